Background: an optimization exercise with open tools, aiming at small area, a short achievable clock period and few clock cycles per item. Do not read the settings as production practice.
At most, simulation tests tie the RTL to the original design; equivalence was not proved.
Order is by start time. A run may have started before the one above it ended, and the first run may already hold edits.
Some runs may be left out. An edit can pass the tests and still lose a function that they never use.
For runs 4, 5 and 16, only the layout was checked, not whether the RTL still works.
Power and IR drop assume default switching activity.

==> flow/design.v <==
`timescale 1ns / 1ps
module my_ma #(
parameter SIZE=8
    )(
    input [SIZE-1:0] A,
    input [SIZE-1:0] B,
    input [SIZE-1:0] C,
    output [SIZE-1:0] P,
    input resetn,
    input clk,
    input valid,
    output dvalid
    );
    reg[SIZE-1:0] result;
    reg temp;
    assign P=result;
    assign dvalid=temp;
    always @(posedge clk) begin
        if(!resetn) begin
           result<=0;
           temp<=0;
        end
        else begin
           if (valid)begin
              result <= C + A*B;
              temp <= 1;
            end
            else begin
              result <= result ;
              temp <=0;
            end
        end
    end
endmodule
`timescale 1ns / 1ps
module my_pe_v1 #(
    parameter SIZE = 8,
    parameter L_RAM_SIZE=3
    )
(
    input aclk,
    input aresetn,
    input [SIZE-1:0] ain,
    input [SIZE-1:0] din,
    input [L_RAM_SIZE-1:0] addr,
    input we,
    input valid,
    output dvalid,
    output [SIZE-1:0] dout
    );
    reg [SIZE-1:0] bin;
    (*ram_style = "block" *) reg [SIZE-1:0] peram [0:2**L_RAM_SIZE-1];
    always @(posedge aclk)
        if(we)
            peram[addr] <= din;
        else
            bin <= peram[addr];
    reg [SIZE-1:0] dout_fb;
    always @(posedge aclk)
        if(!aresetn)
            dout_fb <= 'd0;
        else
            if(dvalid)
                dout_fb <= dout;
            else
                dout_fb <= dout_fb;
    my_ma #(
        .SIZE(SIZE)
    ) MA (
        .A(ain),
        .B(bin),
        .C(dout_fb),
        .P(dout),
        .resetn(aresetn),
        .clk(aclk),
        .valid(valid),
        .dvalid(dvalid)
    );  
endmodule
`timescale 1ns / 1ps
module pe_con#(
       parameter SIZE=16,
       parameter VECTOR_SIZE = 16,  
	   parameter L_RAM_SIZE = 4
    )
    (
        input start,
        output done,
        input aclk,
        input aresetn,
        output [L_RAM_SIZE:0] rdaddr,
	    input [SIZE-1:0] rddata,
	    output reg [SIZE-1:0] wrdata
);
    wire [SIZE-1:0] ain;
    wire [SIZE-1:0] din;
    wire [L_RAM_SIZE-1:0] addr;
    wire we_local;
    wire we_global;
    wire valid;
    wire dvalid;
    wire [SIZE-1:0] dout;
    wire load_done;
    wire calc_done;
    wire done_done;
    wire load_flag_en;
    wire calc_flag_en;
    wire done_flag_en;
    reg load_flag;
    reg calc_flag;
    reg done_flag;
    reg [SIZE-1:0] gdout;
    (* ram_style = "block" *) reg [SIZE-1:0] globalmem [0:VECTOR_SIZE-1];
    always @(posedge aclk)
        if (we_global)
            globalmem[addr] <= rddata;
        else
            gdout <= globalmem[addr];
    localparam [SIZE-1:0] CNTLOAD1 = (4*VECTOR_SIZE) -1;
    localparam [SIZE-1:0] CNTCALC1 = (VECTOR_SIZE) - 1;
    localparam [SIZE-1:0] CNTDONE = 5;
    reg [SIZE-1:0] counter;
    wire [SIZE-1:0] ld_val = (load_flag_en)? CNTLOAD1 :
                         (calc_flag_en)? CNTCALC1 : 
                         (done_flag_en)? CNTDONE  : {SIZE{1'b0}};
    wire counter_ld = load_flag_en || calc_flag_en || done_flag_en;
    wire counter_en = load_flag || dvalid || done_flag;
    wire counter_reset = !aresetn || load_done || calc_done || done_done;
    always @(posedge aclk)
        if (counter_reset)
            counter <= 'd0;
        else
            if (counter_ld)
                counter <= ld_val;
            else if (counter_en)
                counter <= counter - 1;
    reg [3:0] state, state_d;
    localparam S_IDLE = 4'd0;
    localparam S_LOAD = 4'd1;
    localparam S_CALC = 4'd2;
    localparam S_DONE = 4'd3;
    always @(posedge aclk)
        if (!aresetn)
            state <= S_IDLE;
        else
            case (state)
                S_IDLE:
                    state <= (start)? S_LOAD : S_IDLE;
                S_LOAD:  
                    state <= (load_done)? S_CALC : S_LOAD;
                S_CALC:  
                    state <= (calc_done)? S_DONE : S_CALC;
                S_DONE:
                    state <= (done_done)? S_IDLE : S_DONE;
                default:
                    state <= S_IDLE;
            endcase
    always @(posedge aclk)
        if (!aresetn)
            state_d <= S_IDLE;
        else
            state_d <= state;
    wire load_flag_reset = !aresetn || load_done;
    assign load_flag_en = (state_d == S_IDLE) && (state == S_LOAD);
    always @(posedge aclk)
        if (load_flag_reset)
            load_flag <= 'd0;
        else
            if (load_flag_en)
                load_flag <= 'd1;
            else
                load_flag <= load_flag;
    wire calc_flag_reset = !aresetn || calc_done;
    assign calc_flag_en = (state_d == S_LOAD) && (state == S_CALC);
    always @(posedge aclk)
        if (calc_flag_reset)
            calc_flag <= 'd0;
        else
            if (calc_flag_en)
                calc_flag <= 'd1;
            else
                calc_flag <= calc_flag;
    wire done_flag_reset = !aresetn || done_done;
    assign done_flag_en = (state_d == S_CALC) && (state == S_DONE);
    always @(posedge aclk)
        if (done_flag_reset)
            done_flag <= 'd0;
        else
            if (done_flag_en)
                done_flag <= 'd1;
            else
                done_flag <= done_flag;
	assign we_local = (load_flag && counter[L_RAM_SIZE+1] && !counter[0]) ? 1'b1 : 1'b0;
	assign we_global = (load_flag && !counter[L_RAM_SIZE+1] && !counter[0]) ? 1'b1 : 1'b0;
   always @(posedge aclk)
        if (!aresetn)
                wrdata <= 'd0;
        else
            if (calc_done)
                    wrdata <= dout;
            else
                    wrdata <= wrdata;
    reg valid_pre, valid_reg;
    always @(posedge aclk)
        if (!aresetn)
            valid_pre <= 'd0;
        else
            if (counter_ld || counter_en)
                valid_pre <= 'd1;
            else
                valid_pre <= 'd0;
    always @(posedge aclk)
        if (!aresetn)
            valid_reg <= 'd0;
        else if (calc_flag)
            valid_reg <= valid_pre;
    assign valid = (calc_flag) && valid_reg;
	assign ain = (calc_flag)? gdout : {SIZE{1'b0}};
    assign addr = (load_flag)? counter[L_RAM_SIZE:1]:
                  (calc_flag)? counter[L_RAM_SIZE-1:0]: {L_RAM_SIZE{1'b0}};
	assign din = (load_flag)? rddata : {SIZE{1'b0}};
    assign rdaddr = (state == S_LOAD)? counter[L_RAM_SIZE+1:1] : {(L_RAM_SIZE+1){1'b0}};
    assign load_done = (load_flag) && (counter == 'd0);
    assign calc_done = (calc_flag) && (counter == 'd0) && dvalid;
    assign done_done = (done_flag) && (counter == 'd0);
    assign done = (state == S_DONE) && done_done;
        my_pe_v1 #(
            .SIZE(SIZE),
            .L_RAM_SIZE(L_RAM_SIZE)
        ) u_pe (
            .aclk(aclk),
            .aresetn(aresetn && (state != S_DONE)),
            .ain(ain),
            .din(din),
            .addr(addr),
            .we(we_local),
            .valid(valid),
            .dvalid(dvalid),
            .dout(dout)
        );
endmodule
==> flow/run.sh <==
#!/bin/bash
# synth_recipe.tcl (not shown) runs the flow's synth.tcl, then flattens the netlist and writes it again
# the make line also repeats each setting of config.mk as NAME=value (left out here)
make -C /OpenROAD-flow-scripts/flow DESIGN_CONFIG=/design/flow/config.mk WORK_HOME=/design/flow/orfs CLKGATE_MAP_FILE= SYNTH_SCRIPT=/design/flow/synth_recipe.tcl finish
==> flow/config.mk <==
export PLATFORM = sky130hd
export DESIGN_NAME = pe_con
export DESIGN_NICKNAME = pe_con
export VERILOG_FILES = /design/flow/design.v
export SDC_FILE = /design/flow/constraint.sdc
export NUM_CORES = 4
export LEC_CHECK = 0
export CAP_MARGIN = 20
export CORE_MARGIN = 2
export CORE_UTILIZATION = 40
export SLEW_MARGIN = 20
==> flow/constraint.sdc <==
create_clock -name core_clock -period 7.0 [get_ports {aclk}]
set_input_delay 1.4000 -clock core_clock [delete_from_list [all_inputs] [get_ports {aclk}]]
set_output_delay 1.4000 -clock core_clock [all_outputs]
set_load 0.01 [all_outputs]
==> flow_summary.ini, run 1 <==
[status]
status = finished clean

[grt]
grtUsageTotal_pct = 17.7
antenna_found_initial = 2
grt_pass1_vias = 16578
grt_pass1_wl_um = 98200
grt_max_degree = 50
grt_overflow = 0

[worst_setup_path]
cp_max_fo = 40
cp.required_ns = 7.49
crit_start = calc_flag
cp.arrival_ns = 6.41
critPathLaunchType = flip-flop
regToRegSetupSlack_ns = 1.08
critPathKind = flip-flop to flip-flop
worstSetupEndpointType = flip-flop
endpoint = u_pe.MA.result[15]
r2r_end = u_pe.MA.result[15]
ff2ff_path_depth = 20
r2r-start = calc_flag

[timing]
drv_slew = 0
skew_ns = 0.0307
slew_headroom_pct = 36.6
fmax_mhz = 169
fin_crit_sh_pct = 84.5
rsz0062_at_grt = false
setup_tns_ns = 0
hold_viol = 0
setup_violations = 0
tightest_slew_ns = 0.947
min_period_ns = 5.92

[route]
viasPerCell = 5.28
wl_per_cell_um = 21.6
first_pass_iters = 5
postRouteWirelength_um = 63200
detail-route-antenna-nets = 0
drc_errors = 0
drt-initial-drc-count = 1142
vias = 15492

[hold_path]
hold_class = flip-flop to flip-flop

[clocking]
htree_levels = 3
post_cts_resized = 0
numCtsBuffers = 68
cts_tree = built
cts-root-buf = clkbuf_16
cts.clk_slew.worst_paths_ns = 0.06
cts_num_sinks = 618
post-cts-setup-buffer-count = 0
clk_latency_ns = 0.62
cts_max_path_buffers = 3
cts_hold_buf = 0

[floorplanning]
die_y_um = 269
fp-row-count = 97
dieArea_um2 = 72600
die-width_um = 269
start_util_pct = 40.3
io-pin-count = 41
core-area_um2 = 69900

[layout]
area.growth.synth_to_final_pct = 14.1
n_antenna_cell = 0
nets = 2107
postLayoutCellArea_um2 = 32100
top_regs = globalmem (256), u_pe.peram (256)
drive_gt1_share_pct = 16.2

[placed_design]
place_congestion = 0.848
post_dp_cell_area_um2 = 29900
io_buffers = 40
post-dp-hpwl_um = 40400

[power_and_ir_drop]
leakagePower_uw = 0.0113
ir_drop_mv = 0.160
p_per_area_nw_per_um2 = 270

[run]
max_cap_viol_count = 0

[synthesis]
synth_area_leaders = edfxtp_1 (58%), mux4_2 (10%), fa_1 (6.7%), dfxtp_1 (5.3%), nand2_1 (3.7%)
synth_area_um2 = 28200
yosysTopAreaCell = edfxtp_1
yosysTopAreaCellShare_pct = 58.0
synth-async-reset-ratio_pct = 0
ys_warn_count = 3
synth_edf_count = 544
synth.ff_latch_count = 618
avgSynthCellArea_um2 = 15.0
synth_cells = 1875
synth-main-ff-cell = edfxtp_1
ys_types = 47
yosysSeqAreaShare_pct = 63.3
## kinds of logic after synthesis
logic type | Yosys count | synth area share, %
AOI/OAI and AO/OA | 114 | 2.70
and+or+nand+nor | 548 | 9.04
DFF | 618 | 63.3
xor gates and xnor gates | 50 | 1.55
muxes | 147 | 10.9
buffers and inverters | 251 | 3.51
adders and majority gates | 147 | 9.04
## report_power, final
group / switching (uW) / internal, uW
Clock: 1480 / 2050
Sequential: 180 / 4150
Combinational: 480 / 321
## area by class of cell
type,count,area [um^2]
clock inverter,36,412
tap,940,1180
clock buffer,86,1810
multi-input combinational,1006,9510
inverter,154,578
sequential,618,17800
fill,6126,37800
timing repair buffer,93,826
## through the flow
| stage | hold slack, ns | setup WS, ns | utilization [%] | power (uW) | instances |
|---|---|---|---|---|---|
| 6_report | 0.460 | 1.08 | 46.0 | 8660 | 2933 |
| 5_1_grt | 0.488 | 0.660 | 46.0 | 8970 | 2933 |
| 4_1_cts | 0.465 | 1.07 | 45.9 | 8750 | 2933 |
| 3_5_place_dp | 0.457 | 1.09 | 42.8 | 5210 | 2811 |
| 3_3_place_gp | 0.457 | 1.26 | 42.7 | 5190 | 2809 |
| 2_1_floorplan | 0.445 | 1.25 | - | 4870 | 1875 |
## placed cells by master (no fill, tap or decap), types with 3 or more instances in the layout
cell type,count
edfxtp_1,544
nand2_1,273
inv_1,154
mux4_2,128
fa_1,94
and3_1,90
dfxtp_1,73
clkbuf_16,69
nor2_1,59
ha_1,53
buf_4,50
nand3_1,41
clkdlybuf4s50_1,40
xnor2_1,38
and2_1,36
a31oi_1,32
a21oi_1,26
mux2i_1,19
clkbuf_1,15
clkinv_2,13
nor3_2,12
xor2_1,12
nor3_1,9
o21ai_0,9
a21boi_2,9
o21a_1,7
a21boi_0,7
a21o_1,6
nor2b_1,5
clkinv_1,5
bufinv_16,5
o21ai_4,4
nor2_4,4
a211oi_1,4
clkinvlp_4,4
nand2b_1,3
clkinv_8,3
## synthesized netlist by cell type (3+ instances only)
library cell,instances
a211oi_1,4
a21boi_0,7
a21boi_2,9
a21o_1,6
a21oi_1,26
a31oi_1,32
and2_1,36
and3_1,90
buf_1,6
buf_2,19
clkbuf_1,70
dfxtp_1,74
edfxtp_1,544
fa_1,94
ha_1,53
inv_1,154
mux2i_1,19
mux4_2,128
nand2_1,274
nand2b_1,3
nand3_1,41
nor2_1,65
nor2b_1,5
nor3_1,21
o21a_1,8
o21ai_0,12
xnor2_1,38
xor2_1,12
## worst min-delay path by stage
| stage | start | to | slack [ns] | cells past startpoint |
|---|---|---|---|---|
| 3_5_place_dp | wrdata[7] | wrdata[7] | 0.46 | 2 |
| 5_1_grt | wrdata[6] | wrdata[6] | 0.49 | 2 |
| 6_report | wrdata[7] | wrdata[7] | 0.46 | 2 |
| 4_1_cts | wrdata[7] | wrdata[7] | 0.46 | 2 |
| 3_3_place_gp | wrdata[5] | wrdata[5] | 0.46 | 2 |
| 2_1_floorplan | u_pe.MA.result[9] | u_pe.MA.result[9] | 0.44 | 2 |
## critical path, cell delays in order, from the launching register on
cell      delay, ns
dfxtp_2        0.69
and2_1         0.33
nand2_1        0.12
fa_1           0.52
fa_1           0.55
inv_1          0.05
fa_1           0.47
fa_1           0.51
fa_1           0.49
inv_1          0.05
fa_1           0.47
inv_1          0.04
ha_1           0.32
and3_1         0.19
a21oi_1        0.17
nand2_1        0.08
a21o_1         0.18
nand3_1        0.08
nand2_1        0.06
a21o_1         0.15
a311oi_1       0.26
## per-layer routing
metal  vias to the layer above  global-route usage (%)  part of all wire, %
li1                       6942                       -                    -
met4                         2                    5.56                  2.7
met3                       126                    3.48                  5.7
met5                         -                       0                0.013
met1                      8012                    23.1                   43
met2                       410                    29.9                   49
Testbench counts, summed over its fixed seeds: cycles 23,424, items 192.
==> inputs of run 2 (changes only) <==
==> flow/design.v (replaced) <==
`timescale 1ns / 1ps
module pe_con #(
    parameter SIZE = 16,
    parameter VECTOR_SIZE = 16,
    parameter L_RAM_SIZE = 4
) (
    input start,
    output done,
    input aclk,
    input aresetn,
    output [L_RAM_SIZE:0] rdaddr,
    input [SIZE-1:0] rddata,
    output [SIZE-1:0] wrdata
);
    reg [5:0] cnt;
    reg busy;
    reg done_r;
    reg ph_odd;      
    reg ph_even;     
    reg clr;         
    reg fin;         
    always @(posedge aclk)
        if (!aresetn) begin
            cnt <= 6'd0;
            busy <= 1'b0;
            done_r <= 1'b0;
            ph_odd <= 1'b0;
            ph_even <= 1'b0;
            clr <= 1'b1;
            fin <= 1'b0;
        end else begin
            done_r <= busy && (cnt == 6'd36);
            if (start)
                busy <= 1'b1;
            else if (done_r)
                busy <= 1'b0;
            if (start || (busy && !done_r))
                cnt <= cnt + 6'd1;
            else
                cnt <= 6'd0;
            ph_odd <= (start || busy) && !cnt[0];
            ph_even <= busy && cnt[0];
            clr <= !busy || (cnt < 6'd3);
            fin <= busy && (cnt == 6'd35);
        end
    assign rdaddr = {cnt[0], cnt[4:1]};
    assign done = done_r;
    reg [SIZE-1:0] w1, w2;
    reg [7:0] w3;
    always @(posedge aclk) begin
        w1 <= rddata;
        w2 <= w1;
        w3 <= w2[7:0];
    end
    wire [SIZE-1:0] g1 = w1 & {SIZE{ph_odd}};
    wire [7:0] g3 = w3 & {8{ph_even}};
    wire pp1 = (w2[0] & g1[0]);
    wire pp2 = (w2[1] & g1[0]) | (g3[0] & w2[1]);
    wire pp3 = (w2[1] & g1[1]) | (g3[0] & w2[2]);
    wire pp4 = (w2[2] & g1[0]);
    wire pp5 = (w2[2] & g1[1]) | (g3[0] & w2[3]);
    wire pp6 = (w2[3] & g1[0]) | (g3[1] & w2[2]);
    wire pp7 = (w2[2] & g1[2]) | (g3[0] & w2[4]);
    wire pp8 = (w2[3] & g1[1]) | (g3[1] & w2[3]);
    wire pp9 = (w2[4] & g1[0]);
    wire pp10 = (w2[3] & g1[2]) | (g3[0] & w2[5]);
    wire pp11 = (w2[4] & g1[1]) | (g3[1] & w2[4]);
    wire pp12 = (w2[5] & g1[0]) | (g3[2] & w2[3]);
    wire pp13 = (w2[3] & g1[3]) | (g3[0] & w2[6]);
    wire pp14 = (w2[4] & g1[2]) | (g3[1] & w2[5]);
    wire pp15 = (w2[5] & g1[1]) | (g3[2] & w2[4]);
    wire pp16 = (w2[6] & g1[0]);
    wire pp17 = (w2[4] & g1[3]) | (g3[0] & w2[7]);
    wire pp18 = (w2[5] & g1[2]) | (g3[1] & w2[6]);
    wire pp19 = (w2[6] & g1[1]) | (g3[2] & w2[5]);
    wire pp20 = (w2[7] & g1[0]) | (g3[3] & w2[4]);
    wire pp21 = (w2[4] & g1[4]) | (g3[0] & w2[8]);
    wire pp22 = (w2[5] & g1[3]) | (g3[1] & w2[7]);
    wire pp23 = (w2[6] & g1[2]) | (g3[2] & w2[6]);
    wire pp24 = (w2[7] & g1[1]) | (g3[3] & w2[5]);
    wire pp25 = (w2[8] & g1[0]);
    wire pp26 = (w2[5] & g1[4]) | (g3[0] & w2[9]);
    wire pp27 = (w2[6] & g1[3]) | (g3[1] & w2[8]);
    wire pp28 = (w2[7] & g1[2]) | (g3[2] & w2[7]);
    wire pp29 = (w2[8] & g1[1]) | (g3[3] & w2[6]);
    wire pp30 = (w2[9] & g1[0]) | (g3[4] & w2[5]);
    wire pp31 = (w2[5] & g1[5]) | (g3[0] & w2[10]);
    wire pp32 = (w2[6] & g1[4]) | (g3[1] & w2[9]);
    wire pp33 = (w2[7] & g1[3]) | (g3[2] & w2[8]);
    wire pp34 = (w2[8] & g1[2]) | (g3[3] & w2[7]);
    wire pp35 = (w2[9] & g1[1]) | (g3[4] & w2[6]);
    wire pp36 = (w2[10] & g1[0]);
    wire pp37 = (w2[6] & g1[5]) | (g3[0] & w2[11]);
    wire pp38 = (w2[7] & g1[4]) | (g3[1] & w2[10]);
    wire pp39 = (w2[8] & g1[3]) | (g3[2] & w2[9]);
    wire pp40 = (w2[9] & g1[2]) | (g3[3] & w2[8]);
    wire pp41 = (w2[10] & g1[1]) | (g3[4] & w2[7]);
    wire pp42 = (w2[11] & g1[0]) | (g3[5] & w2[6]);
    wire pp43 = (w2[6] & g1[6]) | (g3[0] & w2[12]);
    wire pp44 = (w2[7] & g1[5]) | (g3[1] & w2[11]);
    wire pp45 = (w2[8] & g1[4]) | (g3[2] & w2[10]);
    wire pp46 = (w2[9] & g1[3]) | (g3[3] & w2[9]);
    wire pp47 = (w2[10] & g1[2]) | (g3[4] & w2[8]);
    wire pp48 = (w2[11] & g1[1]) | (g3[5] & w2[7]);
    wire pp49 = (w2[12] & g1[0]);
    wire pp50 = (w2[7] & g1[6]) | (g3[0] & w2[13]);
    wire pp51 = (w2[8] & g1[5]) | (g3[1] & w2[12]);
    wire pp52 = (w2[9] & g1[4]) | (g3[2] & w2[11]);
    wire pp53 = (w2[10] & g1[3]) | (g3[3] & w2[10]);
    wire pp54 = (w2[11] & g1[2]) | (g3[4] & w2[9]);
    wire pp55 = (w2[12] & g1[1]) | (g3[5] & w2[8]);
    wire pp56 = (w2[13] & g1[0]) | (g3[6] & w2[7]);
    wire pp57 = (w2[7] & g1[7]) | (g3[0] & w2[14]);
    wire pp58 = (w2[8] & g1[6]) | (g3[1] & w2[13]);
    wire pp59 = (w2[9] & g1[5]) | (g3[2] & w2[12]);
    wire pp60 = (w2[10] & g1[4]) | (g3[3] & w2[11]);
    wire pp61 = (w2[11] & g1[3]) | (g3[4] & w2[10]);
    wire pp62 = (w2[12] & g1[2]) | (g3[5] & w2[9]);
    wire pp63 = (w2[13] & g1[1]) | (g3[6] & w2[8]);
    wire pp64 = (w2[14] & g1[0]);
    wire pp65 = (w2[8] & g1[7]) | (g3[0] & w2[15]);
    wire pp66 = (w2[9] & g1[6]) | (g3[1] & w2[14]);
    wire pp67 = (w2[10] & g1[5]) | (g3[2] & w2[13]);
    wire pp68 = (w2[11] & g1[4]) | (g3[3] & w2[12]);
    wire pp69 = (w2[12] & g1[3]) | (g3[4] & w2[11]);
    wire pp70 = (w2[13] & g1[2]) | (g3[5] & w2[10]);
    wire pp71 = (w2[14] & g1[1]) | (g3[6] & w2[9]);
    wire pp72 = (w2[15] & g1[0]) | (g3[7] & w2[8]);
    wire s73, c74;
    assign {c74, s73} = pp3 + pp4;
    wire s75, c76;
    assign {c76, s75} = pp5 + pp6 + c74;
    wire s77, c78;
    assign {c78, s77} = pp7 + pp8 + pp9;
    wire s79, c80;
    assign {c80, s79} = s77 + c76;
    wire s81, c82;
    assign {c82, s81} = pp10 + pp11 + pp12;
    wire s83, c84;
    assign {c84, s83} = c78 + s81 + c80;
    wire s85, c86;
    assign {c86, s85} = pp13 + pp14 + pp15;
    wire s87, c88;
    assign {c88, s87} = pp16 + c82 + s85;
    wire s89, c90;
    assign {c90, s89} = pp17 + pp18 + pp19;
    wire s91, c92;
    assign {c92, s91} = pp20 + c86 + s89;
    wire s93, c94;
    assign {c94, s93} = c88 + s91;
    wire s95, c96;
    assign {c96, s95} = pp21 + pp22 + pp23;
    wire s97, c98;
    assign {c98, s97} = pp24 + pp25 + c90;
    wire s99, c100;
    assign {c100, s99} = s95 + c92 + s97;
    wire s101, c102;
    assign {c102, s101} = pp26 + pp27 + pp28;
    wire s103, c104;
    assign {c104, s103} = pp29 + pp30 + c96;
    wire s105, c106;
    assign {c106, s105} = s101 + c98 + s103;
    wire s107, c108;
    assign {c108, s107} = pp31 + pp32 + pp33;
    wire s109, c110;
    assign {c110, s109} = pp34 + pp35 + pp36;
    wire s111, c112;
    assign {c112, s111} = c102 + s107 + s109;
    wire s113, c114;
    assign {c114, s113} = pp37 + pp38 + pp39;
    wire s115, c116;
    assign {c116, s115} = pp40 + pp41 + pp42;
    wire s117, c118;
    assign {c118, s117} = c108 + c110 + s113;
    wire s119, c120;
    assign {c120, s119} = s115 + c112 + s117;
    wire s121, c122;
    assign {c122, s121} = pp43 + pp44 + pp45;
    wire s123, c124;
    assign {c124, s123} = pp46 + pp47 + pp48;
    wire s125, c126;
    assign {c126, s125} = pp49 + c114 + c116;
    wire s127, c128;
    assign {c128, s127} = s121 + s123 + c118;
    wire s129, c130;
    assign {c130, s129} = pp50 + pp51 + pp52;
    wire s131, c132;
    assign {c132, s131} = pp53 + pp54 + pp55;
    wire s133, c134;
    assign {c134, s133} = pp56 + c122 + c124;
    wire s135, c136;
    assign {c136, s135} = s129 + s131 + c126;
    wire s137, c138;
    assign {c138, s137} = pp57 + pp58 + pp59;
    wire s139, c140;
    assign {c140, s139} = pp60 + pp61 + pp62;
    wire s141, c142;
    assign {c142, s141} = pp63 + pp64 + c130;
    wire s143, c144;
    assign {c144, s143} = c132 + s137 + s139;
    wire s145, c146;
    assign {c146, s145} = c134 + s141 + s143;
    wire s147, c148;
    assign {c148, s147} = pp65 + pp66 + pp67;
    wire s149, c150;
    assign {c150, s149} = pp68 + pp69 + pp70;
    wire s151, c152;
    assign {c152, s151} = pp71 + pp72 + c138;
    wire s153, c154;
    assign {c154, s153} = c140 + s147 + s149;
    wire s155, c156;
    assign {c156, s155} = c142 + c144 + s151;
    reg [SIZE-1:0] q0;
    reg [SIZE-1:0] q1;
    reg [SIZE-1:0] q2;
    always @(posedge aclk) begin
        q0 <= {s153, c136, s133, s125, s119, c104, c100, c94, s93, s87, s83, s79, s75, s73, pp2, pp1};
        q1 <= {c146, s145, c128, c120, 1'b0, s111, s105, s99, 1'b0, c84, 1'b0, 1'b0, 1'b0, 1'b0, 1'b0, 1'b0};
        q2 <= {s155, 1'b0, s135, s127, 1'b0, c106, 1'b0, 1'b0, 1'b0, 1'b0, 1'b0, 1'b0, 1'b0, 1'b0, 1'b0, 1'b0};
    end
    reg [SIZE-1:0] acc_s, acc_c;
    wire s157, c158;
    assign {c158, s157} = q0[0] + acc_s[0] + acc_c[0];
    wire s159, c160;
    assign {c160, s159} = q0[1] + acc_s[1] + acc_c[1];
    wire s161, c162;
    assign {c162, s161} = q0[2] + acc_s[2] + acc_c[2];
    wire s163, c164;
    assign {c164, s163} = q0[3] + acc_s[3] + acc_c[3];
    wire s165, c166;
    assign {c166, s165} = q0[4] + acc_s[4] + acc_c[4];
    wire s167, c168;
    assign {c168, s167} = q0[5] + acc_s[5] + acc_c[5];
    wire s169, c170;
    assign {c170, s169} = q0[6] + q1[6] + acc_s[6];
    wire s171, c172;
    assign {c172, s171} = acc_c[6] + c168 + s169;
    wire s173, c174;
    assign {c174, s173} = q0[7] + acc_s[7] + acc_c[7];
    wire s175, c176;
    assign {c176, s175} = c170 + s173 + c172;
    wire s177, c178;
    assign {c178, s177} = q0[8] + q1[8] + acc_s[8];
    wire s179, c180;
    assign {c180, s179} = acc_c[8] + c174 + s177;
    wire s181, c182;
    assign {c182, s181} = q0[9] + q1[9] + acc_s[9];
    wire s183, c184;
    assign {c184, s183} = acc_c[9] + c178 + s181;
    wire s185, c186;
    assign {c186, s185} = q0[10] + q1[10] + q2[10];
    wire s187, c188;
    assign {c188, s187} = acc_s[10] + acc_c[10] + c182;
    wire s189, c190;
    assign {c190, s189} = s185 + c184 + s187;
    wire s191, c192;
    assign {c192, s191} = q0[11] + acc_s[11] + acc_c[11];
    wire s193, c194;
    assign {c194, s193} = c186 + s191 + c188;
    wire s195, c196;
    assign {c196, s195} = q0[12] + q1[12] + q2[12];
    wire s197, c198;
    assign {c198, s197} = acc_s[12] + acc_c[12] + c192;
    wire s199, c200;
    assign {c200, s199} = s195 + s197 + c194;
    wire s201, c202;
    assign {c202, s201} = q0[13] + q1[13] + q2[13];
    wire s203, c204;
    assign {c204, s203} = acc_s[13] + acc_c[13] + c196;
    wire s205, c206;
    assign {c206, s205} = s201 + c198 + s203;
    wire s207, c208;
    assign {c208, s207} = q0[14] + q1[14] + acc_s[14];
    wire s209, c210;
    assign {c210, s209} = acc_c[14] + c202 + s207;
    wire s211, c212;
    assign {c212, s211} = c204 + s209 + c206;
    wire s213, c214;
    assign {c214, s213} = q0[15] + q1[15] + q2[15];
    wire s215, c216;
    assign {c216, s215} = acc_s[15] + acc_c[15] + c208;
    wire s217, c218;
    assign {c218, s217} = s213 + c210 + s215;
    always @(posedge aclk)
        if (clr)
            acc_s <= {SIZE{1'b0}};
        else if (fin)
            acc_s <= acc_s + acc_c;    
        else
            acc_s <= {c212, s211, c200, s199, c190, s189, c180, c176, s175, s171, c166, c164, c162, c160, c158, s157};
    always @(posedge aclk)
        if (clr)
            acc_c <= {SIZE{1'b0}};
        else
            acc_c <= {s217, 1'b0, s205, 1'b0, s193, 1'b0, s183, s179, 1'b0, 1'b0, s167, s165, s163, s161, s159, 1'b0};
    assign wrdata = acc_s;
endmodule
--- a/flow/config.mk
+++ b/flow/config.mk
@@ -8,4 +8,5 @@
 export CAP_MARGIN = 20
 export CORE_MARGIN = 2
 export CORE_UTILIZATION = 40
+export SETUP_SLACK_MARGIN = 4.5
 export SLEW_MARGIN = 20
==> run 2 against run 1 <==
Sequential share of layout area decreased by 22 points. Die area decreased by 79%. Combinational power decreased by 82%. Area after synthesis decreased by 80%. Fmax increased by 140%. Final area decreased by 80%. Global-route usage decreased by 1.5 points. Sequential cell count decreased by 512. Critical path type unchanged. Largest cell class is now multi-input combinational cells. Largest power group unchanged. Highest routed layer is now met4.
==> flow_summary.ini, run 2 <==
[power_and_ir_drop]
swShare_pct = 26.0
p_int_uw = 980
power_switching_uw = 344
power_uw = 1320
leakagePower_uw = 0.00274
clkPwrFrac_pct = 38.5
p_per_area_nw_per_um2 = 202
power_frac_seq_pct = 50.7
power_frac_comb_pct = 10.9
ir_drop_mv = 0.155

[floorplanning]
io-pin-count = 41
fp-row-count = 43
die_y_um = 123
core-area_um2 = 13800
start_util_pct = 40.7
dieArea_um2 = 15000
die-width_um = 123

[synthesis]
synth_cells = 522
avgSynthCellArea_um2 = 10.8
ys_types = 57
synth_area_leaders = dfxtp_1 (38%), fa_1 (20%), ha_1 (4.4%), inv_1 (4.2%), a32oi_1 (3.7%)
synth_edf_count = 0
synth_area_um2 = 5630
yosysTopAreaCell = dfxtp_1
synth-main-ff-cell = dfxtp_1
synthMostInstantiatedCell = dfxtp_1
yosysTopAreaCellShare_pct = 37.7
netlist_top_cells_count = dfxtp_1 (106), inv_1 (63), fa_1 (57)
synth-async-reset-ratio_pct = 0
yosysSeqAreaShare_pct = 37.7
synth.ff_latch_count = 106
ys_warn_count = 1

[layout]
layout.cells.most_common = dfxtp_1
nets = 648
fillCellCount = 1260
area.growth.synth_to_final_pct = 16.3
n_antenna_cell = 0
final_cell_mix = dfxtp_1 (82), inv_1 (63), fa_1 (54), nor2_1 (25)
drive_gt1_share_pct = 15.4

[hold_path]
holdPathStages = 0
hold_class = flip-flop to flip-flop

[clocking]
clk_latency_ns = 0.36
htree_levels = 3
cts-root-buf = clkbuf_16
cts.clk_slew.worst_paths_ns = 0.07
cts_num_sinks = 106
numCtsBuffers = 9
cts_tree = built
cts_max_path_buffers = 2

[route]
wl_met1_um = 5120
postRouteWirelength_um = 11000
top_layer = met4
viasPerCell = 5.24
dr_wl_met2_um = 4940
vias = 3861
wl_per_cell_um = 14.9
dr_wl_met3_um = 662
drt-initial-drc-count = 344
detail-route-antenna-nets = 0
first_pass_iters = 5
drc_errors = 0

[timing]
drv_slew = 0
skew_ns = 0.00601
fin_crit_sh_pct = 35.2
fmax_mhz = 405
setup_violations = 0
rsz0062_at_grt = true
slew_headroom_pct = 63.8
min_period_ns = 2.47
setup_tns_ns = 0
tightest_slew_ns = 0.537
hold_viol = 0

[placed_design]
post-dp-hpwl_um = 7910
place_congestion = 0.897
io_buffers = 40

[worst_setup_path]
cp.arrival_ns = 2.70
critPathKind = flip-flop to flip-flop
cp_max_fo = 1
cp.required_ns = 7.24
worstSetupEndpointType = flip-flop
critPathLaunchType = flip-flop
ff2ff_path_depth = 8
regToRegSetupSlack_ns = 4.53

[grt]
grt_max_degree = 34
grt_pass1_wl_um = 18700
grt_overflow = 0
grtUsageTotal_pct = 16.2
antenna_found_initial = 0
grt_pass1_vias = 3773

[run]
max_cap_viol_count = 0

[status]
status = finished clean
-- run 2: cell count changes after synthesis, sizes merged, moves of 25 or more --
cell,delta
inv,-91
and3,-82
dfxtp,+32
nand3,-31
a31oi,-31
a32oi,+25
ha,-33
clkbuf,-50
and2,-25
fa,-37
nand2,-259
edfxtp,-544
mux4,-128
nor2,-38
-- run 2: worst max-delay path, stage by stage (launching register included) --
cell and delay (ns):
dfxtp_2 0.33, fa_2 0.38, fa_1 0.46, fa_2 0.36, fa_2 0.41, nand2b_1 0.08, a21oi_1 0.06, a41oi_1 0.20
nand3_1 0.09
-- run 2: per-layer routing --
metal	vias up	track usage, %
li1	1825	-
met1	1834	21.4
met2	175	24.8
met3	27	5.11
met4	0	6.25
met5	-	0
-- run 2: worst paths after layout --
| path | startpoint | end |
|---|---|---|
| setup / recovery | q2[12] | acc_s[14] |
| hold / removal | w1[8] | w2[8] |
| setup reg to reg | q2[12] | acc_s[14] |
| hold reg to reg | w1[8] | w2[8] |
-- run 2: power by group through the flow --
stage	logic (uW)	clock network, uW	registers (uW)
2_1_floorplan	112	0	668
3_3_place_gp	131	0	685
3_5_place_dp	136	0	686
4_1_cts	141	527	671
5_1_grt	167	555	675
6_report	144	509	671
-- run 2: logic make-up after synthesis --
logic type | Yosys count | share of synthesized area [%]
buf+inv | 98 | 7.87
fa+ha+maj | 77 | 24.7
xor+xnor | 24 | 3.73
simple gates | 100 | 9.36
mux | 7 | 1.24
flops | 106 | 37.7
compound gates | 110 | 15.4
-- run 2: layout make-up --
cell class / instances / area, um^2 / share of cell area [%]
flip-flops and latches: 106 / 2160 / 33.0
repair buffers: 53 / 480 / 7.34
clock inverters: 5 / 56.3 / 0.860
multi-input cells: 319 / 3140 / 47.9
clock buffers: 11 / 253 / 3.86
well taps: 180 / 225 / 3.44
inverters: 63 / 236 / 3.61
-- run 2: per-stage QoR --
step | cells | setup WS (ns) | util (%) | hold WS, ns | cell area (um^2)
after floorplan | 522 | 4.49 | - | 0.310 | 5680
after global placement | 709 | 3.99 | 44.0 | 0.311 | 6080
after detailed placement | 709 | 3.90 | 44.0 | 0.313 | 6080
after CTS | 727 | 4.45 | 46.5 | 0.329 | 6430
after global routing | 737 | 4.44 | 47.4 | 0.331 | 6550
final | 737 | 4.53 | 47.4 | 0.328 | 6550
-- run 2: what timing repair did --
item | 4_1_cts | 5_1_grt
pin swaps | 6 | 6
hold endpoints to repair | 0 | 0
hold buffers | 0 | 0
gates cloned | 0 | 1
endpoints found under the setup margin | 44 | 11
gates resized for setup | 61 | 10
setup buffers | 2 | 9
Testbench counts for the RTL of run 2, summed over its fixed seeds: cycles 7,296, items 192.
==> inputs of run 3 (changes only) <==
--- a/flow/config.mk
+++ b/flow/config.mk
@@ -8,5 +8,6 @@
 export CAP_MARGIN = 20
 export CORE_MARGIN = 2
 export CORE_UTILIZATION = 40
+export CTS_BUF_LIST = sky130_fd_sc_hd__clkbuf_4 sky130_fd_sc_hd__clkbuf_8
 export SETUP_SLACK_MARGIN = 4.5
 export SLEW_MARGIN = 20
==> run 3 against run 2 <==
Wire length fell by 0.56%. Non-clock buffer count did not move. Final area fell by 1.5%. Cell count fell by 0.14%. Register-to-register slack barely moved. Critical endpoint unchanged. Highest routed layer unchanged.
==> flow_summary.ini, run 3 <==
[grt]
antenna_found_initial = 0
grt_pass1_vias = 3754
grt_overflow = 0
grt_max_degree = 34
grt_pass1_wl_um = 18700
grtUsageTotal_pct = 16.1

[clocking]
cts_num_sinks = 106
cts.clk_slew.worst_paths_ns = 0.10
cts_hold_buf = 0
htree_levels = 3
cts-root-buf = clkbuf_8
cts_tree = built
cts_max_path_buffers = 2
clk_latency_ns = 0.39
numCtsBuffers = 9

[worst_setup_path]
path_buf_inv = 0
critPathMostFrequentCell = fa_2
worstSetupEndpointType = flip-flop
critPathLaunchType = flip-flop
path_delay_family = adder cells
worst_path_largest_cell_delay_ns = 0.46
cp.required_ns = 7.27
path_cells = fa_2, fa_1, fa_2, fa_2, nand2b_1, a21oi_1, a41oi_1, nand3_1
cp.arrival_ns = 2.74
critPathKind = flip-flop to flip-flop
slowest_stage = fa_1
cp_max_fo = 1

[layout]
final_cell_mix = dfxtp_1 (77), inv_1 (63), fa_1 (54), nor2_1 (25)
layout.cells.most_common = dfxtp_1
area.growth.synth_to_final_pct = 14.6
drive_gt1_share_pct = 15.8
n_antenna_cell = 0
nets = 647

[synthesis]
yosysTopAreaCell = dfxtp_1
synth_edf_count = 0
synth.ff_latch_count = 106
yosysSeqAreaShare_pct = 37.7
synth_area_leaders = dfxtp_1 (38%), fa_1 (20%), ha_1 (4.4%), inv_1 (4.2%), a32oi_1 (3.7%)
ys_warn_count = 1
synth-main-ff-cell = dfxtp_1
synthMostInstantiatedCell = dfxtp_1
avgSynthCellArea_um2 = 10.8
synth-async-reset-ratio_pct = 0
ys_types = 57
netlist_top_cells_count = dfxtp_1 (106), inv_1 (63), fa_1 (57)
yosysTopAreaCellShare_pct = 37.7
synth_area_um2 = 5630
synth_cells = 522

[floorplanning]
start_util_pct = 40.7
dieArea_um2 = 15000
core-area_um2 = 13800
die-width_um = 123
io-pin-count = 41
fp-row-count = 43
die_y_um = 123

[timing]
fmax_mhz = 405
setup_slack_ns = 4.53
slew_headroom_pct = 64.0
tightest_slew_ns = 0.534
skew_ns = 0.0103
fin_crit_sh_pct = 35.3
setup_tns_ns = 0
setup_violations = 0
hold_viol = 0
drv_slew = 0
min_period_ns = 2.47
rsz0062_at_grt = true

[route]
drc_errors = 0
detail-route-antenna-nets = 0
postRouteWirelength_um = 11000
first_pass_iters = 6
wl_per_cell_um = 14.9
drt-initial-drc-count = 333
viasPerCell = 5.19
vias = 3823

[status]
status = finished clean

[power_and_ir_drop]
leakagePower_uw = 0.00267
p_per_area_nw_per_um2 = 185
ir_drop_mv = 0.180

[placed_design]
post-dp-hpwl_um = 7910
io_buffers = 40
pre_cts_ws_ns = 3.90
place_congestion = 0.897

[run]
max_cap_viol_count = 0

[hold_path]
hold_class = flip-flop to flip-flop
run 3: cell types whose count changed in the layout (fill, tap and decap cells not counted), moves of 2 or more:
cell	delta
a22oi_1	+2
a22oi_2	-2
clkbuf_16	-9
clkbuf_8	+9
clkdlybuf4s15_1	+6
dfxtp_1	-5
dfxtp_2	-3
dfxtp_4	+8
dlygate4sd2_1	-6
run 3: logic make-up after synthesis:
| group | Yosys count | synth area share [%] |
|---|---|---|
| and+or+nand+nor | 100 | 9.36 |
| adders and majority gates | 77 | 24.7 |
| xor gates and xnor gates | 24 | 3.73 |
| AOI/OAI and AO/OA | 110 | 15.4 |
| buffers and inverters | 98 | 7.87 |
| muxes | 7 | 1.24 |
| DFF | 106 | 37.7 |
run 3: layer usage:
layer  global-route usage, %  routed length (um)  vias to the layer above
met1                    21.5                5030                     1838
met5                       0                   0                        -
met2                    24.9                5040                      139
met3                    4.79                 667                       19
met4                    5.60                 215                        0
li1                        -                   -                     1827
run 3: what timing repair did:
action,in CTS,in global routing
pin swaps,6,5
setup buffers,2,9
setup endpoints to repair,45,23
gates resized for setup,69,19
run 3: cell type report:
type	instances	area, um^2
flip-flops and latches	106	2190
fillers	1267	7380
inverters	63	236
multi-input cells	318	3120
well taps	180	225
clock inverters	5	56.3
repair buffers	53	475
clock buffers	11	151
run 3: where the power goes:
group          switching [uW]  internal, uW
registers                31.8           636
logic                    72.2          69.8
clock network             223           158
run 3: worst paths after layout:
check | from | endpoint | slack [ns] | cells past startpoint
worst min register to register | w1[8] | w2[8] | 0.33 | 0
worst max register to register | q2[12] | acc_s[14] | 4.53 | 8
worst max-delay path | q2[12] | acc_s[14] | 4.53 | 8
worst min-delay path | w1[8] | w2[8] | 0.33 | 0
run 3: per-stage QoR:
step | std cells | hold slack [ns] | area (um^2) | power, uW | utilization (%)
after global placement | 709 | 0.311 | 6080 | 816 | 44.0
after floorplan | 522 | 0.310 | 5680 | 780 | -
after detailed placement | 709 | 0.313 | 6080 | 822 | 44.0
after global routing | 736 | 0.336 | 6450 | 1260 | 46.7
final | 736 | 0.333 | 6450 | 1190 | 46.7
after CTS | 727 | 0.334 | 6340 | 1210 | 45.9
==> inputs of run 4 (changes only) <==
--- a/flow/design.v
+++ b/flow/design.v
@@ -30,14 +30,11 @@
             fin <= 1'b0;
         end else begin
             done_r <= busy && (cnt == 6'd36);
-            if (start)
-                busy <= 1'b1;
-            else if (done_r)
-                busy <= 1'b0;
-            if (start || (busy && !done_r))
+            busy <= start || (busy && !done_r);
+            if (busy && !done_r)
                 cnt <= cnt + 6'd1;
             else
-                cnt <= 6'd0;
+                cnt <= {5'd0, start};
             ph_odd <= (start || busy) && !cnt[0];
             ph_even <= busy && cnt[0];
             clr <= !busy || (cnt < 6'd3);
==> flow/flow/run.sh (new file) <==
#!/bin/bash
# The standard layout (standard synthesis unchanged), except that the
# port buffers are plain sky130_fd_sc_hd__buf_1 cells rather than the delay
# cells buffer_ports picks by default. Each step's full log is kept under
# orfs/logs/; make's own output goes to make_*.log here.
set -euo pipefail
bash standard.sh synth > make_synth.log 2>&1
bash standard.sh finish "BUFFER_PORTS_ARGS=-buffer_cell sky130_fd_sc_hd__buf_1" > make_finish.log 2>&1
==> flow/standard.sh (new file) <==
#!/bin/bash
# synth_recipe.tcl (not shown) runs the flow's synth.tcl, then flattens the netlist and writes it again
# the make line also repeats each setting of config.mk as NAME=value (left out here)
make -C /OpenROAD-flow-scripts/flow DESIGN_CONFIG=/design/flow/config.mk WORK_HOME=/design/flow/orfs CLKGATE_MAP_FILE= SYNTH_SCRIPT=/design/flow/synth_recipe.tcl "${@:-finish}"
removed: flow/run.sh
==> run 4 against run 3 <==
Global-route usage is 0.39 points higher. Die area is 0.12% lower. Sequential power is 1% higher. Critical path depth stayed put. Critical path type unchanged. Highest routed layer unchanged.
==> flow_summary.ini, run 4 <==
[status]
status = finished clean

[placed_design]
dp.cells = 708
io_buffers = 40
post_dp_cell_area_um2 = 5850
post-dp-hpwl_um = 8080
place_congestion = 0.873

[grt]
antenna_found_initial = 0
grt_pass1_wl_um = 19000
grt_max_degree = 33
grtUsageTotal_pct = 16.5
grt_pass1_vias = 3845
grt_overflow = 0

[run]
max_cap_viol_count = 0

[clocking]
htree_levels = 3
clk_latency_ns = 0.40
cts_max_path_buffers = 2
cts_tree = built
cts.clk_slew.worst_paths_ns = 0.11
cts_hold_buf = 0
cts-root-buf = clkbuf_8
numCtsBuffers = 9
cts_num_sinks = 106

[power_and_ir_drop]
p_int_uw = 883
power_frac_seq_pct = 55.1
clkPwrFrac_pct = 32.8
power_frac_comb_pct = 12.2
swShare_pct = 27.9
p_per_area_nw_per_um2 = 197
ir_drop_mv = 0.182
leakagePower_uw = 0.00251
power_uw = 1230
power_switching_uw = 342

[worst_setup_path]
critPathLaunchType = flip-flop
path_delay_family = adder cells
worst_path_largest_cell_delay_ns = 0.51
regToRegSetupSlack_ns = 4.37
cp_max_fo = 1
worstSetupEndpointType = flip-flop
critPathKind = flip-flop to flip-flop
cp.required_ns = 7.33
slowest_stage = fa_1
path_buf_inv = 0
path_cells = fa_2, fa_1, fa_2, fa_1, nor2_1, a311oi_1, o31ai_1, nor3_1
cp.arrival_ns = 2.96

[timing]
min_period_ns = 2.63
fmax_mhz = 380
hold_viol = 0
fin_hold_ws_ns = 0.323
slew_headroom_pct = 71.0
tightest_slew_ns = 0.433
setup_violations = 0
rsz0062_at_grt = true
drv_slew = 0
setup_tns_ns = 0
skew_ns = 0.0167
fin_crit_sh_pct = 37.6

[synthesis]
ys_warn_count = 1
yosysTopAreaCellShare_pct = 37.7
synth_edf_count = 0
muxShareOfSynthArea_pct = 0.890
yosysSeqAreaShare_pct = 37.7
avgSynthCellArea_um2 = 10.8
synth-xor-area-share_pct = 3.58
synth.ff_latch_count = 106
netlist_top_cells_count = dfxtp_1 (106), inv_1 (60), fa_1 (57)
yosys.area_share.simple_pct = 9.77
synthMostInstantiatedCell = dfxtp_1
synth-main-ff-cell = dfxtp_1
synth_compound_area_share_pct = 16.0
synth-adder-area-share_pct = 24.7
ys_types = 61
synth_area_leaders = dfxtp_1 (38%), fa_1 (20%), ha_1 (4.5%), inv_1 (4.0%), a32oi_1 (3.7%)
synth-async-reset-ratio_pct = 0
yosysTopAreaCell = dfxtp_1
synth_area_um2 = 5620
synth_top_family_by_area = adder cells
synth_cells = 521

[route]
viasPerCell = 5.24
drc_errors = 0
wl_per_cell_um = 15.5
detail-route-antenna-nets = 0
vias = 3872
first_pass_iters = 7
drt-initial-drc-count = 376
postRouteWirelength_um = 11500

[layout]
drive_gt1_share_pct = 14.5
finalNonFillerCells = 739
layout.cells.most_common = dfxtp_1
nets = 650
final_cell_mix = dfxtp_1 (91), inv_1 (60), fa_1 (54), buf_1 (40), nor2_1 (28)
postLayoutCellArea_um2 = 6220
n_antenna_cell = 0
area.growth.synth_to_final_pct = 10.6

[floorplanning]
core-area_um2 = 13800
dieArea_um2 = 15000
die_y_um = 123
fp-row-count = 43
die-width_um = 123
io-pin-count = 41
start_util_pct = 40.7

[hold_path]
hold_class = flip-flop to flip-flop
## run 4: cell count changes after synthesis, moves of 3 or more
| cell | delta |
|---|---|
| o21ai_0 | -6 |
| and2_1 | -4 |
| nand3_1 | -4 |
| buf_4 | -3 |
| inv_1 | -3 |
| nor3_1 | +3 |
| nor3b_1 | -3 |
| nor4_1 | +3 |
| o21ai_1 | +3 |
## run 4: path summary, 6_finish.rpt
path	startpoint	end	cells past startpoint
min reg2reg	w1[11]	w2[11]	0
min	w1[11]	w2[11]	0
max	q0[12]	acc_s[14]	8
max reg2reg	q0[12]	acc_s[14]	8
## run 4: power by group through the flow
stage	combinational, uW	sequential, uW	clock, uW
6_report	149	675	402
4_1_cts	145	675	419
2_1_floorplan	121	672	0
5_1_grt	174	680	440
3_5_place_dp	140	690	0
3_3_place_gp	136	689	0
## run 4: through the flow
stage	worst slack (ns)	util, %
after CTS	4.36	44.1
after global routing	4.16	45.0
after global placement	4.06	42.3
final	4.37	45.0
after detailed placement	3.94	42.3
after floorplan	4.49	-
## run 4: final cells by class
cell class	count	area, um^2
clock buffers	9	124
clock inverters	7	83.8
well taps	180	225
inverters	61	229
multi-input cells	320	3140
flip-flops and latches	106	2150
repair buffers	56	268
fillers	1297	7610
## run 4: timing repair
action / in CTS / in global routing
buffers inserted: 2 / 12
gates cloned: 0 / 1
resized for setup: 19 / 12
pin swaps: 0 / 5
setup endpoints to repair: 23 / 13
## run 4: cells by family (layout without fill, tap and decap cells)
| kind of cell | Yosys count | after routing |
|---|---|---|
| fa+ha+maj | 77 | 77 |
| xor+xnor | 23 | 23 |
| mux | 5 | 5 |
| simple gates | 102 | 103 |
| flops | 106 | 106 |
| compound gates | 112 | 112 |
| buf+inv | 96 | 133 |
## run 4: routing by layer
metal	routed length [um]	share of wire, %	vias up	global-route usage [%]
met3	661	5.8	23	5.02
met1	5340	47	1848	22.1
li1	-	-	1851	-
met2	5220	45	150	25.2
met4	253	2.2	0	6.25
met5	0	0	-	0
==> inputs of run 5 (changes only) <==
==> flow/run.sh (new file) <==
#!/bin/bash
# synth_recipe.tcl (not shown) runs the flow's synth.tcl, then flattens the netlist and writes it again
# the make line also repeats each setting of config.mk as NAME=value (left out here)
make -C /OpenROAD-flow-scripts/flow DESIGN_CONFIG=/design/flow/config.mk WORK_HOME=/design/flow/orfs CLKGATE_MAP_FILE= SYNTH_SCRIPT=/design/flow/synth_recipe.tcl finish
removed: flow/flow/run.sh
removed: flow/standard.sh
==> run 5 against run 4 <==
Worst hold slack better by 0.0014 ns. First-iteration DRC count up 4.8%. Still clean. Cell count up 0.14%. Core utilization grew 2.1 points. Critical endpoint unchanged.
==> flow_summary.ini, run 5 <==
[clocking]
cts_hold_buf = 0
cts.clk_slew.worst_paths_ns = 0.11
clk_latency_ns = 0.39
cts_tree = built
numCtsBuffers = 9
cts-root-buf = clkbuf_8
cts_max_path_buffers = 2
htree_levels = 3
cts_num_sinks = 106

[route]
wl_per_cell_um = 15.1
postRouteWirelength_um = 11200
drt-initial-drc-count = 394
detail-route-antenna-nets = 0
first_pass_iters = 5
vias = 3810
viasPerCell = 5.15
drc_errors = 0

[synthesis]
synth_compound_area_share_pct = 16.0
muxShareOfSynthArea_pct = 0.890
ys_warn_count = 1
synth_edf_count = 0
synth.ff_latch_count = 106
synth-adder-area-share_pct = 24.7
yosys.area_share.simple_pct = 9.77
synth-async-reset-ratio_pct = 0
netlist_top_cells_count = dfxtp_1 (106), inv_1 (60), fa_1 (57)
synth_area_leaders = dfxtp_1 (38%), fa_1 (20%), ha_1 (4.5%), inv_1 (4.0%), a32oi_1 (3.7%)
yosysTopAreaCell = dfxtp_1
synth-main-ff-cell = dfxtp_1
ys_types = 61
yosysSeqAreaShare_pct = 37.7
synth_cells = 521
synth_area_um2 = 5620
synth-xor-area-share_pct = 3.58
synthMostInstantiatedCell = dfxtp_1
synth_top_family_by_area = adder cells
avgSynthCellArea_um2 = 10.8
yosysTopAreaCellShare_pct = 37.7

[power_and_ir_drop]
p_int_uw = 891
power_switching_uw = 338
clkPwrFrac_pct = 32.8
leakagePower_uw = 0.00271
ir_drop_mv = 0.147
p_per_area_nw_per_um2 = 189
power_frac_comb_pct = 12.7
swShare_pct = 27.5
power_frac_seq_pct = 54.5

[run]
max_cap_viol_count = 0

[timing]
setup_tns_ns = 0
drv_slew = 0
fin_crit_sh_pct = 37.7
tightest_slew_ns = 0.464
skew_ns = 0.0159
fmax_mhz = 379
min_period_ns = 2.64
fin_hold_ws_ns = 0.325
rsz0062_at_grt = true
hold_viol = 0
slew_headroom_pct = 68.9
setup_slack_ns = 4.36
setup_violations = 0

[layout]
n_antenna_cell = 0
finalNonFillerCells = 740
area.growth.synth_to_final_pct = 15.7
drive_gt1_share_pct = 16.8
nets = 651
final_cell_mix = dfxtp_1 (80), inv_1 (60), fa_1 (54), nor2_1 (28), a32oi_1 (22)
layout.cells.most_common = dfxtp_1

[grt]
grt_pass1_wl_um = 18800
grt_overflow = 0
grtUsageTotal_pct = 16.0
grt_pass1_vias = 3841
antenna_found_initial = 0
grt_max_degree = 33

[worst_setup_path]
cp_max_fo = 1
cp.required_ns = 7.30
path_cells = fa_2, fa_1, fa_2, fa_1, nor2_1, a311oi_1, o31ai_1, nor3_1
worstSetupEndpointType = flip-flop
critPathKind = flip-flop to flip-flop
path_delay_family = adder cells
path_buf_inv = 0
critPathLaunchType = flip-flop
cp.arrival_ns = 2.94
worst_path_largest_cell_delay_ns = 0.53
slowest_stage = fa_1

[floorplanning]
die-width_um = 123
die_y_um = 123
dieArea_um2 = 15000
start_util_pct = 40.7
io-pin-count = 41
fp-row-count = 43
core-area_um2 = 13800

[status]
status = finished clean

[placed_design]
dp.cells = 708
io_buffers = 40
pre_cts_ws_ns = 4.02
post-dp-hpwl_um = 8060
place_congestion = 0.842

[hold_path]
hold_class = flip-flop to flip-flop
run 5: metrics by stage:
step	total power, uW	util [%]	cell area [um^2]
2_1_floorplan	792	-	5670
3_3_place_gp	831	44.1	6100
3_5_place_dp	837	44.1	6100
4_1_cts	1250	46.0	6360
5_1_grt	1300	47.1	6510
6_report	1230	47.1	6510
run 5: timing repair:
item / CTS / global route
buffers inserted: 1 / 15
gates resized for setup: 61 / 17
endpoints found under the setup margin: 44 / 21
pin swaps: 1 / 5
hold endpoints to repair: 0 / 0
run 5: logic make-up after synthesis:
family | count (synthesis)
AOI/OAI and AO/OA | 112
DFF | 106
and+or+nand+nor | 102
buffers and inverters | 96
adders and majority gates | 77
xor gates and xnor gates | 23
muxes | 5
run 5: path summary, 6_finish.rpt:
check / startpoint / cells after the start / end / slack (ns)
setup / recovery: q0[12] / 8 / acc_s[14] / 4.36
hold / removal: w1[13] / 0 / w2[13] / 0.32
setup reg to reg: q0[12] / 8 / acc_s[14] / 4.36
hold reg to reg: w1[13] / 0 / w2[13] / 0.32
run 5: power by group through the flow:
stage | logic (uW) | clock network (uW) | registers (uW)
final | 156 | 403 | 670
after floorplan | 121 | 0 | 672
after detailed placement | 148 | 0 | 689
after CTS | 150 | 423 | 673
after global routing | 179 | 443 | 676
after global placement | 143 | 0 | 688
run 5: final cells by class:
type / count / area (um^2)
timing repair buffer: 58 / 512
clock buffer: 9 / 124
fill: 1300 / 7320
sequential: 106 / 2180
inverter: 61 / 229
clock inverter: 7 / 95.1
multi-input combinational: 319 / 3140
tap: 180 / 225
run 5: per-layer routing:
layer | global-route usage [%] | part of all wire, %
met1 | 20.7 | 46
met2 | 25.7 | 47
met3 | 4.00 | 5.0
met4 | 6.61 | 1.5
met5 | 0 | 0
==> inputs of run 6 (changes only) <==
--- a/flow/design.v
+++ b/flow/design.v
@@ -124,89 +124,89 @@
     wire pp71 = (w2[14] & g1[1]) | (g3[6] & w2[9]);
     wire pp72 = (w2[15] & g1[0]) | (g3[7] & w2[8]);
     wire s73, c74;
-    assign {c74, s73} = pp3 + pp4;
+    pe_ha u_s73 (.a(pp3), .b(pp4), .s(s73), .co(c74));
     wire s75, c76;
-    assign {c76, s75} = pp5 + pp6 + c74;
+    pe_fa u_s75 (.a(pp5), .b(pp6), .c(c74), .s(s75), .co(c76));
     wire s77, c78;
-    assign {c78, s77} = pp7 + pp8 + pp9;
+    pe_fa u_s77 (.a(pp7), .b(pp8), .c(pp9), .s(s77), .co(c78));
     wire s79, c80;
-    assign {c80, s79} = s77 + c76;
+    pe_ha u_s79 (.a(s77), .b(c76), .s(s79), .co(c80));
     wire s81, c82;
-    assign {c82, s81} = pp10 + pp11 + pp12;
+    pe_fa u_s81 (.a(pp10), .b(pp11), .c(pp12), .s(s81), .co(c82));
     wire s83, c84;
-    assign {c84, s83} = c78 + s81 + c80;
+    pe_fa u_s83 (.a(c78), .b(s81), .c(c80), .s(s83), .co(c84));
     wire s85, c86;
-    assign {c86, s85} = pp13 + pp14 + pp15;
+    pe_fa u_s85 (.a(pp13), .b(pp14), .c(pp15), .s(s85), .co(c86));
     wire s87, c88;
-    assign {c88, s87} = pp16 + c82 + s85;
+    pe_fa u_s87 (.a(pp16), .b(c82), .c(s85), .s(s87), .co(c88));
     wire s89, c90;
-    assign {c90, s89} = pp17 + pp18 + pp19;
+    pe_fa u_s89 (.a(pp17), .b(pp18), .c(pp19), .s(s89), .co(c90));
     wire s91, c92;
-    assign {c92, s91} = pp20 + c86 + s89;
+    pe_fa u_s91 (.a(pp20), .b(c86), .c(s89), .s(s91), .co(c92));
     wire s93, c94;
-    assign {c94, s93} = c88 + s91;
+    pe_ha u_s93 (.a(c88), .b(s91), .s(s93), .co(c94));
     wire s95, c96;
-    assign {c96, s95} = pp21 + pp22 + pp23;
+    pe_fa u_s95 (.a(pp21), .b(pp22), .c(pp23), .s(s95), .co(c96));
     wire s97, c98;
-    assign {c98, s97} = pp24 + pp25 + c90;
+    pe_fa u_s97 (.a(pp24), .b(pp25), .c(c90), .s(s97), .co(c98));
     wire s99, c100;
-    assign {c100, s99} = s95 + c92 + s97;
+    pe_fa u_s99 (.a(s95), .b(c92), .c(s97), .s(s99), .co(c100));
     wire s101, c102;
-    assign {c102, s101} = pp26 + pp27 + pp28;
+    pe_fa u_s101 (.a(pp26), .b(pp27), .c(pp28), .s(s101), .co(c102));
     wire s103, c104;
-    assign {c104, s103} = pp29 + pp30 + c96;
+    pe_fa u_s103 (.a(pp29), .b(pp30), .c(c96), .s(s103), .co(c104));
     wire s105, c106;
-    assign {c106, s105} = s101 + c98 + s103;
+    pe_fa u_s105 (.a(s101), .b(c98), .c(s103), .s(s105), .co(c106));
     wire s107, c108;
-    assign {c108, s107} = pp31 + pp32 + pp33;
+    pe_fa u_s107 (.a(pp31), .b(pp32), .c(pp33), .s(s107), .co(c108));
     wire s109, c110;
-    assign {c110, s109} = pp34 + pp35 + pp36;
+    pe_fa u_s109 (.a(pp34), .b(pp35), .c(pp36), .s(s109), .co(c110));
     wire s111, c112;
-    assign {c112, s111} = c102 + s107 + s109;
+    pe_fa u_s111 (.a(c102), .b(s107), .c(s109), .s(s111), .co(c112));
     wire s113, c114;
-    assign {c114, s113} = pp37 + pp38 + pp39;
+    pe_fa u_s113 (.a(pp37), .b(pp38), .c(pp39), .s(s113), .co(c114));
     wire s115, c116;
-    assign {c116, s115} = pp40 + pp41 + pp42;
+    pe_fa u_s115 (.a(pp40), .b(pp41), .c(pp42), .s(s115), .co(c116));
     wire s117, c118;
-    assign {c118, s117} = c108 + c110 + s113;
+    pe_fa u_s117 (.a(c108), .b(c110), .c(s113), .s(s117), .co(c118));
     wire s119, c120;
-    assign {c120, s119} = s115 + c112 + s117;
+    pe_fa u_s119 (.a(s115), .b(c112), .c(s117), .s(s119), .co(c120));
     wire s121, c122;
-    assign {c122, s121} = pp43 + pp44 + pp45;
+    pe_fa u_s121 (.a(pp43), .b(pp44), .c(pp45), .s(s121), .co(c122));
     wire s123, c124;
-    assign {c124, s123} = pp46 + pp47 + pp48;
+    pe_fa u_s123 (.a(pp46), .b(pp47), .c(pp48), .s(s123), .co(c124));
     wire s125, c126;
-    assign {c126, s125} = pp49 + c114 + c116;
+    pe_fa u_s125 (.a(pp49), .b(c114), .c(c116), .s(s125), .co(c126));
     wire s127, c128;
-    assign {c128, s127} = s121 + s123 + c118;
+    pe_fa u_s127 (.a(s121), .b(s123), .c(c118), .s(s127), .co(c128));
     wire s129, c130;
-    assign {c130, s129} = pp50 + pp51 + pp52;
+    pe_fa u_s129 (.a(pp50), .b(pp51), .c(pp52), .s(s129), .co(c130));
     wire s131, c132;
-    assign {c132, s131} = pp53 + pp54 + pp55;
+    pe_fa u_s131 (.a(pp53), .b(pp54), .c(pp55), .s(s131), .co(c132));
     wire s133, c134;
-    assign {c134, s133} = pp56 + c122 + c124;
+    pe_fa u_s133 (.a(pp56), .b(c122), .c(c124), .s(s133), .co(c134));
     wire s135, c136;
-    assign {c136, s135} = s129 + s131 + c126;
+    pe_fa u_s135 (.a(s129), .b(s131), .c(c126), .s(s135), .co(c136));
     wire s137, c138;
-    assign {c138, s137} = pp57 + pp58 + pp59;
+    pe_fa u_s137 (.a(pp57), .b(pp58), .c(pp59), .s(s137), .co(c138));
     wire s139, c140;
-    assign {c140, s139} = pp60 + pp61 + pp62;
+    pe_fa u_s139 (.a(pp60), .b(pp61), .c(pp62), .s(s139), .co(c140));
     wire s141, c142;
-    assign {c142, s141} = pp63 + pp64 + c130;
+    pe_fa u_s141 (.a(pp63), .b(pp64), .c(c130), .s(s141), .co(c142));
     wire s143, c144;
-    assign {c144, s143} = c132 + s137 + s139;
+    pe_fa u_s143 (.a(c132), .b(s137), .c(s139), .s(s143), .co(c144));
     wire s145, c146;
-    assign {c146, s145} = c134 + s141 + s143;
+    pe_fa u_s145 (.a(c134), .b(s141), .c(s143), .s(s145), .co(c146));
     wire s147, c148;
-    assign {c148, s147} = pp65 + pp66 + pp67;
+    pe_fa u_s147 (.a(pp65), .b(pp66), .c(pp67), .s(s147), .co(c148));
     wire s149, c150;
-    assign {c150, s149} = pp68 + pp69 + pp70;
+    pe_fa u_s149 (.a(pp68), .b(pp69), .c(pp70), .s(s149), .co(c150));
     wire s151, c152;
-    assign {c152, s151} = pp71 + pp72 + c138;
+    pe_fa u_s151 (.a(pp71), .b(pp72), .c(c138), .s(s151), .co(c152));
     wire s153, c154;
-    assign {c154, s153} = c140 + s147 + s149;
+    pe_fa u_s153 (.a(c140), .b(s147), .c(s149), .s(s153), .co(c154));
     wire s155, c156;
-    assign {c156, s155} = c142 + c144 + s151;
+    pe_fa u_s155 (.a(c142), .b(c144), .c(s151), .s(s155), .co(c156));
     reg [SIZE-1:0] q0;
     reg [SIZE-1:0] q1;
     reg [SIZE-1:0] q2;
@@ -217,67 +217,67 @@
     end
     reg [SIZE-1:0] acc_s, acc_c;
     wire s157, c158;
-    assign {c158, s157} = q0[0] + acc_s[0] + acc_c[0];
+    pe_fa u_s157 (.a(q0[0]), .b(acc_s[0]), .c(acc_c[0]), .s(s157), .co(c158));
     wire s159, c160;
-    assign {c160, s159} = q0[1] + acc_s[1] + acc_c[1];
+    pe_fa u_s159 (.a(q0[1]), .b(acc_s[1]), .c(acc_c[1]), .s(s159), .co(c160));
     wire s161, c162;
-    assign {c162, s161} = q0[2] + acc_s[2] + acc_c[2];
+    pe_fa u_s161 (.a(q0[2]), .b(acc_s[2]), .c(acc_c[2]), .s(s161), .co(c162));
     wire s163, c164;
-    assign {c164, s163} = q0[3] + acc_s[3] + acc_c[3];
+    pe_fa u_s163 (.a(q0[3]), .b(acc_s[3]), .c(acc_c[3]), .s(s163), .co(c164));
     wire s165, c166;
-    assign {c166, s165} = q0[4] + acc_s[4] + acc_c[4];
+    pe_fa u_s165 (.a(q0[4]), .b(acc_s[4]), .c(acc_c[4]), .s(s165), .co(c166));
     wire s167, c168;
-    assign {c168, s167} = q0[5] + acc_s[5] + acc_c[5];
+    pe_fa u_s167 (.a(q0[5]), .b(acc_s[5]), .c(acc_c[5]), .s(s167), .co(c168));
     wire s169, c170;
-    assign {c170, s169} = q0[6] + q1[6] + acc_s[6];
+    pe_fa u_s169 (.a(q0[6]), .b(q1[6]), .c(acc_s[6]), .s(s169), .co(c170));
     wire s171, c172;
-    assign {c172, s171} = acc_c[6] + c168 + s169;
+    pe_fa u_s171 (.a(acc_c[6]), .b(c168), .c(s169), .s(s171), .co(c172));
     wire s173, c174;
-    assign {c174, s173} = q0[7] + acc_s[7] + acc_c[7];
+    pe_fa u_s173 (.a(q0[7]), .b(acc_s[7]), .c(acc_c[7]), .s(s173), .co(c174));
     wire s175, c176;
-    assign {c176, s175} = c170 + s173 + c172;
+    pe_fa u_s175 (.a(c170), .b(s173), .c(c172), .s(s175), .co(c176));
     wire s177, c178;
-    assign {c178, s177} = q0[8] + q1[8] + acc_s[8];
+    pe_fa u_s177 (.a(q0[8]), .b(q1[8]), .c(acc_s[8]), .s(s177), .co(c178));
     wire s179, c180;
-    assign {c180, s179} = acc_c[8] + c174 + s177;
+    pe_fa u_s179 (.a(acc_c[8]), .b(c174), .c(s177), .s(s179), .co(c180));
     wire s181, c182;
-    assign {c182, s181} = q0[9] + q1[9] + acc_s[9];
+    pe_fa u_s181 (.a(q0[9]), .b(q1[9]), .c(acc_s[9]), .s(s181), .co(c182));
     wire s183, c184;
-    assign {c184, s183} = acc_c[9] + c178 + s181;
+    pe_fa u_s183 (.a(acc_c[9]), .b(c178), .c(s181), .s(s183), .co(c184));
     wire s185, c186;
-    assign {c186, s185} = q0[10] + q1[10] + q2[10];
+    pe_fa u_s185 (.a(q0[10]), .b(q1[10]), .c(q2[10]), .s(s185), .co(c186));
     wire s187, c188;
-    assign {c188, s187} = acc_s[10] + acc_c[10] + c182;
+    pe_fa u_s187 (.a(acc_s[10]), .b(acc_c[10]), .c(c182), .s(s187), .co(c188));
     wire s189, c190;
-    assign {c190, s189} = s185 + c184 + s187;
+    pe_fa u_s189 (.a(s185), .b(c184), .c(s187), .s(s189), .co(c190));
     wire s191, c192;
-    assign {c192, s191} = q0[11] + acc_s[11] + acc_c[11];
+    pe_fa u_s191 (.a(q0[11]), .b(acc_s[11]), .c(acc_c[11]), .s(s191), .co(c192));
     wire s193, c194;
-    assign {c194, s193} = c186 + s191 + c188;
+    pe_fa u_s193 (.a(c186), .b(s191), .c(c188), .s(s193), .co(c194));
     wire s195, c196;
-    assign {c196, s195} = q0[12] + q1[12] + q2[12];
+    pe_fa u_s195 (.a(q0[12]), .b(q1[12]), .c(q2[12]), .s(s195), .co(c196));
     wire s197, c198;
-    assign {c198, s197} = acc_s[12] + acc_c[12] + c192;
+    pe_fa u_s197 (.a(acc_s[12]), .b(acc_c[12]), .c(c192), .s(s197), .co(c198));
     wire s199, c200;
-    assign {c200, s199} = s195 + s197 + c194;
+    pe_fa u_s199 (.a(s195), .b(s197), .c(c194), .s(s199), .co(c200));
     wire s201, c202;
-    assign {c202, s201} = q0[13] + q1[13] + q2[13];
+    pe_fa u_s201 (.a(q0[13]), .b(q1[13]), .c(q2[13]), .s(s201), .co(c202));
     wire s203, c204;
-    assign {c204, s203} = acc_s[13] + acc_c[13] + c196;
+    pe_fa u_s203 (.a(acc_s[13]), .b(acc_c[13]), .c(c196), .s(s203), .co(c204));
     wire s205, c206;
-    assign {c206, s205} = s201 + c198 + s203;
+    pe_fa u_s205 (.a(s201), .b(c198), .c(s203), .s(s205), .co(c206));
     wire s207, c208;
-    assign {c208, s207} = q0[14] + q1[14] + acc_s[14];
+    pe_fa u_s207 (.a(q0[14]), .b(q1[14]), .c(acc_s[14]), .s(s207), .co(c208));
     wire s209, c210;
-    assign {c210, s209} = acc_c[14] + c202 + s207;
+    pe_fa u_s209 (.a(acc_c[14]), .b(c202), .c(s207), .s(s209), .co(c210));
     wire s211, c212;
-    assign {c212, s211} = c204 + s209 + c206;
+    pe_fa u_s211 (.a(c204), .b(s209), .c(c206), .s(s211), .co(c212));
     wire s213, c214;
-    assign {c214, s213} = q0[15] + q1[15] + q2[15];
+    pe_fa u_s213 (.a(q0[15]), .b(q1[15]), .c(q2[15]), .s(s213), .co(c214));
     wire s215, c216;
-    assign {c216, s215} = acc_s[15] + acc_c[15] + c208;
+    pe_fa u_s215 (.a(acc_s[15]), .b(acc_c[15]), .c(c208), .s(s215), .co(c216));
     wire s217, c218;
-    assign {c218, s217} = s213 + c210 + s215;
+    pe_fa u_s217 (.a(s213), .b(c210), .c(s215), .s(s217), .co(c218));
     always @(posedge aclk)
         if (clr)
             acc_s <= {SIZE{1'b0}};
@@ -292,3 +292,20 @@
             acc_c <= {s217, 1'b0, s205, 1'b0, s193, 1'b0, s183, s179, 1'b0, 1'b0, s167, s165, s163, s161, s159, 1'b0};
     assign wrdata = acc_s;
 endmodule
+module pe_fa (
+    input a,
+    input b,
+    input c,
+    output s,
+    output co
+);
+    assign {co, s} = a + b + c;
+endmodule
+module pe_ha (
+    input a,
+    input b,
+    output s,
+    output co
+);
+    assign {co, s} = a + b;
+endmodule
--- a/flow/config.mk
+++ b/flow/config.mk
@@ -11,3 +11,5 @@
 export CTS_BUF_LIST = sky130_fd_sc_hd__clkbuf_4 sky130_fd_sc_hd__clkbuf_8
 export SETUP_SLACK_MARGIN = 4.5
 export SLEW_MARGIN = 20
+export SYNTH_HIERARCHICAL = 1
+export SYNTH_MINIMUM_KEEP_SIZE = 0
==> run 6 against run 5 <==
Critical endpoint unchanged. Area after synthesis is 2.2% lower. Global-route usage is 0.15 points higher. Cell count is 9.7% lower.
==> flow_summary.ini, run 6 <==
[synthesis]
ys_types = 49
yosysTopAreaCell = dfxtp_1
synth_edf_count = 0
synth_area_um2 = 5500
yosysSeqAreaShare_pct = 38.6
netlist_top_cells_count = dfxtp_1 (106), fa_1 (71), a22o_1 (42)
yosysTopAreaCellShare_pct = 38.6
synth-main-ff-cell = dfxtp_1
synth_area_leaders = dfxtp_1 (39%), fa_1 (26%), a22o_1 (6.7%), ha_1 (3.2%), a32o_1 (2.7%)
synth-async-reset-ratio_pct = 0
synth.ff_latch_count = 106
synthMostInstantiatedCell = dfxtp_1
avgSynthCellArea_um2 = 11.9
synth_cells = 461
ys_warn_count = 7

[worst_setup_path]
r2r_end = acc_s[14]
path_buf_inv = 0
cp.required_ns = 7.26
critPathMostFrequentCell = fa_1
cp_max_fo = 1
critPathLaunchType = flip-flop
regToRegSetupSlack_ns = 4.52
cp.arrival_ns = 2.74
ff2ff_path_depth = 6
worst_path_largest_cell_delay_ns = 0.48
slowest_stage = fa_1
critPathKind = flip-flop to flip-flop
r2r-start = q0[12]
path_delay_family = adder cells
worstSetupEndpointType = flip-flop
path_cells = fa_1, fa_1, fa_2, fa_1, o21ai_0, o32ai_1

[route]
wl_per_cell_um = 16.5
detail-route-antenna-nets = 0
drc_errors = 0
postRouteWirelength_um = 11000
viasPerCell = 5.30
vias = 3543
drt-initial-drc-count = 342
first_pass_iters = 5

[hold_path]
hold_class = flip-flop to flip-flop
holdPathStages = 0
worstHoldStart = w1[15]
whs_endpoint = w2[15]

[clocking]
cts_tree = built
clk_latency_ns = 0.38
cts_num_sinks = 106
cts.clk_slew.worst_paths_ns = 0.10
cts_hold_buf = 0
cts_max_path_buffers = 2
htree_levels = 3
numCtsBuffers = 9
cts-root-buf = clkbuf_8

[timing]
setup_violations = 0
skew_ns = 0.00709
fin_hold_ws_ns = 0.333
rsz0062_at_grt = true
setup_tns_ns = 0
drv_slew = 0
setup_slack_ns = 4.52
slew_headroom_pct = 55.3
tightest_slew_ns = 0.663
fmax_mhz = 403
min_period_ns = 2.48
hold_viol = 0
fin_crit_sh_pct = 35.4

[floorplanning]
fp-row-count = 42
dieArea_um2 = 14700
core-area_um2 = 13300
die-width_um = 121
start_util_pct = 41.2
die_y_um = 121
io-pin-count = 41

[placed_design]
place_congestion = 0.911
pre_cts_ws_ns = 4.13
post-dp-hpwl_um = 8100
post_dp_cell_area_um2 = 6000
io_buffers = 40

[power_and_ir_drop]
ir_drop_mv = 0.162
p_per_area_nw_per_um2 = 189
leakagePower_uw = 0.00274

[grt]
antenna_found_initial = 0
grt_max_degree = 30
grt_pass1_wl_um = 18300
grtUsageTotal_pct = 16.2
grt_pass1_vias = 3587
grt_overflow = 0

[layout]
postLayoutCellArea_um2 = 6270
multi_input_comb_area_um2 = 3220
seq_area_um2 = 2180
n_antenna_cell = 0
area.growth.synth_to_final_pct = 14.2
layout.cells.most_common = dfxtp_1
drive_gt1_share_pct = 12.8
final_cell_mix = dfxtp_1 (82), fa_1 (67), a22o_1 (42), nor2_1 (25), dlygate4sd2_1 (20)
nets = 591
fillCellCount = 1248

[status]
status = finished clean

[run]
max_cap_viol_count = 0
[run 6: changes by cell type in the layout (fill, tap and decap cells not counted), sizes merged, moves of 9 or more]
cell / change
inv: -49
a22o: +38
a32oi: -25
a22oi: -24
fa: +14
a32o: +11
buf: -10
xnor2: -10
nand2: -9
[run 6: area by class of cell]
type                    count  share of cell area, %
inverters                  13                  0.778
clock buffers              10                   2.09
clock inverters             6                  0.897
repair buffers             46                   6.70
flip-flops and latches    106                   34.7
multi-input cells         311                   51.3
well taps                 176                   3.51
[run 6: modules after synthesis, one instance, submodules excluded]
module | cells inside | flip-flops and latches | times used | area (um^2)
pe_con | 388 | 106 | 1 | 4060
pe_ha | 1 | 0 | 3 | 12.5
pe_fa | 1 | 0 | 70 | 20.0
[run 6: through the flow]
stage / instances / power [uW] / utilization (%)
5_1_grt: 668 / 1260 / 47.0
3_3_place_gp: 648 / 836 / 44.9
3_5_place_dp: 648 / 842 / 44.9
6_report: 668 / 1180 / 47.0
4_1_cts: 664 / 1210 / 46.6
2_1_floorplan: 466 / 791 / -
[run 6: power by group]
| part | internal [uW] | total, uW | switching [uW] |
|---|---|---|---|
| Clock | 141 | 359 | 218 |
| Sequential | 638 | 674 | 35.7 |
| Combinational | 78.8 | 151 | 71.8 |
| Total | 859 | 1180 | 325 |
[run 6: worst reg2reg max path, delay by kind of cell (launching register included)]
kind,cells,cell delay [ns]
flip-flops,1,0.33
adder cells (fa/ha/maj),4,1.73
AO/OA/AOI/OAI,2,0.31
[run 6: per-layer routing]
| metal | global-route usage, % | wire length [um] | share of wire (%) |
|---|---|---|---|
| met4 | 7.18 | 269 | 2.4 |
| met2 | 25.0 | 5100 | 46 |
| met1 | 21.8 | 5130 | 47 |
| met3 | 3.67 | 518 | 4.7 |
| met5 | 0 | 0 | 0 |
[run 6: worst max path at each step]
stage               startpoint   endpoint  slack (ns)  cells after the start
floorplan               ph_odd     q1[14]        4.48                      7
global placement        ph_odd     q1[14]        4.22                      5
detailed placement      ph_odd     q1[14]        4.13                      5
CTS                   acc_s[6]  wrdata[6]        4.50                      1
global route             w2[7]     q1[14]        4.46                      4
finish                  q0[12]  acc_s[14]        4.52                      6
[run 6: kinds of logic after synthesis]
logic type,share of synthesized area (%)
AOI/OAI and AO/OA,17.0
xor gates and xnor gates,1.43
adders and majority gates,29.0
buffers and inverters,3.69
DFF,38.6
muxes,1.09
other,0.0682
and+or+nand+nor,9.11
[run 6: timing repair]
item	in CTS	in global routing
buffers inserted	0	4
setup endpoints to repair	40	18
gates resized for setup	65	13
endpoints found under the hold margin	0	0
Testbench counts for the RTL of run 6, summed over its fixed seeds: cycles 7,296, items 192.
==> inputs of run 7 (changes only) <==
==> flow/flow/run.sh (new file) <==
#!/bin/bash
# The standard layout (standard synthesis unchanged), except that the
# port buffers are plain sky130_fd_sc_hd__buf_1 cells rather than the delay
# cells buffer_ports picks by default. Each step's full log is kept under
# orfs/logs/; make's own output goes to make_*.log here.
set -euo pipefail
bash standard.sh synth > make_synth.log 2>&1
bash standard.sh finish "BUFFER_PORTS_ARGS=-buffer_cell sky130_fd_sc_hd__buf_1" > make_finish.log 2>&1
==> flow/standard.sh (new file) <==
#!/bin/bash
# synth_recipe.tcl (not shown) runs the flow's synth.tcl, then flattens the netlist and writes it again
# the make line also repeats each setting of config.mk as NAME=value (left out here)
make -C /OpenROAD-flow-scripts/flow DESIGN_CONFIG=/design/flow/config.mk WORK_HOME=/design/flow/orfs CLKGATE_MAP_FILE= SYNTH_SCRIPT=/design/flow/synth_recipe.tcl "${@:-finish}"
--- a/flow/config.mk
+++ b/flow/config.mk
@@ -9,7 +9,7 @@
 export CORE_MARGIN = 2
 export CORE_UTILIZATION = 40
 export CTS_BUF_LIST = sky130_fd_sc_hd__clkbuf_4 sky130_fd_sc_hd__clkbuf_8
-export SETUP_SLACK_MARGIN = 4.5
+export SETUP_SLACK_MARGIN = 4.8
 export SLEW_MARGIN = 20
 export SYNTH_HIERARCHICAL = 1
 export SYNTH_MINIMUM_KEEP_SIZE = 0
removed: flow/run.sh
==> run 7 against run 6 <==
Core utilization rose by 2.8 points. Combinational power increased by 8%. Cell count rose by 4.8%.
==> flow_summary.ini, run 7 <==
[status]
status = finished clean

[synthesis]
synth_area_um2 = 5500
synth.ff_latch_count = 106
synth-main-ff-cell = dfxtp_1
muxShareOfSynthArea_pct = 1.09
synth_top_family_by_area = adder cells
yosysTopAreaCellShare_pct = 38.6
synth-adder-area-share_pct = 29.0
synthMostInstantiatedCell = dfxtp_1
ys_types = 49
avgSynthCellArea_um2 = 11.9
yosysSeqAreaShare_pct = 38.6
synth_cells = 461
synth_compound_area_share_pct = 17.0
yosys.area_share.simple_pct = 9.11
synth_edf_count = 0
synth-xor-area-share_pct = 1.43
synth-async-reset-ratio_pct = 0
yosysTopAreaCell = dfxtp_1
synth_area_leaders = dfxtp_1 (39%), fa_1 (26%), a22o_1 (6.7%), ha_1 (3.2%), a32o_1 (2.7%)
netlist_top_cells_count = dfxtp_1 (106), fa_1 (71), a22o_1 (42)
ys_warn_count = 7

[route]
viasPerCell = 5.32
postRouteWirelength_um = 12000
drt-initial-drc-count = 277
first_pass_iters = 5
wl_per_cell_um = 17.1
detail-route-antenna-nets = 0
vias = 3721
drc_errors = 0

[worst_setup_path]
critPathMostFrequentCell = fa_1
slowest_stage = fa_2
critPathLaunchType = flip-flop
path_cells = and2_4, a32o_1, fa_1, fa_2, fa_1
regToRegSetupSlack_ns = 4.60
worstSetupEndpointType = flip-flop
cp_max_fo = 11
cp.required_ns = 7.27
critPathKind = flip-flop to flip-flop
worst_path_largest_cell_delay_ns = 0.55
cp.arrival_ns = 2.67

[placed_design]
io_buffers = 40
post-dp-hpwl_um = 8330
place_congestion = 0.913
post_dp_cell_area_um2 = 5800

[clocking]
cts_max_path_buffers = 2
cts_hold_buf = 0
numCtsBuffers = 9
cts_tree = built
clk_latency_ns = 0.39
cts.clk_slew.worst_paths_ns = 0.11
htree_levels = 3
cts_num_sinks = 106
cts-root-buf = clkbuf_8

[timing]
setup_tns_ns = 0
setup_violations = 0
rsz0062_at_grt = true
slew_headroom_pct = 62.9
drv_slew = 0
fin_crit_sh_pct = 34.2
skew_ns = 0.00953
hold_viol = 0
min_period_ns = 2.40
tightest_slew_ns = 0.551
fmax_mhz = 417

[floorplanning]
dieArea_um2 = 14700
io-pin-count = 41
die-width_um = 121
die_y_um = 121
start_util_pct = 41.2
core-area_um2 = 13300
fp-row-count = 42

[layout]
final_cell_mix = dfxtp_1 (75), a22o_1 (42), fa_1 (39), fa_2 (32), buf_4 (31)
n_antenna_cell = 0
drive_gt1_share_pct = 30.9
postLayoutCellArea_um2 = 6650
layout.cells.most_common = dfxtp_1
fillCellCount = 1205
nets = 623
area.growth.synth_to_final_pct = 21.0

[grt]
antenna_found_initial = 0
grt_pass1_vias = 3909
grt_pass1_wl_um = 19600
grt_overflow = 0
grt_max_degree = 30
grtUsageTotal_pct = 17.3

[run]
max_cap_viol_count = 0

[power_and_ir_drop]
p_per_area_nw_per_um2 = 185
ir_drop_mv = 0.160
leakagePower_uw = 0.00279

[hold_path]
hold_class = flip-flop to flip-flop
run 7: changes by cell type in the layout (fill, tap and decap cells not counted), moves of 20 or more:
cell,before,now
fa_1,67,39
fa_2,4,32
buf_4,6,31
buf_6,0,25
dlygate4sd2_1,20,0
run 7: cell type report:
| type | count | area (um^2) | area share (%) |
|---|---|---|---|
| multi-input cells | 313 | 3370 | 50.7 |
| flip-flops and latches | 106 | 2200 | 33.0 |
| repair buffers | 76 | 607 | 9.12 |
| well taps | 176 | 220 | 3.31 |
| clock buffers | 10 | 131 | 1.97 |
| clock inverters | 6 | 70.1 | 1.05 |
| inverters | 13 | 51.3 | 0.771 |
run 7: critical path: cells and delay by family, from the launching register on:
| family | cells | cell delay, ns |
|---|---|---|
| adder cells (fa/ha/maj) | 3 | 1.42 |
| flip-flops | 1 | 0.39 |
| AO/OA/AOI/OAI | 1 | 0.25 |
| AND/OR/NAND/NOR | 1 | 0.22 |
run 7: modules after synthesis, one instance, submodules excluded:
| module | cell area (um^2) | copies in the design | cells inside |
|---|---|---|---|
| pe_con | 4060 | 1 | 388 |
| pe_fa | 20.0 | 70 | 1 |
| pe_ha | 12.5 | 3 | 1 |
run 7: cell families after synthesis:
logic type	Yosys count
AO/OA/AOI/OAI	113
multiplexers	6
buffers and inverters	49
XOR/XNOR	9
flip-flops	106
other	1
AND/OR/NAND/NOR	92
adder cells (fa/ha/maj)	85
run 7: per-stage QoR:
stage / util, % / total power, uW / instances / hold WS [ns] / setup slack (ns)
5_1_grt: 49.8 / 1300 / 700 / 0.336 / 4.56
3_5_place_dp: 43.4 / 839 / 648 / 0.312 / 4.05
6_report: 49.8 / 1230 / 700 / 0.329 / 4.60
4_1_cts: 48.8 / 1240 / 693 / 0.331 / 4.60
3_3_place_gp: 43.4 / 830 / 648 / 0.310 / 4.16
2_1_floorplan: - / 799 / 466 / 0.310 / 4.55
run 7: per-layer routing:
| layer | track usage (%) | routed length, um |
|---|---|---|
| met4 | 8.05 | 385 |
| met3 | 4.51 | 585 |
| met1 | 22.4 | 5400 |
| met2 | 27.1 | 5580 |
| met5 | 0 | 0 |
run 7: final timing paths:
path              startpoint      to  cells after the start
setup / recovery      ph_odd  q1[14]                      5
hold / removal        w1[13]  w2[13]                      0
setup reg to reg      ph_odd  q1[14]                      5
hold reg to reg       w1[13]  w2[13]                      0
run 7: report_power, final:
part	internal [uW]	total (uW)	switching, uW	leakage, uW
Sequential	637	672	34.6	0.000893
Combinational	83.7	163	79.4	0.00179
Clock	174	393	219	0.000105
Total	895	1230	333	0.00279
run 7: what timing repair did:
item	CTS	global route
gates resized for setup	115	27
endpoints found under the setup margin	51	47
pin swaps	17	15
setup buffers	27	7
gates cloned	2	0
==> inputs of run 8 (changes only) <==
--- a/flow/config.mk
+++ b/flow/config.mk
@@ -9,7 +9,7 @@
 export CORE_MARGIN = 2
 export CORE_UTILIZATION = 40
 export CTS_BUF_LIST = sky130_fd_sc_hd__clkbuf_4 sky130_fd_sc_hd__clkbuf_8
-export SETUP_SLACK_MARGIN = 4.8
+export SETUP_SLACK_MARGIN = 4.5
 export SLEW_MARGIN = 20
 export SYNTH_HIERARCHICAL = 1
 export SYNTH_MINIMUM_KEEP_SIZE = 0
==> run 8 against run 7 <==
Still clean on timing, DRC and antenna. Worst hold slack better by 0.0026 ns. Core utilization down 5.0 points. Fmax down 3.9%. Power down 4.3%. Combinational power down 15%. Final area down 10%. Clock-buffer cell count unchanged. Synthesized cell count unchanged. Sequential cell count unchanged. Global-route usage down 1.5 points. Critical path depth unchanged. Critical path type unchanged.
==> flow_summary.ini, run 8 <==
[status]
status = finished clean

[synthesis]
ys_warn_count = 7
yosysSeqAreaShare_pct = 38.6
yosys.area_share.simple_pct = 9.11
synth.ff_latch_count = 106
muxShareOfSynthArea_pct = 1.09
synth_area_leaders = dfxtp_1 (39%), fa_1 (26%), a22o_1 (6.7%), ha_1 (3.2%), a32o_1 (2.7%)
yosysTopAreaCell = dfxtp_1
synthMostInstantiatedCell = dfxtp_1
synth_area_um2 = 5500
synth_compound_area_share_pct = 17.0
avgSynthCellArea_um2 = 11.9
synth-adder-area-share_pct = 29.0
synth-async-reset-ratio_pct = 0
synth-main-ff-cell = dfxtp_1
netlist_top_cells_count = dfxtp_1 (106), fa_1 (71), a22o_1 (42)
synth_cells = 461
yosysTopAreaCellShare_pct = 38.6
ys_types = 49
synth_edf_count = 0
synth_top_family_by_area = adder cells
synth-xor-area-share_pct = 1.43

[floorplanning]
die-width_um = 121
dieArea_um2 = 14700
start_util_pct = 41.2
io-pin-count = 41
die_y_um = 121
core-area_um2 = 13300
fp-row-count = 42

[timing]
setup_tns_ns = 0
min_period_ns = 2.49
slew_headroom_pct = 65.6
fin_crit_sh_pct = 35.6
fin_hold_ws_ns = 0.332
drv_slew = 0
hold_viol = 0
rsz0062_at_grt = true
tightest_slew_ns = 0.511
setup_violations = 0
setup_slack_ns = 4.51
fmax_mhz = 401
skew_ns = 0.0105

[clocking]
cts_max_path_buffers = 2
cts_tree = built
cts_num_sinks = 106
clk_latency_ns = 0.38
cts.clk_slew.worst_paths_ns = 0.10
htree_levels = 3
numCtsBuffers = 9
cts-root-buf = clkbuf_8
cts_hold_buf = 0

[layout]
final_cell_mix = dfxtp_1 (97), fa_1 (69), a22o_1 (42), buf_1 (40), nor2_1 (25)
fillCellCount = 1237
drive_gt1_share_pct = 8.61
postLayoutCellArea_um2 = 5980
area.growth.synth_to_final_pct = 8.83
layout.cells.most_common = dfxtp_1
nets = 587
finalNonFillerCells = 664
n_antenna_cell = 0

[worst_setup_path]
path_cells = and2_2, a22o_1, fa_1, fa_1, fa_1
cp.required_ns = 7.27
cp.arrival_ns = 2.76
slowest_stage = fa_1
r2r_end = q1[14]
worst_path_largest_cell_delay_ns = 0.56
critPathLaunchType = flip-flop
ff2ff_path_depth = 5
regToRegSetupSlack_ns = 4.51
r2r-start = ph_odd
worstSetupEndpointType = flip-flop
critPathMostFrequentCell = fa_1
cp_max_fo = 20
critPathKind = flip-flop to flip-flop

[placed_design]
place_congestion = 0.911
pre_cts_ws_ns = 4.14
dp.cells = 648
io_buffers = 40
post_dp_cell_area_um2 = 5750
post-dp-hpwl_um = 8000

[power_and_ir_drop]
power_switching_uw = 323
power_frac_comb_pct = 11.9
clkPwrFrac_pct = 30.5
p_int_uw = 852
leakagePower_uw = 0.00252
ir_drop_mv = 0.169
swShare_pct = 27.5
p_per_area_nw_per_um2 = 197
power_frac_seq_pct = 57.6

[route]
first_pass_iters = 5
drc_errors = 0
postRouteWirelength_um = 10800
viasPerCell = 5.26
vias = 3492
detail-route-antenna-nets = 0
wl_per_cell_um = 16.2
drt-initial-drc-count = 309

[hold_path]
holdPathStages = 0
hold_class = flip-flop to flip-flop
whs_endpoint = w2[8]
worstHoldStart = w1[8]

[grt]
antenna_found_initial = 0
grt_pass1_wl_um = 17900
grt_max_degree = 30
grtUsageTotal_pct = 15.8
grt_pass1_vias = 3574
grt_overflow = 0

[run]
max_cap_viol_count = 0
-- run 8: cell counts after synthesis --
No cell type changed its count.
-- run 8: Yosys stat by module (local to each module, per instance) --
module  cells inside  flip-flops and latches  times used
pe_con           388                     106           1
pe_fa              1                       0          70
pe_ha              1                       0           3
-- run 8: final cells by class --
class | count | area [um^2] | area share [%]
clock buffer | 10 | 131 | 2.20
clock inverter | 6 | 62.6 | 1.05
inverter | 13 | 48.8 | 0.816
multi-input combinational | 311 | 3220 | 53.8
sequential | 106 | 2140 | 35.7
tap | 176 | 220 | 3.68
timing repair buffer | 42 | 165 | 2.76
-- run 8: power by group through the flow --
stage	registers, uW	logic [uW]	clock network (uW)
floorplan	674	118	0
global placement	690	135	0
detailed placement	691	140	0
CTS	677	142	377
global route	683	165	401
finish	677	139	359
-- run 8: per-layer routing --
layer	global-route usage (%)	routed length, um	vias up
li1	-	-	1661
met1	21.4	5200	1729
met2	24.4	4870	86
met3	3.81	454	16
met4	6.47	234	0
met5	0	0	-
-- run 8: cells by family after synthesis --
family,count (synthesis)
AND/OR/NAND/NOR,92
multiplexers,6
AO/OA/AOI/OAI,113
adder cells (fa/ha/maj),85
flip-flops,106
other,1
buffers and inverters,49
XOR/XNOR,9
-- run 8: stage by stage --
step | utilization, % | total power, uW
2_1_floorplan | - | 791
3_3_place_gp | 43.1 | 825
3_5_place_dp | 43.1 | 831
4_1_cts | 44.7 | 1200
5_1_grt | 44.8 | 1250
6_report | 44.8 | 1180
-- run 8: worst max-delay path by stage --
stage                 start      to  slack (ns)  depth (start not counted)
floorplan            ph_odd  q1[14]        4.48                          7
global placement     ph_odd  q1[14]        4.20                          5
detailed placement   ph_odd   q1[8]        4.14                          5
CTS                 ph_even  q1[14]        4.49                          5
global route         ph_odd  q1[14]        4.45                          5
finish               ph_odd  q1[14]        4.51                          5
-- run 8: worst max-delay path: cells and delay by family (launching register included) --
| family | cells | cell delay [ns] |
|---|---|---|
| DFF | 1 | 0.42 |
| AOI/OAI and AO/OA | 1 | 0.28 |
| adders and majority gates | 3 | 1.42 |
| and+or+nand+nor | 1 | 0.26 |
-- run 8: repair_timing --
item,in CTS,in global routing
gates resized for setup,19,11
setup endpoints to repair,20,10
buffers inserted,0,0
==> inputs of run 9 (changes only) <==
--- a/flow/config.mk
+++ b/flow/config.mk
@@ -9,7 +9,7 @@
 export CORE_MARGIN = 2
 export CORE_UTILIZATION = 40
 export CTS_BUF_LIST = sky130_fd_sc_hd__clkbuf_4 sky130_fd_sc_hd__clkbuf_8
-export SETUP_SLACK_MARGIN = 4.5
+export SETUP_SLACK_MARGIN = 4.2
 export SLEW_MARGIN = 20
 export SYNTH_HIERARCHICAL = 1
 export SYNTH_MINIMUM_KEEP_SIZE = 0
==> run 9 against run 8 <==
Synthesized cell count did not move. First-iteration DRC count rose by 13%. Clock-buffer cell count rose by 1. Sequential cell count did not move. Die area did not move. Power rose by 0.86%. Register-to-register slack got worse by 0.23 ns. Fmax fell by 8.4%. Global-route usage rose by 0.25 points. Final area fell by 0.48%. Sequential share of layout area fell by 0.079 points. Largest cell class unchanged. Clock power rose by 3%. Critical endpoint unchanged.
==> flow_summary.ini, run 9 <==
[status]
status = finished clean

[worst_setup_path]
path_delay_family = adder cells
worstSetupEndpointType = flip-flop
critPathMostFrequentCell = fa_1
cp_max_fo = 14
cp.arrival_ns = 2.98
path_cells = and2_1, a22o_1, fa_1, fa_1, fa_1
cp.required_ns = 7.26
ff2ff_path_depth = 5
slowest_stage = dfxtp_1
critPathKind = flip-flop to flip-flop
path_buf_inv = 0
worst-path-stages = 5
worst_path_largest_cell_delay_ns = 0.57
critPathLaunchType = flip-flop

[clocking]
numCtsBuffers = 9
clk_latency_ns = 0.38
cts_tree = built
cts_num_sinks = 106
cts.clk_slew.worst_paths_ns = 0.10
cts_hold_buf = 0
cts_max_path_buffers = 2
htree_levels = 3
cts-root-buf = clkbuf_8

[timing]
setup_violations = 0
slew_headroom_pct = 60.9
min_period_ns = 2.72
fin_hold_ws_ns = 0.335
setup_tns_ns = 0
fin_crit_sh_pct = 38.8
tightest_slew_ns = 0.585
hold_viol = 0
rsz0062_at_grt = true
drv_slew = 0
fmax_mhz = 368
skew_ns = 0.0110

[synthesis]
synth-async-reset-ratio_pct = 0
synth-xor-area-share_pct = 1.43
synth_compound_area_share_pct = 17.0
synth.ff_latch_count = 106
synth-adder-area-share_pct = 29.0
muxShareOfSynthArea_pct = 1.09
synth_area_leaders = dfxtp_1 (39%), fa_1 (26%), a22o_1 (6.7%), ha_1 (3.2%), a32o_1 (2.7%)
ys_warn_count = 7
synth_cells = 461
yosysSeqAreaShare_pct = 38.6
yosysTopAreaCell = dfxtp_1
synthMostInstantiatedCell = dfxtp_1
yosysTopAreaCellShare_pct = 38.6
ys_types = 49
synth-main-ff-cell = dfxtp_1
yosys.area_share.simple_pct = 9.11
synth_top_family_by_area = adder cells
synth_edf_count = 0
synth_area_um2 = 5500
netlist_top_cells_count = dfxtp_1 (106), fa_1 (71), a22o_1 (42)
avgSynthCellArea_um2 = 11.9

[floorplanning]
core-area_um2 = 13300
io-pin-count = 41
die-width_um = 121
dieArea_um2 = 14700
die_y_um = 121
fp-row-count = 42
start_util_pct = 41.2

[layout]
layout.cells.most_common = dfxtp_1
nets = 587
n_antenna_cell = 0
area.growth.synth_to_final_pct = 8.31
final_cell_mix = dfxtp_1 (105), fa_1 (71), a22o_1 (42), buf_1 (40), nor2_1 (25)
fillCellCount = 1272
drive_gt1_share_pct = 5.74

[grt]
grtUsageTotal_pct = 16.1
grt_max_degree = 30
grt_pass1_wl_um = 18300
antenna_found_initial = 0
grt_pass1_vias = 3589
grt_overflow = 0

[route]
viasPerCell = 5.37
vias = 3567
first_pass_iters = 5
detail-route-antenna-nets = 0
wl_per_cell_um = 16.4
drc_errors = 0
postRouteWirelength_um = 10900
drt-initial-drc-count = 348

[placed_design]
io_buffers = 40
post-dp-hpwl_um = 8150
place_congestion = 0.915

[run]
max_cap_viol_count = 0

[power_and_ir_drop]
ir_drop_mv = 0.163
leakagePower_uw = 0.00251
p_per_area_nw_per_um2 = 199

[hold_path]
hold_class = flip-flop to flip-flop
holdPathStages = 0
[run 9: cell count changes in the layout (fill, tap and decap cells not counted), moves of 3 or more]
| cell | before | now |
|---|---|---|
| and2_1 | 3 | 7 |
| dfxtp_1 | 97 | 105 |
| and2_4 | 6 | 0 |
| dfxtp_2 | 7 | 1 |
| clkinv_4 | 4 | 1 |
[run 9: what timing repair did]
action | CTS | global route
buffers inserted | 0 | 0
gates resized for setup | 5 | 2
setup endpoints to repair | 5 | 8
[run 9: final timing paths]
| kind | from | end | slack (ns) |
|---|---|---|---|
| worst max-delay path | ph_even | q1[14] | 4.28 |
| worst max register to register | ph_even | q1[14] | 4.28 |
| worst min register to register | w1[11] | w2[11] | 0.33 |
| worst min-delay path | w1[11] | w2[11] | 0.33 |
[run 9: modules after synthesis (local to each module, per instance)]
module | copies in the design | area [um^2] | flip-flops and latches
pe_ha | 3 | 12.5 | 0
pe_fa | 70 | 20.0 | 0
pe_con | 1 | 4060 | 106
[run 9: routing by layer]
| metal | track usage (%) | part of all wire [%] |
|---|---|---|
| met5 | 0 | 0 |
| met2 | 24.4 | 45 |
| met4 | 5.75 | 2.6 |
| met1 | 21.7 | 47 |
| met3 | 4.98 | 5.6 |
[run 9: area by class of cell]
cell class | count | area (um^2) | area share [%]
Multi-Input combinational cell | 311 | 3200 | 53.7
Sequential cell | 106 | 2120 | 35.7
Tap cell | 176 | 220 | 3.70
Timing Repair Buffer | 42 | 165 | 2.77
Clock buffer | 11 | 151 | 2.54
Inverter | 13 | 48.8 | 0.820
Clock inverter | 5 | 46.3 | 0.778
[run 9: cells by family (layout without fill, tap and decap cells)]
kind of cell    Yosys count  count (layout)
other cells               1               6
fa+ha+maj                85              85
simple gates             92              92
flops                   106             106
compound gates          113             113
mux                       6               6
buf+inv                  49              71
xor+xnor                  9               9
[run 9: where the power goes]
| part | switching, uW | internal [uW] |
|---|---|---|
| Combinational | 69.9 | 68.6 |
| Sequential | 34.8 | 642 |
| Clock | 217 | 154 |
[run 9: per-stage QoR]
step	setup slack [ns]	cell area [um^2]	instances	total power (uW)	utilization, %
after global placement	4.16	5750	648	826	43.1
after floorplan	4.39	5520	466	791	-
after global routing	4.17	5950	664	1260	44.6
after CTS	4.21	5950	664	1210	44.6
final	4.28	5950	664	1190	44.6
after detailed placement	4.13	5750	648	832	43.1
[run 9: worst register-to-register path, stage by stage, from the launching register on]
cell and delay [ns]:
dfxtp_1 0.57, and2_1 0.47, a22o_1 0.24, fa_1 0.41
fa_1 0.51, fa_1 0.40
==> inputs of run 10 (changes only) <==
--- a/flow/design.v
+++ b/flow/design.v
@@ -216,80 +216,80 @@
         q2 <= {s155, 1'b0, s135, s127, 1'b0, c106, 1'b0, 1'b0, 1'b0, 1'b0, 1'b0, 1'b0, 1'b0, 1'b0, 1'b0, 1'b0};
     end
     reg [SIZE-1:0] acc_s, acc_c;
-    wire s157, c158;
-    pe_fa u_s157 (.a(q0[0]), .b(acc_s[0]), .c(acc_c[0]), .s(s157), .co(c158));
-    wire s159, c160;
-    pe_fa u_s159 (.a(q0[1]), .b(acc_s[1]), .c(acc_c[1]), .s(s159), .co(c160));
-    wire s161, c162;
-    pe_fa u_s161 (.a(q0[2]), .b(acc_s[2]), .c(acc_c[2]), .s(s161), .co(c162));
-    wire s163, c164;
-    pe_fa u_s163 (.a(q0[3]), .b(acc_s[3]), .c(acc_c[3]), .s(s163), .co(c164));
-    wire s165, c166;
-    pe_fa u_s165 (.a(q0[4]), .b(acc_s[4]), .c(acc_c[4]), .s(s165), .co(c166));
-    wire s167, c168;
-    pe_fa u_s167 (.a(q0[5]), .b(acc_s[5]), .c(acc_c[5]), .s(s167), .co(c168));
-    wire s169, c170;
-    pe_fa u_s169 (.a(q0[6]), .b(q1[6]), .c(acc_s[6]), .s(s169), .co(c170));
-    wire s171, c172;
-    pe_fa u_s171 (.a(acc_c[6]), .b(c168), .c(s169), .s(s171), .co(c172));
-    wire s173, c174;
-    pe_fa u_s173 (.a(q0[7]), .b(acc_s[7]), .c(acc_c[7]), .s(s173), .co(c174));
-    wire s175, c176;
-    pe_fa u_s175 (.a(c170), .b(s173), .c(c172), .s(s175), .co(c176));
-    wire s177, c178;
-    pe_fa u_s177 (.a(q0[8]), .b(q1[8]), .c(acc_s[8]), .s(s177), .co(c178));
-    wire s179, c180;
-    pe_fa u_s179 (.a(acc_c[8]), .b(c174), .c(s177), .s(s179), .co(c180));
-    wire s181, c182;
-    pe_fa u_s181 (.a(q0[9]), .b(q1[9]), .c(acc_s[9]), .s(s181), .co(c182));
-    wire s183, c184;
-    pe_fa u_s183 (.a(acc_c[9]), .b(c178), .c(s181), .s(s183), .co(c184));
-    wire s185, c186;
-    pe_fa u_s185 (.a(q0[10]), .b(q1[10]), .c(q2[10]), .s(s185), .co(c186));
-    wire s187, c188;
-    pe_fa u_s187 (.a(acc_s[10]), .b(acc_c[10]), .c(c182), .s(s187), .co(c188));
-    wire s189, c190;
-    pe_fa u_s189 (.a(s185), .b(c184), .c(s187), .s(s189), .co(c190));
-    wire s191, c192;
-    pe_fa u_s191 (.a(q0[11]), .b(acc_s[11]), .c(acc_c[11]), .s(s191), .co(c192));
-    wire s193, c194;
-    pe_fa u_s193 (.a(c186), .b(s191), .c(c188), .s(s193), .co(c194));
-    wire s195, c196;
-    pe_fa u_s195 (.a(q0[12]), .b(q1[12]), .c(q2[12]), .s(s195), .co(c196));
-    wire s197, c198;
-    pe_fa u_s197 (.a(acc_s[12]), .b(acc_c[12]), .c(c192), .s(s197), .co(c198));
-    wire s199, c200;
-    pe_fa u_s199 (.a(s195), .b(s197), .c(c194), .s(s199), .co(c200));
-    wire s201, c202;
-    pe_fa u_s201 (.a(q0[13]), .b(q1[13]), .c(q2[13]), .s(s201), .co(c202));
-    wire s203, c204;
-    pe_fa u_s203 (.a(acc_s[13]), .b(acc_c[13]), .c(c196), .s(s203), .co(c204));
-    wire s205, c206;
-    pe_fa u_s205 (.a(s201), .b(c198), .c(s203), .s(s205), .co(c206));
-    wire s207, c208;
-    pe_fa u_s207 (.a(q0[14]), .b(q1[14]), .c(acc_s[14]), .s(s207), .co(c208));
-    wire s209, c210;
-    pe_fa u_s209 (.a(acc_c[14]), .b(c202), .c(s207), .s(s209), .co(c210));
-    wire s211, c212;
-    pe_fa u_s211 (.a(c204), .b(s209), .c(c206), .s(s211), .co(c212));
-    wire s213, c214;
-    pe_fa u_s213 (.a(q0[15]), .b(q1[15]), .c(q2[15]), .s(s213), .co(c214));
-    wire s215, c216;
-    pe_fa u_s215 (.a(acc_s[15]), .b(acc_c[15]), .c(c208), .s(s215), .co(c216));
-    wire s217, c218;
-    pe_fa u_s217 (.a(s213), .b(c210), .c(s215), .s(s217), .co(c218));
+    wire s219, c220;
+    pe_ha u_s219 (.a(q0[0]), .b(acc_s[0]), .s(s219), .co(c220));
+    wire s221, c222;
+    pe_fa u_s221 (.a(q0[1]), .b(acc_s[1]), .c(acc_c[1]), .s(s221), .co(c222));
+    wire s223, c224;
+    pe_fa u_s223 (.a(q0[2]), .b(acc_s[2]), .c(acc_c[2]), .s(s223), .co(c224));
+    wire s225, c226;
+    pe_fa u_s225 (.a(q0[3]), .b(acc_s[3]), .c(acc_c[3]), .s(s225), .co(c226));
+    wire s227, c228;
+    pe_fa u_s227 (.a(q0[4]), .b(acc_s[4]), .c(acc_c[4]), .s(s227), .co(c228));
+    wire s229, c230;
+    pe_fa u_s229 (.a(q0[5]), .b(acc_s[5]), .c(acc_c[5]), .s(s229), .co(c230));
+    wire s231, c232;
+    pe_fa u_s231 (.a(q0[6]), .b(q1[6]), .c(acc_s[6]), .s(s231), .co(c232));
+    wire s233, c234;
+    pe_ha u_s233 (.a(c230), .b(s231), .s(s233), .co(c234));
+    wire s235, c236;
+    pe_fa u_s235 (.a(q0[7]), .b(acc_s[7]), .c(c232), .s(s235), .co(c236));
+    wire s237, c238;
+    pe_ha u_s237 (.a(c234), .b(s235), .s(s237), .co(c238));
+    wire s239, c240;
+    pe_fa u_s239 (.a(q0[8]), .b(q1[8]), .c(acc_s[8]), .s(s239), .co(c240));
+    wire s241, c242;
+    pe_fa u_s241 (.a(acc_c[8]), .b(s239), .c(c236), .s(s241), .co(c242));
+    wire s243, c244;
+    pe_fa u_s243 (.a(q0[9]), .b(q1[9]), .c(acc_s[9]), .s(s243), .co(c244));
+    wire s245, c246;
+    pe_fa u_s245 (.a(acc_c[9]), .b(c240), .c(s243), .s(s245), .co(c246));
+    wire s247, c248;
+    pe_fa u_s247 (.a(q0[10]), .b(q1[10]), .c(q2[10]), .s(s247), .co(c248));
+    wire s249, c250;
+    pe_fa u_s249 (.a(acc_s[10]), .b(c244), .c(s247), .s(s249), .co(c250));
+    wire s251, c252;
+    pe_ha u_s251 (.a(c246), .b(s249), .s(s251), .co(c252));
+    wire s253, c254;
+    pe_fa u_s253 (.a(q0[11]), .b(acc_s[11]), .c(acc_c[11]), .s(s253), .co(c254));
+    wire s255, c256;
+    pe_fa u_s255 (.a(c248), .b(s253), .c(c250), .s(s255), .co(c256));
+    wire s257, c258;
+    pe_fa u_s257 (.a(q0[12]), .b(q1[12]), .c(q2[12]), .s(s257), .co(c258));
+    wire s259, c260;
+    pe_fa u_s259 (.a(acc_s[12]), .b(c254), .c(s257), .s(s259), .co(c260));
+    wire s261, c262;
+    pe_ha u_s261 (.a(s259), .b(c256), .s(s261), .co(c262));
+    wire s263, c264;
+    pe_fa u_s263 (.a(q0[13]), .b(q1[13]), .c(q2[13]), .s(s263), .co(c264));
+    wire s265, c266;
+    pe_fa u_s265 (.a(acc_s[13]), .b(acc_c[13]), .c(c258), .s(s265), .co(c266));
+    wire s267, c268;
+    pe_fa u_s267 (.a(s263), .b(c260), .c(s265), .s(s267), .co(c268));
+    wire s269, c270;
+    pe_fa u_s269 (.a(q0[14]), .b(q1[14]), .c(acc_s[14]), .s(s269), .co(c270));
+    wire s271, c272;
+    pe_fa u_s271 (.a(c264), .b(s269), .c(c266), .s(s271), .co(c272));
+    wire s273, c274;
+    pe_ha u_s273 (.a(c268), .b(s271), .s(s273), .co(c274));
+    wire s275, c276;
+    pe_fa u_s275 (.a(q0[15]), .b(q1[15]), .c(q2[15]), .s(s275), .co(c276));
+    wire s277, c278;
+    pe_fa u_s277 (.a(acc_s[15]), .b(acc_c[15]), .c(c270), .s(s277), .co(c278));
+    wire s279, c280;
+    pe_fa u_s279 (.a(s275), .b(s277), .c(c272), .s(s279), .co(c280));
     always @(posedge aclk)
         if (clr)
             acc_s <= {SIZE{1'b0}};
         else if (fin)
             acc_s <= acc_s + acc_c;    
         else
-            acc_s <= {c212, s211, c200, s199, c190, s189, c180, c176, s175, s171, c166, c164, c162, c160, c158, s157};
+            acc_s <= {c274, s273, c262, s261, c252, s251, c242, c238, s237, s233, c228, c226, c224, c222, c220, s219};
     always @(posedge aclk)
         if (clr)
             acc_c <= {SIZE{1'b0}};
         else
-            acc_c <= {s217, 1'b0, s205, 1'b0, s193, 1'b0, s183, s179, 1'b0, 1'b0, s167, s165, s163, s161, s159, 1'b0};
+            acc_c <= {s279, 1'b0, s267, 1'b0, s255, 1'b0, s245, s241, 1'b0, 1'b0, s229, s227, s225, s223, s221, 1'b0};
     assign wrdata = acc_s;
 endmodule
 module pe_fa (
--- a/flow/config.mk
+++ b/flow/config.mk
@@ -9,7 +9,7 @@
 export CORE_MARGIN = 2
 export CORE_UTILIZATION = 40
 export CTS_BUF_LIST = sky130_fd_sc_hd__clkbuf_4 sky130_fd_sc_hd__clkbuf_8
-export SETUP_SLACK_MARGIN = 4.2
+export SETUP_SLACK_MARGIN = 4.5
 export SLEW_MARGIN = 20
 export SYNTH_HIERARCHICAL = 1
 export SYNTH_MINIMUM_KEEP_SIZE = 0
==> run 10 against run 9 <==
Non-clock buffer count unchanged. Worst hold slack lost 0.014 ns. Die area is 0.86% lower. Critical path type unchanged.
==> flow_summary.ini, run 10 <==
[grt]
grt_max_degree = 30
met2_usage_pct = 25.6
gr-max-usage-layer = met2
antenna_found_initial = 0
grtUsageTotal_pct = 16.1
met1_usage_pct = 21.7
grt_overflow = 0
grtUsageMet3_pct = 3.49
grt_pass1_wl_um = 18400
grt_pass1_vias = 3679

[route]
drt-initial-drc-count = 240
vias = 3489
wl_per_cell_um = 16.2
viasPerCell = 5.30
detail-route-antenna-nets = 0
first_pass_iters = 4
drc_errors = 0
postRouteWirelength_um = 10700

[synthesis]
ys_warn_count = 7
synth_area_um2 = 5450
yosysTopAreaCell = dfxtp_1
yosysTopAreaCellShare_pct = 39.0
avgSynthCellArea_um2 = 11.8
synth_area_leaders = dfxtp_1 (39%), fa_1 (24%), a22o_1 (6.8%), ha_1 (4.6%), a32o_1 (2.8%)
synth_edf_count = 0
synth.ff_latch_count = 106
netlist_top_cells_count = dfxtp_1 (106), fa_1 (65), a22o_1 (42)
synth-async-reset-ratio_pct = 0
yosysSeqAreaShare_pct = 39.0
ys_types = 48
synth-main-ff-cell = dfxtp_1
synthMostInstantiatedCell = dfxtp_1
synth_cells = 460

[floorplanning]
core-area_um2 = 13300
die_y_um = 121
fp-row-count = 42
dieArea_um2 = 14600
start_util_pct = 41.0
io-pin-count = 41
die-width_um = 121

[timing]
setup_violations = 0
hold_viol = 0
setup_tns_ns = 0
fmax_mhz = 412
tightest_slew_ns = 0.565
drv_slew = 0
rsz0062_at_grt = false
fin_crit_sh_pct = 34.7
skew_ns = 0.0116
min_period_ns = 2.43
slew_headroom_pct = 61.9

[layout]
nets = 581
postLayoutCellArea_um2 = 5920
layout.cells.most_common = dfxtp_1
drive_gt1_share_pct = 7.88
n_antenna_cell = 0
area.growth.synth_to_final_pct = 8.68
final_cell_mix = dfxtp_1 (98), fa_1 (65), a22o_1 (42), buf_1 (40), nor2_1 (25)

[power_and_ir_drop]
power_switching_uw = 308
p_int_uw = 879
p_per_area_nw_per_um2 = 201
ir_drop_mv = 0.161
power_frac_comb_pct = 10.7
clkPwrFrac_pct = 32.3
swShare_pct = 26.0
power_frac_seq_pct = 57.0
leakagePower_uw = 0.00251

[worst_setup_path]
critPathMostFrequentCell = fa_1
worstSetupEndpointType = flip-flop
path_buf_inv = 0
cp.arrival_ns = 2.69
cp_max_fo = 20
worst_path_largest_cell_delay_ns = 0.53
cp.required_ns = 7.26
slowest_stage = fa_1
path_delay_family = adder cells
path_cells = and2_1, a22o_1, fa_1, fa_1, fa_1
critPathKind = flip-flop to flip-flop
critPathLaunchType = flip-flop

[clocking]
cts_num_sinks = 106
cts_tree = built
numCtsBuffers = 9
clk_latency_ns = 0.37
cts-root-buf = clkbuf_8
post-cts-setup-buffer-count = 0
cts_max_path_buffers = 2
htree_levels = 3
cts.clk_slew.worst_paths_ns = 0.10

[placed_design]
io_buffers = 40
post_dp_cell_area_um2 = 5680
post-dp-hpwl_um = 8040
place_congestion = 0.924

[run]
max_cap_viol_count = 0

[status]
status = finished clean

[hold_path]
hold_class = flip-flop to flip-flop
[run 10: cell count changes after synthesis, sizes merged]
cell,before,now
fa,71,65
conb,1,0
ha,14,20
[run 10: layout make-up]
| class | count | area [um^2] |
|---|---|---|
| Inverter | 13 | 48.8 |
| Clock buffer | 10 | 131 |
| Sequential cell | 106 | 2140 |
| Multi-Input combinational cell | 305 | 3140 |
| Clock inverter | 6 | 73.8 |
| Fill cell | 1264 | 7370 |
| Tap cell | 176 | 220 |
| Timing Repair Buffer | 42 | 165 |
[run 10: through the flow]
stage | instances | utilization, % | total power (uW) | setup slack [ns] | hold WS, ns
after floorplan | 460 | - | 780 | 4.48 | 0.310
final | 658 | 44.5 | 1190 | 4.57 | 0.321
after global routing | 658 | 44.5 | 1260 | 4.50 | 0.323
after global placement | 642 | 42.7 | 811 | 4.22 | 0.310
after detailed placement | 642 | 42.7 | 819 | 4.13 | 0.312
after CTS | 658 | 44.4 | 1210 | 4.50 | 0.321
[run 10: final timing paths]
check	start	to	slack, ns	depth (start not counted)
max reg2reg	ph_odd	q1[14]	4.57	5
max	ph_odd	q1[14]	4.57	5
min reg2reg	w1[9]	w2[9]	0.32	0
min	w1[9]	w2[9]	0.32	0
[run 10: layer usage]
metal,vias up,share of wire (%)
met4,0,2.3
met2,80,46
met5,-,0
met1,1729,47
met3,17,4.1
li1,1663,-
[run 10: power by group through the flow]
stage	Sequential [uW]	Combinational (uW)	Clock, uW
2_1_floorplan	673	106	0
3_3_place_gp	690	121	0
3_5_place_dp	691	129	0
4_1_cts	677	130	404
5_1_grt	683	151	427
6_report	677	127	383
[run 10: Yosys stat by module (local to each module, per instance)]
module	flip-flops and latches	area, um^2	cells	times used
pe_fa	0	20.0	1	64
pe_ha	0	12.5	1	9
pe_con	106	4050	387	1
[run 10: cells by family (layout without fill, tap and decap cells)]
logic type | Yosys count | in the layout | synth area share [%]
buffers and inverters | 49 | 71 | 3.72
xor gates and xnor gates | 9 | 9 | 1.45
adders and majority gates | 85 | 85 | 28.5
AOI/OAI and AO/OA | 113 | 113 | 17.1
DFF | 106 | 106 | 39.0
muxes | 6 | 6 | 1.10
and+or+nand+nor | 92 | 92 | 9.19
[run 10: repair_timing]
item,CTS,global route
hold buffers,0,0
setup endpoints to repair,20,8
resized for setup,19,8
Testbench counts for the RTL of run 10, summed over its fixed seeds: cycles 7,296, items 192.
==> inputs of run 11 (changes only) <==
--- a/flow/config.mk
+++ b/flow/config.mk
@@ -7,9 +7,9 @@
 export LEC_CHECK = 0
 export CAP_MARGIN = 20
 export CORE_MARGIN = 2
-export CORE_UTILIZATION = 40
+export CORE_UTILIZATION = 60
 export CTS_BUF_LIST = sky130_fd_sc_hd__clkbuf_4 sky130_fd_sc_hd__clkbuf_8
-export SETUP_SLACK_MARGIN = 4.5
+export SETUP_SLACK_MARGIN = 4.6
 export SLEW_MARGIN = 20
 export SYNTH_HIERARCHICAL = 1
 export SYNTH_MINIMUM_KEEP_SIZE = 0
==> run 11 against run 10 <==
Via count up 2.3%. First-iteration DRC count down 19%. Setup slack better by 0.055 ns. Sequential share of layout area up 0.28 points. Critical endpoint is now q0[11]. Fmax up 2.3%. Combinational power up 6%. Critical path type unchanged.
==> flow_summary.ini, run 11 <==
[status]
status = finished clean

[clocking]
cts_hold_buf = 0
numCtsBuffers = 9
cts_num_sinks = 106
cts_tree = built
cts-root-buf = clkbuf_8
clk_latency_ns = 0.37
htree_levels = 3
cts.clk_slew.worst_paths_ns = 0.12
cts_max_path_buffers = 2

[grt]
grtUsageTotal_pct = 23.5
antenna_found_initial = 0
grt_overflow = 0
grt_pass1_vias = 3769
grt_max_degree = 30
grt_pass1_wl_um = 18400

[floorplanning]
die_y_um = 99.3
fp-row-count = 34
io-pin-count = 41
die-width_um = 99.3
dieArea_um2 = 9860
start_util_pct = 62.2
core-area_um2 = 8760

[synthesis]
synth_edf_count = 0
synth_area_leaders = dfxtp_1 (39%), fa_1 (24%), a22o_1 (6.8%), ha_1 (4.6%), a32o_1 (2.8%)
yosysTopAreaCell = dfxtp_1
avgSynthCellArea_um2 = 11.8
synth_cells = 460
yosysSeqAreaShare_pct = 39.0
synthMostInstantiatedCell = dfxtp_1
ys_types = 48
netlist_top_cells_count = dfxtp_1 (106), fa_1 (65), a22o_1 (42)
yosysTopAreaCellShare_pct = 39.0
synth_area_um2 = 5450
synth.ff_latch_count = 106
ys_warn_count = 7
synth-async-reset-ratio_pct = 0
synth-main-ff-cell = dfxtp_1

[timing]
fmax_mhz = 421
fin_hold_ws_ns = 0.328
setup_tns_ns = 0
drv_slew = 0
hold_viol = 0
skew_ns = 0.0190
setup_violations = 0
tightest_slew_ns = 0.622
fin_crit_sh_pct = 33.9
rsz0062_at_grt = true
min_period_ns = 2.37
slew_headroom_pct = 58.1

[route]
detail-route-antenna-nets = 0
postRouteWirelength_um = 10400
drt-initial-drc-count = 195
first_pass_iters = 5
drc_errors = 0
viasPerCell = 5.99
vias = 3568
wl_per_cell_um = 17.5

[placed_design]
post-dp-hpwl_um = 7660
place_congestion = 0.927
io_buffers = 40
dp.cells = 574

[worst_setup_path]
critPathLaunchType = flip-flop
path_delay_family = adder cells
cp.required_ns = 7.26
path_buf_inv = 0
worst_path_largest_cell_delay_ns = 0.55
cp_max_fo = 14
critPathMostFrequentCell = fa_1
slowest_stage = fa_1
critPathKind = flip-flop to flip-flop
path_cells = and2_4, a22o_1, fa_1, fa_1, fa_1
worstSetupEndpointType = flip-flop
cp.arrival_ns = 2.63

[layout]
nets = 587
area.growth.synth_to_final_pct = 9.23
n_antenna_cell = 0
layout.cells.most_common = dfxtp_1
final_core_util_pct = 67.9
drive_gt1_share_pct = 14.5
final_cell_mix = dfxtp_1 (84), fa_1 (56), a22o_1 (42), buf_1 (39), nor2_1 (25)
finalNonFillerCells = 596

[run]
max_cap_viol_count = 0

[hold_path]
hold_class = flip-flop to flip-flop

[power_and_ir_drop]
p_per_area_nw_per_um2 = 200
leakagePower_uw = 0.00254
ir_drop_mv = 0.180
## run 11: cell types whose count changed in the layout (fill, tap and decap cells not counted), sizes merged
cell	previous run	this run
inv	14	15
buf	42	47
clkinv	4	5
bufinv	1	0
## run 11: path summary, 6_finish.rpt
path                               from     end  slack [ns]  cells past startpoint
worst max-delay path            ph_even  q0[11]        4.63                      5
worst min-delay path             w1[12]  w2[12]        0.33                      0
worst max register to register  ph_even  q0[11]        4.63                      5
worst min register to register   w1[12]  w2[12]        0.33                      0
## run 11: per-module statistics from Yosys, one instance, submodules excluded
module / cells / flops+latches / copies in the design
pe_fa: 1 / 0 / 64
pe_con: 387 / 106 / 1
pe_ha: 1 / 0 / 9
## run 11: layout make-up
| class | instances | area, um^2 |
|---|---|---|
| clock buffers | 9 | 124 |
| clock inverters | 7 | 91.3 |
| inverters | 13 | 48.8 |
| repair buffers | 48 | 209 |
| multi-input cells | 305 | 3180 |
| well taps | 108 | 135 |
| fillers | 680 | 2810 |
| flip-flops and latches | 106 | 2160 |
## run 11: layer usage
layer / part of all wire (%) / wire length, um / track usage, % / vias to the layer above
li1: - / - / - / 1678
met1: 44 / 4620 / 31.3 / 1731
met2: 49 / 5070 / 38.6 / 136
met3: 5.3 / 552 / 4.78 / 23
met4: 1.7 / 182 / 8.22 / 0
met5: 0 / 0 / 0 / -
## run 11: kinds of logic (layout without fill, tap and decap cells)
logic type               after synthesis  after routing  synth area share [%]
AO/OA/AOI/OAI                        113            113                  17.1
XOR/XNOR                               9              9                  1.45
adder cells (fa/ha/maj)               85             85                  28.5
buffers and inverters                 49             77                  3.72
flip-flops                           106            106                  39.0
multiplexers                           6              6                  1.10
AND/OR/NAND/NOR                       92             92                  9.19
## run 11: stage by stage
stage	power [uW]	instance area [um^2]	setup slack, ns
3_5_place_dp	819	5600	4.12
3_3_place_gp	808	5600	4.17
4_1_cts	1210	5880	4.60
2_1_floorplan	782	5510	4.55
6_report	1190	5950	4.63
5_1_grt	1260	5950	4.56
## run 11: power by group
part / leakage, uW / total (uW) / internal [uW] / switching, uW
logic: 0.00155 / 135 / 67.6 / 67.0
registers: 0.000886 / 673 / 640 / 33.4
clock network: 0.000108 / 385 / 147 / 238
## run 11: worst register-to-register path: stages, from the launching register on
cell and delay [ns]:
dfxtp_4 0.38, and2_4 0.19, a22o_1 0.26, fa_1 0.55, fa_1 0.43, fa_1 0.43
## run 11: what timing repair did
| action | in CTS | in global routing |
|---|---|---|
| pin swaps | 1 | 5 |
| endpoints found under the hold margin | 0 | 0 |
| setup endpoints to repair | 27 | 24 |
| setup buffers | 3 | 3 |
| resized for setup | 30 | 27 |
| cloned | 0 | 0 |
==> inputs of run 12 (changes only) <==
--- a/flow/config.mk
+++ b/flow/config.mk
@@ -7,9 +7,9 @@
 export LEC_CHECK = 0
 export CAP_MARGIN = 20
 export CORE_MARGIN = 2
-export CORE_UTILIZATION = 60
+export CORE_UTILIZATION = 40
 export CTS_BUF_LIST = sky130_fd_sc_hd__clkbuf_4 sky130_fd_sc_hd__clkbuf_8
-export SETUP_SLACK_MARGIN = 4.6
+export SETUP_SLACK_MARGIN = 4.7
 export SLEW_MARGIN = 20
 export SYNTH_HIERARCHICAL = 1
 export SYNTH_MINIMUM_KEEP_SIZE = 0
==> run 12 against run 11 <==
Still clean. Register-to-register slack better by 0.02 ns. Sequential cell count unchanged. Core utilization down 20 points. Wire length up 8.4%. Critical endpoint unchanged.
==> flow_summary.ini, run 12 <==
[timing]
tightest_slew_ns = 0.453
setup_slack_ns = 4.64
fin_hold_ws_ns = 0.332
fmax_mhz = 425
rsz0062_at_grt = true
fin_crit_sh_pct = 33.6
setup_violations = 0
setup_tns_ns = 0
drv_slew = 0
hold_viol = 0
slew_headroom_pct = 69.7
min_period_ns = 2.36
skew_ns = 0.00856

[hold_path]
holdPathStages = 0
hold_class = flip-flop to flip-flop

[route]
drc_errors = 0
postRouteWirelength_um = 11300
drt-initial-drc-count = 339
wl_per_cell_um = 16.5
vias = 3634
detail-route-antenna-nets = 0
viasPerCell = 5.30
first_pass_iters = 5

[synthesis]
synth_area_um2 = 5450
ys_types = 48
avgSynthCellArea_um2 = 11.8
synth_cells = 460
yosysSeqAreaShare_pct = 39.0
synth_area_leaders = dfxtp_1 (39%), fa_1 (24%), a22o_1 (6.8%), ha_1 (4.6%), a32o_1 (2.8%)
netlist_top_cells_count = dfxtp_1 (106), fa_1 (65), a22o_1 (42)
yosysTopAreaCell = dfxtp_1
synth_edf_count = 0
ys_warn_count = 7
synthMostInstantiatedCell = dfxtp_1
synth-async-reset-ratio_pct = 0
yosysTopAreaCellShare_pct = 39.0
synth.ff_latch_count = 106
synth-main-ff-cell = dfxtp_1

[grt]
grt_max_degree = 30
grtUsageTotal_pct = 16.5
antenna_found_initial = 0
grt_pass1_vias = 3803
grt_pass1_wl_um = 18800
grt_overflow = 0

[placed_design]
post_dp_cell_area_um2 = 5700
dp.cells = 642
post-dp-hpwl_um = 8160
io_buffers = 40
pre_cts_ws_ns = 4.12
place_congestion = 0.912

[worst_setup_path]
worstSetupEndpointType = flip-flop
r2r_end = q0[11]
r2r-start = ph_even
cp.arrival_ns = 2.69
regToRegSetupSlack_ns = 4.64
cp.required_ns = 7.33
endpoint = q0[11]
crit_start = ph_even
critPathKind = flip-flop to flip-flop
ff2ff_path_depth = 5
critPathLaunchType = flip-flop
cp_max_fo = 11

[clocking]
cts_tree = built
numCtsBuffers = 9
cts_max_path_buffers = 2
htree_levels = 3
cts.clk_slew.worst_paths_ns = 0.11
clk_latency_ns = 0.38
cts_num_sinks = 106
cts-root-buf = clkbuf_8
cts_hold_buf = 0

[layout]
finalNonFillerCells = 686
area.growth.synth_to_final_pct = 16.4
postLayoutCellArea_um2 = 6340
n_antenna_cell = 0
nets = 609
drive_gt1_share_pct = 26.3
layout.cells.most_common = dfxtp_1
final_cell_mix = dfxtp_1 (74), fa_1 (47), a22o_1 (42), buf_4 (26), nor2_1 (25)

[floorplanning]
die_y_um = 121
core-area_um2 = 13300
dieArea_um2 = 14600
fp-row-count = 42
io-pin-count = 41
die-width_um = 121
start_util_pct = 41.0

[power_and_ir_drop]
leakagePower_uw = 0.00274
ir_drop_mv = 0.123
p_per_area_nw_per_um2 = 188

[status]
status = finished clean

[run]
max_cap_viol_count = 0
==> run 12: timing repair <==
action                                  CTS  global route
pin swaps                                 2            12
gates cloned                              0             2
gates resized for setup                  90            23
hold endpoints to repair                  0             0
buffers inserted                         21             5
endpoints found under the setup margin   45            25
==> run 12: worst min-delay path by stage <==
stage / from / to / slack, ns
2_1_floorplan: w1[10] / w2[10] / 0.31
3_3_place_gp: w1[10] / w2[10] / 0.31
3_5_place_dp: w1[12] / w2[12] / 0.31
4_1_cts: w1[9] / w2[9] / 0.33
5_1_grt: w1[8] / w2[8] / 0.34
6_report: w1[8] / w2[8] / 0.33
==> run 12: report_power, final <==
part | internal (uW) | leakage [uW] | switching (uW)
combinational | 71.1 | 0.00175 | 69.0
sequential | 638 | 0.000892 | 34.5
clock | 150 | 0.000103 | 229
==> run 12: area by class of cell <==
type / count / area (um^2)
flip-flops and latches: 106 / 2190
fillers: 1235 / 6950
well taps: 176 / 220
clock buffers: 10 / 138
repair buffers: 68 / 460
clock inverters: 6 / 62.6
inverters: 13 / 48.8
multi-input cells: 307 / 3220
==> run 12: Yosys stat by module (local to each module, per instance) <==
module,copies in the design,flops+latches,cell area (um^2)
pe_ha,9,0,12.5
pe_fa,64,0,20.0
pe_con,1,106,4050
==> run 12: cell families (layout without fill, tap and decap cells) <==
kind of cell,after synthesis,in the layout,share of synthesized area [%]
muxes,6,6,1.10
adders and majority gates,85,85,28.5
DFF,106,106,39.0
buffers and inverters,49,97,3.72
and+or+nand+nor,92,94,9.19
AOI/OAI and AO/OA,113,113,17.1
xor gates and xnor gates,9,9,1.45
==> run 12: through the flow <==
step | total power (uW) | util [%]
after floorplan | 784 | -
after detailed placement | 821 | 42.9
after CTS | 1200 | 46.6
after global placement | 812 | 42.9
after global routing | 1260 | 47.7
final | 1190 | 47.7
==> run 12: critical path, stage by stage (launching register included) <==
cell	delay, ns
dfxtp_4	0.38
and2_4	0.19
a22o_1	0.26
fa_1	0.52
fa_1	0.43
fa_2	0.53
==> run 12: per-layer routing <==
metal	share of wire [%]	wire length, um	GRT usage, %	vias up
met1	47	5260	21.6	1775
met3	4.4	500	3.49	25
met5	0	0	0	-
met4	3.0	340	7.56	0
met2	46	5200	26.3	111
li1	-	-	-	1723
==> inputs of run 13 (changes only) <==
--- a/flow/config.mk
+++ b/flow/config.mk
@@ -9,7 +9,7 @@
 export CORE_MARGIN = 2
 export CORE_UTILIZATION = 40
 export CTS_BUF_LIST = sky130_fd_sc_hd__clkbuf_4 sky130_fd_sc_hd__clkbuf_8
-export SETUP_SLACK_MARGIN = 4.7
+export SETUP_SLACK_MARGIN = 4.6
 export SLEW_MARGIN = 20
 export SYNTH_HIERARCHICAL = 1
 export SYNTH_MINIMUM_KEEP_SIZE = 0
==> run 13 against run 12 <==
Still clean on timing, DRC and antenna. Area after synthesis is the same. Worst hold slack lost 0.0014 ns. Sequential cell count stayed put. Clock skew about the same. Cell count is 3.4% lower. Clock-buffer cell count unchanged. Core utilization decreased by 2.7 points. Setup slack got worse by 0.018 ns. Die area unchanged. First-iteration DRC count is 27% lower. Sequential power about the same. Register-to-register slack got worse by 0.02 ns. Critical path type unchanged. Largest cell class unchanged. Largest power group unchanged.
==> flow_summary.ini, run 13 <==
[power_and_ir_drop]
ir_drop_mv = 0.179
p_int_uw = 845
clkPwrFrac_pct = 30.5
leakagePower_uw = 0.00253
power_frac_comb_pct = 11.5
swShare_pct = 27.3
power_switching_uw = 317
power_uw = 1160
p_per_area_nw_per_um2 = 194
power_frac_seq_pct = 58.0

[worst_setup_path]
critPathLaunchType = flip-flop
worstSetupEndpointType = flip-flop
cp_max_fo = 13
cp.required_ns = 7.26
cp.arrival_ns = 2.64
critPathKind = flip-flop to flip-flop

[floorplanning]
fp-row-count = 42
die_y_um = 121
core-area_um2 = 13300
start_util_pct = 41.0
die-width_um = 121
dieArea_um2 = 14600
io-pin-count = 41

[synthesis]
ys_types = 48
synth-adder-area-share_pct = 28.5
synth-async-reset-ratio_pct = 0
synth.ff_latch_count = 106
synth_top_family_by_area = adder cells
synth_compound_area_share_pct = 17.1
yosysTopAreaCell = dfxtp_1
synth-main-ff-cell = dfxtp_1
synth-xor-area-share_pct = 1.45
synth_area_um2 = 5450
ys_warn_count = 7
avgSynthCellArea_um2 = 11.8
synthMostInstantiatedCell = dfxtp_1
synth_cells = 460
muxShareOfSynthArea_pct = 1.10
synth_edf_count = 0
yosys.area_share.simple_pct = 9.19
synth_area_leaders = dfxtp_1 (39%), fa_1 (24%), a22o_1 (6.8%), ha_1 (4.6%), a32o_1 (2.8%)
yosysTopAreaCellShare_pct = 39.0
yosysSeqAreaShare_pct = 39.0
netlist_top_cells_count = dfxtp_1 (106), fa_1 (65), a22o_1 (42)

[grt]
grt_pass1_wl_um = 18500
antenna_found_initial = 0
grtUsageTotal_pct = 16.2
grt_pass1_vias = 3649
grt_max_degree = 30
grt_overflow = 0

[timing]
min_period_ns = 2.37
skew_ns = 0.00893
hold_viol = 0
slew_headroom_pct = 63.6
tightest_slew_ns = 0.541
fmax_mhz = 421
rsz0062_at_grt = true
setup_violations = 0
drv_slew = 0
fin_crit_sh_pct = 33.9
setup_tns_ns = 0

[placed_design]
dp.cells = 641
post-dp-hpwl_um = 8070
place_congestion = 0.893
io_buffers = 40
post_dp_cell_area_um2 = 5680

[route]
first_pass_iters = 5
drc_errors = 0
postRouteWirelength_um = 10900
vias = 3574
wl_per_cell_um = 16.5
detail-route-antenna-nets = 0
viasPerCell = 5.39
drt-initial-drc-count = 249

[layout]
final_core_util_pct = 45.0
postLayoutCellArea_um2 = 5980
layout.cells.most_common = dfxtp_1
nets = 586
final_cell_mix = dfxtp_1 (81), fa_1 (58), a22o_1 (42), buf_1 (36), nor2_1 (25)
n_antenna_cell = 0
area.growth.synth_to_final_pct = 9.85
finalNonFillerCells = 663
drive_gt1_share_pct = 14.8

[clocking]
clk_latency_ns = 0.38
cts_tree = built
cts_num_sinks = 106
numCtsBuffers = 9
htree_levels = 3
cts-root-buf = clkbuf_8
cts_max_path_buffers = 2
cts_hold_buf = 0
cts.clk_slew.worst_paths_ns = 0.10

[run]
max_cap_viol_count = 0

[hold_path]
hold_class = flip-flop to flip-flop

[status]
status = finished clean
## run 13: cell counts after synthesis
Identical to the previous run, type by type.
## run 13: critical path, cell delays in order (launching register included)
cell and delay, ns:
dfxtp_4 0.38, and2_4 0.19, a32o_1 0.23, fa_1 0.51, fa_1 0.53, fa_1 0.41
## run 13: power groups by stage
stage / clock network [uW] / logic (uW) / registers, uW
global placement: 0 / 121 / 690
floorplan: 0 / 109 / 673
global route: 396 / 156 / 679
CTS: 370 / 132 / 675
finish: 355 / 134 / 674
detailed placement: 0 / 128 / 690
## run 13: what timing repair did
action / CTS / global route
gates resized for setup: 33 / 24
gates cloned: 0 / 0
setup endpoints to repair: 31 / 26
setup buffers: 1 / 5
pin swaps: 0 / 2
## run 13: stage by stage
stage | hold WS (ns) | setup slack [ns]
2_1_floorplan | 0.310 | 4.55
3_3_place_gp | 0.310 | 4.22
3_5_place_dp | 0.314 | 4.11
4_1_cts | 0.333 | 4.56
5_1_grt | 0.343 | 4.57
6_report | 0.330 | 4.63
## run 13: Yosys stat by module, one instance, submodules excluded
module	area [um^2]	cells inside	flops+latches
pe_ha	12.5	1	0
pe_fa	20.0	1	0
pe_con	4050	387	106
## run 13: path summary, 6_finish.rpt
| path | from | end | slack [ns] | depth (start not counted) |
|---|---|---|---|---|
| max | ph_even | q1[14] | 4.63 | 5 |
| min | w1[8] | w2[8] | 0.33 | 0 |
| max reg2reg | ph_even | q1[14] | 4.63 | 5 |
| min reg2reg | w1[8] | w2[8] | 0.33 | 0 |
## run 13: layout make-up
type | instances | area (um^2)
Timing Repair Buffer | 47 | 205
Sequential cell | 106 | 2170
Multi-Input combinational cell | 305 | 3160
Clock inverter | 6 | 48.8
Fill cell | 1267 | 7310
Clock buffer | 10 | 131
Tap cell | 176 | 220
Inverter | 13 | 48.8
## run 13: kinds of logic (layout without fill, tap and decap cells)
group / Yosys count / after routing
buf+inv: 49 / 76
compound gates: 113 / 113
fa+ha+maj: 85 / 85
mux: 6 / 6
flops: 106 / 106
simple gates: 92 / 92
xor+xnor: 9 / 9
## run 13: routing by layer
layer	routed length [um]	global-route usage [%]	share of wire [%]
met1	5120	21.8	47
met4	250	6.40	2.3
met2	5070	25.6	46
met5	0	0	0
met3	470	3.54	4.3
==> inputs of run 14 (changes only) <==
--- a/flow/config.mk
+++ b/flow/config.mk
@@ -8,7 +8,9 @@
 export CAP_MARGIN = 20
 export CORE_MARGIN = 2
 export CORE_UTILIZATION = 40
-export CTS_BUF_LIST = sky130_fd_sc_hd__clkbuf_4 sky130_fd_sc_hd__clkbuf_8
+export CTS_BUF_LIST = sky130_fd_sc_hd__clkbuf_16
+export CTS_CLUSTER_DIAMETER = 500
+export CTS_CLUSTER_SIZE = 100
 export SETUP_SLACK_MARGIN = 4.6
 export SLEW_MARGIN = 20
 export SYNTH_HIERARCHICAL = 1
==> run 14 against run 13 <==
Critical path type unchanged. Largest cell class unchanged. Fmax shrank 2.1%. Power rose by 10%. Highest routed layer unchanged. Sequential power is essentially flat. Clock-buffer cell count shrank 1. Synthesized cell count unchanged. Clock power increased by 34%. Critical path depth increased by 1. Via count is 0.14% higher. Still clean on timing, DRC and antenna. Wire length up 0.25%. Largest power group unchanged. Sequential cell count did not move. Die area stayed put. Combinational power about the same.
==> flow_summary.ini, run 14 <==
[synthesis]
synth_area_leaders = dfxtp_1 (39%), fa_1 (24%), a22o_1 (6.8%), ha_1 (4.6%), a32o_1 (2.8%)
synth-async-reset-ratio_pct = 0
yosysTopAreaCell = dfxtp_1
netlist_top_cells_count = dfxtp_1 (106), fa_1 (65), a22o_1 (42)
yosysSeqAreaShare_pct = 39.0
synthMostInstantiatedCell = dfxtp_1
synth-main-ff-cell = dfxtp_1
synth_cells = 460
synth_area_um2 = 5450
ys_types = 48
yosysTopAreaCellShare_pct = 39.0
ys_warn_count = 7
synth.ff_latch_count = 106
synth_edf_count = 0
avgSynthCellArea_um2 = 11.8

[layout]
area.growth.synth_to_final_pct = 11.6
nets = 587
fillCellCount = 1253
n_antenna_cell = 0
drive_gt1_share_pct = 12.7
finalNonFillerCells = 664
final_cell_mix = dfxtp_1 (89), fa_1 (56), a22o_1 (42), buf_1 (40), nor2_1 (25)
layout.cells.most_common = dfxtp_1

[timing]
min_period_ns = 2.42
setup_violations = 0
hold_viol = 0
fmax_mhz = 412
rsz0062_at_grt = true
slew_headroom_pct = 64.7
drv_slew = 0
fin_hold_ws_ns = 0.327
tightest_slew_ns = 0.530
skew_ns = 0.00565
setup_tns_ns = 0
fin_crit_sh_pct = 34.6

[power_and_ir_drop]
p_int_uw = 952
power_frac_seq_pct = 52.6
power_switching_uw = 331
p_per_area_nw_per_um2 = 211
leakagePower_uw = 0.00256
clkPwrFrac_pct = 37.0
power_frac_comb_pct = 10.4
swShare_pct = 25.8
ir_drop_mv = 0.148

[run]
max_cap_viol_count = 0

[placed_design]
place_congestion = 0.893
dp.cells = 641
post-dp-hpwl_um = 8070
io_buffers = 40

[clocking]
cts_max_path_buffers = 2
numCtsBuffers = 9
cts_tree = built
cts.clk_slew.worst_paths_ns = 0.07
clk_latency_ns = 0.35
cts-root-buf = clkbuf_16
htree_levels = 3
cts_num_sinks = 106

[grt]
grt_pass1_wl_um = 18400
antenna_found_initial = 0
grt_overflow = 0
grt_pass1_vias = 3672
grtUsageTotal_pct = 16.2
grt_max_degree = 30

[floorplanning]
die_y_um = 121
start_util_pct = 41.0
dieArea_um2 = 14600
fp-row-count = 42
die-width_um = 121
core-area_um2 = 13300
io-pin-count = 41

[route]
viasPerCell = 5.39
detail-route-antenna-nets = 0
wl_per_cell_um = 16.5
vias = 3579
postRouteWirelength_um = 10900
drt-initial-drc-count = 270
drc_errors = 0
first_pass_iters = 5

[worst_setup_path]
cp.arrival_ns = 2.65
r2r_end = q1[14]
crit_start = ph_even
cp_max_fo = 8
critPathKind = flip-flop to flip-flop
worstSetupEndpointType = flip-flop
r2r-start = ph_even
critPathLaunchType = flip-flop
cp.required_ns = 7.23
ff2ff_path_depth = 6
regToRegSetupSlack_ns = 4.58

[hold_path]
holdPathStages = 0
worstHoldStart = w1[15]
whs_endpoint = w2[15]
hold_class = flip-flop to flip-flop

[status]
status = finished clean
## run 14: cell counts after synthesis
No cell type changed its count.
## run 14: worst max-delay path by stage
stage | slack, ns | endpoint | cells after the start
2_1_floorplan | 4.55 | q1[14] | 7
5_1_grt | 4.53 | q1[14] | 6
6_report | 4.58 | q1[14] | 6
3_3_place_gp | 4.22 | q1[14] | 5
4_1_cts | 4.56 | q1[14] | 4
3_5_place_dp | 4.11 | q1[14] | 5
## run 14: per-module statistics from Yosys, one instance, submodules excluded
module	cells	copies in the design
pe_fa	1	64
pe_ha	1	9
pe_con	387	1
## run 14: worst max-delay path, cell delays in order (launching register included)
cell and delay [ns]:
dfxtp_4 0.37, and2_4 0.19, buf_6 0.14, a32o_1 0.21
fa_2 0.53, fa_1 0.42, fa_1 0.44
## run 14: area by class of cell
cell class	instances	area [um^2]	share of cell area, %
clock buffer	9	225	3.70
timing repair buffer	48	211	3.48
sequential	106	2150	35.4
clock inverter	7	52.6	0.864
multi-input combinational	305	3170	52.2
tap	176	220	3.62
inverter	13	48.8	0.803
## run 14: stage by stage
stage / util [%] / setup WS, ns / area [um^2] / power, uW
6_report: 45.7 / 4.58 / 6080 / 1280
3_3_place_gp: 42.7 / 4.22 / 5680 / 811
5_1_grt: 45.7 / 4.53 / 6080 / 1360
2_1_floorplan: - / 4.55 / 5510 / 782
4_1_cts: 45.2 / 4.56 / 6000 / 1300
3_5_place_dp: 42.7 / 4.11 / 5680 / 818
## run 14: per-layer routing
layer	GRT usage [%]	wire, um	vias up
met5	0	0	-
met4	7.27	314	0
met3	4.34	515	22
met2	24.7	5000	110
met1	21.6	5110	1765
li1	-	-	1682
## run 14: power by group through the flow
stage,clock [uW],combinational [uW],sequential (uW)
6_report,475,133,675
5_1_grt,520,155,680
4_1_cts,494,132,675
3_5_place_dp,0,128,690
3_3_place_gp,0,121,690
2_1_floorplan,0,109,673
## run 14: cells by family (layout without fill, tap and decap cells)
kind of cell	count (synthesis)	in the layout	share of synthesized area (%)
adder cells (fa/ha/maj)	85	85	28.5
buffers and inverters	49	77	3.72
XOR/XNOR	9	9	1.45
multiplexers	6	6	1.10
AND/OR/NAND/NOR	92	92	9.19
AO/OA/AOI/OAI	113	113	17.1
flip-flops	106	106	39.0
## run 14: repair_timing
item | 4_1_cts | 5_1_grt
setup buffers | 1 | 6
gates resized for setup | 27 | 22
pin swaps | 1 | 5
endpoints found under the setup margin | 25 | 18
hold buffers | 0 | 0
==> inputs of run 15 (changes only) <==
--- a/flow/design.v
+++ b/flow/design.v
@@ -16,8 +16,7 @@
     reg busy;
     reg done_r;
     reg ph_odd;      
-    reg ph_even;     
-    reg clr;         
+    reg run;         
     reg fin;         
     always @(posedge aclk)
         if (!aresetn) begin
@@ -25,8 +24,7 @@
             busy <= 1'b0;
             done_r <= 1'b0;
             ph_odd <= 1'b0;
-            ph_even <= 1'b0;
-            clr <= 1'b1;
+            run <= 1'b0;
             fin <= 1'b0;
         end else begin
             done_r <= busy && (cnt == 6'd36);
@@ -36,8 +34,7 @@
             else
                 cnt <= {5'd0, start};
             ph_odd <= (start || busy) && !cnt[0];
-            ph_even <= busy && cnt[0];
-            clr <= !busy || (cnt < 6'd3);
+            run <= busy && (cnt >= 6'd3) && (cnt < 6'd35);
             fin <= busy && (cnt == 6'd35);
         end
     assign rdaddr = {cnt[0], cnt[4:1]};
@@ -47,10 +44,10 @@
     always @(posedge aclk) begin
         w1 <= rddata;
         w2 <= w1;
-        w3 <= w2[7:0];
+        w3 <= w2[7:0] & {8{ph_odd}};
     end
     wire [SIZE-1:0] g1 = w1 & {SIZE{ph_odd}};
-    wire [7:0] g3 = w3 & {8{ph_even}};
+    wire [7:0] g3 = w3;
     wire pp1 = (w2[0] & g1[0]);
     wire pp2 = (w2[1] & g1[0]) | (g3[0] & w2[1]);
     wire pp3 = (w2[1] & g1[1]) | (g3[0] & w2[2]);
@@ -278,18 +275,13 @@
     pe_fa u_s277 (.a(acc_s[15]), .b(acc_c[15]), .c(c270), .s(s277), .co(c278));
     wire s279, c280;
     pe_fa u_s279 (.a(s275), .b(s277), .c(c272), .s(s279), .co(c280));
-    always @(posedge aclk)
-        if (clr)
-            acc_s <= {SIZE{1'b0}};
-        else if (fin)
-            acc_s <= acc_s + acc_c;    
-        else
-            acc_s <= {c274, s273, c262, s261, c252, s251, c242, c238, s237, s233, c228, c226, c224, c222, c220, s219};
-    always @(posedge aclk)
-        if (clr)
-            acc_c <= {SIZE{1'b0}};
-        else
-            acc_c <= {s279, 1'b0, s267, 1'b0, s255, 1'b0, s245, s241, 1'b0, 1'b0, s229, s227, s225, s223, s221, 1'b0};
+    wire [SIZE-1:0] nxt_s = {c274, s273, c262, s261, c252, s251, c242, c238, s237, s233, c228, c226, c224, c222, c220, s219};
+    wire [SIZE-1:0] nxt_c = {s279, 1'b0, s267, 1'b0, s255, 1'b0, s245, s241, 1'b0, 1'b0, s229, s227, s225, s223, s221, 1'b0};
+    wire [SIZE-1:0] sum = acc_s + acc_c;    
+    always @(posedge aclk) begin
+        acc_s <= ({SIZE{run}} & nxt_s) | ({SIZE{fin}} & sum);
+        acc_c <= {SIZE{run}} & nxt_c;
+    end
     assign wrdata = acc_s;
 endmodule
 module pe_fa (
--- a/flow/config.mk
+++ b/flow/config.mk
@@ -8,9 +8,7 @@
 export CAP_MARGIN = 20
 export CORE_MARGIN = 2
 export CORE_UTILIZATION = 40
-export CTS_BUF_LIST = sky130_fd_sc_hd__clkbuf_16
-export CTS_CLUSTER_DIAMETER = 500
-export CTS_CLUSTER_SIZE = 100
+export CTS_BUF_LIST = sky130_fd_sc_hd__clkbuf_4 sky130_fd_sc_hd__clkbuf_8
 export SETUP_SLACK_MARGIN = 4.6
 export SLEW_MARGIN = 20
 export SYNTH_HIERARCHICAL = 1
==> run 15 against run 14 <==
Register-to-register slack better by 0.05 ns. Largest cell class unchanged. Global-route usage is 0.97 points lower. Clock power shrank 19%. Sequential share of layout area is 1.7 points higher. Still clean on timing, DRC and antenna. Area after synthesis is 3.4% lower. Setup slack gained 0.053 ns. Critical path type unchanged. Cell count decreased by 6.3%. Critical endpoint unchanged. Sequential cell count decreased by 1. Final area shrank 4.5%.
==> flow_summary.ini, run 15 <==
[placed_design]
io_buffers = 40
post-dp-hpwl_um = 7260
place_congestion = 0.839
dp.cells = 602

[timing]
fin_crit_sh_pct = 33.9
drv_slew = 0
hold_viol = 0
skew_ns = 0.00995
setup_violations = 0
fmax_mhz = 422
rsz0062_at_grt = true
slew_headroom_pct = 40.9
fin_hold_ws_ns = 0.332
tightest_slew_ns = 0.886
setup_tns_ns = 0
min_period_ns = 2.37

[route]
viasPerCell = 5.15
drc_errors = 0
first_pass_iters = 4
postRouteWirelength_um = 10100
drt-initial-drc-count = 277
vias = 3204
wl_per_cell_um = 16.2
detail-route-antenna-nets = 0

[worst_setup_path]
cp.arrival_ns = 2.63
critPathKind = flip-flop to flip-flop
r2r_end = q1[14]
worstSetupEndpointType = flip-flop
ff2ff_path_depth = 5
critPathLaunchType = flip-flop
regToRegSetupSlack_ns = 4.63
cp.required_ns = 7.26
r2r-start = ph_odd
cp_max_fo = 15

[layout]
seq_area_um2 = 2150
finalNonFillerCells = 622
fillCellCount = 1205
area.growth.synth_to_final_pct = 10.3
n_antenna_cell = 0
multi_input_comb_area_um2 = 3040
nets = 549
final_cell_mix = dfxtp_1 (80), fa_1 (64), a22o_1 (63), buf_1 (34), ha_1 (20)
layout.cells.most_common = dfxtp_1
drive_gt1_share_pct = 15.1

[hold_path]
worstHoldStart = w1[9]
hold_class = flip-flop to flip-flop
holdPathStages = 0
whs_endpoint = w2[9]

[floorplanning]
io-pin-count = 41
die_y_um = 119
core-area_um2 = 12700
dieArea_um2 = 14100
die-width_um = 119
fp-row-count = 41
start_util_pct = 41.4

[grt]
grt_pass1_wl_um = 16900
grt_max_degree = 27
grt_pass1_vias = 3333
grtUsageTotal_pct = 15.2
grt_overflow = 0
antenna_found_initial = 0

[synthesis]
synth_area_um2 = 5270
synth-adder-area-share_pct = 29.5
synth_area_leaders = dfxtp_1 (40%), fa_1 (25%), a22o_1 (10%), ha_1 (4.8%), and2_1 (2.7%)
yosys.area_share.simple_pct = 7.87
synth_cells = 421
synth-main-ff-cell = dfxtp_1
synthMostInstantiatedCell = dfxtp_1
yosysSeqAreaShare_pct = 39.9
synth_edf_count = 0
avgSynthCellArea_um2 = 12.5
synth_compound_area_share_pct = 16.9
synth-xor-area-share_pct = 2.66
synth_top_family_by_area = adder cells
synth.ff_latch_count = 105
ys_types = 45
netlist_top_cells_count = dfxtp_1 (105), fa_1 (65), a22o_1 (63)
yosysTopAreaCellShare_pct = 39.9
ys_warn_count = 7
yosysTopAreaCell = dfxtp_1
muxShareOfSynthArea_pct = 0.190
synth-async-reset-ratio_pct = 0

[power_and_ir_drop]
p_per_area_nw_per_um2 = 217
ir_drop_mv = 0.129
leakagePower_uw = 0.00255

[clocking]
htree_levels = 3
numCtsBuffers = 9
cts_num_sinks = 105
clk_latency_ns = 0.38
cts.clk_slew.worst_paths_ns = 0.09
cts_max_path_buffers = 2
cts_tree = built
cts-root-buf = clkbuf_8

[run]
max_cap_viol_count = 0

[status]
status = finished clean
## run 15: repair_timing
action | 4_1_cts | 5_1_grt
hold buffers | 0 | 0
cloned | 0 | 1
pin swaps | 1 | 2
gates resized for setup | 33 | 19
setup endpoints to repair | 35 | 22
setup buffers | 2 | 1
## run 15: routing by layer
| layer | GRT usage [%] | wire length (um) |
|---|---|---|
| met1 | 20.8 | 4910 |
| met3 | 3.23 | 356 |
| met2 | 23.1 | 4530 |
| met5 | 0 | 0 |
| met4 | 7.22 | 255 |
## run 15: per-stage QoR
stage / utilization (%) / setup slack [ns] / total power, uW / instance area [um^2]
after global placement: 43.1 / 3.96 / 878 / 5490
after detailed placement: 43.1 / 3.84 / 889 / 5490
after floorplan: - / 4.59 / 835 / 5270
after global routing: 45.6 / 4.56 / 1340 / 5810
after CTS: 45.2 / 4.60 / 1280 / 5760
final: 45.6 / 4.63 / 1260 / 5810
## run 15: per-module statistics from Yosys, one instance, submodules excluded
module | area, um^2 | times used
pe_con | 3870 | 1
pe_fa | 20.0 | 64
pe_ha | 12.5 | 9
## run 15: cell families after synthesis
kind of cell	Yosys count
and+or+nand+nor	74
muxes	1
DFF	105
adders and majority gates	85
buffers and inverters	34
xor gates and xnor gates	16
AOI/OAI and AO/OA	106
## run 15: worst max path at each step
stage | start | endpoint | slack (ns) | depth (start not counted)
after global routing | ph_odd | q0[11] | 4.56 | 5
after CTS | ph_odd | q1[14] | 4.60 | 5
after detailed placement | ph_odd | q1[8] | 3.84 | 5
after floorplan | ph_odd | q1[8] | 4.59 | 7
final | ph_odd | q1[14] | 4.63 | 5
after global placement | ph_odd | q0[11] | 3.96 | 5
## run 15: worst max-delay path, cell delays in order (launching register included)
cell	delay [ns]
dfxtp_4	0.40
buf_4	0.15
a32o_1	0.23
fa_1	0.51
fa_1	0.55
fa_1	0.41
## run 15: power by group
group / internal, uW / switching, uW / leakage (uW)
Clock: 184 / 201 / 0.000109
Combinational: 91.5 / 91.1 / 0.00156
Sequential: 646 / 44.4 / 0.000879
Total: 921 / 336 / 0.00255
## run 15: final cells by class
type / count / share of cell area (%)
Timing Repair Buffer: 43 / 3.10
Tap cell: 172 / 3.71
Inverter: 3 / 0.194
Clock buffer: 11 / 2.61
Clock inverter: 5 / 0.927
Sequential cell: 105 / 37.1
Multi-Input combinational cell: 283 / 52.4
Testbench counts for the RTL of run 15, summed over its fixed seeds: cycles 7,296, items 192.
==> inputs of run 16 (changes only) <==
--- a/flow/design.v
+++ b/flow/design.v
@@ -277,7 +277,61 @@
     pe_fa u_s279 (.a(s275), .b(s277), .c(c272), .s(s279), .co(c280));
     wire [SIZE-1:0] nxt_s = {c274, s273, c262, s261, c252, s251, c242, c238, s237, s233, c228, c226, c224, c222, c220, s219};
     wire [SIZE-1:0] nxt_c = {s279, 1'b0, s267, 1'b0, s255, 1'b0, s245, s241, 1'b0, 1'b0, s229, s227, s225, s223, s221, 1'b0};
-    wire [SIZE-1:0] sum = acc_s + acc_c;    
+    wire cx1 = (acc_s[1] & acc_c[1]);
+    wire cx2 = (acc_s[1] ^ acc_c[1]);
+    wire cx3 = (acc_s[2] & acc_c[2]);
+    wire cx4 = (acc_s[2] ^ acc_c[2]);
+    wire cx5 = (acc_s[3] & acc_c[3]);
+    wire cx6 = (acc_s[3] ^ acc_c[3]);
+    wire cx7 = (acc_s[4] & acc_c[4]);
+    wire cx8 = (acc_s[4] ^ acc_c[4]);
+    wire cx9 = (acc_s[5] & acc_c[5]);
+    wire cx10 = (acc_s[5] ^ acc_c[5]);
+    wire cx11 = (acc_s[8] & acc_c[8]);
+    wire cx12 = (acc_s[8] ^ acc_c[8]);
+    wire cx13 = (acc_s[9] & acc_c[9]);
+    wire cx14 = (acc_s[9] ^ acc_c[9]);
+    wire cx15 = (acc_s[11] & acc_c[11]);
+    wire cx16 = (acc_s[11] ^ acc_c[11]);
+    wire cx17 = (acc_s[13] & acc_c[13]);
+    wire cx18 = (acc_s[13] ^ acc_c[13]);
+    wire cx19 = (acc_s[15] & acc_c[15]);
+    wire cx20 = (acc_s[15] ^ acc_c[15]);
+    wire cx21 = cx2 & acc_s[0];
+    wire cx22 = cx5 | (cx6 & cx3);
+    wire cx23 = cx6 & cx4;
+    wire cx24 = cx9 | (cx10 & cx7);
+    wire cx25 = cx10 & cx8;
+    wire cx26 = cx13 | (cx14 & cx11);
+    wire cx27 = cx14 & cx12;
+    wire cx28 = cx16 & acc_s[10];
+    wire cx29 = cx18 & acc_s[12];
+    wire cx30 = cx20 & acc_s[14];
+    wire cx31 = cx22 | (cx23 & cx1);
+    wire cx32 = cx23 & cx21;
+    wire cx33 = cx15 | (cx28 & cx26);
+    wire cx34 = cx28 & cx27;
+    wire cx35 = cx19 | (cx30 & cx17);
+    wire cx36 = cx30 & cx29;
+    wire cx37 = cx35 | (cx36 & cx33);
+    wire cx38 = cx36 & cx34;
+    wire cx39 = cx37 | (cx38 & acc_s[7] & acc_s[6] & cx24 | (acc_s[7] & acc_s[6] & cx25 & cx31));
+    wire cx40 = cx38 & acc_s[7] & acc_s[6] & cx25 & cx32;
+    wire cx41 = cx33 | (cx34 & acc_s[7] & acc_s[6] & cx24 | (acc_s[7] & acc_s[6] & cx25 & cx31));
+    wire cx42 = cx34 & acc_s[7] & acc_s[6] & cx25 & cx32;
+    wire cx43 = cx24 | (cx25 & cx31);
+    wire cx44 = cx25 & cx32;
+    wire cx45 = cx26 | (cx27 & acc_s[7] & acc_s[6] & cx24 | (acc_s[7] & acc_s[6] & cx25 & cx31));
+    wire cx46 = cx27 & acc_s[7] & acc_s[6] & cx25 & cx32;
+    wire cx47 = cx17 | (cx29 & cx41);
+    wire cx48 = cx29 & cx42;
+    wire cx49 = cx3 | (cx4 & cx1);
+    wire cx50 = cx4 & cx21;
+    wire cx51 = cx7 | (cx8 & cx31);
+    wire cx52 = cx8 & cx32;
+    wire cx53 = cx11 | (cx12 & acc_s[7] & acc_s[6] & cx24 | (acc_s[7] & acc_s[6] & cx25 & cx31));
+    wire cx54 = cx12 & acc_s[7] & acc_s[6] & cx25 & cx32;
+    wire [SIZE-1:0] sum = {cx20 ^ acc_s[14] & cx47, acc_s[14] ^ cx47, cx18 ^ acc_s[12] & cx41, acc_s[12] ^ cx41, cx16 ^ acc_s[10] & cx45, acc_s[10] ^ cx45, cx14 ^ cx53, cx12 ^ acc_s[7] & acc_s[6] & cx24 | (acc_s[7] & acc_s[6] & cx25 & cx31), acc_s[7] ^ acc_s[6] & cx43, acc_s[6] ^ cx43, cx10 ^ cx51, cx8 ^ cx31, cx6 ^ cx49, cx4 ^ cx1, cx2, acc_s[0]};
     always @(posedge aclk) begin
         acc_s <= ({SIZE{run}} & nxt_s) | ({SIZE{fin}} & sum);
         acc_c <= {SIZE{run}} & nxt_c;
==> run 16 against run 15 <==
Still clean on timing, DRC and antenna. Wire length fell by 5.5%. Clock-buffer cell count rose by 2. Final area fell by 0.50%. Clock power fell by 2%. Die area fell by 1.5%. Area after synthesis fell by 1.6%. Worst hold slack got worse by 0.0011 ns. Sequential share of layout area rose by 0.055 points. Clock skew rose by 0.0013 ns. Register-to-register slack improved by 0.04 ns. Combinational power barely moved. Highest routed layer unchanged.
==> flow_summary.ini, run 16 <==
[worst_setup_path]
critPathLaunchType = flip-flop
worstSetupEndpointType = output port
path_cells = buf_1
cp.arrival_ns = 0.95
slowest_stage = dfxtp_1
cp.required_ns = 5.60
cp_max_fo = 3
path_buf_inv = 1
critPathKind = flip-flop to output port
worst_path_largest_cell_delay_ns = 0.41
path_delay_family = flip-flops
r2r-start = acc_s[2]
crit_start = acc_s[15]

[placed_design]
io_buffers = 40
place_congestion = 0.841
post-dp-hpwl_um = 6910
post_dp_cell_area_um2 = 5420
dp.cells = 599

[layout]
area.growth.synth_to_final_pct = 11.5
postLayoutCellArea_um2 = 5780
drive_gt1_share_pct = 15.6
nets = 552
n_antenna_cell = 0
finalNonFillerCells = 620
layout.cells.most_common = dfxtp_1
final_core_util_pct = 45.8
fillCellCount = 1196
final_cell_mix = dfxtp_1 (78), fa_1 (65), a22o_1 (56), buf_1 (37), dfxtp_2 (23)

[grt]
grt_pass1_vias = 3185
grt_overflow = 0
grtUsageTotal_pct = 14.8
grt_max_degree = 29
antenna_found_initial = 0
grt_pass1_wl_um = 16100

[synthesis]
synth_edf_count = 0
synth_cells = 417
avgSynthCellArea_um2 = 12.4
ys_types = 40
synth_area_leaders = dfxtp_1 (41%), fa_1 (26%), a22o_1 (9.5%), ha_1 (5.8%), and2_1 (2.7%)
synth_area_um2 = 5180
synth-async-reset-ratio_pct = 0
netlist_top_cells_count = dfxtp_1 (105), fa_1 (66), a22o_1 (56)
ys_warn_count = 7
synth.ff_latch_count = 105
yosysTopAreaCellShare_pct = 40.6
synthMostInstantiatedCell = dfxtp_1
yosysSeqAreaShare_pct = 40.6
synth-main-ff-cell = dfxtp_1
yosysTopAreaCell = dfxtp_1

[floorplanning]
die-width_um = 118
fp-row-count = 41
core-area_um2 = 12600
start_util_pct = 41.1
dieArea_um2 = 13900
io-pin-count = 41
die_y_um = 118

[power_and_ir_drop]
p_per_area_nw_per_um2 = 216
ir_drop_mv = 0.158
leakagePower_uw = 0.00250

[run]
max_cap_viol_count = 0

[clocking]
cts_max_path_buffers = 2
numCtsBuffers = 9
cts-root-buf = clkbuf_8
clk_latency_ns = 0.37
cts_hold_buf = 0
cts.clk_slew.worst_paths_ns = 0.09
htree_levels = 3
cts_tree = built
cts_num_sinks = 105

[route]
detail-route-antenna-nets = 0
vias = 3118
viasPerCell = 5.03
postRouteWirelength_um = 9500
drc_errors = 0
first_pass_iters = 4
wl_per_cell_um = 15.3
drt-initial-drc-count = 252

[timing]
slew_headroom_pct = 71.8
tightest_slew_ns = 0.423
drv_slew = 0
min_period_ns = 2.35
rsz0062_at_grt = true
hold_viol = 0
fin_crit_sh_pct = 33.6
skew_ns = 0.0113
setup_violations = 0
fmax_mhz = 425
setup_tns_ns = 0
fin_hold_ws_ns = 0.331

[hold_path]
hold_class = flip-flop to flip-flop
worstHoldStart = w1[9]

[status]
status = finished clean
==> run 16: cell types whose count changed after synthesis, moves of 2 or more <==
cell / before / now
a21o_1: 2 / 0
and4_1: 3 / 0
xnor2_1: 11 / 6
a31oi_1: 4 / 0
a21oi_1: 2 / 5
o21ai_0: 7 / 11
inv_1: 3 / 9
a211oi_1: 3 / 1
nand2_1: 12 / 15
ha_1: 20 / 24
a22o_1: 63 / 56
==> run 16: worst paths after layout <==
| kind | slack (ns) | depth (start not counted) | end |
|---|---|---|---|
| worst max-delay path | 4.65 | 1 | wrdata[15] |
| worst min-delay path | 0.33 | 0 | w2[9] |
| worst max register to register | 4.67 | 9 | acc_s[15] |
| worst min register to register | 0.33 | 0 | w2[9] |
==> run 16: cells by family (layout without fill, tap and decap cells) <==
group | Yosys count | after routing | share of synthesized area (%)
AOI/OAI and AO/OA | 97 | 97 | 15.3
adders and majority gates | 90 | 90 | 31.3
muxes | 1 | 1 | 0.193
xor gates and xnor gates | 12 | 12 | 2.03
buffers and inverters | 40 | 71 | 3.28
and+or+nand+nor | 72 | 72 | 7.34
DFF | 105 | 105 | 40.6
==> run 16: repair_timing <==
action / CTS / global route
endpoints found under the setup margin: 32 / 20
resized for setup: 30 / 24
endpoints found under the hold margin: 0 / 0
gates cloned: 0 / 0
pin swaps: 3 / 3
buffers inserted: 2 / 3
==> run 16: cell type report <==
cell class | count | area, um^2 | area share, %
repair buffers | 46 | 199 | 3.44
multi-input cells | 272 | 2980 | 51.6
well taps | 172 | 215 | 3.73
flip-flops and latches | 105 | 2150 | 37.1
clock inverters | 3 | 40.0 | 0.693
inverters | 9 | 33.8 | 0.585
clock buffers | 13 | 160 | 2.77
==> run 16: per-module statistics from Yosys (local to each module, per instance) <==
module	area, um^2	flops+latches	copies in the design	cells inside
pe_fa	20.0	0	64	1
pe_con	3790	105	1	344
pe_ha	12.5	0	9	1
==> run 16: stage by stage <==
step           worst slack (ns)  power [uW]
5_1_grt                    4.54        1340
6_report                   4.65        1250
3_3_place_gp               3.96         874
3_5_place_dp               3.89         886
2_1_floorplan              4.59         835
4_1_cts                    4.57        1270
==> run 16: power by group <==
part	internal, uW	switching [uW]
logic	91.1	89.8
clock network	186	192
registers	648	42.1
total	925	324
==> run 16: metal layers <==
| layer | wire length (um) | global-route usage, % |
|---|---|---|
| met5 | 0 | 0 |
| met3 | 404 | 2.86 |
| met1 | 4600 | 20.6 |
| met2 | 4330 | 21.6 |
| met4 | 174 | 7.91 |
==> inputs of run 17 (changes only) <==
--- a/flow/design.v
+++ b/flow/design.v
@@ -27,7 +27,7 @@
             run <= 1'b0;
             fin <= 1'b0;
         end else begin
-            done_r <= busy && (cnt == 6'd36);
+            done_r <= fin;
             busy <= start || (busy && !done_r);
             if (busy && !done_r)
                 cnt <= cnt + 6'd1;
@@ -302,36 +302,49 @@
     wire cx23 = cx6 & cx4;
     wire cx24 = cx9 | (cx10 & cx7);
     wire cx25 = cx10 & cx8;
-    wire cx26 = cx13 | (cx14 & cx11);
-    wire cx27 = cx14 & cx12;
-    wire cx28 = cx16 & acc_s[10];
-    wire cx29 = cx18 & acc_s[12];
-    wire cx30 = cx20 & acc_s[14];
-    wire cx31 = cx22 | (cx23 & cx1);
-    wire cx32 = cx23 & cx21;
-    wire cx33 = cx15 | (cx28 & cx26);
-    wire cx34 = cx28 & cx27;
-    wire cx35 = cx19 | (cx30 & cx17);
-    wire cx36 = cx30 & cx29;
-    wire cx37 = cx35 | (cx36 & cx33);
-    wire cx38 = cx36 & cx34;
-    wire cx39 = cx37 | (cx38 & acc_s[7] & acc_s[6] & cx24 | (acc_s[7] & acc_s[6] & cx25 & cx31));
-    wire cx40 = cx38 & acc_s[7] & acc_s[6] & cx25 & cx32;
-    wire cx41 = cx33 | (cx34 & acc_s[7] & acc_s[6] & cx24 | (acc_s[7] & acc_s[6] & cx25 & cx31));
-    wire cx42 = cx34 & acc_s[7] & acc_s[6] & cx25 & cx32;
-    wire cx43 = cx24 | (cx25 & cx31);
-    wire cx44 = cx25 & cx32;
-    wire cx45 = cx26 | (cx27 & acc_s[7] & acc_s[6] & cx24 | (acc_s[7] & acc_s[6] & cx25 & cx31));
-    wire cx46 = cx27 & acc_s[7] & acc_s[6] & cx25 & cx32;
-    wire cx47 = cx17 | (cx29 & cx41);
-    wire cx48 = cx29 & cx42;
-    wire cx49 = cx3 | (cx4 & cx1);
-    wire cx50 = cx4 & cx21;
-    wire cx51 = cx7 | (cx8 & cx31);
-    wire cx52 = cx8 & cx32;
-    wire cx53 = cx11 | (cx12 & acc_s[7] & acc_s[6] & cx24 | (acc_s[7] & acc_s[6] & cx25 & cx31));
-    wire cx54 = cx12 & acc_s[7] & acc_s[6] & cx25 & cx32;
-    wire [SIZE-1:0] sum = {cx20 ^ acc_s[14] & cx47, acc_s[14] ^ cx47, cx18 ^ acc_s[12] & cx41, acc_s[12] ^ cx41, cx16 ^ acc_s[10] & cx45, acc_s[10] ^ cx45, cx14 ^ cx53, cx12 ^ acc_s[7] & acc_s[6] & cx24 | (acc_s[7] & acc_s[6] & cx25 & cx31), acc_s[7] ^ acc_s[6] & cx43, acc_s[6] ^ cx43, cx10 ^ cx51, cx8 ^ cx31, cx6 ^ cx49, cx4 ^ cx1, cx2, acc_s[0]};
+    wire cx26 = acc_s[7] & acc_s[6];
+    wire cx27 = cx13 | (cx14 & cx11);
+    wire cx28 = cx14 & cx12;
+    wire cx29 = cx16 & acc_s[10];
+    wire cx30 = cx18 & acc_s[12];
+    wire cx31 = cx20 & acc_s[14];
+    wire cx32 = cx22 | (cx23 & cx1);
+    wire cx33 = cx23 & cx21;
+    wire cx34 = cx26 & cx24;
+    wire cx35 = cx26 & cx25;
+    wire cx36 = cx15 | (cx29 & cx27);
+    wire cx37 = cx29 & cx28;
+    wire cx38 = cx19 | (cx31 & cx17);
+    wire cx39 = cx31 & cx30;
+    wire cx40 = cx34 | (cx35 & cx32);
+    wire cx41 = cx35 & cx33;
+    wire cx42 = cx38 | (cx39 & cx36);
+    wire cx43 = cx39 & cx37;
+    wire cx44 = cx42 | (cx43 & cx40);
+    wire cx45 = cx43 & cx41;
+    wire cx46 = cx36 | (cx37 & cx40);
+    wire cx47 = cx37 & cx41;
+    wire cx48 = cx24 | (cx25 & cx32);
+    wire cx49 = cx25 & cx33;
+    wire cx50 = cx27 | (cx28 & cx40);
+    wire cx51 = cx28 & cx41;
+    wire cx52 = cx17 | (cx30 & cx46);
+    wire cx53 = cx30 & cx47;
+    wire cx54 = cx3 | (cx4 & cx1);
+    wire cx55 = cx4 & cx21;
+    wire cx56 = cx7 | (cx8 & cx32);
+    wire cx57 = cx8 & cx33;
+    wire cx58 = acc_s[6] & cx48;
+    wire cx59 = acc_s[6] & cx49;
+    wire cx60 = cx11 | (cx12 & cx40);
+    wire cx61 = cx12 & cx41;
+    wire cx62 = acc_s[10] & cx50;
+    wire cx63 = acc_s[10] & cx51;
+    wire cx64 = acc_s[12] & cx46;
+    wire cx65 = acc_s[12] & cx47;
+    wire cx66 = acc_s[14] & cx52;
+    wire cx67 = acc_s[14] & cx53;
+    wire [SIZE-1:0] sum = {cx20 ^ cx66, acc_s[14] ^ cx52, cx18 ^ cx64, acc_s[12] ^ cx46, cx16 ^ cx62, acc_s[10] ^ cx50, cx14 ^ cx60, cx12 ^ cx40, acc_s[7] ^ cx58, acc_s[6] ^ cx48, cx10 ^ cx56, cx8 ^ cx32, cx6 ^ cx54, cx4 ^ cx1, cx2, acc_s[0]};
     always @(posedge aclk) begin
         acc_s <= ({SIZE{run}} & nxt_s) | ({SIZE{fin}} & sum);
         acc_c <= {SIZE{run}} & nxt_c;
==> run 17 against run 16 <==
Still clean. Core utilization decreased by 0.69 points. Final area decreased by 1.9%. Setup slack improved by 0.0059 ns. Sequential cell count unchanged. Global-route usage decreased by 0.054 points. Clock power about the same. Non-clock buffer count decreased by 2. Critical path depth unchanged. Sequential share of layout area increased by 0.77 points. Power increased by 0.74%. Clock-buffer cell count decreased by 4. Fmax increased by 0.25%. Critical path type unchanged. Largest cell class unchanged.
==> flow_summary.ini, run 17 <==
[worst_setup_path]
cp.required_ns = 5.60
r2r_end = q0[11]
slowest_stage = dfxtp_1
worst-path-stages = 1
path_delay_family = flip-flops
endpoint = wrdata[13]
r2r-start = w2[5]
cp.arrival_ns = 0.95
path_buf_inv = 1
ff2ff_path_depth = 4
path_cells = buf_2
worstSetupEndpointType = output port
critPathLaunchType = flip-flop
crit_start = acc_s[13]
worst_path_largest_cell_delay_ns = 0.41
cp_max_fo = 3
regToRegSetupSlack_ns = 4.66
critPathKind = flip-flop to output port

[synthesis]
synth-async-reset-ratio_pct = 0
synth.ff_latch_count = 105
synth_area_um2 = 5130
synthMostInstantiatedCell = dfxtp_1
ys_types = 31
synth_area_leaders = dfxtp_1 (41%), fa_1 (26%), a22o_1 (9.6%), ha_1 (5.6%), and2_1 (2.9%)
synth_edf_count = 0
avgSynthCellArea_um2 = 12.6
yosysSeqAreaShare_pct = 41.0
synth_cells = 408
yosysTopAreaCell = dfxtp_1
ys_warn_count = 7
synth-main-ff-cell = dfxtp_1
yosysTopAreaCellShare_pct = 41.0
netlist_top_cells_count = dfxtp_1 (105), fa_1 (67), a22o_1 (56)

[timing]
tightest_slew_ns = 0.839
fin_crit_sh_pct = 33.5
drv_slew = 0
hold_viol = 0
skew_ns = 0.00763
rsz0062_at_grt = true
fmax_mhz = 426
slew_headroom_pct = 44.0
min_period_ns = 2.35
setup_violations = 0
setup_tns_ns = 0

[floorplanning]
dieArea_um2 = 13700
die-width_um = 117
core-area_um2 = 12600
die_y_um = 117
io-pin-count = 41
start_util_pct = 40.8
fp-row-count = 41

[placed_design]
place_congestion = 0.859
dp.cells = 590
io_buffers = 40
post-dp-hpwl_um = 6770

[route]
first_pass_iters = 4
viasPerCell = 4.94
vias = 3013
postRouteWirelength_um = 9300
drt-initial-drc-count = 169
drc_errors = 0
detail-route-antenna-nets = 0
wl_per_cell_um = 15.3

[hold_path]
hold_class = flip-flop to flip-flop

[clocking]
cts_num_sinks = 105
htree_levels = 3
clk_latency_ns = 0.37
cts-root-buf = clkbuf_8
cts.clk_slew.worst_paths_ns = 0.10
numCtsBuffers = 9
cts_tree = built
cts_max_path_buffers = 2

[power_and_ir_drop]
leakagePower_uw = 0.00246
ir_drop_mv = 0.137
p_int_uw = 910
power_switching_uw = 348
p_per_area_nw_per_um2 = 222
swShare_pct = 27.6
power_frac_comb_pct = 14.7
clkPwrFrac_pct = 30.1
power_frac_seq_pct = 55.2

[grt]
grt_pass1_vias = 3177
grt_pass1_wl_um = 15400
antenna_found_initial = 0
grt_overflow = 0
grt_max_degree = 27
grtUsageTotal_pct = 14.7

[layout]
finalNonFillerCells = 610
layout.cells.most_common = dfxtp_1
final_cell_mix = dfxtp_1 (78), fa_1 (65), a22o_1 (56), buf_1 (39)
nets = 542
area.growth.synth_to_final_pct = 10.5
drive_gt1_share_pct = 13.7
n_antenna_cell = 0

[run]
max_cap_viol_count = 0

[status]
status = finished clean
==> run 17: cell type report <==
class	instances	area (um^2)
Inverter	10	37.5
Fill cell	1159	6900
Clock inverter	7	80.1
Sequential cell	105	2150
Tap cell	172	215
Clock buffer	9	124
Timing Repair Buffer	44	176
Multi-Input combinational cell	263	2890
==> run 17: logic make-up after synthesis <==
group	Yosys count	synth area share [%]
xor+xnor	13	2.22
simple gates	70	7.35
buf+inv	40	3.34
compound gates	90	14.3
fa+ha+maj	90	31.8
flops	105	41.0
==> run 17: power by group through the flow <==
stage | logic (uW) | registers, uW | clock network (uW)
6_report | 185 | 695 | 379
5_1_grt | 221 | 703 | 418
4_1_cts | 186 | 697 | 393
3_5_place_dp | 183 | 712 | 0
3_3_place_gp | 173 | 710 | 0
2_1_floorplan | 153 | 690 | 0
==> run 17: worst min-delay path by stage <==
stage | from | to | slack [ns] | depth (start not counted)
final | w1[8] | w2[8] | 0.33 | 0
after global routing | w1[10] | w2[10] | 0.34 | 0
after CTS | w1[8] | w2[8] | 0.33 | 0
after detailed placement | w1[8] | w2[8] | 0.31 | 0
after global placement | w1[15] | w2[15] | 0.31 | 0
after floorplan | w1[10] | w2[10] | 0.31 | 0
==> run 17: what timing repair did <==
item / 4_1_cts / 5_1_grt
gates resized for setup: 25 / 23
hold buffers: 0 / 0
pin swaps: 1 / 5
buffers inserted: 1 / 3
setup endpoints to repair: 31 / 19
==> run 17: modules after synthesis (local to each module, per instance) <==
module  flops+latches  cell area, um^2  times used  cells inside
pe_con            105             3730           1           335
pe_fa               0             20.0          64             1
pe_ha               0             12.5           9             1
==> run 17: stage by stage <==
step,area (um^2),utilization [%],worst slack (ns),total power (uW),hold WS [ns]
global route,5670,45.1,4.58,1340,0.341
detailed placement,5360,42.6,3.92,895,0.312
CTS,5600,44.6,4.58,1280,0.332
finish,5670,45.1,4.65,1260,0.331
floorplan,5130,-,4.59,843,0.310
global placement,5360,42.6,3.99,883,0.311
==> run 17: per-layer routing <==
| metal | global-route usage, % | vias up | share of wire, % |
|---|---|---|---|
| li1 | - | 1447 | - |
| met1 | 20.2 | 1464 | 48 |
| met2 | 22.5 | 88 | 45 |
| met3 | 2.88 | 14 | 4.4 |
| met4 | 6.90 | 0 | 2.4 |
| met5 | 0 | - | 0 |
Testbench counts for the RTL of run 17, summed over its fixed seeds: cycles 7,296, items 192.
==> inputs of run 18 (changes only) <==
--- a/flow/config.mk
+++ b/flow/config.mk
@@ -9,7 +9,7 @@
 export CORE_MARGIN = 2
 export CORE_UTILIZATION = 40
 export CTS_BUF_LIST = sky130_fd_sc_hd__clkbuf_4 sky130_fd_sc_hd__clkbuf_8
-export SETUP_SLACK_MARGIN = 4.6
+export SETUP_SLACK_MARGIN = 4.7
 export SLEW_MARGIN = 20
 export SYNTH_HIERARCHICAL = 1
 export SYNTH_MINIMUM_KEEP_SIZE = 0
==> run 18 against run 17 <==
Still clean. Via count up 3.3%. Register-to-register slack got worse by 0.02 ns. Worst hold slack better by 0.0015 ns. Sequential share of layout area decreased by 1.2 points. Combinational power grew 4%. Clock-buffer cell count is the same. Setup slack got worse by 0.014 ns.
==> flow_summary.ini, run 18 <==
[status]
status = finished clean

[clocking]
cts-root-buf = clkbuf_8
cts_tree = built
cts_hold_buf = 0
numCtsBuffers = 9
cts.clk_slew.worst_paths_ns = 0.10
htree_levels = 3
cts_max_path_buffers = 2
cts_num_sinks = 105
clk_latency_ns = 0.37

[layout]
final_cell_mix = dfxtp_1 (72), a22o_1 (56), fa_1 (56), ha_1 (23), dfxtp_2 (21)
layout.cells.most_common = dfxtp_1
n_antenna_cell = 0
drive_gt1_share_pct = 24.6
fillCellCount = 1158
multi_input_comb_area_um2 = 2900
area.growth.synth_to_final_pct = 15.4
seq_area_um2 = 2170
nets = 559

[synthesis]
yosysTopAreaCell = dfxtp_1
synth.ff_latch_count = 105
synth_edf_count = 0
yosysSeqAreaShare_pct = 41.0
synth_area_leaders = dfxtp_1 (41%), fa_1 (26%), a22o_1 (9.6%), ha_1 (5.6%), and2_1 (2.9%)
synth-async-reset-ratio_pct = 0
ys_warn_count = 7
synth-main-ff-cell = dfxtp_1
ys_types = 31
synth_cells = 408
avgSynthCellArea_um2 = 12.6
synthMostInstantiatedCell = dfxtp_1
netlist_top_cells_count = dfxtp_1 (105), fa_1 (67), a22o_1 (56)
synth_area_um2 = 5130
yosysTopAreaCellShare_pct = 41.0

[timing]
skew_ns = 0.0103
setup_violations = 0
slew_headroom_pct = 44.8
fmax_mhz = 423
setup_tns_ns = 0
hold_viol = 0
tightest_slew_ns = 0.827
drv_slew = 0
min_period_ns = 2.36
fin_crit_sh_pct = 33.8
rsz0062_at_grt = true

[placed_design]
io_buffers = 40
place_congestion = 0.841
post-dp-hpwl_um = 6900

[route]
drc_errors = 0
vias = 3112
wl_per_cell_um = 15.3
detail-route-antenna-nets = 0
first_pass_iters = 4
postRouteWirelength_um = 9620
viasPerCell = 4.96
drt-initial-drc-count = 205

[hold_path]
hold_class = flip-flop to flip-flop

[worst_setup_path]
cp_max_fo = 9
cp.arrival_ns = 2.63
regToRegSetupSlack_ns = 4.64
cp.required_ns = 7.26
critPathLaunchType = flip-flop
worstSetupEndpointType = flip-flop
critPathKind = flip-flop to flip-flop

[floorplanning]
die-width_um = 117
fp-row-count = 41
io-pin-count = 41
die_y_um = 117
dieArea_um2 = 13700
core-area_um2 = 12600
start_util_pct = 40.8

[power_and_ir_drop]
p_per_area_nw_per_um2 = 215
ir_drop_mv = 0.127
leakagePower_uw = 0.00265
power_uw = 1270

[grt]
grt_pass1_wl_um = 16700
grtUsageTotal_pct = 15.9
antenna_found_initial = 0
grt_max_degree = 27
grt_overflow = 0
grt_pass1_vias = 3373

[run]
max_cap_viol_count = 0
[run 18: path summary, 6_finish.rpt]
| path | from | end | cells after the start |
|---|---|---|---|
| setup reg to reg | ph_odd | q1[14] | 5 |
| setup / recovery | ph_odd | q1[14] | 5 |
| hold reg to reg | w1[10] | w2[10] | 0 |
| hold / removal | w1[10] | w2[10] | 0 |
[run 18: layout make-up]
| class | count | area share (%) |
|---|---|---|
| multi-input cells | 263 | 49.0 |
| inverters | 10 | 0.634 |
| flip-flops and latches | 105 | 36.7 |
| repair buffers | 61 | 6.47 |
| clock inverters | 7 | 1.44 |
| well taps | 172 | 3.64 |
| clock buffers | 9 | 2.09 |
[run 18: what timing repair did]
action                     4_1_cts  5_1_grt
gates resized for setup         69       27
pin swaps                        4        3
buffers inserted                16        5
setup endpoints to repair       42       27
cloned                           0        0
[run 18: power breakdown]
| group | switching, uW | internal (uW) | leakage (uW) | total (uW) |
|---|---|---|---|---|
| Sequential | 43.8 | 647 | 0.000883 | 691 |
| Combinational | 95.7 | 97.0 | 0.00166 | 193 |
| Clock | 217 | 172 | 0.000106 | 389 |
[run 18: through the flow]
stage / hold WS [ns] / cell area, um^2 / util [%] / instances / setup slack [ns]
after floorplan: 0.310 / 5150 / - / 408 / 4.67
after global placement: 0.310 / 5370 / 42.7 / 590 / 4.18
after detailed placement: 0.312 / 5370 / 42.7 / 590 / 4.10
after CTS: 0.335 / 5790 / 46.1 / 622 / 4.65
after global routing: 0.338 / 5920 / 47.1 / 627 / 4.56
final: 0.333 / 5920 / 47.1 / 627 / 4.64
[run 18: Yosys stat by module (local to each module, per instance)]
| module | cells inside | flops+latches | copies in the design |
|---|---|---|---|
| pe_fa | 1 | 0 | 64 |
| pe_ha | 1 | 0 | 9 |
| pe_con | 335 | 105 | 1 |
[run 18: per-layer routing]
| metal | vias to the layer above | part of all wire (%) | GRT usage, % |
|---|---|---|---|
| li1 | 1482 | - | - |
| met1 | 1515 | 46 | 21.4 |
| met2 | 91 | 46 | 24.1 |
| met3 | 24 | 5.3 | 3.91 |
| met4 | 0 | 3.0 | 7.45 |
| met5 | - | 0 | 0 |
[run 18: cell families after synthesis]
group / after synthesis / share of synthesized area [%]
DFF: 105 / 41.0
AOI/OAI and AO/OA: 90 / 14.3
adders and majority gates: 90 / 31.8
and+or+nand+nor: 70 / 7.35
buffers and inverters: 40 / 3.34
xor gates and xnor gates: 13 / 2.22
[run 18: critical path, cell delays in order, from the launching register on]
cell and delay (ns):
dfxtp_4 0.39, buf_2 0.18, a32o_1 0.25, fa_2 0.56
fa_2 0.45, fa_1 0.42
==> inputs of run 19 (changes only) <==
--- a/flow/config.mk
+++ b/flow/config.mk
@@ -7,9 +7,9 @@
 export LEC_CHECK = 0
 export CAP_MARGIN = 20
 export CORE_MARGIN = 2
-export CORE_UTILIZATION = 40
+export CORE_UTILIZATION = 55
 export CTS_BUF_LIST = sky130_fd_sc_hd__clkbuf_4 sky130_fd_sc_hd__clkbuf_8
-export SETUP_SLACK_MARGIN = 4.7
+export SETUP_SLACK_MARGIN = 4.6
 export SLEW_MARGIN = 20
 export SYNTH_HIERARCHICAL = 1
 export SYNTH_MINIMUM_KEEP_SIZE = 0
==> run 19 against run 18 <==
Global-route usage up 3.4 points. Fmax fell by 0.50%. Non-clock buffer count down 18. Still clean on timing, DRC and antenna. Critical endpoint is now q0[11].
==> flow_summary.ini, run 19 <==
[status]
status = finished clean

[timing]
setup_tns_ns = 0
min_period_ns = 2.37
drv_slew = 0
skew_ns = 0.0211
setup_violations = 0
fin_crit_sh_pct = 33.9
slew_headroom_pct = 45.9
setup_slack_ns = 4.63
fmax_mhz = 421
tightest_slew_ns = 0.810
rsz0062_at_grt = true
hold_viol = 0

[worst_setup_path]
worstSetupEndpointType = flip-flop
cp.required_ns = 7.23
cp_max_fo = 14
critPathKind = flip-flop to flip-flop
critPathLaunchType = flip-flop
r2r-start = ph_odd
regToRegSetupSlack_ns = 4.63
r2r_end = q0[11]
ff2ff_path_depth = 5
cp.arrival_ns = 2.60

[floorplanning]
die-width_um = 101
io-pin-count = 41
core-area_um2 = 9150
die_y_um = 101
dieArea_um2 = 10100
fp-row-count = 35
start_util_pct = 56.0

[grt]
antenna_found_initial = 0
grt_max_degree = 27
grt_pass1_wl_um = 15300
grt_overflow = 0
grt_pass1_vias = 3114
grtUsageTotal_pct = 19.3

[clocking]
cts_num_sinks = 105
htree_levels = 3
clk_latency_ns = 0.36
cts_max_path_buffers = 2
cts.clk_slew.worst_paths_ns = 0.12
numCtsBuffers = 9
cts-root-buf = clkbuf_8
cts_tree = built

[route]
vias = 3024
first_pass_iters = 5
drc_errors = 0
postRouteWirelength_um = 8950
wl_per_cell_um = 16.3
detail-route-antenna-nets = 0
drt-initial-drc-count = 204
viasPerCell = 5.52

[synthesis]
synthMostInstantiatedCell = dfxtp_1
yosysSeqAreaShare_pct = 41.0
ys_types = 31
ys_warn_count = 7
netlist_top_cells_count = dfxtp_1 (105), fa_1 (67), a22o_1 (56)
synth-main-ff-cell = dfxtp_1
yosysTopAreaCellShare_pct = 41.0
avgSynthCellArea_um2 = 12.6
synth_edf_count = 0
synth_area_um2 = 5130
synth-async-reset-ratio_pct = 0
synth.ff_latch_count = 105
yosysTopAreaCell = dfxtp_1
synth_cells = 408
synth_area_leaders = dfxtp_1 (41%), fa_1 (26%), a22o_1 (9.6%), ha_1 (5.6%), and2_1 (2.9%)

[power_and_ir_drop]
leakagePower_uw = 0.00244
p_per_area_nw_per_um2 = 222
ir_drop_mv = 0.148

[layout]
layout.cells.most_common = dfxtp_1
n_antenna_cell = 0
area.growth.synth_to_final_pct = 8.13
nets = 541
final_cell_mix = dfxtp_1 (86), fa_1 (66), a22o_1 (56), buf_1 (40), ha_1 (22)
drive_gt1_share_pct = 11.0
postLayoutCellArea_um2 = 5540
finalNonFillerCells = 548

[run]
max_cap_viol_count = 0

[placed_design]
post_dp_cell_area_um2 = 5280
dp.cells = 529
io_buffers = 40
post-dp-hpwl_um = 6580
place_congestion = 0.796
pre_cts_ws_ns = 3.83

[hold_path]
hold_class = flip-flop to flip-flop
worstHoldStart = w1[11]
whs_endpoint = w2[11]
holdPathStages = 0
## run 19: Yosys stat by module (local to each module, per instance)
module  cell area [um^2]  flip-flops and latches  times used
pe_con              3730                     105           1
pe_fa               20.0                       0          64
pe_ha               12.5                       0           9
## run 19: final cells by class
cell class	instances	area, um^2
Clock buffer	10	131
Clock inverter	6	52.6
Fill cell	776	3610
Inverter	10	37.5
Multi-Input combinational cell	263	2880
Sequential cell	105	2130
Tap cell	111	139
Timing Repair Buffer	43	173
## run 19: cell families (layout without fill, tap and decap cells)
logic type / after synthesis / count (layout) / synth area share, %
flip-flops: 105 / 105 / 41.0
adder cells (fa/ha/maj): 90 / 90 / 31.8
AO/OA/AOI/OAI: 90 / 90 / 14.3
AND/OR/NAND/NOR: 70 / 70 / 7.35
buffers and inverters: 40 / 69 / 3.34
XOR/XNOR: 13 / 13 / 2.22
## run 19: worst max-delay path, cell delays in order (launching register included)
cell and delay, ns:
dfxtp_4 0.40, and2_1 0.19, a22o_1 0.21, fa_1 0.57, fa_1 0.43, fa_1 0.44
## run 19: worst max path at each step
stage,from,to,slack [ns],depth (start not counted)
finish,ph_odd,q0[11],4.63,5
floorplan,ph_odd,q1[14],4.59,7
detailed placement,ph_odd,q0[11],3.83,5
CTS,acc_s[7],wrdata[7],4.60,1
global route,ph_odd,q0[11],4.56,5
global placement,ph_odd,q0[11],3.96,5
## run 19: metal layers
metal / vias to the layer above / wire length, um / global-route usage, %
li1: 1448 / - / -
met1: 1481 / 4300 / 27.4
met2: 89 / 4160 / 30.7
met3: 6 / 415 / 3.47
met4: 0 / 71 / 5.48
met5: - / 0 / 0
## run 19: metrics by stage
stage	utilization (%)	power (uW)	hold slack, ns
after floorplan	-	843	0.310
after global placement	57.7	884	0.311
after detailed placement	57.7	896	0.312
after CTS	60.2	1250	0.321
after global routing	60.6	1310	0.338
final	60.6	1230	0.317
## run 19: timing repair
| action | CTS | global route |
|---|---|---|
| resized for setup | 18 | 15 |
| gates cloned | 0 | 0 |
| setup endpoints to repair | 26 | 16 |
| pin swaps | 1 | 1 |
| setup buffers | 2 | 1 |
| hold buffers | 0 | 0 |
## run 19: report_power, final
group          switching, uW  internal [uW]  total (uW)
sequential              45.1            650         695
combinational           91.9           93.3         185
clock                    211            139         350
total                    348            883        1230

port drivers added, routing unchanged:
The results above use ideal ports. As a check the final layouts listed here were re-extracted and re-timed, cells and wires unchanged.
Step 1 assumes that a clkbuf_16 drives the clock port and a buf_2 every other input.
Step 2, shift: input delay + t, output delay - t, t = (earliest + latest rising clock arrival at the registers) / 2. This alone moves slack from input paths to output paths.
a / b / c = no drivers / after step 1 / after step 2; a / b = the first two.
run	shift t [ns]	setup WS [ns]	worst hold slack (ns)	clock arrival spread, ns	slew at the worst register clock pin (ns)
run 1	0.664	1.083 / 1.083 / 1.083	0.460 / 0.460 / 0.460	0.037 / 0.036	0.07 / 0.07
run 2	0.391	4.533 / 4.522 / 4.277	0.328 / 0.328 / 0.328	0.006 / 0.006	0.07 / 0.07
run 3	0.414	4.529 / 4.526 / 4.284	0.333 / 0.333 / 0.333	0.011 / 0.011	0.11 / 0.11
run 4	0.421	4.369 / 4.369 / 4.369	0.323 / 0.323 / 0.323	0.018 / 0.018	0.11 / 0.11
run 5	0.416	4.363 / 4.363 / 4.363	0.325 / 0.325 / 0.325	0.016 / 0.016	0.11 / 0.11
run 6	0.416	4.519 / 4.519 / 4.519	0.333 / 0.333 / 0.333	0.008 / 0.009	0.10 / 0.10
run 7	0.416	4.605 / 4.605 / 4.605	0.329 / 0.329 / 0.329	0.009 / 0.010	0.11 / 0.11
run 8	0.411	4.508 / 4.508 / 4.508	0.332 / 0.332 / 0.332	0.011 / 0.011	0.10 / 0.10
run 9	0.407	4.281 / 4.281 / 4.281	0.335 / 0.335 / 0.335	0.011 / 0.011	0.11 / 0.11
run 10	0.400	4.571 / 4.571 / 4.571	0.321 / 0.321 / 0.321	0.012 / 0.012	0.10 / 0.10
run 11	0.397	4.626 / 4.616 / 4.626	0.328 / 0.328 / 0.328	0.019 / 0.019	0.12 / 0.12
run 12	0.409	4.645 / 4.645 / 4.645	0.332 / 0.332 / 0.332	0.009 / 0.008	0.11 / 0.11
run 13	0.405	4.627 / 4.598 / 4.627	0.330 / 0.330 / 0.330	0.009 / 0.009	0.10 / 0.10
run 14	0.383	4.575 / 4.575 / 4.575	0.327 / 0.327 / 0.327	0.007 / 0.006	0.07 / 0.07
run 15	0.407	4.628 / 4.625 / 4.628	0.332 / 0.332 / 0.332	0.011 / 0.011	0.10 / 0.10
run 16	0.402	4.646 / 4.609 / 4.672	0.331 / 0.331 / 0.331	0.011 / 0.011	0.10 / 0.10
run 17	0.402	4.652 / 4.620 / 4.659	0.331 / 0.331 / 0.331	0.008 / 0.008	0.10 / 0.10
run 18	0.403	4.637 / 4.637 / 4.637	0.333 / 0.333 / 0.333	0.010 / 0.010	0.10 / 0.10
run 19	0.386	4.625 / 4.625 / 4.625	0.317 / 0.317 / 0.317	0.022 / 0.021	0.12 / 0.12
After both steps every run listed still meets setup and hold. For run 2, which loses most, drivers alone change the setup slack by -0.011 ns; drivers and shift together by -0.256 ns.
